What follows belongs to an exercise in optimizing a design on an open flow for small area and a short achievable clock period; a production flow would make more cautious choices.
The RTL was checked by simulation tests, not by an equivalence proof against the original design.
Order is by start time. A run may have started before the one above it ended, and the first run may already hold edits.
Some runs may be left out. An edit can pass the tests and still lose a function that they never use.
Power figures rest on the tool's default switching activity, not on a simulated workload.

<file path="flow/run.sh">
#!/bin/bash
# synth_recipe.tcl (not shown) runs the flow's synth.tcl, then flattens the netlist and writes it again
# the make line also repeats each setting of config.mk as NAME=value (left out here)
make -C /OpenROAD-flow-scripts/flow DESIGN_CONFIG=/design/flow/config.mk WORK_HOME=/design/flow/orfs CLKGATE_MAP_FILE= SYNTH_SCRIPT=/design/flow/synth_recipe.tcl finish
</file>
<file path="flow/config.mk">
export PLATFORM = sky130hd
export DESIGN_NAME = RISCV_architecture
export DESIGN_NICKNAME = RISCV_architecture
export VERILOG_FILES = /design/flow/design.v
export SDC_FILE = /design/flow/constraint.sdc
export NUM_CORES = 4
export LEC_CHECK = 0
export CAP_MARGIN = 20
export CORE_MARGIN = 2
export CORE_UTILIZATION = 40
export SLEW_MARGIN = 20
</file>
<file path="flow/constraint.sdc">
create_clock -name core_clock -period 16.0 [get_ports {clk}]
set_input_delay 3.2000 -clock core_clock [delete_from_list [all_inputs] [get_ports {clk}]]
set_output_delay 3.2000 -clock core_clock [all_outputs]
set_load 0.01 [all_outputs]
</file>
<file path="flow/design.v">
`timescale 1ns / 1ps
module instructiondecoder #(parameter bitwidth = 32) (instruction, opcode, funct7,rd,funct3,rs1,rs2);
    input [bitwidth-1:0] instruction;
    output [6:0] opcode;
    output [6:0] funct7;
    output [4:0] rd;
    output [2:0] funct3;
    output [4:0] rs1;
    output [4:0] rs2;
    reg [6:0] opcode,funct7;
    reg [4:0] rd;
    reg [4:0] rs1, rs2;
    reg [2:0] funct3;
    always@(*) begin
        opcode = instruction[6:0];
        rd = instruction[11:7];
        funct3 = instruction[14:12];
        rs1 = instruction[19:15];
        rs2 = instruction[24:20];
        funct7 = instruction[31:25];
    end
 endmodule
`timescale 1ns / 1ps
module Control_Unit #(parameter bitwidth = 32) (opcode, funct3, funct7, zero, less_than, less_than_unsigned, greater_than, greater_than_or_equal, greater_than_or_equal_unsigned, RegWrite,MemRead,MemWrite,
    branch,ALUOp,ALUSrc, byte_enable);
    input [6:0] opcode; 
    input [2:0] funct3;
    input [6:0] funct7;
    input zero;
    input less_than;
    input less_than_unsigned;
    input greater_than;
    input greater_than_or_equal;
    input greater_than_or_equal_unsigned;
    output RegWrite;
    output MemRead;
    output MemWrite;
    output branch;
    output [3:0] ALUOp;
    output ALUSrc;
    output [3:0] byte_enable;
    reg RegWrite;
    reg MemRead;
    reg MemWrite;
    reg branch;
    reg [3:0] ALUOp;
    reg ALUSrc;
    reg [3:0] byte_enable;
    always@(*) begin
        ALUOp = 4'b0000;  
        ALUSrc = 0;
        MemRead = 0;
        MemWrite =0;
        RegWrite =0;
        byte_enable =0;
        if(opcode == 7'b0110011) begin  
            case (funct3)
                3'b000 : if(funct7 == 7'b000_0000) begin  
                            ALUOp = 4'b0000;
                            RegWrite = 1;
                         end
                         else if(funct7 == 7'b010_0000) begin
                            ALUOp = 4'b0001;
                            RegWrite = 1; 
                         end
                3'b001 : begin
                            ALUOp = 4'b0111;   
                            RegWrite = 1;
                         end
                3'b010 : begin
                            ALUOp = 4'b0101;  
                            RegWrite = 1;
                         end
                3'b011 : begin
                            ALUOp = 4'b1010;  
                            RegWrite = 1;
                         end
                3'b100 : begin
                            ALUOp = 4'b0100;  
                            RegWrite = 1;
                         end
                3'b101 : if(funct7 == 7'b000_0000) begin  
                            ALUOp = 4'b0110;  
                            RegWrite = 1;
                         end
                         else if(funct7 == 7'b0100000) begin
                            ALUOp = 4'b1001;  
                            RegWrite = 1;
                         end
                3'b110 : begin
                            ALUOp = 4'b0011;  
                            RegWrite = 1;
                         end
                3'b111 : begin
                            ALUOp = 4'b0010;  
                         end
            endcase
        end
        if(opcode == 7'b0000011) begin  
            case (funct3)
                3'b000 : begin  
                    ALUOp = 4'b0000; 
                    ALUSrc = 1;
                    MemRead = 1;  
                    RegWrite = 1;  
                    byte_enable = 4'b0001;
                end
                3'b001 : begin  
                    ALUOp = 4'b0000; 
                    ALUSrc = 1;
                    MemRead = 1; 
                    RegWrite = 1;
                    byte_enable = 4'b0011;
                end
                3'b010 : begin  
                    ALUOp = 4'b0000; 
                    ALUSrc = 1;
                    MemRead = 1;
                    RegWrite = 1;
                    byte_enable = 4'b1111;
                end
                default : begin
                    ALUOp = 4'b0000;
                    ALUSrc = 0;
                    MemRead = 0;
                    RegWrite = 0;
                end
            endcase
        end
        if(opcode == 7'b0010011) begin  
            case (funct3)
                3'b000 : begin  
                    ALUOp = 4'b0000; 
                    ALUSrc = 1;
                    RegWrite = 1;
                end
                3'b010 : begin  
                    ALUOp = 4'b0101;
                    ALUSrc = 1;
                    RegWrite = 1;
                end
                3'b011 : begin  
                    ALUOp = 4'b0100;
                    ALUSrc =1;
                    RegWrite = 1;
                end
                3'b100 : begin  
                    ALUOp = 4'b0100;
                    ALUSrc =1;
                    RegWrite = 1;
                end
                3'b110 : begin  
                    ALUOp = 4'b0011;
                    ALUSrc =1;
                    RegWrite = 1;
                end
                3'b111 : begin  
                    ALUOp = 4'b0010;
                    ALUSrc =1;
                    RegWrite = 1;
                end
                3'b001 : begin  
                    if(funct7 == 7'b000_000) begin
                        ALUOp = 4'b0111;
                        ALUSrc = 1;
                        RegWrite = 1;
                    end
                end
                3'b101 : begin  
                    if(funct7 == 7'b000_0000) begin
                        ALUOp = 4'b0110;
                        ALUSrc = 1;
                        RegWrite = 1;
                    end
                    else if(funct7 == 7'b010_0000) begin
                        ALUOp = 4'b1001;
                        ALUSrc = 1;
                        RegWrite = 1;
                    end
                end
                default : begin
                    ALUOp = 4'b0000;
                    ALUSrc = 0;
                    RegWrite = 0;
                end
            endcase
        end
        if(opcode == 7'b0100011) begin  
            case(funct3) 
                3'b000 : begin
                            ALUOp = 4'b0000;  
                            MemWrite = 1;  
                            byte_enable = 4'b0001;
                            ALUSrc = 1;
                         end
                3'b001 : begin
                            MemWrite = 1;  
                            byte_enable = 4'b0011;
                            ALUSrc = 1;
                            MemWrite = 1;
                         end
                3'b010 : begin
                            MemWrite = 1;  
                            byte_enable = 4'b1111;
                            ALUSrc = 1;
                            MemWrite = 1;
                         end
                default : MemWrite =0;
           endcase
        end
        if(opcode == 7'b1100011) begin  
            case(funct3)
                3'b000 : begin  
                    ALUOp = 4'b0001;  
                end
                3'b001 : begin  
                    ALUOp = 4'b0001;  
                end
                3'b100 : begin  
                    ALUOp = 4'b0001;  
                end
                3'b101 : begin  
                    ALUOp = 4'b0001;  
                end
                3'b110 : begin  
                    ALUOp = 4'b1010;  
                end
                3'b111 : begin  
                    ALUOp = 4'b1010;  
                end
                default : begin
                    ALUOp = 4'b0000;
                end
            endcase
         end
        if(opcode == 7'b0110111) begin   
            ALUSrc = 1;
            RegWrite = 1;
            ALUOp = 4'b1111;  
        end
        else if(opcode == 7'b0010111) begin  
            ALUSrc = 1;
            RegWrite = 1;
            ALUOp = 4'b0000;  
        end
        if(opcode == 7'b1101111) begin  
            ALUSrc = 1;
            RegWrite = 1;
            ALUOp = 4'b0000;  
        end
        else if(opcode == 7'b1100111 && funct3 == 3'b000) begin  
            ALUSrc = 1;
            RegWrite = 1;
            ALUOp = 4'b0000;  
        end
    end
    always @(*) begin
    branch = 0;
    if(opcode == 7'b1100011) begin
        case(funct3)
            3'b000 : if (zero == 1) branch = 1;  
            3'b001 : if (zero == 0) branch = 1;  
            3'b100 : if (less_than == 1) branch = 1;  
            3'b101 : if (greater_than_or_equal == 1) branch = 1;  
            3'b110 : if (less_than_unsigned == 1) branch = 1;  
            3'b111 : if (greater_than_or_equal_unsigned == 1) branch = 1;  
            default: branch = 0;
        endcase
   end
end
endmodule
`timescale 1ns / 1ps
module ALU_32bit #(parameter bitwidth = 32) (operand_A,operand_B,ALUSrc,immediate,ALUOp,ALU_Result,zero,less_than, less_than_unsigned, greater_than, greater_than_or_equal, greater_than_or_equal_unsigned);
    input [bitwidth-1:0] operand_A;
    input [bitwidth-1:0] operand_B;
    input [bitwidth-1:0] immediate;
    input ALUSrc;
    input [3:0] ALUOp;
    output [bitwidth-1:0] ALU_Result; 
    output zero, less_than, less_than_unsigned, greater_than, greater_than_or_equal, greater_than_or_equal_unsigned;
    wire [bitwidth-1:0] Value_B;
    reg [bitwidth-1:0] ALU_Result;
    reg zero, less_than, less_than_unsigned, greater_than, greater_than_or_equal, greater_than_or_equal_unsigned;
    assign Value_B = ALUSrc ? immediate : operand_B;  
    always@(*) begin
        zero = 0;  
        less_than = 0;
        less_than_unsigned = 0;  
        greater_than = 0;  
        greater_than_or_equal = 0;  
        greater_than_or_equal_unsigned = 0;  
        case (ALUOp)
            4'b0000 : ALU_Result = operand_A + Value_B;  
            4'b0001 : ALU_Result = operand_A - Value_B;  
            4'b0010 : ALU_Result = operand_A & Value_B;  
            4'b0011 : ALU_Result = operand_A | Value_B;  
            4'b0100 : ALU_Result = operand_A ^ Value_B;  
            4'b0101 : ALU_Result = operand_A < Value_B ? 32'b1 : 32'b0;  
            4'b1010 : begin  
                            ALU_Result = ($unsigned(operand_A) < $unsigned(Value_B)) ? 32'b1 : 32'b0;
                            less_than_unsigned = (ALU_Result == 1) ? 1'b1 : 1'b0;
                      end
            4'b1011 : begin  
                            ALU_Result = ($unsigned(operand_A) >= $unsigned(Value_B)) ? 32'b1 : 32'b0;
                            greater_than_or_equal_unsigned = (ALU_Result == 1) ? 1'b1 : 1'b0;
                      end          
            4'b0110 : ALU_Result = operand_A >> Value_B;  
            4'b0111 : ALU_Result = operand_A << Value_B;  
            4'b1001 : ALU_Result = {$signed(operand_A) >>> Value_B};  
            default : ALU_Result = 0;
       endcase
       if (ALUOp == 4'b0001) begin  
            zero = (ALU_Result == 8'h00000000) ? 1'b1 : 1'b0;  
            less_than = (ALU_Result[bitwidth-1] == 1) ? 1'b1 : 1'b0;  
            greater_than = (ALU_Result[bitwidth-1] == 0 && ALU_Result != 0) ? 1'b1 : 1'b0;  
            greater_than_or_equal = (ALU_Result[bitwidth-1] == 0) ? 1'b1 : 1'b0;  
       end
       else begin
            zero = 0;
            less_than = 0;
            greater_than = 0;  
            greater_than_or_equal = 0;  
       end
   end
endmodule
`timescale 1ns / 1ps
module ProgramCounter #(parameter bitwidth = 32) (clk, rst, pc_plus_4, branch_decision,branch_target, PC);
    input clk;
    input rst;
    input [bitwidth-1:0] pc_plus_4;
    input [bitwidth-1:0] branch_target;
    input branch_decision;
    output [bitwidth-1:0] PC;
    wire [bitwidth-1:0] pc_plus_4;
    wire [bitwidth-1:0] branch_target; 
    reg [bitwidth-1:0] PC;
    always @ (posedge clk or posedge rst) begin
        if(rst) begin
            PC <= 32'b0;  
        end
        else if (branch_decision) begin  
            PC <= branch_target;
        end
        else begin
            PC <= pc_plus_4;
        end
    end
endmodule
`timescale 1ns / 1ps
module Register_File #(parameter bitwidth = 32)(clk, write_enable, rd, write_data, rs1, rs2, operand_A, operand_B);
    input clk;
    input write_enable;  
    input [bitwidth-1:0] write_data;
    input [4:0] rd;
    input [4:0] rs1;    
    input [4:0] rs2;
    output [bitwidth-1:0] operand_A;
    output[bitwidth-1:0] operand_B;
    reg [bitwidth-1:0] operand_A;
    reg [bitwidth-1:0] operand_B;
    reg [bitwidth-1:0] registers [31:0];  
    always@(*)begin
       operand_A = (rs1 == 0) ? 0 : registers[rs1];  
       operand_B = (rs2 == 0) ? 0 : registers[rs2];
    end
    always @(posedge clk) begin
        if (write_enable && rd != 0) begin
            registers[rd] <= write_data;
        end
    end 
endmodule
`timescale 1ns / 1ps
module Data_Memory #(parameter bitwidth = 32) (clk, write_enable, byte_enable, read_enable, address, write_data, read_data);
    input clk;
    input write_enable;
    input [3:0] byte_enable;  
    input read_enable;
    input [bitwidth-1:0] address;
    input [bitwidth-1:0] write_data;
    output [bitwidth-1:0] read_data;
    wire [3:0] byte_enable;
    reg [bitwidth-1:0] read_data;
    reg [7:0] memory [31:0];  
    integer i;
    always @(posedge clk) begin 
        if (write_enable) begin
            for (i = 0; i < 4; i = i + 1) begin
                if (byte_enable[i]) begin  
                    memory[{address[2:0], i[1:0]}] <= write_data[i*8 +: 8];
                end 
            end
        end
    end 
     always @(*) begin 
        read_data = 0;  
        if (read_enable) begin
            read_data = 8'h00000000;  
            for (i = 0; i < 4; i = i + 1) begin
                if (byte_enable[i]) begin
                    read_data = read_data | (memory[{address[2:0], i[1:0]}] << (i*8));
                end  
            end
        end
    end
endmodule
`timescale 1ns / 1ps
module immediate_generator #(parameter bitwidth = 32)(instruction, immediate);
    input [bitwidth-1:0] instruction;
    output [bitwidth-1:0] immediate;
    reg [bitwidth-1:0] immediate;
    reg [6:0]opcode;
    always@(*) begin
        opcode  = instruction[6:0];
        case (opcode)
            7'b0010011, 7'b0000011 : immediate =  { {12{instruction[31]}}, instruction[31:20] };  
            7'b0100011 : immediate =  { {20{instruction[31]}}, instruction[31:25], instruction[11:7] };  
            7'b1100011 : immediate = { {19{instruction[31]}}, instruction[31], instruction[7], instruction[30:25], instruction[11:8], 1'b0 }; 
            7'b0110111, 7'b0010111 : immediate = { {19{instruction[31]}}, instruction[31:12] };  
            7'b1101111 : immediate = { {12{instruction[31]}}, instruction[31], instruction[30:21], instruction[20], instruction[19:12] };  
            default : immediate = 0;  
        endcase
    end
endmodule
`timescale 1ns / 1ps
module RISCV_architecture #(parameter bitwidth = 32)(clk, rst, instruction, ALU_Result, PC, immediate, address, ALU_Result_reg, 
read_data, ALUSrc, RegWrite, MemRead, MemWrite, branch, operand_A, operand_B, rd, byte_enable, rs2);
    input clk;
    input rst;
    input [bitwidth-1:0] instruction;  
    output [bitwidth-1:0] ALU_Result;
    output [bitwidth-1:0] PC;
    output [bitwidth-1:0] immediate;
    output [bitwidth-1:0] address; 
    output [bitwidth-1:0] ALU_Result_reg;
    output [bitwidth-1:0] read_data;
    output [bitwidth-1:0] operand_A; 
    output [bitwidth-1:0] operand_B;
    output [4:0] rd; 
    output [4:0] rs2;
    output [3:0] byte_enable;
    output ALUSrc;
    output RegWrite;
    output MemRead; 
    output MemWrite; 
    output branch;
    reg [bitwidth-1:0] operand_B_ALU;
    reg [bitwidth-1:0] operand_B_Mem;
    reg [bitwidth-1:0] address;
    reg [bitwidth-1:0] ALU_Result_reg;
    reg [bitwidth-1:0] read_data;
    wire [bitwidth-1:0] ALU_Result;
    wire [bitwidth-1:0] PC;
    wire [bitwidth-1:0] immediate;
    wire [bitwidth-1:0] operand_A;
    wire [bitwidth-1:0] operand_B;
    wire [6:0] opcode, funct7;
    wire [4:0] rs1;
    wire [4:0] rd;
    wire [4:0] rs2;
    wire [3:0] ALUOp;
    wire [3:0] byte_enable;
    wire [2:0] funct3;
    wire ALUSrc; 
    wire RegWrite; 
    wire MemRead; 
    wire MemWrite;
    wire branch;
    wire zero;
    wire [bitwidth-1:0] pc_plus_4, branch_target;
    wire less_than, less_than_unsigned, greater_than, greater_than_or_equal, greater_than_or_equal_unsigned;
    instructiondecoder U0 (.instruction(instruction), .opcode(opcode), .funct7(funct7), .funct3(funct3), .rs1(rs1), .rs2(rs2), .rd(rd));
    Control_Unit U1 (.opcode(opcode), .byte_enable(byte_enable), .funct3(funct3), .funct7(funct7), .zero(zero), .ALUOp(ALUOp), .RegWrite(RegWrite), .MemRead(MemRead), .MemWrite(MemWrite), .branch(branch), .ALUSrc(ALUSrc),
                     .less_than(less_than), .less_than_unsigned(less_than_unsigned), .greater_than(greater_than), .greater_than_or_equal(greater_than_or_equal), .greater_than_or_equal_unsigned(greater_than_or_equal_unsigned));
    ALU_32bit U2 (.operand_A(operand_A), .operand_B(operand_B_ALU), .ALUOp(ALUOp), .ALU_Result(ALU_Result), .zero(zero), .ALUSrc(ALUSrc), .immediate(immediate),
                   .less_than(less_than), .less_than_unsigned(less_than_unsigned), .greater_than(greater_than), .greater_than_or_equal(greater_than_or_equal), .greater_than_or_equal_unsigned(greater_than_or_equal_unsigned));
    ProgramCounter U3 (.clk(clk), .rst(rst), .pc_plus_4(pc_plus_4), .branch_target(branch_target), .branch_decision(branch), .PC(PC));
    Register_File U4 (.clk(clk), .write_enable(RegWrite), .rd(rd), .write_data(ALU_Result_reg), .rs1(rs1), .rs2(rs2), .operand_A(operand_A), .operand_B(operand_B));
    Data_Memory U5 (.clk(clk), .write_enable(MemWrite), .read_enable(MemRead), .address(address), .write_data(operand_B_Mem), .read_data(read_data), .byte_enable(byte_enable));
    assign pc_plus_4 = PC + 1;
    assign branch_target = PC + {{2{immediate[bitwidth-1]}}, immediate[bitwidth-1:2]};
    immediate_generator U7 (.instruction(instruction), .immediate(immediate));
    always @(*) begin
        if(opcode == 7'b0100011) begin  
            address = ALU_Result;
            operand_B_Mem = operand_B;
            ALU_Result_reg = 0;
            operand_B_ALU = 0;
        end
        else if(opcode == 7'b0000011)begin  
            address = ALU_Result;
            ALU_Result_reg = read_data;
            operand_B_Mem = 0;
            operand_B_ALU = operand_B;
        end
        else if(opcode != 7'b0000011)begin  
            ALU_Result_reg = ALU_Result;
            operand_B_ALU = operand_B;
            address = 0;
            operand_B_Mem = 0;
        end
        else begin
            address = 0;
            operand_B_Mem = 0;
            ALU_Result_reg = 0;
            operand_B_ALU = 0;
        end
    end
endmodule
</file>
==> results of run 1 <==
==> metrics by stage <==
| stage | instances | instance area [µm²] | hold WS, ns | setup WS, ns | total power [µW] |
|---|---|---|---|---|---|
| global placement | 8085 | 79500 | 0.545 | -0.118 | 7230 |
| CTS | 8341 | 84100 | 0.564 | 0.127 | 10500 |
| floorplan | 5383 | 71500 | 0.545 | 1.34 | 5630 |
| finish | 8360 | 84200 | 0.554 | 0.322 | 10500 |
| detailed placement | 8085 | 79500 | 0.547 | 0.0461 | 7230 |
| global route | 8347 | 84100 | 0.591 | 0.00773 | 10800 |
==> cell usage in the layout (no fill, tap or decap), types with 146 or more instances in the layout <==
master,n
inv_1,159
mux4_2,343
o21ai_0,159
clkdlybuf4s50_1,300
a22oi_1,246
buf_4,400
a21oi_1,169
nand2_1,321
clkbuf_16,146
edfxtp_1,1280
nor2_1,398
mux2i_1,459
nand3_1,150
==> where the power goes <==
| group | switching [µW] | internal [µW] |
|---|---|---|
| sequential | 20.1 | 4190 |
| combinational | 2040 | 983 |
| clock | 1430 | 1870 |
==> worst paths after layout <==
path                                              startpoint                   to  cells past startpoint
worst max-delay path                         instruction[24]               branch                     32
worst min-delay path                      U3.PC[0]$_DFF_PP0_   U3.PC[0]$_DFF_PP0_                      1
worst max register to register  U4.registers[7][4]$_DFFE_PP_  U3.PC[28]$_DFF_PP0_                     46
worst min register to register            U3.PC[0]$_DFF_PP0_   U3.PC[0]$_DFF_PP0_                      1
max in group asynchronous                                rst  U3.PC[20]$_DFF_PP0_                      3
min in group asynchronous                                rst   U3.PC[1]$_DFF_PP0_                      3
==> routing by layer <==
| metal | vias to the layer above | GRT usage | share of wire |
|---|---|---|---|
| met4 | 16 | 0.223 | 0.080 |
| met2 | 3344 | 0.528 | 0.46 |
| met3 | 811 | 0.0751 | 0.098 |
| met1 | 28000 | 0.416 | 0.36 |
| li1 | 22400 | - | - |
| met5 | - | 0 | 0.00045 |
==> cells by family after synthesis <==
logic type / Yosys count / synth area share
xor+xnor: 51 / 0.00626
other cells: 1 / 0.0000526
compound gates: 1169 / 0.116
flops: 1312 / 0.550
buf+inv: 561 / 0.0387
simple gates: 1287 / 0.0848
fa+ha+maj: 130 / 0.0231
mux: 841 / 0.181
==> state kept, by name, indices dropped and copies added, names as in the netlist <==
name          count
U4.registers   1024
U5.memory       256
U3.PC            32
==> cell type report <==
cell class / count / area [µm²] / share of cell area
clock inverters: 81 / 833 / 0.00990
inverters: 169 / 642 / 0.00763
multi-input cells: 3510 / 29900 / 0.356
flip-flops and latches: 1312 / 39200 / 0.466
well taps: 2355 / 2950 / 0.0350
diodes: 16 / 40.0 / 0.000476
clock buffers: 175 / 3760 / 0.0447
repair buffers: 742 / 6780 / 0.0806
==> repair_timing <==
item / 4_1_cts / 5_1_grt
buffers inserted: 0 / 3
hold endpoints to repair: 0 / 0
gates resized for setup: 0 / 1
setup endpoints to repair: 0 / 10
==> metrics list, run 1 <==
- The run finished with no timing, DRC or antenna violations.
* Clock buffer count from CTS: 145
* Clk sink count: between 1000 and 1500
* Overall overflow remaining after global route: 0
* Arrival @ worst endpoint: 12.48 ns
- STA classifies the critical path startpoint as an input port.
* P per Cell Area: 125 nW/µm²
- The most numerous cell type found on the critical path is buf_4.
- The first global-routing pass estimated 423 mm of wire.
- First-pass iteration count of the detailed router: 6
- The final layout contains routed wiring with a total length of roughly 310 mm.
* Seq cells post-synth: 1312
* Asr flop ratio synth: 0.0244
- Synth-to-Final Area Change: 18.0%
- The count of buffers added on input and output ports is just over 300.
- Core Area: 178000 µm²
* Kind of capture point of the worst setup path: primary output
* Initial core utilization: 0.401
- Pin count of the biggest net entering global routing: 76
- Post-layout minimum cycle time: about 16 ns
* Ranking of synthesized cells by area: edfxtp_1, mux4_2, mux2i_1, a22oi_1, nor2_1
- Clock latency on the worst-skew pair: a little under 0.9 ns
* Routed WL per cell: 37.1 µm
- The longest clock path from root to sink contains 3 buffers.
- Across every metal layer, demand over resource in global routing totals 0.336.
- IR analysis of the VDD net gives a maximum drop of about 0.13 mV.
- Summed over all instances, the cell type with the most area after synthesis is edfxtp_1.
* Share of layout cells above drive strength 1: 0.188
- The critical path in this run is classified as in2out.
- Of the post-synthesis cell area, the dominant cell type holds 0.539.
* Floorplan row count: 155
* Number of fill cells: around 16000
* Commonest register cell after synthesis: edfxtp_1
- Biggest fanout along the worst timing path: 24
- In the routed layout, each cell is associated on average with a via count of 6.52.
* Antenna violations before repair: 20
* Area of the mapped netlist: 71300 µm²
- Counting distinct cell types in the post-synthesis netlist gives between 100 and 150.
* Worst-case clock skew: 0.0774 ns
- Leading cell types by count after synthesis: edfxtp_1, mux2i_1, nor2_1
- Static Leak: 0.0298 µW
- The die covers 182000 µm².
* DP Wirelength: 215 mm
* DRC Markers: 0
- Across the run, the number of max-cap violations was 0.
- The detail route stage leaves a number of antenna-violating nets equal to 0.
- Max Freq: 63.8 MHz
- Setup violators final: 0
- In this run the worst hold path is classified as reg2reg.
- In this run the register-to-register setup slack is 3.87 ns.
* Share of synthesized area occupied by flip-flops and latches: 0.550
- On the worst path, the slowest cell contributes a delay of 0.59 ns.
- The floorplan step set the die width to 426 µm.
- Vert. Die Dim: 426 µm
* Slew Limit Fails: 0
- Via count of the first global-routing pass: ~52000
- 1st-iter DRT viols: 7233
* Final Hold Violating Endpoints: 0
- The tree is rooted in a clkbuf_16.
- Measured on the finished design, the core utilization comes to 0.473.
- The H-tree was split into 4 levels.
- The slowest stage of the critical path belongs to the cell buf_2.
* Category of cells accounting for the largest share of critical-path delay: simple AND/OR/NAND/NOR gates
- Total via count in the routed design: 54500
- Clock tree from TritonCTS: built
- After routing, the total negative slack on setup checks comes to 0 ns.
- At the worst endpoint, the required time is 12.80 ns.
* Number of top-level pins: 309
- Final worst path period share: 0.980
* Post-layout net count: 6044
- Slew at the pin with the worst max-slew slack: 1.17 ns
* Routability congestion estimate from global placement: 1.00
- Yosys mapped a number of flops with a built-in enable equal to 1280.
- Headroom to the max-slew limit came out at 0.215.
- For this run, the number of Yosys warnings is 8.
* Count of buffering cells on the critical path with inverters included: 9
- The average instance in the mapped netlist occupies 13.3 µm².
* Cell with the most instances after synthesis: edfxtp_1
- Clock-pin slew on the worst setup and hold paths: approximately 0.060 ns
- Setup repair after global routing left no endpoint under its margin.
- In the synthesized netlist, the number of instances is 5352.
- Post-CTS Hold Buffers: 0
## Run 2: large edit since run 1, in outline
flow/design.v: 508 -> 3593 lines; modules unchanged: 0
  RISCV_architecture: edited, 84 -> 3577 lines, shown in part
  g_inv: new, 1 line
  g_nand2: new, 1 line
  g_nor2: new, 1 line
  g_nand3: new, 1 line
  g_nand4: new, 1 line
  g_nor4: new, 1 line
  g_xor2: new, 1 line
  g_xnor2: new, 1 line
  g_a21o: new, 1 line
  g_a21oi: new, 1 line
  g_o21ai: new, 1 line
  g_a22oi: new, 1 line
  g_ao8: new, 1 line
  g_ao7: new, 1 line
  g_mux2i: new, 1 line
  removed: instructiondecoder, Control_Unit, ALU_32bit, ProgramCounter, Register_File, Data_Memory, immediate_generator
  code outside the modules changed too, not shown
==> module RISCV_architecture, changes in run 2, first 51 of 3650 lines <==
@@ -1,84 +1,3577 @@
-module RISCV_architecture #(parameter bitwidth = 32)(clk, rst, instruction, ALU_Result, PC, immediate, address, ALU_Result_reg, 
+module RISCV_architecture #(parameter bitwidth = 32)(clk, rst, instruction, ALU_Result, PC, immediate, address, ALU_Result_reg,
 read_data, ALUSrc, RegWrite, MemRead, MemWrite, branch, operand_A, operand_B, rd, byte_enable, rs2);
     input clk;
     input rst;
-    input [bitwidth-1:0] instruction;  
-    output [bitwidth-1:0] ALU_Result;
-    output [bitwidth-1:0] PC;
-    output [bitwidth-1:0] immediate;
-    output [bitwidth-1:0] address; 
-    output [bitwidth-1:0] ALU_Result_reg;
-    output [bitwidth-1:0] read_data;
-    output [bitwidth-1:0] operand_A; 
-    output [bitwidth-1:0] operand_B;
-    output [4:0] rd; 
+    input [31:0] instruction;
+    output [31:0] ALU_Result;
+    output [31:0] PC;
+    output [31:0] immediate;
+    output [31:0] address;
+    output [31:0] ALU_Result_reg;
+    output [31:0] read_data;
+    output [31:0] operand_A;
+    output [31:0] operand_B;
+    output [4:0] rd;
     output [4:0] rs2;
     output [3:0] byte_enable;
     output ALUSrc;
     output RegWrite;
-    output MemRead; 
-    output MemWrite; 
+    output MemRead;
+    output MemWrite;
     output branch;
-    reg [bitwidth-1:0] operand_B_ALU;
-    reg [bitwidth-1:0] operand_B_Mem;
-    reg [bitwidth-1:0] address;
-    reg [bitwidth-1:0] ALU_Result_reg;
-    reg [bitwidth-1:0] read_data;
-    wire [bitwidth-1:0] ALU_Result;
-    wire [bitwidth-1:0] PC;
-    wire [bitwidth-1:0] immediate;
-    wire [bitwidth-1:0] operand_A;
-    wire [bitwidth-1:0] operand_B;
-    wire [6:0] opcode, funct7;
-    wire [4:0] rs1;
-    wire [4:0] rd;
-    wire [4:0] rs2;
-    wire [3:0] ALUOp;
-    wire [3:0] byte_enable;
==> module g_inv as of run 2 <==
module g_inv   (a, y);             input a; output y;                assign y = ~a; endmodule
==> module g_nand2 as of run 2 <==
module g_nand2 (a, b, y);          input a, b; output y;             assign y = ~(a & b); endmodule
==> module g_nor2 as of run 2 <==
module g_nor2  (a, b, y);          input a, b; output y;             assign y = ~(a | b); endmodule
==> module g_nand3 as of run 2 <==
module g_nand3 (a, b, c, y);       input a, b, c; output y;          assign y = ~(a & b & c); endmodule
==> module g_nand4 as of run 2 <==
module g_nand4 (a, b, c, d, y);    input a, b, c, d; output y;       assign y = ~(a & b & c & d); endmodule
==> module g_nor4 as of run 2 <==
module g_nor4  (a, b, c, d, y);    input a, b, c, d; output y;       assign y = ~(a | b | c | d); endmodule
==> module g_xor2 as of run 2 <==
module g_xor2  (a, b, y);          input a, b; output y;             assign y = a ^ b; endmodule
==> module g_xnor2 as of run 2 <==
module g_xnor2 (a, b, y);          input a, b; output y;             assign y = ~(a ^ b); endmodule
==> module g_a21o as of run 2 <==
module g_a21o  (a1, a2, b1, y);    input a1, a2, b1; output y;       assign y = (a1 & a2) | b1; endmodule
==> module g_a21oi as of run 2 <==
module g_a21oi (a1, a2, b1, y);    input a1, a2, b1; output y;       assign y = ~((a1 & a2) | b1); endmodule
==> module g_o21ai as of run 2 <==
module g_o21ai (a1, a2, b1, y);    input a1, a2, b1; output y;       assign y = ~((a1 | a2) & b1); endmodule
==> module g_a22oi as of run 2 <==
module g_a22oi (a1, a2, b1, b2, y); input a1, a2, b1, b2; output y;  assign y = ~((a1 & a2) | (b1 & b2)); endmodule
==> module g_ao8 as of run 2 <==
module g_ao8   (s, d, y);          input [7:0] s, d; output y;       assign y = |(s & d); endmodule
==> module g_ao7 as of run 2 <==
module g_ao7   (s, d, y);          input [6:0] s, d; output y;       assign y = |(s & d); endmodule
==> module g_mux2i as of run 2 <==
module g_mux2i (a0, a1, s, y);     input a0, a1, s; output y;        assign y = ~(s ? a1 : a0); endmodule
--- a/flow/config.mk
+++ b/flow/config.mk
@@ -7,5 +7,9 @@
 export LEC_CHECK = 0
 export CAP_MARGIN = 20
 export CORE_MARGIN = 2
-export CORE_UTILIZATION = 40
+export CORE_UTILIZATION = 60
+export SETUP_SLACK_MARGIN = 5
 export SLEW_MARGIN = 20
+export SYNTH_HIERARCHICAL = 1
+export SYNTH_MINIMUM_KEEP_SIZE = 0
+export TNS_END_PERCENT = 5
==> run 2 against run 1 <==
Effect of this change:
- non-clock buffer count is 42 higher
- fmax up 35%
- worst hold slack got worse by 0.036 ns
- still clean
- highest routed layer unchanged
- largest cell class unchanged
- sequential power about the same
- utilization up 29 points
- worst setup slack gained 4.1 ns
==> metrics list, run 2 <==
* Run status: finished clean
- STA puts the critical path data required time at around 13 ns.
- Static Leak: 0.0277 µW
- Pin count of the biggest net entering global routing: 42
* Type of the setup path with the least slack: in2out
* Post-layout minimum cycle time: approximately 12 ns
- In this run the vertical extent of the chip is ~330 µm.
- Max-slew headroom at the worst pin: 0.215
- For this run, the number of Yosys warnings is 8.
- The cell sitting at the root of the clock tree is a clkbuf_16.
- For this block, the initial DRC count from the detailed router was 12200.
- The net count of the finished layout is 6028.
- Number of top-level pins: 309
* Portion of synthesized cell area occupied by the leading cell type: 0.586
* Arrival @ worst endpoint: around 8.4 ns
* MaxCap Viol Count: 0
- FF-to-FF Start: regs[29][17]$_DFFE_PP_
- The library cell used most frequently in the layout, excluding fill and tap cells, is edfxtp_1.
* Clock buffer count from CTS: 132
- Synthesis instantiated 64 different standard cells from the library.
- The final number of max-transition violations is 0.
- P per Cell Area: 136 nW/µm²
- The first global-routing pass estimated 389 mm of wire.
- Kind of launch point of the worst setup path: input port
- In this run the worst setup path begins at instruction[18].
- Final worst path period share: 0.724
- Asr flop ratio synth: 0.0250
- The startpoint identified for the worst hold timing path is pc_r[0]$_DFF_PP0_.
* Slew at the pin with the worst max-slew slack: 1.17 ns
* DP Wirelength: roughly 180 mm
* Routed WL per cell: 39.3 µm
* CTS H-Tree Depth: 4
- Dividing the detail-routed via count by the number of cells gives 7.75.
* Share of layout cells above drive strength 1: 0.237
- Die area: approximately 110000 µm²
* Post-route worst setup slack: about 4.4 ns
- In this run the critical register-to-register path is captured at pc_r[30]$_DFF_PP0_.
- The synthesized design spends more area on one cell type than any other, namely edfxtp_1.
- Total power for the finished layout comes to 11000 µW.
- Core Area: 106000 µm²
- Along the worst path, the maximum fanout reaches 12.
- Most flops, register: regs
- Compared with the post-synthesis result, the final layout area differs by 26.6%.
- The floorplan has 119 rows.
- Across all register-to-register paths, the minimum setup slack is 8.98 ns.
* DRC Markers: 0
- A synthesized cell averages 12.5 µm².
* Overall overflow remaining after global route: 0
* Via count of the first global-routing pass: 52200
- By count the netlist is led by edfxtp_1, a22oi_1, nand2_1.
* Final Hold Violating Endpoints: 0
* Routability congestion estimate from global placement: ~1.1
- The detail route stage leaves a number of antenna-violating nets equal to 0.
- Of the synthesized area, sequential elements account for 0.598.
* Setup slack after placement: 1.99 ns
- Worst-case clock skew: 0.0425 ns
* Peak supply drop: around 0.17 mV
* RSZ-0062 raised after global routing: yes
- Type of the worst min-delay path: reg2reg
- Counting every instance in the synthesized netlist gives between 5000 and 6000.
- The top cell types in the final layout, fill and taps aside, are edfxtp_1, a22oi_1, nand2_1.
- Final Routed Wirelength: 290 mm
* Seq cells post-synth: 1280
- Across all hold checks on the routed design, the worst slack comes to slightly above 0.5 ns.
* Cell with the most instances after synthesis: edfxtp_1
- Antenna violations before repair: 21
- The detailed router placed 57300 vias in this run.
- Largest register FFs: 992
- Number of fill cells: 6546
* Kind of capture point of the worst setup path: primary output
- Clock latency on the worst-skew pair: 0.79 ns
- Clk sink count: between 1000 and 1500
- Based on the critical path, the design can be clocked at up to approximately 86 MHz.
- Clock-pin slew on the worst setup and hold paths: 0.06 ns
- Global-route usage over all layers: 0.513
* Count of flip-flops with a built-in enable after synthesis: 1248
- Area of the mapped netlist: ~64000 µm²
- Number of port buffers: 308
- Setup violations remaining at the end of the flow were counted as 0.
- Chip Width: 331 µm
- Setup TNS: 0 ns
* Number of cell instances on the worst register-to-register path: 29
* Ranking of synthesized cells by area: edfxtp_1, a22oi_1, mux2i_1, nand2_1, nor2_1
- No sink is reached through more buffers than the 3 on the longest clock path.
- Initial core utilization: 0.606
* First-pass iteration count of the detailed router: 13
- Worst setup path endpoint: ALU_Result[9]
* Clock tree from TritonCTS: built
- For this run, the leading register cell type out of synthesis is edfxtp_1.
-- run 2: cell types whose count changed after synthesis, moves of 130 or more --
cell	delta
a22oi_1	+652
mux4_2	-300
mux2i_1	-250
nand4_1	+223
o21ai_1	+141
nand2_1	+138
a21oi_2	+137
clkbuf_1	-130
-- run 2: per-stage QoR --
stage                     utilization  instances  area (µm²)
after detailed placement        0.664       6851       70100
after global placement          0.664       6849       70100
after CTS                       0.746       7293       78800
after floorplan                     -       5110       64100
after global routing            0.767       7387       81000
final                           0.767       7396       81000
-- run 2: cell type report --
type	instances	area, µm²	area share
Tap cell	1391	1740	0.0215
Clock buffer	160	3470	0.0429
Antenna cell	10	25.0	0.000309
Sequential cell	1280	38300	0.473
Timing Repair Buffer	784	8480	0.105
Timing Repair inverter	1	7.51	0.0000927
Clock inverter	73	731	0.00902
Inverter	125	515	0.00637
Multi-Input combinational cell	3572	27700	0.343
-- run 2: cell families (layout without fill, tap and decap cells) --
logic type,count (synthesis),in the layout,synth area share
compound gates,1550,1554,0.180
simple gates,1460,1475,0.106
flops,1280,1280,0.598
buf+inv,278,1143,0.0217
mux,254,254,0.0482
xor+xnor,190,191,0.0260
fa+ha+maj,98,98,0.0194
other cells,0,10,0
-- run 2: power by group --
group	leakage, µW	internal, µW	switching (µW)
clock	0.00203	1730	1340
sequential	0.0117	4210	13.5
combinational	0.0140	1110	2640
total	0.0277	7040	3990
-- run 2: worst min-delay path by stage --
stage	endpoint	cells after the start
floorplan	pc_r[0]$_DFF_PP0_	1
global placement	pc_r[0]$_DFF_PP0_	1
detailed placement	pc_r[0]$_DFF_PP0_	1
CTS	pc_r[0]$_DFF_PP0_	1
global route	pc_r[0]$_DFF_PP0_	1
finish	pc_r[0]$_DFF_PP0_	1
-- run 2: critical path, cell delays in order --
cell	delay, ns
buf_6	0.19
inv_4	0.10
nand3_4	0.17
buf_4	0.22
nor2_4	0.07
buf_4	0.19
a22oi_1	0.21
nand4_1	0.33
nor2_2	0.64
nand2_4	0.36
mux2i_1	0.31
mux2i_1	0.13
mux2i_1	0.22
mux2i_1	0.13
mux2i_1	0.28
buf_4	0.17
mux2i_1	0.10
a22oi_2	0.53
nand4_1	0.45
dlymetal6s2s_1	0.31
-- run 2: per-module statistics from Yosys, one instance, submodules excluded, a selection --
module              copies in the design  area [µm²]  flip-flops and latches
g_xnor2                               55        8.76                       0
g_a22oi                               34        12.5                       0
g_o21ai                              147        5.00                       0
g_nor4                                 2        12.5                       0
g_inv                                 29        3.75                       0
g_nand4                               72        6.26                       0
g_nor2                               358        3.75                       0
RISCV_architecture                     1       46000                    1280
g_nand2                              317        3.75                       0
g_xor2                               103        8.76                       0
g_mux2i                              192        10.0                       0
g_ao8                                192        36.3                       0
g_nand3                               17        5.00                       0
-- run 2: per-layer routing --
layer,up-vias,wire (µm),global-route usage
li1,22200,-,-
met3,1610,54300,0.269
met4,36,28300,0.360
met5,-,696,0
met2,6116,117000,0.720
met1,27400,90100,0.606
-- run 2: what timing repair did --
action                                 CTS  global route
gates cloned                            37            11
endpoints found under the hold margin    0             0
setup endpoints to repair              147           106
hold buffers                             0             0
pin swaps                              132            91
setup buffers                          172            79
resized for setup                      613           299
## Run 3: large edit since run 2, in outline
flow/design.v: 3593 -> 3807 lines; modules unchanged: 15
  RISCV_architecture: edited, 3577 -> 3787 lines, shown in part
  g_a32oi: new, 1 line
  g_a211oi: new, 1 line
  g_nor3: new, 1 line
  g_a221oi: new, 1 line
==> module RISCV_architecture, changes in run 3, first 96 of 4628 lines <==
@@ -82,10 +82,12 @@
     wire en_b = ~ALUSrc & ~isS;
     wire [31:0] bimm = {32{ALUSrc}} & immediate;
     wire [31:0] Bv;
-    wire fill, filln, shR, shL;
+    wire fill, filln, shR, shL, shF;
+    wire srR, slR, sfR, srIn, slIn, sfI;
     wire [31:0] miscn, miscwn;
     wire misc0n, miscw0n;
     wire branch_w;
+    wire [31:0] wdata;                    
     wire n_1;
     wire n_3;
     wire n_5;
@@ -141,240 +143,272 @@
     wire n_74;
     wire n_76;
     wire opA_0;
-    wire n_79;
-    wire n_81;
-    wire n_83;
-    wire n_85;
-    wire n_87;
-    wire n_89;
+    wire opAc_0;
+    wire n_80;
+    wire n_82;
+    wire n_84;
+    wire n_86;
+    wire n_88;
+    wire n_90;
     wire opA_1;
-    wire n_92;
+    wire opAc_1;
     wire n_94;
     wire n_96;
     wire n_98;
     wire n_100;
     wire n_102;
+    wire n_104;
     wire opA_2;
-    wire n_105;
-    wire n_107;
-    wire n_109;
-    wire n_111;
-    wire n_113;
-    wire n_115;
-    wire opA_3;
+    wire opAc_2;
+    wire n_108;
+    wire n_110;
+    wire n_112;
+    wire n_114;
+    wire n_116;
     wire n_118;
-    wire n_120;
+    wire opA_3;
+    wire opAc_3;
     wire n_122;
     wire n_124;
     wire n_126;
     wire n_128;
+    wire n_130;
+    wire n_132;
     wire opA_4;
-    wire n_131;
-    wire n_133;
-    wire n_135;
-    wire n_137;
-    wire n_139;
-    wire n_141;
-    wire opA_5;
+    wire opAc_4;
+    wire n_136;
+    wire n_138;
+    wire n_140;
+    wire n_142;
     wire n_144;
     wire n_146;
-    wire n_148;
+    wire opA_5;
+    wire opAc_5;
     wire n_150;
     wire n_152;
     wire n_154;
+    wire n_156;
+    wire n_158;
+    wire n_160;
     wire opA_6;
-    wire n_157;
-    wire n_159;
-    wire n_161;
-    wire n_163;
-    wire n_165;
-    wire n_167;
-    wire opA_7;
==> module g_a32oi as of run 3 <==
module g_a32oi  (a1, a2, a3, b1, b2, y); input a1, a2, a3, b1, b2; output y; assign y = ~((a1 & a2 & a3) | (b1 & b2)); endmodule
==> module g_a211oi as of run 3 <==
module g_a211oi (a1, a2, b1, c1, y); input a1, a2, b1, c1; output y;  assign y = ~((a1 & a2) | b1 | c1); endmodule
==> module g_nor3 as of run 3 <==
module g_nor3  (a, b, c, y);       input a, b, c; output y;          assign y = ~(a | b | c); endmodule
==> module g_a221oi as of run 3 <==
module g_a221oi (a1, a2, b1, b2, c1, y); input a1, a2, b1, b2, c1; output y; assign y = ~((a1 & a2) | (b1 & b2) | c1); endmodule
removed: flow/run.sh
==> flow/flow/run.sh (new file) <==
#!/bin/bash
# Layout: the standard ORFS flow (standard.sh, with its standard synthesis), with
# three changes to how repair works:
#  - gate sizing may pick a cell of another footprint (MATCH_CELL_FOOTPRINT=0), so
#    repair_timing can up- and downsize gates instead of only buffering them;
#  - the ports are buffered with buf_4 instead of the delay buffer buffer_ports picks;
#  - repair_timing aims for SETUP_SLACK_MARGIN ns of slack.
# Every tool's output stays in orfs/logs/ (one log per step); make's output is in
# standard.log.
set -euo pipefail
bash standard.sh MATCH_CELL_FOOTPRINT=0 \
  "BUFFER_PORTS_ARGS=-buffer_cell sky130_fd_sc_hd__buf_4" \
  SETUP_SLACK_MARGIN=6.5 \
  finish > standard.log 2>&1
==> flow/standard.sh (new file) <==
#!/bin/bash
# synth_recipe.tcl (not shown) runs the flow's synth.tcl, then flattens the netlist and writes it again
# the make line also repeats each setting of config.mk as NAME=value (left out here)
make -C /OpenROAD-flow-scripts/flow DESIGN_CONFIG=/design/flow/config.mk WORK_HOME=/design/flow/orfs CLKGATE_MAP_FILE= SYNTH_SCRIPT=/design/flow/synth_recipe.tcl "${@:-finish}"
--- a/flow/config.mk
+++ b/flow/config.mk
@@ -7,7 +7,7 @@
 export LEC_CHECK = 0
 export CAP_MARGIN = 20
 export CORE_MARGIN = 2
-export CORE_UTILIZATION = 60
+export CORE_UTILIZATION = 50
 export SETUP_SLACK_MARGIN = 5
 export SLEW_MARGIN = 20
 export SYNTH_HIERARCHICAL = 1
==> run 3 against run 2 <==
Effect of this change:
- still clean
- combinational power shrank 14%
- register-to-register slack gained 0.59 ns
- die area increased by 22%
- clock power grew 6%
- first-iteration DRC count down 17%
- fmax grew 7.8%
- power shrank 3.0%
- clock skew up 0.0055 ns
- largest cell class unchanged
- largest power group unchanged
- highest routed layer unchanged
==> metrics list, run 3 <==
- Chip Width: 364 µm
- Most common library cell in the layout ignoring fill and taps: edfxtp_1
* Vert. Die Dim: 364 µm
- Arrival @ worst endpoint: 7.54 ns
- NetSw: 3670 µW
* Share of synthesized area occupied by flip-flops and latches: 0.589
* Clock-pin slew on the worst setup and hold paths: 0.05 ns
- Post-synth cell types: 68
* Wire length on met3: about 45 mm
- Sequential share of power: 0.393
* Wire length of the first global-routing pass: between 300 and 400 mm
* Type of the worst min-delay path: reg2reg
- The number of antenna violations at the first check in global routing is 6.
* P per Cell Area: 132 nW/µm²
* Warnings from Yosys: 8
* Met2 Routed Length: about 120 mm
* Synth Area per Inst: 12.4 µm²
* Uppermost signal routing layer after detailed routing: met5
- R2R Path End: pc_r[30]$_DFF_PP0_
* Biggest fanout along the worst timing path: 32
* Ranking of synthesized cells by area: edfxtp_1, a22oi_1, mux2i_1, nand4_1, nand2_1
- The number of failing hold endpoints at the final stage is 0.
* Number of top-level pins: 309
- The share of total power dissipated in the clock network is 0.305.
- The worst setup path is captured at a primary output.
- Setup violations remaining at the end of the flow were counted as 0.
- The longest clock path from root to sink contains 3 buffers.
- Global-route usage over all layers: 0.433
- Counting every instance in the synthesized netlist gives between 5000 and 6000.
* Type of the setup path with the least slack: in2out
- Largest register FFs: 992
- Synth-to-Final Area Change: 24.7%
- The final number of max-transition violations came to 0.
- Number of port buffers: 308
- After clock tree synthesis, the flow added hold-fix buffers numbering 0.
- Routed WL per cell: ~38 µm
* Highest-count cells in the layout ignoring fill and taps: edfxtp_1, a22oi_1, buf_4
* Total power: 10700 µW
- Core Area: 129000 µm²
* Int Pwr: 7040 µW
- Buffer type at the clock tree root: clkbuf_16
- Via count of the first global-routing pass: 51500
- Global routing finished with a remaining overflow of 0.
- Of the total power, combinational logic draws 0.302.
- Post-layout minimum cycle time: 10.74 ns
- After detailed routing, the number of vias per cell comes to 7.17.
* Clock buffer count from CTS: 138
- The H-tree was split into 4 levels.
* Static Leak: about 0.028 µW
* Final worst path period share: 0.671
- The run finished with no timing, DRC or antenna violations.
* Cell with the most instances after synthesis: edfxtp_1
- Summed over all instances, the cell type with the most area after synthesis is edfxtp_1.
* Clock tree from TritonCTS: built
- After routing, the total negative slack on setup checks comes to 0 ns.
- Kind of launch point of the worst setup path: input port
* Clk sink count: between 1000 and 1500
- Net switching fraction of the power: 0.342
- The critical path starts at instruction[22].
- Of the cells placed in the final design, the portion with a size suffix greater than 1 is 0.276.
- Max-slew headroom at the worst pin: 0.175
- 1st-iter DRT viols: between 10000 and 15000
* Detailed-routing wirelength on met1: 108 mm
- Count of flip-flops with a built-in enable after synthesis: 1248
- At the later pin of the worst-skew pair, clock insertion delay measures 0.81 ns.
- Seq cells post-synth: 1280
* Worst R2R Setup Slack: 9.57 ns
* Total via count in the routed design: 55700
- After synthesis, the share of flip-flops with an asynchronous set or reset is 0.0250.
* Commonest register cell after synthesis: edfxtp_1
* Leading cell types by count after synthesis: edfxtp_1, a22oi_1, nand2_1
- The share of synthesized area in the top cell type comes to 0.577.
- Row generation in the floorplan step produced 132 rows.
* Final instance area: 81000 µm²
- After the last flow step, the layout net total stands at 6046.
- The detail route stage leaves a number of antenna-violating nets equal to 0.
- Worst-case clock skew: 0.0480 ns
- For this run, the top clock speed supported by timing is 93.1 MHz.
- Placed standard-cell area: 70700 µm²
- Initial core utilization: 0.503
- For the pin with the worst max-slew slack, the measured transition is roughly 1.2 ns.
- The first detailed-routing pass ran for 12 iterations.
* MaxCap Viol Count: 0
- Summed over all nets, the half-perimeter wirelength after detailed placement is 186 mm.
* Required @ worst endpoint: 12.80 ns
* Die area: 133000 µm²
- The congestion estimate from routability-driven global placement came to 1.05.
- Hold is met by ~0.57 ns.
* Number of cell instances on the worst register-to-register path: 27
- DRC Markers: 0
* Area of the mapped netlist: 64900 µm²
* Final Routed Wirelength: 295 mm
- Peak supply drop: 0.149 mV
* Pin count of the biggest net entering global routing: 77
* FF-to-FF Start: regs[7][1]$_DFFE_PP_
- Setup repair after global routing could not meet its margin everywhere.
* Most flops, register: regs
- Worst setup path endpoint: ALU_Result_reg[30]
-- run 3: timing repair --
action,4_1_cts,5_1_grt
pin swaps,96,65
gates resized for setup,668,154
endpoints found under the setup margin,171,133
gates cloned,35,4
buffers inserted,111,56
endpoints found under the hold margin,0,0
-- run 3: how the worst min path moves through the flow --
stage	from	endpoint	slack (ns)	cells after the start
after floorplan	pc_r[0]$_DFF_PP0_	pc_r[0]$_DFF_PP0_	0.55	1
after global placement	pc_r[0]$_DFF_PP0_	pc_r[0]$_DFF_PP0_	0.58	1
after detailed placement	pc_r[0]$_DFF_PP0_	pc_r[0]$_DFF_PP0_	0.57	1
after CTS	pc_r[0]$_DFF_PP0_	pc_r[0]$_DFF_PP0_	0.58	1
after global routing	pc_r[0]$_DFF_PP0_	pc_r[0]$_DFF_PP0_	0.60	1
final	pc_r[0]$_DFF_PP0_	pc_r[0]$_DFF_PP0_	0.57	1
-- run 3: power by group through the flow --
stage	Combinational (µW)	Clock, µW	Sequential [µW]
2_1_floorplan	1480	0	4300
3_3_place_gp	2800	0	4280
3_5_place_dp	2810	0	4280
4_1_cts	3050	3280	4210
5_1_grt	3340	3420	4210
6_report	3240	3260	4210
-- run 3: metal layers --
metal | vias to the layer above | GRT usage
li1 | 22600 | -
met1 | 27500 | 0.577
met2 | 4728 | 0.613
met4 | 4 | 0.244
met5 | - | 0
met3 | 893 | 0.156
-- run 3: logic make-up after synthesis --
logic type      share of synthesized area
simple gates                        0.108
compound gates                      0.192
mux                                0.0439
buf+inv                            0.0217
xor+xnor                           0.0254
fa+ha+maj                          0.0191
flops                               0.589
-- run 3: modules after synthesis, one instance, submodules excluded, a selection --
module / copies in the design / flops+latches
g_a211oi: 30 / 0
g_a21o: 32 / 0
g_a22oi: 2 / 0
g_a32oi: 31 / 0
g_inv: 30 / 0
g_mux2i: 192 / 0
g_nand2: 357 / 0
g_nor4: 8 / 0
g_xnor2: 55 / 0
g_xor2: 103 / 0
-- run 3: layout make-up --
type | instances | area, µm²
antenna | 1 | 2.50
multi-input combinational | 3677 | 28800
timing repair buffer | 684 | 6630
fill | 9970 | 48200
sequential | 1280 | 38300
inverter | 133 | 544
clock inverter | 79 | 938
tap | 1742 | 2180
clock buffer | 170 | 3650
-- run 3: stage by stage --
step | setup WS, ns | utilization | cells
after CTS | 5.42 | 0.617 | 7705
after floorplan | 3.71 | - | 5230
after global placement | 3.25 | 0.548 | 7310
after detailed placement | 3.24 | 0.548 | 7310
final | 5.26 | 0.627 | 7766
after global routing | 5.26 | 0.627 | 7765
-- run 3: worst max-delay path: stages --
cell	delay, ns
buf_8	0.16
nand3_2	0.25
nor2_4	0.16
buf_4	0.57
a22oi_1	0.22
nand4_1	0.18
nor2_4	0.06
buf_12	0.14
nand2_4	0.15
buf_4	0.15
a32oi_4	0.16
o21ai_4	0.30
inv_1	0.12
o21ai_2	0.34
a21oi_2	0.18
o21ai_1	0.36
xor2_2	0.30
nand2_1	0.12
nand4_1	0.19
buf_4	0.15
--- run 4: outline of the changes from run 3 ---
flow/design.v: 3807 -> 4010 lines; modules unchanged: 19
  RISCV_architecture: edited, 3787 -> 3989 lines, shown in part
  g_ao6: new, 1 line
==> module RISCV_architecture, changes in run 4, first 105 of 6906 lines <==
@@ -142,273 +142,337 @@
     wire n_72;
     wire n_74;
     wire n_76;
+    wire n_78;
     wire opA_0;
+    wire opAs_0;
     wire opAc_0;
-    wire n_80;
-    wire n_82;
-    wire n_84;
-    wire n_86;
-    wire n_88;
-    wire n_90;
+    wire n_83;
+    wire n_85;
+    wire n_87;
+    wire n_89;
+    wire n_91;
+    wire n_93;
+    wire n_95;
     wire opA_1;
+    wire opAs_1;
     wire opAc_1;
-    wire n_94;
-    wire n_96;
-    wire n_98;
     wire n_100;
     wire n_102;
     wire n_104;
-    wire opA_2;
-    wire opAc_2;
+    wire n_106;
     wire n_108;
     wire n_110;
     wire n_112;
-    wire n_114;
-    wire n_116;
-    wire n_118;
+    wire opA_2;
+    wire opAs_2;
+    wire opAc_2;
+    wire n_117;
+    wire n_119;
+    wire n_121;
+    wire n_123;
+    wire n_125;
+    wire n_127;
+    wire n_129;
     wire opA_3;
+    wire opAs_3;
     wire opAc_3;
-    wire n_122;
-    wire n_124;
-    wire n_126;
-    wire n_128;
-    wire n_130;
-    wire n_132;
-    wire opA_4;
-    wire opAc_4;
+    wire n_134;
     wire n_136;
     wire n_138;
     wire n_140;
     wire n_142;
     wire n_144;
     wire n_146;
+    wire opA_4;
+    wire opAs_4;
+    wire opAc_4;
+    wire n_151;
+    wire n_153;
+    wire n_155;
+    wire n_157;
+    wire n_159;
+    wire n_161;
+    wire n_163;
     wire opA_5;
+    wire opAs_5;
     wire opAc_5;
-    wire n_150;
-    wire n_152;
-    wire n_154;
-    wire n_156;
-    wire n_158;
-    wire n_160;
-    wire opA_6;
-    wire opAc_6;
-    wire n_164;
-    wire n_166;
     wire n_168;
     wire n_170;
     wire n_172;
     wire n_174;
-    wire opA_7;
-    wire opAc_7;
+    wire n_176;
     wire n_178;
     wire n_180;
-    wire n_182;
-    wire n_184;
-    wire n_186;
-    wire n_188;
-    wire opA_8;
-    wire opAc_8;
==> module g_ao6 as of run 4 <==
module g_ao6   (s, d, y);          input [5:0] s, d; output y;       assign y = |(s & d); endmodule
==> flow/flow/run.sh (replaced) <==
#!/bin/bash
set -euo pipefail
bash standard.sh MATCH_CELL_FOOTPRINT=0 \
  "BUFFER_PORTS_ARGS=-buffer_cell sky130_fd_sc_hd__buf_4" \
  SETUP_SLACK_MARGIN=5.2 \
  finish > standard.log 2>&1
==> run 4 against run 3 <==
Effect of this change:
- still clean on timing, DRC and antenna
- worst setup slack lost 0.32 ns
- critical path depth is the same
- combinational power shrank 2%
- wire length shrank 3.6%
- area after synthesis grew 0.66%
==> metrics list, run 4 <==
- The flow ran to the end and the layout has no timing, DRC or antenna violations.
- The die covers roughly 130000 µm².
- FF-to-FF Start: regs[28][6]$_DFFE_PP_
* Commonest register cell after synthesis: edfxtp_1
- Setup TNS: 0 ns
- Static Leak: 0.0270 µW
* Int Pwr: 6740 µW
* Kind of capture point of the worst setup path: primary output
- Setup violators final: 0
* Via count of the first global-routing pass: 50800
* Number of cell instances on the worst register-to-register path: 21
- Dividing total power by cell area gives a power density of ~130 nW/µm².
- Routability congestion estimate from global placement: around 1.1
- Routed WL per cell: roughly 37 µm
- Slew at the pin with the worst max-slew slack: 1.05 ns
- Highest-count cells in the layout ignoring fill and taps: edfxtp_1, a22oi_1, buf_4
- Traced cell by cell, the critical path runs through buf_4 > inv_1 > nand3_2 > nor2_4 > buf_4 > a22oi_1 > nand3_1 > nor2_2 > nand3_2 > a21oi_2 > nor2_1 > nor2_1 > nand2_1 > nor2_1 > nand2_1 > o21ai_1 > xor2_1 > nand2_1 > nand4_1 > buf_4.
- For the worst setup path, the data required time is 12.80 ns.
- Counting I/O delays and the setup requirement, the final critical path takes 11.06 ns.
* Count of buffering cells on the critical path with inverters included: 4
- Portion of synthesized cell area occupied by the leading cell type: 0.573
* Post-layout net count: 5979
- The die is roughly 370 µm wide.
- The final number of max-transition violations came to 0.
* Asr flop ratio synth: 0.0250
- Instance count along the most critical hold path: 1
* Crit-path max cell delay: 0.45 ns
* Max-slew headroom at the worst pin: 0.295
- The number of failing hold endpoints at the final stage came to 0.
* Seq cells post-synth: ~1300
* Origin of the worst min-delay path: pc_r[0]$_DFF_PP0_
- For this run, the register share of the synthesized area comes to 0.586.
- Post-CTS Hold Buffers: 0
- Antenna Violating Nets Remaining: 0
- Most flops, register: regs
- The clock passes through at most 3 buffers.
- The tree built by TritonCTS fans out to about 1300 sinks.
- RSZ-0062 raised after global routing: yes
- Worst R2R Setup Slack: 9.07 ns
* Core Area: approximately 130000 µm²
- Entering global routing, the biggest net connects 60 pins.
* NetSw: 3680 µW
- Type of the worst min-delay path: reg2reg
* Antenna violations before repair: 10
* Number of top-level pins: 309
- The share of total power dissipated in the clock network is 0.293.
- Warnings from Yosys: 9
- Floorplan row count: ~130
- Leading cell types by count after synthesis: edfxtp_1, a22oi_1, nand2_1
- First-pass iteration count of the detailed router: 12
* 1st-iter DRT viols: 9134
* Arrival @ worst endpoint: 7.86 ns
* Area of the mapped netlist: 65400 µm²
* Initial core utilization: 0.504
* Clock buffer count from CTS: 138
* Category of cells accounting for the largest share of critical-path delay: simple AND/OR/NAND/NOR gates
- The largest individual stage delay along the critical path comes from the cell xor2_1.
- The register with the most flip-flops in the layout has roughly 990 of them.
* Worst-case clock skew: between 0.05 and 0.06 ns
- Ranked by total cell area, the synthesized netlist is headed by edfxtp_1, a22oi_1, mux2i_1, nand4_1, nand2_1.
- Cell with the most instances after synthesis: edfxtp_1
- The clock reaches the later pin of the worst-skew pair after 0.80 ns.
* Clock-pin slew on the worst setup and hold paths: 0.06 ns
- After legalization and detailed placement, the total HPWL measured 194 mm.
* Overall overflow remaining after global route: 0
- Leaving out fill and tap cells, the most frequent cell in the layout is edfxtp_1.
- Peak supply drop: 0.113 mV
* Clock tree from TritonCTS: built
- At the end of the flow the core is filled with cells to 0.604.
- Number of port buffers: 308
* CTS H-Tree Depth: 4
- For this block, the routed nets add up to 285 mm of wire.
- Buffer type at the clock tree root: clkbuf_16
* Global-route usage over all layers: 0.416
- Total via count in the routed design: 55100
- DRC Markers: 0
- Kind of launch point of the worst setup path: input port
- Synth Area per Inst: 12.3 µm²
- Type of the setup path with the least slack: in2out
- The first global-routing pass estimated 387 mm of wire.
- Relative to the synthesized area, the layout overhead comes to 19.8%.
* Sequential share of power: 0.404
* Biggest fanout along the worst timing path: 32
- R2R Path End: pc_r[27]$_DFF_PP0_
* Vert. Die Dim: 366 µm
* Hold Path Sink: pc_r[0]$_DFF_PP0_
- The most critical setup path has its startpoint at instruction[24].
* Count of flip-flops with a built-in enable after synthesis: 1248
- Max-cap violations in this run came to 0.
- Summed over all instances, the cell type with the most area after synthesis is edfxtp_1.
* Logic gate share of total power: 0.303
* Final worst path period share: 0.691
* Cells after synthesis: 5331
- In the final layout, the share of cells above drive strength 1 is 0.229.
- Of the total power, the share spent switching nets is 0.353.
- Avg Vias per Cell: 7.16
- Timing would allow up to 90.5 MHz.
* Post-synth cell types: 68
run 4: cell count changes after synthesis:
cell and delta:
a222oi_1 -64, nand2_1 -64, nand3_1 +165, a22oi_1 +64
run 4: kinds of logic after synthesis:
| logic type | after synthesis | synth area share |
|---|---|---|
| simple gates | 1603 | 0.117 |
| mux | 241 | 0.0436 |
| fa+ha+maj | 98 | 0.0190 |
| xor+xnor | 188 | 0.0252 |
| flops | 1280 | 0.586 |
| compound gates | 1638 | 0.188 |
| buf+inv | 283 | 0.0215 |
run 4: timing repair:
action	CTS	global route
pin swaps	18	19
endpoints found under the hold margin	0	0
gates cloned	5	2
resized for setup	383	134
setup buffers	21	10
endpoints found under the setup margin	132	93
run 4: how the worst max path moves through the flow:
stage                              end  cells past startpoint  slack [ns]
finish                  ALU_Result[19]                     20        4.94
global route        ALU_Result_reg[15]                     20        4.92
CTS                 ALU_Result_reg[30]                     18        5.15
detailed placement  ALU_Result_reg[14]                     18        3.76
global placement    ALU_Result_reg[14]                     18        3.79
floorplan               ALU_Result[16]                     17        3.71
run 4: final cells by class:
| class | instances | area (µm²) |
|---|---|---|
| Clock inverter | 73 | 702 |
| Fill cell | 10400 | 51400 |
| Timing Repair Buffer | 526 | 4640 |
| Clock buffer | 173 | 3620 |
| Inverter | 133 | 518 |
| Sequential cell | 1280 | 38300 |
| Tap cell | 1742 | 2180 |
| Antenna cell | 2 | 5.00 |
| Multi-Input combinational cell | 3768 | 28300 |
run 4: through the flow:
| stage | cells | instance area, µm² | hold slack [ns] | setup WS [ns] | power [µW] |
|---|---|---|---|---|---|
| after floorplan | 5331 | 65400 | 0.545 | 3.71 | 5800 |
| after global placement | 7411 | 71100 | 0.572 | 3.79 | 7140 |
| after detailed placement | 7411 | 71100 | 0.581 | 3.76 | 7160 |
| after CTS | 7683 | 77500 | 0.594 | 5.15 | 10300 |
| after global routing | 7695 | 78300 | 0.611 | 4.92 | 10700 |
| final | 7697 | 78300 | 0.592 | 4.94 | 10400 |
run 4: Yosys stat by module, one instance, submodules excluded, a selection:
module	cells	cell area (µm²)
g_nand3	1	5.00
g_a21o	1	7.51
g_xnor2	1	8.76
g_a21oi	1	8.76
g_ao6	4	27.5
g_a211oi	1	12.5
g_nor2	1	3.75
g_a221oi	1	15.0
g_inv	1	3.75
g_nand2	1	3.75
g_o21ai	1	5.00
g_ao8	5	36.3
run 4: power by group through the flow:
stage | sequential [µW] | clock [µW] | combinational (µW)
final | 4210 | 3050 | 3160
after global routing | 4210 | 3210 | 3250
after CTS | 4210 | 3080 | 2990
after detailed placement | 4280 | 0 | 2880
after global placement | 4280 | 0 | 2860
after floorplan | 4300 | 0 | 1490
run 4: per-layer routing:
| layer | global-route usage | routed length (µm) | vias up |
|---|---|---|---|
| li1 | - | - | 22600 |
| met5 | 0 | 23 | - |
| met3 | 0.137 | 42000 | 768 |
| met4 | 0.220 | 16400 | 2 |
| met2 | 0.579 | 117000 | 4585 |
| met1 | 0.575 | 109000 | 27200 |
==> run 5: changes to the inputs <==
==> flow/flow/run.sh (replaced) <==
#!/bin/bash
set -euo pipefail
bash standard.sh MATCH_CELL_FOOTPRINT=0 \
  "BUFFER_PORTS_ARGS=-buffer_cell sky130_fd_sc_hd__buf_2" \
  SETUP_SLACK_MARGIN=5.2 \
  finish > standard.log 2>&1
--- a/flow/config.mk
+++ b/flow/config.mk
@@ -8,6 +8,8 @@
 export CAP_MARGIN = 20
 export CORE_MARGIN = 2
 export CORE_UTILIZATION = 50
+export CTS_CLUSTER_DIAMETER = 80
+export CTS_CLUSTER_SIZE = 20
 export SETUP_SLACK_MARGIN = 5
 export SLEW_MARGIN = 20
 export SYNTH_HIERARCHICAL = 1
==> run 5 against run 4 <==
Effect of this change:
- utilization is 0.60 points lower
- worst setup slack better by 0.12 ns
- register-to-register slack better by 0.20 ns
- clock-buffer cell count is 86 lower
- power is 8.7% lower
- critical path depth stayed put
- sequential cell count stayed put
- sequential share of layout area is 0.49 points higher
==> metrics list, run 5 <==
* MaxCap Viol Count: 0
- Seq cells post-synth: 1280
* Count of buffering cells on the critical path with inverters included: 6
* Post-layout net count: between 5000 and 6000
- Summing every instance area after synthesis gives about 65000 µm².
* Kind of capture point of the worst setup path: primary output
* Chip Width: 366 µm
- Cell with the most instances after synthesis: edfxtp_1
- By startpoint and endpoint, the worst setup path is classified as in2out.
- Leading cell types by count after synthesis: edfxtp_1, a22oi_1, nand2_1
- DP Wirelength: about 190 mm
* Post-synth top area cell: edfxtp_1
- Number of cell instances on the worst register-to-register path: 24
- The startpoint identified for the worst hold timing path is pc_r[0]$_DFF_PP0_.
- The worst pin sits at a relative slew slack of 0.259.
- For this run, the number of Yosys warnings is 9.
* Initial core utilization: 0.504
* Cells after synthesis: 5331
* Kind of launch point of the worst setup path: input port
- Commonest register cell after synthesis: edfxtp_1
- Slew Limit Fails: 0
- Of the available clock period, the critical path in the final layout requires 0.684.
- Post-synth cell types: 68
- Largest register FFs: 992
- CTS built an H-tree with a depth of 3.
- Count of flip-flops with a built-in enable after synthesis: 1248
- After clock tree synthesis, the clock-pin slew on the worst setup and hold paths is approximately 0.080 ns.
* Via count of the first global-routing pass: 49700
* First-pass iteration count of the detailed router: 7
- Antenna Violating Nets Remaining: 0
- Avg Vias per Cell: 7.18
- In the routed design, unresolved DRC markers number 0.
- The first global-routing pass estimated 385 mm of wire.
- The worst register-to-register path ends at pc_r[30]$_DFF_PP0_.
* Worst-case clock skew: roughly 0.08 ns
- The core region is 130000 µm².
- Clock buffer count from CTS: 80
- Overall overflow remaining after global route: 0
* Max Freq: approximately 90 MHz
* Worst R2R Setup Slack: between 9 and 10 ns
* Number of port buffers: slightly above 300
- For the final routed database, the setup TNS stands at 0 ns.
- Along the worst hold path, the cell count comes to 1.
* Most flops, register: regs
- TritonCTS built the clock tree.
- The multi-input combinational cells in the finished layout cover a total of 29500 µm².
- Number of fill cells: between 10000 and 15000
* Crit-path max cell delay: 0.47 ns
- Clk sink count: 1280
* Static Leak: 0.0267 µW
- Final Util: 0.598
- Ranking of synthesized cells by area: edfxtp_1, a22oi_1, mux2i_1, nand4_1, nand2_1
- In this run the critical register-to-register path is launched from regs[18][28]$_DFFE_PP_.
- In this run the count of I/O pins placed on the die edge is 309.
- IR analysis of the VDD net gives a maximum drop of 0.118 mV.
- A synthesized cell averages 12.3 µm².
- For this run, the total global-route usage over all layers was measured as 0.414.
- For hold timing, the worst endpoint is pc_r[0]$_DFF_PP0_.
- Asr flop ratio synth: 0.0250
* Synth-to-Final Area Change: 18.6%
- Type of the worst min-delay path: reg2reg
* Die area: 134000 µm²
- Portion of synthesized cell area occupied by the leading cell type: 0.573
- Routed WL per cell: ~37 µm
- In the final layout, the share of cells above drive strength 1 is 0.246.
- Entering global routing, the biggest net connects 51 pins.
- Highest-count cells in the layout ignoring fill and taps: edfxtp_1, a22oi_1, nand2_1
- Row generation in the floorplan step produced between 100 and 150 rows.
- The clock period could shrink to 10.94 ns.
- Hold Slack: 0.571 ns
* Crit-path most repeated cell: mux2i_1
* P per Cell Area: 123 nW/µm²
- Final Hold Violating Endpoints: 0
* Clock latency on the worst-skew pair: 0.76 ns
* Run status: finished clean
- Ordered cell list for the critical path: buf_4 > clkinvlp_4 > nand3_4 > nor2_4 > buf_4 > buf_12 > a22oi_1 > nand3_1 > nor2_4 > buf_12 > nand3_2 > mux2i_1 > mux2i_1 > mux2i_1 > mux2i_1 > mux2i_1 > mux2i_2 > a221oi_4 > nand4_1 > buf_2
* Final Routed Wirelength: ~280 mm
- Of all nets on the critical path, the largest fanout is 30.
- Routability congestion estimate from global placement: 1.04
- Setup violators final: 0
- Share of synthesized area occupied by flip-flops and latches: 0.586
- The longest clock path from root to sink contains 3 buffers.
- Register Area: 38300 µm²
* Arrival @ worst endpoint: 7.74 ns
- Clock tree synthesis selected as its root buffer the cell clkbuf_16.
- Antenna violations before repair: 12
- Slew at the pin with the worst max-slew slack: 1.11 ns
- In this run the vertical extent of the chip is 366 µm.
- STA puts the critical path data required time at 12.80 ns.
- After the first detailed-routing iteration, the DRC count stood at 9119.
- In this design, the largest share of critical-path delay is due to multiplexers.
- The largest individual stage delay along the critical path comes from the cell a221oi_4.
- Total via count in the routed design: 54700
- RSZ-0062 raised after global routing: yes
- The library cell used most frequently in the layout, excluding fill and tap cells, is edfxtp_1.
-- run 5: cell counts after synthesis --
Identical to the previous run, type by type.
-- run 5: repair_timing --
item,4_1_cts,5_1_grt
gates resized for setup,435,308
buffers inserted,25,75
endpoints found under the setup margin,141,85
hold buffers,0,0
pin swaps,37,78
cloned,4,4
-- run 5: Yosys stat by module, one instance, submodules excluded, a selection --
module	cells inside	flops+latches	cell area (µm²)	copies in the design
g_ao6	4	0	27.5	64
g_o21ai	1	0	5.00	147
g_a211oi	1	0	12.5	30
g_ao8	5	0	36.3	192
g_mux2i	1	0	10.0	192
g_nand4	1	0	6.26	105
-- run 5: cell type report --
class,instances,area share
sequential,1280,0.494
multi-input combinational,3768,0.380
timing repair buffer,585,0.0596
tap,1742,0.0281
clock buffer,87,0.0263
inverter,133,0.00678
clock inverter,26,0.00501
antenna,4,0.000129
-- run 5: how the worst max path moves through the flow --
stage,from,to,slack [ns],cells after the start
2_1_floorplan,instruction[5],ALU_Result[16],3.71,17
3_3_place_gp,instruction[12],ALU_Result_reg[14],3.27,17
3_5_place_dp,instruction[12],branch,3.44,20
4_1_cts,instruction[5],ALU_Result_reg[15],5.14,15
5_1_grt,instruction[19],ALU_Result[8],5.07,20
6_report,instruction[19],ALU_Result_reg[8],5.06,20
-- run 5: kinds of logic after synthesis --
family	synth area share
buffers and inverters	0.0215
DFF	0.586
adders and majority gates	0.0190
AOI/OAI and AO/OA	0.188
muxes	0.0436
xor gates and xnor gates	0.0252
and+or+nand+nor	0.117
-- run 5: power breakdown --
group	switching, µW	internal [µW]
clock network	1180	976
registers	14.1	4190
logic	2330	832
total	3520	6000
-- run 5: metal layers --
| layer | track usage | part of all wire |
|---|---|---|
| met4 | 0.190 | 0.054 |
| met1 | 0.574 | 0.38 |
| met3 | 0.126 | 0.14 |
| met5 | 0 | 0.00058 |
| met2 | 0.596 | 0.42 |
-- run 5: stage by stage --
stage                     total power, µW  cells  cell area [µm²]  worst slack, ns
after floorplan                      5800   5331            65400             3.71
after detailed placement             7070   7400            70300             3.44
after global routing                 9760   7623            77500             5.07
final                                9520   7625            77500             5.06
after CTS                            9290   7542            75200             5.14
after global placement               7050   7399            70300             3.27
==> run 6: changes to the inputs <==
--- a/flow/config.mk
+++ b/flow/config.mk
@@ -7,7 +7,7 @@
 export LEC_CHECK = 0
 export CAP_MARGIN = 20
 export CORE_MARGIN = 2
-export CORE_UTILIZATION = 50
+export CORE_UTILIZATION = 58
 export CTS_CLUSTER_DIAMETER = 80
 export CTS_CLUSTER_SIZE = 20
 export SETUP_SLACK_MARGIN = 5
==> run 6 against run 5 <==
Effect of this change:
- worst setup slack better by 0.018 ns
- sequential power about the same
- area after synthesis unchanged
- combinational power up 2%
- die area down 14%
- sequential share of layout area up 0.29 points
- clock skew down 0.015 ns
- sequential cell count unchanged
- critical endpoint is now ALU_Result[15]
- register-to-register slack worse by 0.05 ns
- still clean
- cell count down 2.6%
==> metrics list, run 6 <==
- The run finished with no timing, DRC or antenna violations.
- Avg Vias per Cell: 7.45
- On the final layout, the worst clock skew is 0.0669 ns.
- The final number of max-transition violations is 0.
- Number of port buffers: 308
- By instance count, the leading cell after synthesis is edfxtp_1.
* Post-layout minimum cycle time: 10.92 ns
- CTS H-Tree Depth: 3
* Area of the mapped netlist: 65400 µm²
* Net switching fraction of the power: 0.371
- Leaving out fill and tap cells, the most frequent cell in the layout is edfxtp_1.
- DRC Markers: 0
- CP Launch Point: instruction[18]
- The first detailed-routing pass ran for 10 iterations.
- Dividing the final minimum period by the clock period gives 0.683.
* Via count of the first global-routing pass: ~50000
- In this run the standard cell core region covers 112000 µm².
- Counting every instance in the synthesized netlist gives 5331.
- In the layout the commonest cells are edfxtp_1, a22oi_1, nand2_1.
- regs holds more flip-flops than any other register.
- Type of the setup path with the least slack: in2out
- Warnings from Yosys: 9
- FF-to-FF Start: regs[20][3]$_DFFE_PP_
* Number of fill cells: slightly above 8000
* Kind of launch point of the worst setup path: input port
- Worst-case clock buffer depth: 3
- The area growth from synthesis to layout is 17.9%.
- Antenna violations before repair: 16
- Share of layout cells above drive strength 1: 0.245
- The die covers 115000 µm².
- Logic gate share of total power: 0.340
- The number of failing hold endpoints at the final stage is 0.
- Clk network pwr share: 0.214
- Setup violations remaining at the end of the flow were counted as 0.
- Worst R2R Setup Slack: 9.22 ns
- The number of hold buffers added after CTS was 0.
- The number of different library cells used by synthesis comes to 68.
* Clk sink count: ~1300
- After synthesis, the most frequently instantiated cells are edfxtp_1, a22oi_1, nand2_1.
* Type of the worst min-delay path: reg2reg
- Kind of capture point of the worst setup path: primary output
- Largest register FFs: 992
- Asr flop ratio synth: 0.0250
* Setup TNS: 0 ns
- Vert. Die Dim: between 300 and 400 µm
* Synth Area per Inst: between 10 and 15 µm²
- Final Routed Wirelength: ~280 mm
* Antenna Violating Nets Remaining: 0
- Based on the critical path, the design can be clocked at up to between 90 and 100 MHz.
* Ranking of synthesized cells by area: edfxtp_1, a22oi_1, mux2i_1, nand4_1, nand2_1
* P per Cell Area: 123 nW/µm²
- Clock latency on the worst-skew pair: 0.72 ns
- Max-slew headroom at the worst pin: 0.254
- In the global route stage, overall resource usage came out at 0.461.
- In this run the static leakage power is approximately 0.027 µW.
- In this run the critical register-to-register path is captured at pc_r[27]$_DFF_PP0_.
- In the final design database the tool counted between 6000 and 7000 nets.
- For this design the top-level I/O count stands at between 300 and 400.
- The most used flip-flop cell after synthesis is edfxtp_1.
* DP Wirelength: about 180 mm
* Routability congestion estimate from global placement: about 1.1
- In this run, the number of DRC markers left after iteration 0 of detailed routing was 9978.
- After floorplanning, the core was divided into 123 placement rows.
* Chip Width: 340 µm
- NetSw: 3500 µW
- Arrival @ worst endpoint: 7.72 ns
- Measured on the finished design, the core utilization comes to 0.687.
- Portion of synthesized cell area occupied by the leading cell type: 0.573
* Slew at the pin with the worst max-slew slack: 1.12 ns
- Total via count in the routed design: 55300
- Wire length of the first global-routing pass: 375 mm
- Max-cap violations in this run came to 0.
* Count of flip-flops with a built-in enable after synthesis: 1248
- Peak supply drop: 0.116 mV
* Buffer type at the clock tree root: clkbuf_16
* Clock buffer count from CTS: 77
* Clock tree from TritonCTS: built
* Int Pwr: 5940 µW
* Sequential share of power: 0.446
* Seq cells post-synth: 1280
- In this run the worst path has a maximum fanout of 32.
- Share of synthesized area occupied by flip-flops and latches: 0.586
- Number of cell instances on the worst register-to-register path: 24
- Following the worst setup path forward leads to its endpoint at ALU_Result[15].
- Required @ worst endpoint: approximately 13 ns
- Pin count of the biggest net entering global routing: 69
* Routed WL per cell: 37.0 µm
- RSZ-0062 raised after global routing: yes
* Overall overflow remaining after global route: 0
- For this configuration, the core starts out at a cell density of 0.583.
- Of all cell types, the one taking the most synthesized area is edfxtp_1.
- Clock-pin slew on the worst setup and hold paths: 0.08 ns
[run 6: worst max-delay path, cell delays in order]
cell and delay (ns):
buf_6 0.19, clkinvlp_4 0.24, nand3_4 0.22, nor2_4 0.06
buf_8 0.22, a22oi_1 0.25, nand4_1 0.27, nor2_4 0.42
nand3_1 0.25, mux2i_1 0.27, mux2i_1 0.15, mux2i_1 0.28
mux2i_1 0.20, mux2i_1 0.27, mux2i_2 0.17, a221oi_4 0.38
nand4_1 0.37, buf_2 0.27
[run 6: routing by layer]
metal | routed length [µm] | global-route usage | vias up
met3 | 44600 | 0.180 | 950
li1 | - | - | 22500
met1 | 93800 | 0.595 | 26900
met4 | 21900 | 0.269 | 10
met2 | 115000 | 0.663 | 4911
met5 | 85 | 0.000817 | -
[run 6: final cells by class]
| cell class | instances | area [µm²] | area share |
|---|---|---|---|
| Sequential cell | 1280 | 38300 | 0.497 |
| Multi-Input combinational cell | 3777 | 29200 | 0.379 |
| Timing Repair Buffer | 626 | 4860 | 0.0631 |
| Clock buffer | 92 | 2000 | 0.0260 |
| Tap cell | 1500 | 1880 | 0.0244 |
| Inverter | 133 | 544 | 0.00707 |
| Clock inverter | 15 | 243 | 0.00315 |
| Antenna cell | 4 | 10.0 | 0.000130 |
[run 6: logic make-up (layout without fill, tap and decap cells)]
| group | after synthesis | in the layout | share of synthesized area |
|---|---|---|---|
| multiplexers | 241 | 241 | 0.0436 |
| buffers and inverters | 283 | 866 | 0.0215 |
| AND/OR/NAND/NOR | 1603 | 1611 | 0.117 |
| adder cells (fa/ha/maj) | 98 | 98 | 0.0190 |
| flip-flops | 1280 | 1280 | 0.586 |
| other | 0 | 4 | 0 |
| AO/OA/AOI/OAI | 1638 | 1638 | 0.188 |
| XOR/XNOR | 188 | 189 | 0.0252 |
[run 6: worst min-delay path by stage]
stage                           start                end  cells after the start
floorplan           pc_r[0]$_DFF_PP0_  pc_r[0]$_DFF_PP0_                      1
global placement    pc_r[0]$_DFF_PP0_  pc_r[0]$_DFF_PP0_                      1
detailed placement  pc_r[0]$_DFF_PP0_  pc_r[0]$_DFF_PP0_                      1
CTS                 pc_r[0]$_DFF_PP0_  pc_r[0]$_DFF_PP0_                      1
global route        pc_r[0]$_DFF_PP0_  pc_r[0]$_DFF_PP0_                      1
finish              pc_r[0]$_DFF_PP0_  pc_r[0]$_DFF_PP0_                      1
[run 6: per-stage QoR]
| stage | cell area, µm² | std cells | hold slack [ns] | worst slack (ns) | total power, µW |
|---|---|---|---|---|---|
| floorplan | 65400 | 5331 | 0.545 | 3.71 | 5800 |
| global placement | 69900 | 7147 | 0.585 | 3.62 | 7060 |
| detailed placement | 69900 | 7147 | 0.582 | 3.54 | 7090 |
| CTS | 74400 | 7306 | 0.600 | 5.15 | 9150 |
| global route | 77000 | 7423 | 0.620 | 5.09 | 9630 |
| finish | 77000 | 7427 | 0.609 | 5.08 | 9440 |
[run 6: power by group through the flow]
stage | registers, µW | clock network [µW] | logic, µW
3_5_place_dp | 4280 | 0 | 2810
6_report | 4210 | 2020 | 3210
2_1_floorplan | 4300 | 0 | 1490
4_1_cts | 4200 | 2030 | 2910
5_1_grt | 4210 | 2150 | 3280
3_3_place_gp | 4280 | 0 | 2780
[run 6: modules after synthesis, one instance, submodules excluded, excerpt]
module	area (µm²)	times used
g_ao6	27.5	64
g_nand4	6.26	105
g_nor4	12.5	8
g_mux2i	10.0	192
g_a221oi	15.0	32
g_a21oi	8.76	143
[run 6: timing repair]
action                                  in CTS  in global routing
endpoints found under the setup margin     134                105
pin swaps                                   41                112
gates cloned                                 9                  7
setup buffers                               43                104
resized for setup                          395                289
==> run 7: changes to the inputs <==
--- a/flow/config.mk
+++ b/flow/config.mk
@@ -7,9 +7,9 @@
 export LEC_CHECK = 0
 export CAP_MARGIN = 20
 export CORE_MARGIN = 2
-export CORE_UTILIZATION = 58
-export CTS_CLUSTER_DIAMETER = 80
-export CTS_CLUSTER_SIZE = 20
+export CORE_UTILIZATION = 50
+export CTS_CLUSTER_DIAMETER = 100
+export CTS_CLUSTER_SIZE = 24
 export SETUP_SLACK_MARGIN = 5
 export SLEW_MARGIN = 20
 export SYNTH_HIERARCHICAL = 1
==> run 7 against run 6 <==
Effect of this change:
- highest routed layer unchanged
- critical path depth increased by 4
- wire length increased by 3.1%
- area after synthesis unchanged
- still clean
- sequential power about the same
- non-clock buffer count decreased by 54
- cell count increased by 2.2%
==> metrics list, run 7 <==
* Run status: finished clean
- The worst register-to-register path begins at regs[20][14]$_DFFE_PP_.
* Simple-gate share of the synthesized area: 0.117
- The synthesized netlist occupies a cell area of 65400 µm².
- Of the post-synthesis cell area, the dominant cell type holds 0.573.
- Final Hold Violating Endpoints: 0
* Worst-case clock buffer depth: 3
- Post-synth top area cell: edfxtp_1
- The floorplan step defined a die boundary enclosing 134000 µm².
- Final Routed Wirelength: 284 mm
- Fraction of synthesized cell area in xor and xnor cells: 0.0252
* DRC Markers: 0
- Summing all non-filler instances in the final layout gives an area of 76700 µm².
- For the pin with the worst max-slew slack, the measured transition is 1.14 ns.
* Number of cell instances on the worst register-to-register path: 24
- Type of the setup path with the least slack: in2out
- Initial core utilization: 0.504
* Adder-cell share of the synthesized area: 0.0190
- Compound-gate portion of the synthesized area: 0.188
- Ranking of synthesized cells by area: edfxtp_1, a22oi_1, mux2i_1, nand4_1, nand2_1
- Floorplan row count: 132
* Peak supply drop: approximately 0.11 mV
- Type of the worst min-delay path: reg2reg
- More flip-flops sit in one register than any other, and that register is regs.
- STA classifies the critical path startpoint as an input port.
- For the finished layout, the period the worst path requires is 10.93 ns.
- Max Freq: 91.5 MHz
- Data on the critical path is required at its endpoint by 12.80 ns.
* Cells after synthesis: between 5000 and 6000
- In the synthesized netlist the async set-or-reset flop fraction comes to 0.0250.
- Synth Area per Inst: 12.3 µm²
- First-pass iteration count of the detailed router: 6
* Number of top-level pins: 309
* Clock buffer count from CTS: 66
* Setup TNS: 0 ns
- Routed WL per cell: roughly 37 µm
* Global-route usage over all layers: 0.412
- Summing all placed instances gives a cell area of 70300 µm².
- The final number of max-transition violations was 0.
- From synthesis to final layout, the design area changed by 17.3%.
- Counting distinct cell types in the post-synthesis netlist gives 68.
- Clock tree synthesis selected as its root buffer the cell clkbuf_16.
- The register with the most flip-flops in the layout has roughly 990 of them.
* Warnings from Yosys: 9
- In the synthesized netlist, the cells that appear most often are edfxtp_1, a22oi_1, nand2_1.
- Setup violators final: 0
- Clock latency on the worst-skew pair: 0.71 ns
- MaxCap Viol Count: 0
- Core Area: around 130000 µm²
* DP Wirelength: 194 mm
- The most critical setup path has its startpoint at instruction[21].
- The worst setup path is captured at a primary output.
* Clock tree from TritonCTS: built
- In this run, synthesis produced a sequential element count of 1280.
* P per Cell Area: 121 nW/µm²
- Overall overflow remaining after global route: 0
- In the finished design, the share of the clock period the worst path needs comes to 0.683.
- Post-layout net count: 5953
* Arrival @ worst endpoint: 7.73 ns
- RSZ-0062 raised after global routing: yes
- The critical path ends at ALU_Result[24].
- In this run the register-to-register setup slack is ~9 ns.
- The die is 366 µm tall.
* Most common library cell in the layout ignoring fill and taps: edfxtp_1
* Chip Width: approximately 370 µm
* Placed Cells: 7400
* Static Leak: 0.0264 µW
* Via count of the first global-routing pass: just under 50000
- Routability congestion estimate from global placement: 1.04
- Commonest register cell after synthesis: edfxtp_1
- Post-CTS Hold Buffers: 0
- In this run the critical register-to-register path is captured at pc_r[30]$_DFF_PP0_.
- Count of flip-flops with a built-in enable after synthesis: between 1000 and 1500
- Post-Layout Cell Count: 7593
- After clock tree synthesis, the clock-pin slew on the worst setup and hold paths is around 0.1 ns.
- CTS H-Tree Depth: 3
* Max-slew headroom at the worst pin: 0.241
- For this run, the register share of the synthesized area comes to 0.586.
- The first global-routing pass estimated just under 400 mm of wire.
- Worst-case clock skew: 0.0629 ns
* Cell with the most instances after synthesis: edfxtp_1
* Final Util: 0.591
- For this design, the sink count on the clock tree is 1280.
* Share of layout cells above drive strength 1: 0.239
- Along the worst path, the maximum fanout reaches 32.
- Antenna Violating Nets Remaining: 0
- Entering global routing, the biggest net connects ~50 pins.
- The first routing iteration left 9179 violations.
- Antenna violations before repair: 13
- By area, the combinational part of the netlist is dominated by compound AO/OA/AOI/OAI gates.
* Multiplexer share of the synthesized area: 0.0436
- Avg Vias per Cell: approximately 7.2
* Total via count in the routed design: 54500
- Number of port buffers: ~310
* Highest-count cells in the layout ignoring fill and taps: edfxtp_1, a22oi_1, nand2_1
- Total power: 9280 µW
run 7: cell type report:
class | count | area [µm²]
antenna | 4 | 10.0
timing repair buffer | 572 | 4390
fill | 10500 | 53000
multi-input combinational | 3768 | 29300
clock inverter | 12 | 221
clock buffer | 82 | 1750
sequential | 1280 | 38300
inverter | 133 | 514
tap | 1742 | 2180
run 7: report_power, final:
| group | total, µW | switching (µW) | internal (µW) |
|---|---|---|---|
| clock | 1930 | 1130 | 806 |
| sequential | 4200 | 13.9 | 4190 |
| combinational | 3150 | 2320 | 833 |
| total | 9280 | 3450 | 5830 |
run 7: cell families after synthesis:
| group | after synthesis |
|---|---|
| and+or+nand+nor | 1603 |
| buffers and inverters | 283 |
| adders and majority gates | 98 |
| AOI/OAI and AO/OA | 1638 |
| xor gates and xnor gates | 188 |
| muxes | 241 |
| DFF | 1280 |
run 7: per-module statistics from Yosys, one instance, submodules excluded, excerpt:
| module | times used | flops+latches | cells | area, µm² |
|---|---|---|---|---|
| g_o21ai | 147 | 0 | 1 | 5.00 |
| g_ao6 | 64 | 0 | 4 | 27.5 |
| g_ao8 | 192 | 0 | 5 | 36.3 |
| g_nand3 | 183 | 0 | 1 | 5.00 |
| g_nand4 | 105 | 0 | 1 | 6.26 |
| g_a22oi | 2 | 0 | 1 | 12.5 |
run 7: routing by layer:
layer	GRT usage	routed length, µm	up-vias
met5	0	46	-
met4	0.183	15400	6
met3	0.120	40500	628
met2	0.597	120000	4105
met1	0.575	108000	27400
li1	-	-	22400
run 7: worst min-delay path by stage:
stage	to	from	slack [ns]	cells after the start
final	pc_r[0]$_DFF_PP0_	pc_r[0]$_DFF_PP0_	0.59	1
after global routing	pc_r[0]$_DFF_PP0_	pc_r[0]$_DFF_PP0_	0.58	1
after CTS	pc_r[0]$_DFF_PP0_	pc_r[0]$_DFF_PP0_	0.59	1
after detailed placement	pc_r[0]$_DFF_PP0_	pc_r[0]$_DFF_PP0_	0.56	1
after global placement	pc_r[0]$_DFF_PP0_	pc_r[0]$_DFF_PP0_	0.56	1
after floorplan	pc_r[0]$_DFF_PP0_	pc_r[0]$_DFF_PP0_	0.55	1
run 7: what timing repair did:
action                                  in CTS  in global routing
pin swaps                                   39                 75
resized for setup                          443                260
cloned                                       4                  2
setup buffers                               24                 65
endpoints found under the setup margin     142                 83
hold endpoints to repair                     0                  0
run 7: metrics by stage:
step	hold WS, ns	setup slack [ns]
floorplan	0.545	3.71
global placement	0.562	3.27
detailed placement	0.564	3.44
CTS	0.587	5.14
global route	0.583	5.03
finish	0.586	5.07
run 7: critical path: stages:
cell and delay (ns):
clkbuf_4 0.23, clkinvlp_4 0.24, nand2_8 0.19, buf_4 0.14, nor2_4 0.03, buf_6 0.22, a22oi_2 0.28, nand3_2 0.21
nor2_4 0.16, nand3_1 0.14, a21oi_4 0.21, buf_4 0.15, clkbuf_16 0.19, mux2i_1 0.13, mux2i_1 0.25, mux2i_1 0.19
mux2i_1 0.32, buf_4 0.18, mux2i_2 0.12, a221oi_4 0.46, nand4_1 0.22, buf_2 0.19
==> run 8: changes to the inputs <==
--- a/flow/config.mk
+++ b/flow/config.mk
@@ -8,8 +8,8 @@
 export CAP_MARGIN = 20
 export CORE_MARGIN = 2
 export CORE_UTILIZATION = 50
-export CTS_CLUSTER_DIAMETER = 100
-export CTS_CLUSTER_SIZE = 24
+export CTS_CLUSTER_DIAMETER = 110
+export CTS_CLUSTER_SIZE = 28
 export SETUP_SLACK_MARGIN = 5
 export SLEW_MARGIN = 20
 export SYNTH_HIERARCHICAL = 1
==> run 8 against run 7 <==
Effect of this change:
- largest cell class unchanged
- highest routed layer unchanged
- power decreased by 2.8%
- wire length shrank 0.23%
- first-iteration DRC count is 2.5% lower
- clock power decreased by 12%
==> metrics list, run 8 <==
- Run status: finished clean
* Overall overflow remaining after global route: 0
- Setup TNS: 0 ns
* Largest register FFs: 992
- Multiplexer share of the synthesized area: 0.0436
- Of the total power, the share spent switching nets is 0.376.
- The layout has around 11000 filler cells.
- Count of buffering cells on the critical path with inverters included: 4
* Slew Limit Fails: 0
- The average instance in the mapped netlist occupies 12.3 µm².
* Ranking of synthesized cells by area: edfxtp_1, a22oi_1, mux2i_1, nand4_1, nand2_1
* CTS H-Tree Depth: 2
* DRC Markers: 0
* Ordered cell list for the critical path: clkbuf_4 > clkinvlp_4 > nand3_4 > nor2_4 > buf_4 > a22oi_1 > nand4_1 > nor2_1 > nand3_4 > a21oi_2 > nor2_1 > nor2_1 > nand2_1 > nor2_1 > nand2_1 > o21ai_1 > xor2_1 > nand2_1 > nand4_1 > buf_2
* Sequential share of power: 0.466
- Clk network pwr share: 0.187
* Max Freq: 91.1 MHz
- The number of failing hold endpoints at the final stage came to 0.
* Area of the mapped netlist: between 60000 and 70000 µm²
* Clock buffer count from CTS: 53
- The worst setup path is of the in2out kind.
- Worst-case clock skew: 0.0902 ns
* Simple-gate share of the synthesized area: 0.117
* Core Area: 130000 µm²
- Warnings from Yosys: 9
- After routing the design area is between 70000 and 80000 µm².
- Clock tree from TritonCTS: built
- The complex-gate fraction of the synthesized area was 0.188.
- On the worst path, the slowest cell contributes a delay of 0.38 ns.
- The first TritonRoute pass finished after 8 iterations.
- Of the total synthesized cell area, the portion taken by XOR and XNOR cells is 0.0252.
- In this run the deepest clock path goes through 3 buffers.
- Biggest fanout along the worst timing path: 32
- The worst pin sits at a relative slew slack of 0.0946.
- Of all flip-flops after synthesis, the portion carrying an async set or reset was 0.0250.
- Clock-pin slew on the worst setup and hold paths: about 0.12 ns
- The routed design has 283 mm of wire.
- Commonest register cell after synthesis: edfxtp_1
- Dividing the detail-routed wire length by the instance count gives approximately 37 µm.
* Adder-cell share of the synthesized area: 0.0190
- After synthesis, the largest family of logic cells by area is compound AO/OA/AOI/OAI gates.
- Count of flip-flops with a built-in enable after synthesis: 1248
- The largest individual stage delay along the critical path comes from the cell nor2_1.
- Required @ worst endpoint: about 13 ns
- Slew at the pin with the worst max-slew slack: 1.35 ns
- Post-layout minimum cycle time: 10.98 ns
* 1st-iter DRT viols: 8947
* Die area: between 100000 and 150000 µm²
- Portion of synthesized cell area occupied by the leading cell type: 0.573
- For this configuration, the core starts out at a cell density of 0.504.
- The tool flagged a number of max-cap violations equal to 0.
* Share of layout cells above drive strength 1: 0.235
- After detailed routing, the number of vias per cell comes to 7.17.
- The clock drives 1280 sinks.
- Int Pwr: 5640 µW
- Buffer type at the clock tree root: clkbuf_16
- For this run, the register share of the synthesized area comes to 0.586.
* Most flops, register: regs
* Vert. Die Dim: 366 µm
- Leaving out fill and tap cells, the most frequent cell in the layout is edfxtp_1.
- In this run the cell area measured after placement is 70300 µm².
* Peak supply drop: 0.126 mV
- In the synthesized netlist, the cells that appear most often are edfxtp_1, a22oi_1, nand2_1.
* Antenna violations before repair: 12
- At the end of the flow, the number of nets in the layout was 5944.
- Row generation in the floorplan step produced 132 rows.
- For this design the top-level I/O count stands at 309.
- Synthesis handed over a netlist of approximately 5300 instances.
* Clock latency on the worst-skew pair: 0.75 ns
* Arrival @ worst endpoint: 7.78 ns
* Routability congestion estimate from global placement: 1.04
- Antenna Violating Nets Remaining: 0
- Kind of capture point of the worst setup path: primary output
* NetSw: 3390 µW
- Setup repair after global routing could not meet its margin everywhere.
- The tightest min-delay check is of the reg2reg type.
* Kind of launch point of the worst setup path: input port
- Static Leak: about 0.026 µW
- Setup violations remaining at the end of the flow were counted as 0.
- Global-route usage over all layers: 0.411
- Final worst path period share: 0.686
- Wire length of the first global-routing pass: between 300 and 400 mm
- Synth-to-Final Area Change: 16.5%
* Category of cells accounting for the largest share of critical-path delay: simple AND/OR/NAND/NOR gates
- The number of global-route vias before repair came to 49500.
* Logic gate share of total power: 0.347
- Crit-path most repeated cell: nor2_1
- Total via count in the routed design: 54400
- Entering global routing, the biggest net connects between 50 and 60 pins.
* Cell with the most instances after synthesis: edfxtp_1
* Post-synth cell types: between 60 and 70
- The HPWL after detailed placement is 194 mm.
- The biggest area contributor in the post-synthesis netlist is edfxtp_1.
- The top cell types in the final layout, fill and taps aside, are edfxtp_1, a22oi_1, nand2_1.
- Seq cells post-synth: 1280
* Post-CTS Hold Buffers: 0
* P per Cell Area: 119 nW/µm²
* Chip Width: around 370 µm
- Buffers placed on the I/O ports in this run total 308.
-- run 8: layout make-up --
| cell class | instances | area (µm²) | share of cell area |
|---|---|---|---|
| antenna | 9 | 22.5 | 0.000296 |
| clock buffer | 69 | 1390 | 0.0182 |
| clock inverter | 7 | 151 | 0.00199 |
| inverter | 133 | 537 | 0.00705 |
| multi-input combinational | 3768 | 29200 | 0.384 |
| sequential | 1280 | 38300 | 0.503 |
| tap | 1742 | 2180 | 0.0286 |
| timing repair buffer | 576 | 4360 | 0.0573 |
-- run 8: per-layer routing --
metal  vias up  part of all wire  global-route usage
met5         -            0.0011                   0
met4        10             0.056               0.195
met1     27300              0.38               0.564
met3       578              0.14               0.129
met2      4106              0.42               0.594
li1      22400                 -                   -
-- run 8: cells by family after synthesis --
| kind of cell | Yosys count |
|---|---|
| compound gates | 1638 |
| xor+xnor | 188 |
| fa+ha+maj | 98 |
| buf+inv | 283 |
| flops | 1280 |
| mux | 241 |
| simple gates | 1603 |
-- run 8: worst paths after layout --
path                                   startpoint                  to  slack, ns  depth (start not counted)
max in group asynchronous                     rst   pc_r[7]$_DFF_PP0_      13.13                          3
min                             pc_r[0]$_DFF_PP0_   pc_r[0]$_DFF_PP0_       0.58                          1
max                               instruction[22]  ALU_Result_reg[19]       5.02                         20
min in group asynchronous                     rst  pc_r[18]$_DFF_PP0_       2.53                          3
max reg2reg                regs[28][13]$_DFFE_PP_  pc_r[30]$_DFF_PP0_       9.24                         22
min reg2reg                     pc_r[0]$_DFF_PP0_   pc_r[0]$_DFF_PP0_       0.58                          1
-- run 8: power by group through the flow --
stage / clock [µW] / combinational (µW) / sequential [µW]
finish: 1690 / 3130 / 4210
global placement: 0 / 2770 / 4280
floorplan: 0 / 1490 / 4300
CTS: 1700 / 2920 / 4200
detailed placement: 0 / 2790 / 4280
global route: 1800 / 3240 / 4210
-- run 8: modules after synthesis (local to each module, per instance), a selection --
module	copies in the design	flops+latches
g_a22oi	2	0
g_nand4	105	0
g_nor3	1	0
g_nor4	8	0
g_o21ai	147	0
g_xnor2	55	0
g_xor2	103	0
-- run 8: repair_timing --
action,in CTS,in global routing
setup endpoints to repair,142,82
cloned,4,2
pin swaps,38,75
gates resized for setup,444,245
buffers inserted,25,68
-- run 8: per-stage QoR --
stage                     hold WS, ns  total power, µW  utilization  cells  worst slack, ns
after floorplan                 0.545             5800            -   5331             3.71
final                           0.583             9020        0.587   7584             5.02
after global placement          0.562             7050        0.542   7399             3.27
after CTS                       0.591             8830        0.573   7505             5.14
after global routing            0.586             9250        0.587   7578             5.02
after detailed placement        0.564             7070        0.542   7400             3.44
==> run 9: changes to the inputs <==
--- a/flow/design.v
+++ b/flow/design.v
@@ -1765,141 +1765,141 @@
     wire n_3152;
     wire n_3154;
     wire n_3156;
-    wire n_3159;
+    wire n_3158;
+    wire n_3160;
     wire n_3162;
     wire n_3164;
-    wire n_3167;
+    wire n_3166;
     wire n_3169;
-    wire n_3171;
-    wire n_3176;
-    wire n_3178;
-    wire n_3180;
-    wire n_3182;
-    wire n_3187;
-    wire n_3189;
-    wire n_3191;
-    wire n_3193;
-    wire n_3198;
-    wire n_3200;
-    wire n_3202;
-    wire n_3204;
-    wire n_3209;
-    wire n_3211;
-    wire n_3213;
-    wire n_3215;
-    wire n_3220;
-    wire n_3222;
-    wire n_3224;
-    wire n_3226;
-    wire n_3231;
-    wire n_3233;
-    wire n_3235;
-    wire n_3237;
-    wire n_3242;
-    wire n_3244;
-    wire n_3246;
-    wire n_3248;
-    wire n_3253;
-    wire n_3255;
-    wire n_3257;
-    wire n_3259;
-    wire n_3264;
-    wire n_3266;
-    wire n_3268;
-    wire n_3270;
-    wire n_3275;
-    wire n_3277;
-    wire n_3279;
-    wire n_3281;
-    wire n_3286;
-    wire n_3288;
-    wire n_3290;
-    wire n_3292;
-    wire n_3297;
-    wire n_3299;
-    wire n_3301;
-    wire n_3303;
-    wire n_3308;
-    wire n_3310;
-    wire n_3312;
-    wire n_3314;
-    wire n_3319;
-    wire n_3321;
-    wire n_3323;
-    wire n_3325;
-    wire n_3330;
-    wire n_3332;
-    wire n_3334;
-    wire n_3336;
-    wire n_3341;
-    wire n_3343;
-    wire n_3345;
-    wire n_3347;
-    wire n_3352;
-    wire n_3354;
-    wire n_3356;
-    wire n_3358;
-    wire n_3363;
-    wire n_3365;
-    wire n_3367;
-    wire n_3369;
-    wire n_3374;
-    wire n_3376;
-    wire n_3378;
-    wire n_3380;
-    wire n_3385;
-    wire n_3387;
-    wire n_3389;
-    wire n_3391;
-    wire n_3396;
-    wire n_3398;
-    wire n_3400;
-    wire n_3402;
-    wire n_3407;
-    wire n_3409;
-    wire n_3411;
-    wire n_3413;
-    wire n_3418;
-    wire n_3420;
-    wire n_3422;
-    wire n_3424;
-    wire n_3429;
-    wire n_3431;
-    wire n_3433;
-    wire n_3435;
-    wire n_3440;
-    wire n_3442;
-    wire n_3444;
-    wire n_3446;
-    wire n_3451;
-    wire n_3453;
-    wire n_3455;
-    wire n_3457;
-    wire n_3462;
-    wire n_3464;
-    wire n_3466;
-    wire n_3468;
-    wire n_3473;
-    wire n_3475;
-    wire n_3477;
-    wire n_3479;
-    wire n_3484;
-    wire n_3486;
-    wire n_3488;
-    wire n_3490;
-    wire n_3495;
-    wire n_3497;
-    wire n_3499;
-    wire n_3501;
-    wire n_3506;
-    wire n_3508;
-    wire n_3510;
-    wire n_3512;
-    wire n_3517;
-    wire n_3519;
-    wire n_3521;
-    wire n_3523;
-    wire n_3525;
+    wire n_3172;
+    wire n_3174;
+    wire n_3177;
+    wire n_3179;
+    wire n_3181;
+    wire n_3186;
+    wire n_3188;
+    wire n_3190;
+    wire n_3192;
+    wire n_3197;
+    wire n_3199;
+    wire n_3201;
+    wire n_3203;
+    wire n_3208;
+    wire n_3210;
+    wire n_3212;
+    wire n_3214;
+    wire n_3219;
+    wire n_3221;
+    wire n_3223;
+    wire n_3225;
+    wire n_3230;
+    wire n_3232;
+    wire n_3234;
+    wire n_3236;
+    wire n_3241;
+    wire n_3243;
+    wire n_3245;
+    wire n_3247;
+    wire n_3252;
+    wire n_3254;
+    wire n_3256;
+    wire n_3258;
+    wire n_3263;
+    wire n_3265;
+    wire n_3267;
+    wire n_3269;
+    wire n_3274;
+    wire n_3276;
+    wire n_3278;
+    wire n_3280;
+    wire n_3285;
+    wire n_3287;
+    wire n_3289;
+    wire n_3291;
+    wire n_3296;
+    wire n_3298;
+    wire n_3300;
+    wire n_3302;
+    wire n_3307;
+    wire n_3309;
+    wire n_3311;
+    wire n_3313;
+    wire n_3318;
+    wire n_3320;
+    wire n_3322;
+    wire n_3324;
+    wire n_3329;
+    wire n_3331;
+    wire n_3333;
+    wire n_3335;
+    wire n_3340;
+    wire n_3342;
+    wire n_3344;
+    wire n_3346;
+    wire n_3351;
+    wire n_3353;
+    wire n_3355;
+    wire n_3357;
+    wire n_3362;
+    wire n_3364;
+    wire n_3366;
+    wire n_3368;
+    wire n_3373;
+    wire n_3375;
+    wire n_3377;
+    wire n_3379;
+    wire n_3384;
+    wire n_3386;
+    wire n_3388;
+    wire n_3390;
+    wire n_3395;
+    wire n_3397;
+    wire n_3399;
+    wire n_3401;
+    wire n_3406;
+    wire n_3408;
+    wire n_3410;
+    wire n_3412;
+    wire n_3417;
+    wire n_3419;
+    wire n_3421;
+    wire n_3423;
+    wire n_3428;
+    wire n_3430;
+    wire n_3432;
+    wire n_3434;
+    wire n_3439;
+    wire n_3441;
+    wire n_3443;
+    wire n_3445;
+    wire n_3450;
+    wire n_3452;
+    wire n_3454;
+    wire n_3456;
+    wire n_3461;
+    wire n_3463;
+    wire n_3465;
+    wire n_3467;
+    wire n_3472;
+    wire n_3474;
+    wire n_3476;
+    wire n_3478;
+    wire n_3483;
+    wire n_3485;
+    wire n_3487;
+    wire n_3489;
+    wire n_3494;
+    wire n_3496;
+    wire n_3498;
+    wire n_3500;
+    wire n_3505;
+    wire n_3507;
+    wire n_3509;
+    wire n_3511;
+    wire n_3516;
+    wire n_3518;
+    wire n_3520;
+    wire n_3522;
     wire n_3527;
     wire n_3529;
     wire n_3531;
@@ -1943,6 +1943,11 @@
     wire n_3607;
     wire n_3609;
     wire n_3611;
+    wire n_3613;
+    wire n_3615;
+    wire n_3617;
+    wire n_3619;
+    wire n_3621;
     wire [31:0] opA = {opA_31, opA_30, opA_29, opA_28, opA_27, opA_26, opA_25, opA_24, opA_23, opA_22, opA_21, opA_20, opA_19, opA_18, opA_17, opA_16, opA_15, opA_14, opA_13, opA_12, opA_11, opA_10, opA_9, opA_8, opA_7, opA_6, opA_5, opA_4, opA_3, opA_2, opA_1, opA_0};
     wire [31:0] opB = {opB_31, opB_30, opB_29, opB_28, opB_27, opB_26, opB_25, opB_24, opB_23, opB_22, opB_21, opB_20, opB_19, opB_18, opB_17, opB_16, opB_15, opB_14, opB_13, opB_12, opB_11, opB_10, opB_9, opB_8, opB_7, opB_6, opB_5, opB_4, opB_3, opB_2, opB_1, opB_0};
     wire [31:0] opAc = {opAc_31, opAc_30, opAc_29, opAc_28, opAc_27, opAc_26, opAc_25, opAc_24, opAc_23, opAc_22, opAc_21, opAc_20, opAc_19, opAc_18, opAc_17, opAc_16, opAc_15, opAc_14, opAc_13, opAc_12, opAc_11, opAc_10, opAc_9, opAc_8, opAc_7, opAc_6, opAc_5, opAc_4, opAc_3, opAc_2, opAc_1, opAc_0};
@@ -3482,460 +3487,465 @@
     g_mux2i u2800 (opAs_30, opAs_1, opSLL, n_2800);
     g_mux2i u2802 (opAs_31, opAs_0, opSLL, n_2802);
     g_a21oi u2804 (opBs_0, en_b, bimm[0], n_2804);
-    g_mux2i u2806 (n_2742, n_2740, n_2804, n_2806);
-    g_mux2i u2808 (n_2744, n_2742, n_2804, n_2808);
-    g_mux2i u2810 (n_2746, n_2744, n_2804, n_2810);
-    g_mux2i u2812 (n_2748, n_2746, n_2804, n_2812);
-    g_mux2i u2814 (n_2750, n_2748, n_2804, n_2814);
-    g_mux2i u2816 (n_2752, n_2750, n_2804, n_2816);
-    g_mux2i u2818 (n_2754, n_2752, n_2804, n_2818);
-    g_mux2i u2820 (n_2756, n_2754, n_2804, n_2820);
-    g_mux2i u2822 (n_2758, n_2756, n_2804, n_2822);
-    g_mux2i u2824 (n_2760, n_2758, n_2804, n_2824);
-    g_mux2i u2826 (n_2762, n_2760, n_2804, n_2826);
-    g_mux2i u2828 (n_2764, n_2762, n_2804, n_2828);
-    g_mux2i u2830 (n_2766, n_2764, n_2804, n_2830);
-    g_mux2i u2832 (n_2768, n_2766, n_2804, n_2832);
-    g_mux2i u2834 (n_2770, n_2768, n_2804, n_2834);
-    g_mux2i u2836 (n_2772, n_2770, n_2804, n_2836);
-    g_mux2i u2838 (n_2774, n_2772, n_2804, n_2838);
-    g_mux2i u2840 (n_2776, n_2774, n_2804, n_2840);
-    g_mux2i u2842 (n_2778, n_2776, n_2804, n_2842);
-    g_mux2i u2844 (n_2780, n_2778, n_2804, n_2844);
-    g_mux2i u2846 (n_2782, n_2780, n_2804, n_2846);
-    g_mux2i u2848 (n_2784, n_2782, n_2804, n_2848);
-    g_mux2i u2850 (n_2786, n_2784, n_2804, n_2850);
-    g_mux2i u2852 (n_2788, n_2786, n_2804, n_2852);
-    g_mux2i u2854 (n_2790, n_2788, n_2804, n_2854);
-    g_mux2i u2856 (n_2792, n_2790, n_2804, n_2856);
-    g_mux2i u2858 (n_2794, n_2792, n_2804, n_2858);
-    g_mux2i u2860 (n_2796, n_2794, n_2804, n_2860);
-    g_mux2i u2862 (n_2798, n_2796, n_2804, n_2862);
-    g_mux2i u2864 (n_2800, n_2798, n_2804, n_2864);
-    g_mux2i u2866 (n_2802, n_2800, n_2804, n_2866);
-    g_mux2i u2868 (filln, n_2802, n_2804, n_2868);
-    g_a21oi u2870 (opBs_1, en_b, bimm[1], n_2870);
-    g_mux2i u2872 (n_2810, n_2806, n_2870, n_2872);
-    g_mux2i u2874 (n_2812, n_2808, n_2870, n_2874);
-    g_mux2i u2876 (n_2814, n_2810, n_2870, n_2876);
-    g_mux2i u2878 (n_2816, n_2812, n_2870, n_2878);
-    g_mux2i u2880 (n_2818, n_2814, n_2870, n_2880);
-    g_mux2i u2882 (n_2820, n_2816, n_2870, n_2882);
-    g_mux2i u2884 (n_2822, n_2818, n_2870, n_2884);
-    g_mux2i u2886 (n_2824, n_2820, n_2870, n_2886);
-    g_mux2i u2888 (n_2826, n_2822, n_2870, n_2888);
-    g_mux2i u2890 (n_2828, n_2824, n_2870, n_2890);
-    g_mux2i u2892 (n_2830, n_2826, n_2870, n_2892);
-    g_mux2i u2894 (n_2832, n_2828, n_2870, n_2894);
-    g_mux2i u2896 (n_2834, n_2830, n_2870, n_2896);
-    g_mux2i u2898 (n_2836, n_2832, n_2870, n_2898);
-    g_mux2i u2900 (n_2838, n_2834, n_2870, n_2900);
-    g_mux2i u2902 (n_2840, n_2836, n_2870, n_2902);
-    g_mux2i u2904 (n_2842, n_2838, n_2870, n_2904);
-    g_mux2i u2906 (n_2844, n_2840, n_2870, n_2906);
-    g_mux2i u2908 (n_2846, n_2842, n_2870, n_2908);
-    g_mux2i u2910 (n_2848, n_2844, n_2870, n_2910);
-    g_mux2i u2912 (n_2850, n_2846, n_2870, n_2912);
-    g_mux2i u2914 (n_2852, n_2848, n_2870, n_2914);
-    g_mux2i u2916 (n_2854, n_2850, n_2870, n_2916);
-    g_mux2i u2918 (n_2856, n_2852, n_2870, n_2918);
-    g_mux2i u2920 (n_2858, n_2854, n_2870, n_2920);
-    g_mux2i u2922 (n_2860, n_2856, n_2870, n_2922);
-    g_mux2i u2924 (n_2862, n_2858, n_2870, n_2924);
-    g_mux2i u2926 (n_2864, n_2860, n_2870, n_2926);
-    g_mux2i u2928 (n_2866, n_2862, n_2870, n_2928);
-    g_mux2i u2930 (n_2868, n_2864, n_2870, n_2930);
-    g_mux2i u2932 (fill, n_2866, n_2870, n_2932);
-    g_mux2i u2934 (fill, n_2868, n_2870, n_2934);
-    g_a21oi u2936 (opBs_2, en_b, bimm[2], n_2936);
-    g_mux2i u2938 (n_2880, n_2872, n_2936, n_2938);
-    g_mux2i u2940 (n_2882, n_2874, n_2936, n_2940);
-    g_mux2i u2942 (n_2884, n_2876, n_2936, n_2942);
-    g_mux2i u2944 (n_2886, n_2878, n_2936, n_2944);
-    g_mux2i u2946 (n_2888, n_2880, n_2936, n_2946);
-    g_mux2i u2948 (n_2890, n_2882, n_2936, n_2948);
-    g_mux2i u2950 (n_2892, n_2884, n_2936, n_2950);
-    g_mux2i u2952 (n_2894, n_2886, n_2936, n_2952);
-    g_mux2i u2954 (n_2896, n_2888, n_2936, n_2954);
-    g_mux2i u2956 (n_2898, n_2890, n_2936, n_2956);
-    g_mux2i u2958 (n_2900, n_2892, n_2936, n_2958);
-    g_mux2i u2960 (n_2902, n_2894, n_2936, n_2960);
-    g_mux2i u2962 (n_2904, n_2896, n_2936, n_2962);
-    g_mux2i u2964 (n_2906, n_2898, n_2936, n_2964);
-    g_mux2i u2966 (n_2908, n_2900, n_2936, n_2966);
-    g_mux2i u2968 (n_2910, n_2902, n_2936, n_2968);
-    g_mux2i u2970 (n_2912, n_2904, n_2936, n_2970);
-    g_mux2i u2972 (n_2914, n_2906, n_2936, n_2972);
-    g_mux2i u2974 (n_2916, n_2908, n_2936, n_2974);
-    g_mux2i u2976 (n_2918, n_2910, n_2936, n_2976);
-    g_mux2i u2978 (n_2920, n_2912, n_2936, n_2978);
-    g_mux2i u2980 (n_2922, n_2914, n_2936, n_2980);
-    g_mux2i u2982 (n_2924, n_2916, n_2936, n_2982);
-    g_mux2i u2984 (n_2926, n_2918, n_2936, n_2984);
-    g_mux2i u2986 (n_2928, n_2920, n_2936, n_2986);
-    g_mux2i u2988 (n_2930, n_2922, n_2936, n_2988);
-    g_mux2i u2990 (n_2932, n_2924, n_2936, n_2990);
-    g_mux2i u2992 (n_2934, n_2926, n_2936, n_2992);
-    g_mux2i u2994 (filln, n_2928, n_2936, n_2994);
-    g_mux2i u2996 (filln, n_2930, n_2936, n_2996);
-    g_mux2i u2998 (filln, n_2932, n_2936, n_2998);
-    g_mux2i u3000 (filln, n_2934, n_2936, n_3000);
-    g_a21oi u3002 (opBs_3, en_b, bimm[3], n_3002);
-    g_mux2i u3004 (n_2954, n_2938, n_3002, n_3004);
-    g_mux2i u3006 (n_2956, n_2940, n_3002, n_3006);
-    g_mux2i u3008 (n_2958, n_2942, n_3002, n_3008);
-    g_mux2i u3010 (n_2960, n_2944, n_3002, n_3010);
-    g_mux2i u3012 (n_2962, n_2946, n_3002, n_3012);
-    g_mux2i u3014 (n_2964, n_2948, n_3002, n_3014);
-    g_mux2i u3016 (n_2966, n_2950, n_3002, n_3016);
-    g_mux2i u3018 (n_2968, n_2952, n_3002, n_3018);
-    g_mux2i u3020 (n_2970, n_2954, n_3002, n_3020);
-    g_mux2i u3022 (n_2972, n_2956, n_3002, n_3022);
-    g_mux2i u3024 (n_2974, n_2958, n_3002, n_3024);
-    g_mux2i u3026 (n_2976, n_2960, n_3002, n_3026);
-    g_mux2i u3028 (n_2978, n_2962, n_3002, n_3028);
-    g_mux2i u3030 (n_2980, n_2964, n_3002, n_3030);
-    g_mux2i u3032 (n_2982, n_2966, n_3002, n_3032);
-    g_mux2i u3034 (n_2984, n_2968, n_3002, n_3034);
-    g_mux2i u3036 (n_2986, n_2970, n_3002, n_3036);
-    g_mux2i u3038 (n_2988, n_2972, n_3002, n_3038);
-    g_mux2i u3040 (n_2990, n_2974, n_3002, n_3040);
-    g_mux2i u3042 (n_2992, n_2976, n_3002, n_3042);
-    g_mux2i u3044 (n_2994, n_2978, n_3002, n_3044);
-    g_mux2i u3046 (n_2996, n_2980, n_3002, n_3046);
-    g_mux2i u3048 (n_2998, n_2982, n_3002, n_3048);
-    g_mux2i u3050 (n_3000, n_2984, n_3002, n_3050);
-    g_mux2i u3052 (fill, n_2986, n_3002, n_3052);
-    g_mux2i u3054 (fill, n_2988, n_3002, n_3054);
-    g_mux2i u3056 (fill, n_2990, n_3002, n_3056);
-    g_mux2i u3058 (fill, n_2992, n_3002, n_3058);
-    g_mux2i u3060 (fill, n_2994, n_3002, n_3060);
-    g_mux2i u3062 (fill, n_2996, n_3002, n_3062);
-    g_mux2i u3064 (fill, n_2998, n_3002, n_3064);
-    g_mux2i u3066 (fill, n_3000, n_3002, n_3066);
-    g_a21oi u3068 (opBs_4, en_b, bimm[4], n_3068);
-    g_mux2i u3070 (n_3036, n_3004, n_3068, n_3070);
-    g_mux2i u3072 (n_3038, n_3006, n_3068, n_3072);
-    g_mux2i u3074 (n_3040, n_3008, n_3068, n_3074);
-    g_mux2i u3076 (n_3042, n_3010, n_3068, n_3076);
-    g_mux2i u3078 (n_3044, n_3012, n_3068, n_3078);
-    g_mux2i u3080 (n_3046, n_3014, n_3068, n_3080);
-    g_mux2i u3082 (n_3048, n_3016, n_3068, n_3082);
-    g_mux2i u3084 (n_3050, n_3018, n_3068, n_3084);
-    g_mux2i u3086 (n_3052, n_3020, n_3068, n_3086);
-    g_mux2i u3088 (n_3054, n_3022, n_3068, n_3088);
-    g_mux2i u3090 (n_3056, n_3024, n_3068, n_3090);
-    g_mux2i u3092 (n_3058, n_3026, n_3068, n_3092);
-    g_mux2i u3094 (n_3060, n_3028, n_3068, n_3094);
-    g_mux2i u3096 (n_3062, n_3030, n_3068, n_3096);
-    g_mux2i u3098 (n_3064, n_3032, n_3068, n_3098);
-    g_mux2i u3100 (n_3066, n_3034, n_3068, n_3100);
-    g_mux2i u3102 (filln, n_3036, n_3068, n_3102);
-    g_mux2i u3104 (filln, n_3038, n_3068, n_3104);
-    g_mux2i u3106 (filln, n_3040, n_3068, n_3106);
-    g_mux2i u3108 (filln, n_3042, n_3068, n_3108);
-    g_mux2i u3110 (filln, n_3044, n_3068, n_3110);
-    g_mux2i u3112 (filln, n_3046, n_3068, n_3112);
-    g_mux2i u3114 (filln, n_3048, n_3068, n_3114);
-    g_mux2i u3116 (filln, n_3050, n_3068, n_3116);
-    g_mux2i u3118 (filln, n_3052, n_3068, n_3118);
-    g_mux2i u3120 (filln, n_3054, n_3068, n_3120);
-    g_mux2i u3122 (filln, n_3056, n_3068, n_3122);
-    g_mux2i u3124 (filln, n_3058, n_3068, n_3124);
-    g_mux2i u3126 (filln, n_3060, n_3068, n_3126);
-    g_mux2i u3128 (filln, n_3062, n_3068, n_3128);
-    g_mux2i u3130 (filln, n_3064, n_3068, n_3130);
-    g_mux2i u3132 (filln, n_3066, n_3068, n_3132);
-    g_nor4 u3134 (opB_5, opB_6, opB_7, opB_8, n_3134);
-    g_nor4 u3136 (opB_9, opB_10, opB_11, opB_12, n_3136);
-    g_nor4 u3138 (opB_13, opB_14, opB_15, opB_16, n_3138);
-    g_nor4 u3140 (opB_17, opB_18, opB_19, opB_20, n_3140);
-    g_nor4 u3142 (opB_21, opB_22, opB_23, opB_24, n_3142);
-    g_nor4 u3144 (opB_25, opB_26, opB_27, opB_28, n_3144);
-    g_nor3 u3146 (opB_29, opB_30, opB_31, n_3146);
-    g_nand4 u3148 (n_3134, n_3136, n_3138, n_3140, n_3148);
-    g_nand3 u3150 (n_3142, n_3144, n_3146, n_3150);
-    g_nor2 u3152 (n_3148, n_3150, n_3152);
-    g_inv u3154 (n_3152, n_3154);
-    g_nand2 u3156 (srR, n_3152, n_3156);
-    g_nand2 u3157 (n_3156, srIn, shR);
-    g_nand2 u3159 (slR, n_3152, n_3159);
-    g_nand2 u3160 (n_3159, slIn, shL);
-    g_nand2 u3162 (sfR, n_3154, n_3162);
-    g_nand2 u3164 (sfI, opA_31, n_3164);
-    g_nand2 u3165 (n_3162, n_3164, shF);
-    g_a221oi u3167 (n_3070, shR, n_3132, shL, shF, n_3167);
-    g_nand2 u3169 (n_2674, opSUB, n_3169);
-    g_nand2 u3171 (n_2738, opSLT, n_3171);
-    g_nand4 u3172 (n_3169, n_3167, n_3171, misc0n, ALU_Result[0]);
-    g_nand4 u3173 (n_3169, n_3167, n_3171, miscw0n, ALU_Result_reg[0]);
-    g_nand4 u3174 (n_3169, n_3167, n_3171, miscw0n, wdata[0]);
-    g_a221oi u3176 (n_3072, shR, n_3130, shL, shF, n_3176);
-    g_nand2 u3178 (n_2676, opSUB, n_3178);
-    g_nand2 u3180 (n_1950, opADD, n_3180);
-    g_nand2 u3182 (n_1950, wADD, n_3182);
-    g_nand4 u3183 (n_3180, n_3178, n_3176, miscn[1], ALU_Result[1]);
-    g_nand4 u3184 (n_3182, n_3178, n_3176, miscwn[1], ALU_Result_reg[1]);
-    g_nand4 u3185 (n_3182, n_3178, n_3176, miscwn[1], wdata[1]);
-    g_a221oi u3187 (n_3074, shR, n_3128, shL, shF, n_3187);
-    g_nand2 u3189 (n_2678, opSUB, n_3189);
-    g_nand2 u3191 (n_1952, opADD, n_3191);
-    g_nand2 u3193 (n_1952, wADD, n_3193);
-    g_nand4 u3194 (n_3191, n_3189, n_3187, miscn[2], ALU_Result[2]);
-    g_nand4 u3195 (n_3193, n_3189, n_3187, miscwn[2], ALU_Result_reg[2]);
-    g_nand4 u3196 (n_3193, n_3189, n_3187, miscwn[2], wdata[2]);
-    g_a221oi u3198 (n_3076, shR, n_3126, shL, shF, n_3198);
-    g_nand2 u3200 (n_2680, opSUB, n_3200);
-    g_nand2 u3202 (n_1954, opADD, n_3202);
-    g_nand2 u3204 (n_1954, wADD, n_3204);
-    g_nand4 u3205 (n_3202, n_3200, n_3198, miscn[3], ALU_Result[3]);
-    g_nand4 u3206 (n_3204, n_3200, n_3198, miscwn[3], ALU_Result_reg[3]);
-    g_nand4 u3207 (n_3204, n_3200, n_3198, miscwn[3], wdata[3]);
-    g_a221oi u3209 (n_3078, shR, n_3124, shL, shF, n_3209);
-    g_nand2 u3211 (n_2682, opSUB, n_3211);
-    g_nand2 u3213 (n_1956, opADD, n_3213);
-    g_nand2 u3215 (n_1956, wADD, n_3215);
-    g_nand4 u3216 (n_3213, n_3211, n_3209, miscn[4], ALU_Result[4]);
-    g_nand4 u3217 (n_3215, n_3211, n_3209, miscwn[4], ALU_Result_reg[4]);
-    g_nand4 u3218 (n_3215, n_3211, n_3209, miscwn[4], wdata[4]);
-    g_a221oi u3220 (n_3080, shR, n_3122, shL, shF, n_3220);
-    g_nand2 u3222 (n_2684, opSUB, n_3222);
-    g_nand2 u3224 (n_1958, opADD, n_3224);
-    g_nand2 u3226 (n_1958, wADD, n_3226);
-    g_nand4 u3227 (n_3224, n_3222, n_3220, miscn[5], ALU_Result[5]);
-    g_nand4 u3228 (n_3226, n_3222, n_3220, miscwn[5], ALU_Result_reg[5]);
-    g_nand4 u3229 (n_3226, n_3222, n_3220, miscwn[5], wdata[5]);
-    g_a221oi u3231 (n_3082, shR, n_3120, shL, shF, n_3231);
-    g_nand2 u3233 (n_2686, opSUB, n_3233);
-    g_nand2 u3235 (n_1960, opADD, n_3235);
-    g_nand2 u3237 (n_1960, wADD, n_3237);
-    g_nand4 u3238 (n_3235, n_3233, n_3231, miscn[6], ALU_Result[6]);
-    g_nand4 u3239 (n_3237, n_3233, n_3231, miscwn[6], ALU_Result_reg[6]);
-    g_nand4 u3240 (n_3237, n_3233, n_3231, miscwn[6], wdata[6]);
-    g_a221oi u3242 (n_3084, shR, n_3118, shL, shF, n_3242);
-    g_nand2 u3244 (n_2688, opSUB, n_3244);
-    g_nand2 u3246 (n_1962, opADD, n_3246);
-    g_nand2 u3248 (n_1962, wADD, n_3248);
-    g_nand4 u3249 (n_3246, n_3244, n_3242, miscn[7], ALU_Result[7]);
-    g_nand4 u3250 (n_3248, n_3244, n_3242, miscwn[7], ALU_Result_reg[7]);
-    g_nand4 u3251 (n_3248, n_3244, n_3242, miscwn[7], wdata[7]);
-    g_a221oi u3253 (n_3086, shR, n_3116, shL, shF, n_3253);
-    g_nand2 u3255 (n_2690, opSUB, n_3255);
-    g_nand2 u3257 (n_1964, opADD, n_3257);
-    g_nand2 u3259 (n_1964, wADD, n_3259);
-    g_nand4 u3260 (n_3257, n_3255, n_3253, miscn[8], ALU_Result[8]);
-    g_nand4 u3261 (n_3259, n_3255, n_3253, miscwn[8], ALU_Result_reg[8]);
-    g_nand4 u3262 (n_3259, n_3255, n_3253, miscwn[8], wdata[8]);
-    g_a221oi u3264 (n_3088, shR, n_3114, shL, shF, n_3264);
-    g_nand2 u3266 (n_2692, opSUB, n_3266);
-    g_nand2 u3268 (n_1966, opADD, n_3268);
-    g_nand2 u3270 (n_1966, wADD, n_3270);
-    g_nand4 u3271 (n_3268, n_3266, n_3264, miscn[9], ALU_Result[9]);
-    g_nand4 u3272 (n_3270, n_3266, n_3264, miscwn[9], ALU_Result_reg[9]);
-    g_nand4 u3273 (n_3270, n_3266, n_3264, miscwn[9], wdata[9]);
-    g_a221oi u3275 (n_3090, shR, n_3112, shL, shF, n_3275);
-    g_nand2 u3277 (n_2694, opSUB, n_3277);
-    g_nand2 u3279 (n_1968, opADD, n_3279);
-    g_nand2 u3281 (n_1968, wADD, n_3281);
-    g_nand4 u3282 (n_3279, n_3277, n_3275, miscn[10], ALU_Result[10]);
-    g_nand4 u3283 (n_3281, n_3277, n_3275, miscwn[10], ALU_Result_reg[10]);
-    g_nand4 u3284 (n_3281, n_3277, n_3275, miscwn[10], wdata[10]);
-    g_a221oi u3286 (n_3092, shR, n_3110, shL, shF, n_3286);
-    g_nand2 u3288 (n_2696, opSUB, n_3288);
-    g_nand2 u3290 (n_1970, opADD, n_3290);
-    g_nand2 u3292 (n_1970, wADD, n_3292);
-    g_nand4 u3293 (n_3290, n_3288, n_3286, miscn[11], ALU_Result[11]);
-    g_nand4 u3294 (n_3292, n_3288, n_3286, miscwn[11], ALU_Result_reg[11]);
-    g_nand4 u3295 (n_3292, n_3288, n_3286, miscwn[11], wdata[11]);
-    g_a221oi u3297 (n_3094, shR, n_3108, shL, shF, n_3297);
-    g_nand2 u3299 (n_2698, opSUB, n_3299);
-    g_nand2 u3301 (n_1972, opADD, n_3301);
-    g_nand2 u3303 (n_1972, wADD, n_3303);
-    g_nand4 u3304 (n_3301, n_3299, n_3297, miscn[12], ALU_Result[12]);
-    g_nand4 u3305 (n_3303, n_3299, n_3297, miscwn[12], ALU_Result_reg[12]);
-    g_nand4 u3306 (n_3303, n_3299, n_3297, miscwn[12], wdata[12]);
-    g_a221oi u3308 (n_3096, shR, n_3106, shL, shF, n_3308);
-    g_nand2 u3310 (n_2700, opSUB, n_3310);
-    g_nand2 u3312 (n_1974, opADD, n_3312);
-    g_nand2 u3314 (n_1974, wADD, n_3314);
-    g_nand4 u3315 (n_3312, n_3310, n_3308, miscn[13], ALU_Result[13]);
-    g_nand4 u3316 (n_3314, n_3310, n_3308, miscwn[13], ALU_Result_reg[13]);
-    g_nand4 u3317 (n_3314, n_3310, n_3308, miscwn[13], wdata[13]);
-    g_a221oi u3319 (n_3098, shR, n_3104, shL, shF, n_3319);
-    g_nand2 u3321 (n_2702, opSUB, n_3321);
-    g_nand2 u3323 (n_1976, opADD, n_3323);
-    g_nand2 u3325 (n_1976, wADD, n_3325);
-    g_nand4 u3326 (n_3323, n_3321, n_3319, miscn[14], ALU_Result[14]);
-    g_nand4 u3327 (n_3325, n_3321, n_3319, miscwn[14], ALU_Result_reg[14]);
-    g_nand4 u3328 (n_3325, n_3321, n_3319, miscwn[14], wdata[14]);
-    g_a221oi u3330 (n_3100, shR, n_3102, shL, shF, n_3330);
-    g_nand2 u3332 (n_2704, opSUB, n_3332);
-    g_nand2 u3334 (n_1978, opADD, n_3334);
-    g_nand2 u3336 (n_1978, wADD, n_3336);
-    g_nand4 u3337 (n_3334, n_3332, n_3330, miscn[15], ALU_Result[15]);
-    g_nand4 u3338 (n_3336, n_3332, n_3330, miscwn[15], ALU_Result_reg[15]);
-    g_nand4 u3339 (n_3336, n_3332, n_3330, miscwn[15], wdata[15]);
-    g_a221oi u3341 (n_3102, shR, n_3100, shL, shF, n_3341);
-    g_nand2 u3343 (n_2706, opSUB, n_3343);
-    g_nand2 u3345 (n_1980, opADD, n_3345);
-    g_nand2 u3347 (n_1980, wADD, n_3347);
-    g_nand4 u3348 (n_3345, n_3343, n_3341, miscn[16], ALU_Result[16]);
-    g_nand4 u3349 (n_3347, n_3343, n_3341, miscwn[16], ALU_Result_reg[16]);
-    g_nand4 u3350 (n_3347, n_3343, n_3341, miscwn[16], wdata[16]);
-    g_a221oi u3352 (n_3104, shR, n_3098, shL, shF, n_3352);
-    g_nand2 u3354 (n_2708, opSUB, n_3354);
-    g_nand2 u3356 (n_1982, opADD, n_3356);
-    g_nand2 u3358 (n_1982, wADD, n_3358);
-    g_nand4 u3359 (n_3356, n_3354, n_3352, miscn[17], ALU_Result[17]);
-    g_nand4 u3360 (n_3358, n_3354, n_3352, miscwn[17], ALU_Result_reg[17]);
-    g_nand4 u3361 (n_3358, n_3354, n_3352, miscwn[17], wdata[17]);
-    g_a221oi u3363 (n_3106, shR, n_3096, shL, shF, n_3363);
-    g_nand2 u3365 (n_2710, opSUB, n_3365);
-    g_nand2 u3367 (n_1984, opADD, n_3367);
-    g_nand2 u3369 (n_1984, wADD, n_3369);
-    g_nand4 u3370 (n_3367, n_3365, n_3363, miscn[18], ALU_Result[18]);
-    g_nand4 u3371 (n_3369, n_3365, n_3363, miscwn[18], ALU_Result_reg[18]);
-    g_nand4 u3372 (n_3369, n_3365, n_3363, miscwn[18], wdata[18]);
-    g_a221oi u3374 (n_3108, shR, n_3094, shL, shF, n_3374);
-    g_nand2 u3376 (n_2712, opSUB, n_3376);
-    g_nand2 u3378 (n_1986, opADD, n_3378);
-    g_nand2 u3380 (n_1986, wADD, n_3380);
-    g_nand4 u3381 (n_3378, n_3376, n_3374, miscn[19], ALU_Result[19]);
-    g_nand4 u3382 (n_3380, n_3376, n_3374, miscwn[19], ALU_Result_reg[19]);
-    g_nand4 u3383 (n_3380, n_3376, n_3374, miscwn[19], wdata[19]);
-    g_a221oi u3385 (n_3110, shR, n_3092, shL, shF, n_3385);
-    g_nand2 u3387 (n_2714, opSUB, n_3387);
-    g_nand2 u3389 (n_1988, opADD, n_3389);
-    g_nand2 u3391 (n_1988, wADD, n_3391);
-    g_nand4 u3392 (n_3389, n_3387, n_3385, miscn[20], ALU_Result[20]);
-    g_nand4 u3393 (n_3391, n_3387, n_3385, miscwn[20], ALU_Result_reg[20]);
-    g_nand4 u3394 (n_3391, n_3387, n_3385, miscwn[20], wdata[20]);
-    g_a221oi u3396 (n_3112, shR, n_3090, shL, shF, n_3396);
-    g_nand2 u3398 (n_2716, opSUB, n_3398);
-    g_nand2 u3400 (n_1990, opADD, n_3400);
-    g_nand2 u3402 (n_1990, wADD, n_3402);
-    g_nand4 u3403 (n_3400, n_3398, n_3396, miscn[21], ALU_Result[21]);
-    g_nand4 u3404 (n_3402, n_3398, n_3396, miscwn[21], ALU_Result_reg[21]);
-    g_nand4 u3405 (n_3402, n_3398, n_3396, miscwn[21], wdata[21]);
-    g_a221oi u3407 (n_3114, shR, n_3088, shL, shF, n_3407);
-    g_nand2 u3409 (n_2718, opSUB, n_3409);
-    g_nand2 u3411 (n_1992, opADD, n_3411);
-    g_nand2 u3413 (n_1992, wADD, n_3413);
-    g_nand4 u3414 (n_3411, n_3409, n_3407, miscn[22], ALU_Result[22]);
-    g_nand4 u3415 (n_3413, n_3409, n_3407, miscwn[22], ALU_Result_reg[22]);
-    g_nand4 u3416 (n_3413, n_3409, n_3407, miscwn[22], wdata[22]);
-    g_a221oi u3418 (n_3116, shR, n_3086, shL, shF, n_3418);
-    g_nand2 u3420 (n_2720, opSUB, n_3420);
-    g_nand2 u3422 (n_1994, opADD, n_3422);
-    g_nand2 u3424 (n_1994, wADD, n_3424);
-    g_nand4 u3425 (n_3422, n_3420, n_3418, miscn[23], ALU_Result[23]);
-    g_nand4 u3426 (n_3424, n_3420, n_3418, miscwn[23], ALU_Result_reg[23]);
-    g_nand4 u3427 (n_3424, n_3420, n_3418, miscwn[23], wdata[23]);
-    g_a221oi u3429 (n_3118, shR, n_3084, shL, shF, n_3429);
-    g_nand2 u3431 (n_2722, opSUB, n_3431);
-    g_nand2 u3433 (n_1996, opADD, n_3433);
-    g_nand2 u3435 (n_1996, wADD, n_3435);
-    g_nand4 u3436 (n_3433, n_3431, n_3429, miscn[24], ALU_Result[24]);
-    g_nand4 u3437 (n_3435, n_3431, n_3429, miscwn[24], ALU_Result_reg[24]);
-    g_nand4 u3438 (n_3435, n_3431, n_3429, miscwn[24], wdata[24]);
-    g_a221oi u3440 (n_3120, shR, n_3082, shL, shF, n_3440);
-    g_nand2 u3442 (n_2724, opSUB, n_3442);
-    g_nand2 u3444 (n_1998, opADD, n_3444);
-    g_nand2 u3446 (n_1998, wADD, n_3446);
-    g_nand4 u3447 (n_3444, n_3442, n_3440, miscn[25], ALU_Result[25]);
-    g_nand4 u3448 (n_3446, n_3442, n_3440, miscwn[25], ALU_Result_reg[25]);
-    g_nand4 u3449 (n_3446, n_3442, n_3440, miscwn[25], wdata[25]);
-    g_a221oi u3451 (n_3122, shR, n_3080, shL, shF, n_3451);
-    g_nand2 u3453 (n_2726, opSUB, n_3453);
-    g_nand2 u3455 (n_2000, opADD, n_3455);
-    g_nand2 u3457 (n_2000, wADD, n_3457);
-    g_nand4 u3458 (n_3455, n_3453, n_3451, miscn[26], ALU_Result[26]);
-    g_nand4 u3459 (n_3457, n_3453, n_3451, miscwn[26], ALU_Result_reg[26]);
-    g_nand4 u3460 (n_3457, n_3453, n_3451, miscwn[26], wdata[26]);
-    g_a221oi u3462 (n_3124, shR, n_3078, shL, shF, n_3462);
-    g_nand2 u3464 (n_2728, opSUB, n_3464);
-    g_nand2 u3466 (n_2002, opADD, n_3466);
-    g_nand2 u3468 (n_2002, wADD, n_3468);
-    g_nand4 u3469 (n_3466, n_3464, n_3462, miscn[27], ALU_Result[27]);
-    g_nand4 u3470 (n_3468, n_3464, n_3462, miscwn[27], ALU_Result_reg[27]);
-    g_nand4 u3471 (n_3468, n_3464, n_3462, miscwn[27], wdata[27]);
-    g_a221oi u3473 (n_3126, shR, n_3076, shL, shF, n_3473);
-    g_nand2 u3475 (n_2730, opSUB, n_3475);
-    g_nand2 u3477 (n_2004, opADD, n_3477);
-    g_nand2 u3479 (n_2004, wADD, n_3479);
-    g_nand4 u3480 (n_3477, n_3475, n_3473, miscn[28], ALU_Result[28]);
-    g_nand4 u3481 (n_3479, n_3475, n_3473, miscwn[28], ALU_Result_reg[28]);
-    g_nand4 u3482 (n_3479, n_3475, n_3473, miscwn[28], wdata[28]);
-    g_a221oi u3484 (n_3128, shR, n_3074, shL, shF, n_3484);
-    g_nand2 u3486 (n_2732, opSUB, n_3486);
-    g_nand2 u3488 (n_2006, opADD, n_3488);
-    g_nand2 u3490 (n_2006, wADD, n_3490);
-    g_nand4 u3491 (n_3488, n_3486, n_3484, miscn[29], ALU_Result[29]);
-    g_nand4 u3492 (n_3490, n_3486, n_3484, miscwn[29], ALU_Result_reg[29]);
-    g_nand4 u3493 (n_3490, n_3486, n_3484, miscwn[29], wdata[29]);
-    g_a221oi u3495 (n_3130, shR, n_3072, shL, shF, n_3495);
-    g_nand2 u3497 (n_2734, opSUB, n_3497);
-    g_nand2 u3499 (n_2008, opADD, n_3499);
-    g_nand2 u3501 (n_2008, wADD, n_3501);
-    g_nand4 u3502 (n_3499, n_3497, n_3495, miscn[30], ALU_Result[30]);
-    g_nand4 u3503 (n_3501, n_3497, n_3495, miscwn[30], ALU_Result_reg[30]);
-    g_nand4 u3504 (n_3501, n_3497, n_3495, miscwn[30], wdata[30]);
-    g_a221oi u3506 (n_3132, shR, n_3070, shL, shF, n_3506);
-    g_nand2 u3508 (n_2736, opSUB, n_3508);
-    g_nand2 u3510 (n_2010, opADD, n_3510);
-    g_nand2 u3512 (n_2010, wADD, n_3512);
-    g_nand4 u3513 (n_3510, n_3508, n_3506, miscn[31], ALU_Result[31]);
-    g_nand4 u3514 (n_3512, n_3508, n_3506, miscwn[31], ALU_Result_reg[31]);
-    g_nand4 u3515 (n_3512, n_3508, n_3506, miscwn[31], wdata[31]);
-    g_xnor2 u3517 (opA_0, opB_0, n_3517);
-    g_xnor2 u3519 (opA_1, opB_1, n_3519);
-    g_xnor2 u3521 (opA_2, opB_2, n_3521);
-    g_xnor2 u3523 (opA_3, opB_3, n_3523);
-    g_xnor2 u3525 (opA_4, opB_4, n_3525);
-    g_xnor2 u3527 (opA_5, opB_5, n_3527);
-    g_xnor2 u3529 (opA_6, opB_6, n_3529);
-    g_xnor2 u3531 (opA_7, opB_7, n_3531);
-    g_xnor2 u3533 (opA_8, opB_8, n_3533);
-    g_xnor2 u3535 (opA_9, opB_9, n_3535);
-    g_xnor2 u3537 (opA_10, opB_10, n_3537);
-    g_xnor2 u3539 (opA_11, opB_11, n_3539);
-    g_xnor2 u3541 (opA_12, opB_12, n_3541);
-    g_xnor2 u3543 (opA_13, opB_13, n_3543);
-    g_xnor2 u3545 (opA_14, opB_14, n_3545);
-    g_xnor2 u3547 (opA_15, opB_15, n_3547);
-    g_xnor2 u3549 (opA_16, opB_16, n_3549);
-    g_xnor2 u3551 (opA_17, opB_17, n_3551);
-    g_xnor2 u3553 (opA_18, opB_18, n_3553);
-    g_xnor2 u3555 (opA_19, opB_19, n_3555);
-    g_xnor2 u3557 (opA_20, opB_20, n_3557);
-    g_xnor2 u3559 (opA_21, opB_21, n_3559);
-    g_xnor2 u3561 (opA_22, opB_22, n_3561);
-    g_xnor2 u3563 (opA_23, opB_23, n_3563);
-    g_xnor2 u3565 (opA_24, opB_24, n_3565);
-    g_xnor2 u3567 (opA_25, opB_25, n_3567);
-    g_xnor2 u3569 (opA_26, opB_26, n_3569);
-    g_xnor2 u3571 (opA_27, opB_27, n_3571);
-    g_xnor2 u3573 (opA_28, opB_28, n_3573);
-    g_xnor2 u3575 (opA_29, opB_29, n_3575);
-    g_xnor2 u3577 (opA_30, opB_30, n_3577);
-    g_xnor2 u3579 (opA_31, opB_31, n_3579);
-    g_nand4 u3581 (n_3517, n_3519, n_3521, n_3523, n_3581);
-    g_nand4 u3583 (n_3525, n_3527, n_3529, n_3531, n_3583);
-    g_nand4 u3585 (n_3533, n_3535, n_3537, n_3539, n_3585);
-    g_nand4 u3587 (n_3541, n_3543, n_3545, n_3547, n_3587);
-    g_nand4 u3589 (n_3549, n_3551, n_3553, n_3555, n_3589);
-    g_nand4 u3591 (n_3557, n_3559, n_3561, n_3563, n_3591);
-    g_nand4 u3593 (n_3565, n_3567, n_3569, n_3571, n_3593);
-    g_nand4 u3595 (n_3573, n_3575, n_3577, n_3579, n_3595);
-    g_nor4 u3597 (n_3581, n_3583, n_3585, n_3587, n_3597);
-    g_nor4 u3599 (n_3589, n_3591, n_3593, n_3595, n_3599);
-    g_nand2 u3601 (n_3597, n_3599, n_3601);
-    g_inv u3603 (n_3601, n_3603);
-    g_inv u3605 (n_2736, n_3605);
-    g_a22oi u3607 (bEQ, n_3603, bNE, n_3601, n_3607);
-    g_a22oi u3609 (bLT, n_2736, bGE, n_3605, n_3609);
-    g_nand2 u3611 (bLTU, n_2738, n_3611);
-    g_nand3 u3612 (n_3607, n_3609, n_3611, branch_w);
+    g_a21oi u2806 (opBs_0, en_b, bimm[0], n_2806);
+    g_mux2i u2808 (n_2742, n_2740, n_2804, n_2808);
+    g_mux2i u2810 (n_2744, n_2742, n_2804, n_2810);
+    g_mux2i u2812 (n_2746, n_2744, n_2804, n_2812);
+    g_mux2i u2814 (n_2748, n_2746, n_2804, n_2814);
+    g_mux2i u2816 (n_2750, n_2748, n_2804, n_2816);
+    g_mux2i u2818 (n_2752, n_2750, n_2804, n_2818);
+    g_mux2i u2820 (n_2754, n_2752, n_2804, n_2820);
+    g_mux2i u2822 (n_2756, n_2754, n_2804, n_2822);
+    g_mux2i u2824 (n_2758, n_2756, n_2804, n_2824);
+    g_mux2i u2826 (n_2760, n_2758, n_2804, n_2826);
+    g_mux2i u2828 (n_2762, n_2760, n_2804, n_2828);
+    g_mux2i u2830 (n_2764, n_2762, n_2804, n_2830);
+    g_mux2i u2832 (n_2766, n_2764, n_2804, n_2832);
+    g_mux2i u2834 (n_2768, n_2766, n_2804, n_2834);
+    g_mux2i u2836 (n_2770, n_2768, n_2804, n_2836);
+    g_mux2i u2838 (n_2772, n_2770, n_2804, n_2838);
+    g_mux2i u2840 (n_2774, n_2772, n_2806, n_2840);
+    g_mux2i u2842 (n_2776, n_2774, n_2806, n_2842);
+    g_mux2i u2844 (n_2778, n_2776, n_2806, n_2844);
+    g_mux2i u2846 (n_2780, n_2778, n_2806, n_2846);
+    g_mux2i u2848 (n_2782, n_2780, n_2806, n_2848);
+    g_mux2i u2850 (n_2784, n_2782, n_2806, n_2850);
+    g_mux2i u2852 (n_2786, n_2784, n_2806, n_2852);
+    g_mux2i u2854 (n_2788, n_2786, n_2806, n_2854);
+    g_mux2i u2856 (n_2790, n_2788, n_2806, n_2856);
+    g_mux2i u2858 (n_2792, n_2790, n_2806, n_2858);
+    g_mux2i u2860 (n_2794, n_2792, n_2806, n_2860);
+    g_mux2i u2862 (n_2796, n_2794, n_2806, n_2862);
+    g_mux2i u2864 (n_2798, n_2796, n_2806, n_2864);
+    g_mux2i u2866 (n_2800, n_2798, n_2806, n_2866);
+    g_mux2i u2868 (n_2802, n_2800, n_2806, n_2868);
+    g_mux2i u2870 (filln, n_2802, n_2806, n_2870);
+    g_a21oi u2872 (opBs_1, en_b, bimm[1], n_2872);
+    g_a21oi u2874 (opBs_1, en_b, bimm[1], n_2874);
+    g_mux2i u2876 (n_2812, n_2808, n_2872, n_2876);
+    g_mux2i u2878 (n_2814, n_2810, n_2872, n_2878);
+    g_mux2i u2880 (n_2816, n_2812, n_2872, n_2880);
+    g_mux2i u2882 (n_2818, n_2814, n_2872, n_2882);
+    g_mux2i u2884 (n_2820, n_2816, n_2872, n_2884);
+    g_mux2i u2886 (n_2822, n_2818, n_2872, n_2886);
+    g_mux2i u2888 (n_2824, n_2820, n_2872, n_2888);
+    g_mux2i u2890 (n_2826, n_2822, n_2872, n_2890);
+    g_mux2i u2892 (n_2828, n_2824, n_2872, n_2892);
+    g_mux2i u2894 (n_2830, n_2826, n_2872, n_2894);
+    g_mux2i u2896 (n_2832, n_2828, n_2872, n_2896);
+    g_mux2i u2898 (n_2834, n_2830, n_2872, n_2898);
+    g_mux2i u2900 (n_2836, n_2832, n_2872, n_2900);
+    g_mux2i u2902 (n_2838, n_2834, n_2872, n_2902);
+    g_mux2i u2904 (n_2840, n_2836, n_2872, n_2904);
+    g_mux2i u2906 (n_2842, n_2838, n_2872, n_2906);
+    g_mux2i u2908 (n_2844, n_2840, n_2874, n_2908);
+    g_mux2i u2910 (n_2846, n_2842, n_2874, n_2910);
+    g_mux2i u2912 (n_2848, n_2844, n_2874, n_2912);
+    g_mux2i u2914 (n_2850, n_2846, n_2874, n_2914);
+    g_mux2i u2916 (n_2852, n_2848, n_2874, n_2916);
+    g_mux2i u2918 (n_2854, n_2850, n_2874, n_2918);
+    g_mux2i u2920 (n_2856, n_2852, n_2874, n_2920);
+    g_mux2i u2922 (n_2858, n_2854, n_2874, n_2922);
+    g_mux2i u2924 (n_2860, n_2856, n_2874, n_2924);
+    g_mux2i u2926 (n_2862, n_2858, n_2874, n_2926);
+    g_mux2i u2928 (n_2864, n_2860, n_2874, n_2928);
+    g_mux2i u2930 (n_2866, n_2862, n_2874, n_2930);
+    g_mux2i u2932 (n_2868, n_2864, n_2874, n_2932);
+    g_mux2i u2934 (n_2870, n_2866, n_2874, n_2934);
+    g_mux2i u2936 (fill, n_2868, n_2874, n_2936);
+    g_mux2i u2938 (fill, n_2870, n_2874, n_2938);
+    g_a21oi u2940 (opBs_2, en_b, bimm[2], n_2940);
+    g_a21oi u2942 (opBs_2, en_b, bimm[2], n_2942);
+    g_mux2i u2944 (n_2884, n_2876, n_2940, n_2944);
+    g_mux2i u2946 (n_2886, n_2878, n_2940, n_2946);
+    g_mux2i u2948 (n_2888, n_2880, n_2940, n_2948);
+    g_mux2i u2950 (n_2890, n_2882, n_2940, n_2950);
+    g_mux2i u2952 (n_2892, n_2884, n_2940, n_2952);
+    g_mux2i u2954 (n_2894, n_2886, n_2940, n_2954);
+    g_mux2i u2956 (n_2896, n_2888, n_2940, n_2956);
+    g_mux2i u2958 (n_2898, n_2890, n_2940, n_2958);
+    g_mux2i u2960 (n_2900, n_2892, n_2940, n_2960);
+    g_mux2i u2962 (n_2902, n_2894, n_2940, n_2962);
+    g_mux2i u2964 (n_2904, n_2896, n_2940, n_2964);
+    g_mux2i u2966 (n_2906, n_2898, n_2940, n_2966);
+    g_mux2i u2968 (n_2908, n_2900, n_2940, n_2968);
+    g_mux2i u2970 (n_2910, n_2902, n_2940, n_2970);
+    g_mux2i u2972 (n_2912, n_2904, n_2940, n_2972);
+    g_mux2i u2974 (n_2914, n_2906, n_2940, n_2974);
+    g_mux2i u2976 (n_2916, n_2908, n_2942, n_2976);
+    g_mux2i u2978 (n_2918, n_2910, n_2942, n_2978);
+    g_mux2i u2980 (n_2920, n_2912, n_2942, n_2980);
+    g_mux2i u2982 (n_2922, n_2914, n_2942, n_2982);
+    g_mux2i u2984 (n_2924, n_2916, n_2942, n_2984);
+    g_mux2i u2986 (n_2926, n_2918, n_2942, n_2986);
+    g_mux2i u2988 (n_2928, n_2920, n_2942, n_2988);
+    g_mux2i u2990 (n_2930, n_2922, n_2942, n_2990);
+    g_mux2i u2992 (n_2932, n_2924, n_2942, n_2992);
+    g_mux2i u2994 (n_2934, n_2926, n_2942, n_2994);
+    g_mux2i u2996 (n_2936, n_2928, n_2942, n_2996);
+    g_mux2i u2998 (n_2938, n_2930, n_2942, n_2998);
+    g_mux2i u3000 (filln, n_2932, n_2942, n_3000);
+    g_mux2i u3002 (filln, n_2934, n_2942, n_3002);
+    g_mux2i u3004 (filln, n_2936, n_2942, n_3004);
+    g_mux2i u3006 (filln, n_2938, n_2942, n_3006);
+    g_a21oi u3008 (opBs_3, en_b, bimm[3], n_3008);
+    g_a21oi u3010 (opBs_3, en_b, bimm[3], n_3010);
+    g_mux2i u3012 (n_2960, n_2944, n_3008, n_3012);
+    g_mux2i u3014 (n_2962, n_2946, n_3008, n_3014);
+    g_mux2i u3016 (n_2964, n_2948, n_3008, n_3016);
+    g_mux2i u3018 (n_2966, n_2950, n_3008, n_3018);
+    g_mux2i u3020 (n_2968, n_2952, n_3008, n_3020);
+    g_mux2i u3022 (n_2970, n_2954, n_3008, n_3022);
+    g_mux2i u3024 (n_2972, n_2956, n_3008, n_3024);
+    g_mux2i u3026 (n_2974, n_2958, n_3008, n_3026);
+    g_mux2i u3028 (n_2976, n_2960, n_3008, n_3028);
+    g_mux2i u3030 (n_2978, n_2962, n_3008, n_3030);
+    g_mux2i u3032 (n_2980, n_2964, n_3008, n_3032);
+    g_mux2i u3034 (n_2982, n_2966, n_3008, n_3034);
+    g_mux2i u3036 (n_2984, n_2968, n_3008, n_3036);
+    g_mux2i u3038 (n_2986, n_2970, n_3008, n_3038);
+    g_mux2i u3040 (n_2988, n_2972, n_3008, n_3040);
+    g_mux2i u3042 (n_2990, n_2974, n_3008, n_3042);
+    g_mux2i u3044 (n_2992, n_2976, n_3010, n_3044);
+    g_mux2i u3046 (n_2994, n_2978, n_3010, n_3046);
+    g_mux2i u3048 (n_2996, n_2980, n_3010, n_3048);
+    g_mux2i u3050 (n_2998, n_2982, n_3010, n_3050);
+    g_mux2i u3052 (n_3000, n_2984, n_3010, n_3052);
+    g_mux2i u3054 (n_3002, n_2986, n_3010, n_3054);
+    g_mux2i u3056 (n_3004, n_2988, n_3010, n_3056);
+    g_mux2i u3058 (n_3006, n_2990, n_3010, n_3058);
+    g_mux2i u3060 (fill, n_2992, n_3010, n_3060);
+    g_mux2i u3062 (fill, n_2994, n_3010, n_3062);
+    g_mux2i u3064 (fill, n_2996, n_3010, n_3064);
+    g_mux2i u3066 (fill, n_2998, n_3010, n_3066);
+    g_mux2i u3068 (fill, n_3000, n_3010, n_3068);
+    g_mux2i u3070 (fill, n_3002, n_3010, n_3070);
+    g_mux2i u3072 (fill, n_3004, n_3010, n_3072);
+    g_mux2i u3074 (fill, n_3006, n_3010, n_3074);
+    g_a21oi u3076 (opBs_4, en_b, bimm[4], n_3076);
+    g_a21oi u3078 (opBs_4, en_b, bimm[4], n_3078);
+    g_mux2i u3080 (n_3044, n_3012, n_3076, n_3080);
+    g_mux2i u3082 (n_3046, n_3014, n_3076, n_3082);
+    g_mux2i u3084 (n_3048, n_3016, n_3076, n_3084);
+    g_mux2i u3086 (n_3050, n_3018, n_3076, n_3086);
+    g_mux2i u3088 (n_3052, n_3020, n_3076, n_3088);
+    g_mux2i u3090 (n_3054, n_3022, n_3076, n_3090);
+    g_mux2i u3092 (n_3056, n_3024, n_3076, n_3092);
+    g_mux2i u3094 (n_3058, n_3026, n_3076, n_3094);
+    g_mux2i u3096 (n_3060, n_3028, n_3076, n_3096);
+    g_mux2i u3098 (n_3062, n_3030, n_3076, n_3098);
+    g_mux2i u3100 (n_3064, n_3032, n_3076, n_3100);
+    g_mux2i u3102 (n_3066, n_3034, n_3076, n_3102);
+    g_mux2i u3104 (n_3068, n_3036, n_3076, n_3104);
+    g_mux2i u3106 (n_3070, n_3038, n_3076, n_3106);
+    g_mux2i u3108 (n_3072, n_3040, n_3076, n_3108);
+    g_mux2i u3110 (n_3074, n_3042, n_3076, n_3110);
+    g_mux2i u3112 (filln, n_3044, n_3078, n_3112);
+    g_mux2i u3114 (filln, n_3046, n_3078, n_3114);
+    g_mux2i u3116 (filln, n_3048, n_3078, n_3116);
+    g_mux2i u3118 (filln, n_3050, n_3078, n_3118);
+    g_mux2i u3120 (filln, n_3052, n_3078, n_3120);
+    g_mux2i u3122 (filln, n_3054, n_3078, n_3122);
+    g_mux2i u3124 (filln, n_3056, n_3078, n_3124);
+    g_mux2i u3126 (filln, n_3058, n_3078, n_3126);
+    g_mux2i u3128 (filln, n_3060, n_3078, n_3128);
+    g_mux2i u3130 (filln, n_3062, n_3078, n_3130);
+    g_mux2i u3132 (filln, n_3064, n_3078, n_3132);
+    g_mux2i u3134 (filln, n_3066, n_3078, n_3134);
+    g_mux2i u3136 (filln, n_3068, n_3078, n_3136);
+    g_mux2i u3138 (filln, n_3070, n_3078, n_3138);
+    g_mux2i u3140 (filln, n_3072, n_3078, n_3140);
+    g_mux2i u3142 (filln, n_3074, n_3078, n_3142);
+    g_nor4 u3144 (opB_5, opB_6, opB_7, opB_8, n_3144);
+    g_nor4 u3146 (opB_9, opB_10, opB_11, opB_12, n_3146);
+    g_nor4 u3148 (opB_13, opB_14, opB_15, opB_16, n_3148);
+    g_nor4 u3150 (opB_17, opB_18, opB_19, opB_20, n_3150);
+    g_nor4 u3152 (opB_21, opB_22, opB_23, opB_24, n_3152);
+    g_nor4 u3154 (opB_25, opB_26, opB_27, opB_28, n_3154);
+    g_nor3 u3156 (opB_29, opB_30, opB_31, n_3156);
+    g_nand4 u3158 (n_3144, n_3146, n_3148, n_3150, n_3158);
+    g_nand3 u3160 (n_3152, n_3154, n_3156, n_3160);
+    g_nor2 u3162 (n_3158, n_3160, n_3162);
+    g_inv u3164 (n_3162, n_3164);
+    g_nand2 u3166 (srR, n_3162, n_3166);
+    g_nand2 u3167 (n_3166, srIn, shR);
+    g_nand2 u3169 (slR, n_3162, n_3169);
+    g_nand2 u3170 (n_3169, slIn, shL);
+    g_nand2 u3172 (sfR, n_3164, n_3172);
+    g_nand2 u3174 (sfI, opA_31, n_3174);
+    g_nand2 u3175 (n_3172, n_3174, shF);
+    g_a221oi u3177 (n_3080, shR, n_3142, shL, shF, n_3177);
+    g_nand2 u3179 (n_2674, opSUB, n_3179);
+    g_nand2 u3181 (n_2738, opSLT, n_3181);
+    g_nand4 u3182 (n_3179, n_3177, n_3181, misc0n, ALU_Result[0]);
+    g_nand4 u3183 (n_3179, n_3177, n_3181, miscw0n, ALU_Result_reg[0]);
+    g_nand4 u3184 (n_3179, n_3177, n_3181, miscw0n, wdata[0]);
+    g_a221oi u3186 (n_3082, shR, n_3140, shL, shF, n_3186);
+    g_nand2 u3188 (n_2676, opSUB, n_3188);
+    g_nand2 u3190 (n_1950, opADD, n_3190);
+    g_nand2 u3192 (n_1950, wADD, n_3192);
+    g_nand4 u3193 (n_3190, n_3188, n_3186, miscn[1], ALU_Result[1]);
+    g_nand4 u3194 (n_3192, n_3188, n_3186, miscwn[1], ALU_Result_reg[1]);
+    g_nand4 u3195 (n_3192, n_3188, n_3186, miscwn[1], wdata[1]);
+    g_a221oi u3197 (n_3084, shR, n_3138, shL, shF, n_3197);
+    g_nand2 u3199 (n_2678, opSUB, n_3199);
+    g_nand2 u3201 (n_1952, opADD, n_3201);
+    g_nand2 u3203 (n_1952, wADD, n_3203);
+    g_nand4 u3204 (n_3201, n_3199, n_3197, miscn[2], ALU_Result[2]);
+    g_nand4 u3205 (n_3203, n_3199, n_3197, miscwn[2], ALU_Result_reg[2]);
+    g_nand4 u3206 (n_3203, n_3199, n_3197, miscwn[2], wdata[2]);
+    g_a221oi u3208 (n_3086, shR, n_3136, shL, shF, n_3208);
+    g_nand2 u3210 (n_2680, opSUB, n_3210);
+    g_nand2 u3212 (n_1954, opADD, n_3212);
+    g_nand2 u3214 (n_1954, wADD, n_3214);
+    g_nand4 u3215 (n_3212, n_3210, n_3208, miscn[3], ALU_Result[3]);
+    g_nand4 u3216 (n_3214, n_3210, n_3208, miscwn[3], ALU_Result_reg[3]);
+    g_nand4 u3217 (n_3214, n_3210, n_3208, miscwn[3], wdata[3]);
+    g_a221oi u3219 (n_3088, shR, n_3134, shL, shF, n_3219);
+    g_nand2 u3221 (n_2682, opSUB, n_3221);
+    g_nand2 u3223 (n_1956, opADD, n_3223);
+    g_nand2 u3225 (n_1956, wADD, n_3225);
+    g_nand4 u3226 (n_3223, n_3221, n_3219, miscn[4], ALU_Result[4]);
+    g_nand4 u3227 (n_3225, n_3221, n_3219, miscwn[4], ALU_Result_reg[4]);
+    g_nand4 u3228 (n_3225, n_3221, n_3219, miscwn[4], wdata[4]);
+    g_a221oi u3230 (n_3090, shR, n_3132, shL, shF, n_3230);
+    g_nand2 u3232 (n_2684, opSUB, n_3232);
+    g_nand2 u3234 (n_1958, opADD, n_3234);
+    g_nand2 u3236 (n_1958, wADD, n_3236);
+    g_nand4 u3237 (n_3234, n_3232, n_3230, miscn[5], ALU_Result[5]);
+    g_nand4 u3238 (n_3236, n_3232, n_3230, miscwn[5], ALU_Result_reg[5]);
+    g_nand4 u3239 (n_3236, n_3232, n_3230, miscwn[5], wdata[5]);
+    g_a221oi u3241 (n_3092, shR, n_3130, shL, shF, n_3241);
+    g_nand2 u3243 (n_2686, opSUB, n_3243);
+    g_nand2 u3245 (n_1960, opADD, n_3245);
+    g_nand2 u3247 (n_1960, wADD, n_3247);
+    g_nand4 u3248 (n_3245, n_3243, n_3241, miscn[6], ALU_Result[6]);
+    g_nand4 u3249 (n_3247, n_3243, n_3241, miscwn[6], ALU_Result_reg[6]);
+    g_nand4 u3250 (n_3247, n_3243, n_3241, miscwn[6], wdata[6]);
+    g_a221oi u3252 (n_3094, shR, n_3128, shL, shF, n_3252);
+    g_nand2 u3254 (n_2688, opSUB, n_3254);
+    g_nand2 u3256 (n_1962, opADD, n_3256);
+    g_nand2 u3258 (n_1962, wADD, n_3258);
+    g_nand4 u3259 (n_3256, n_3254, n_3252, miscn[7], ALU_Result[7]);
+    g_nand4 u3260 (n_3258, n_3254, n_3252, miscwn[7], ALU_Result_reg[7]);
+    g_nand4 u3261 (n_3258, n_3254, n_3252, miscwn[7], wdata[7]);
+    g_a221oi u3263 (n_3096, shR, n_3126, shL, shF, n_3263);
+    g_nand2 u3265 (n_2690, opSUB, n_3265);
+    g_nand2 u3267 (n_1964, opADD, n_3267);
+    g_nand2 u3269 (n_1964, wADD, n_3269);
+    g_nand4 u3270 (n_3267, n_3265, n_3263, miscn[8], ALU_Result[8]);
+    g_nand4 u3271 (n_3269, n_3265, n_3263, miscwn[8], ALU_Result_reg[8]);
+    g_nand4 u3272 (n_3269, n_3265, n_3263, miscwn[8], wdata[8]);
+    g_a221oi u3274 (n_3098, shR, n_3124, shL, shF, n_3274);
+    g_nand2 u3276 (n_2692, opSUB, n_3276);
+    g_nand2 u3278 (n_1966, opADD, n_3278);
+    g_nand2 u3280 (n_1966, wADD, n_3280);
+    g_nand4 u3281 (n_3278, n_3276, n_3274, miscn[9], ALU_Result[9]);
+    g_nand4 u3282 (n_3280, n_3276, n_3274, miscwn[9], ALU_Result_reg[9]);
+    g_nand4 u3283 (n_3280, n_3276, n_3274, miscwn[9], wdata[9]);
+    g_a221oi u3285 (n_3100, shR, n_3122, shL, shF, n_3285);
+    g_nand2 u3287 (n_2694, opSUB, n_3287);
+    g_nand2 u3289 (n_1968, opADD, n_3289);
+    g_nand2 u3291 (n_1968, wADD, n_3291);
+    g_nand4 u3292 (n_3289, n_3287, n_3285, miscn[10], ALU_Result[10]);
+    g_nand4 u3293 (n_3291, n_3287, n_3285, miscwn[10], ALU_Result_reg[10]);
+    g_nand4 u3294 (n_3291, n_3287, n_3285, miscwn[10], wdata[10]);
+    g_a221oi u3296 (n_3102, shR, n_3120, shL, shF, n_3296);
+    g_nand2 u3298 (n_2696, opSUB, n_3298);
+    g_nand2 u3300 (n_1970, opADD, n_3300);
+    g_nand2 u3302 (n_1970, wADD, n_3302);
+    g_nand4 u3303 (n_3300, n_3298, n_3296, miscn[11], ALU_Result[11]);
+    g_nand4 u3304 (n_3302, n_3298, n_3296, miscwn[11], ALU_Result_reg[11]);
+    g_nand4 u3305 (n_3302, n_3298, n_3296, miscwn[11], wdata[11]);
+    g_a221oi u3307 (n_3104, shR, n_3118, shL, shF, n_3307);
+    g_nand2 u3309 (n_2698, opSUB, n_3309);
+    g_nand2 u3311 (n_1972, opADD, n_3311);
+    g_nand2 u3313 (n_1972, wADD, n_3313);
+    g_nand4 u3314 (n_3311, n_3309, n_3307, miscn[12], ALU_Result[12]);
+    g_nand4 u3315 (n_3313, n_3309, n_3307, miscwn[12], ALU_Result_reg[12]);
+    g_nand4 u3316 (n_3313, n_3309, n_3307, miscwn[12], wdata[12]);
+    g_a221oi u3318 (n_3106, shR, n_3116, shL, shF, n_3318);
+    g_nand2 u3320 (n_2700, opSUB, n_3320);
+    g_nand2 u3322 (n_1974, opADD, n_3322);
+    g_nand2 u3324 (n_1974, wADD, n_3324);
+    g_nand4 u3325 (n_3322, n_3320, n_3318, miscn[13], ALU_Result[13]);
+    g_nand4 u3326 (n_3324, n_3320, n_3318, miscwn[13], ALU_Result_reg[13]);
+    g_nand4 u3327 (n_3324, n_3320, n_3318, miscwn[13], wdata[13]);
+    g_a221oi u3329 (n_3108, shR, n_3114, shL, shF, n_3329);
+    g_nand2 u3331 (n_2702, opSUB, n_3331);
+    g_nand2 u3333 (n_1976, opADD, n_3333);
+    g_nand2 u3335 (n_1976, wADD, n_3335);
+    g_nand4 u3336 (n_3333, n_3331, n_3329, miscn[14], ALU_Result[14]);
+    g_nand4 u3337 (n_3335, n_3331, n_3329, miscwn[14], ALU_Result_reg[14]);
+    g_nand4 u3338 (n_3335, n_3331, n_3329, miscwn[14], wdata[14]);
+    g_a221oi u3340 (n_3110, shR, n_3112, shL, shF, n_3340);
+    g_nand2 u3342 (n_2704, opSUB, n_3342);
+    g_nand2 u3344 (n_1978, opADD, n_3344);
+    g_nand2 u3346 (n_1978, wADD, n_3346);
+    g_nand4 u3347 (n_3344, n_3342, n_3340, miscn[15], ALU_Result[15]);
+    g_nand4 u3348 (n_3346, n_3342, n_3340, miscwn[15], ALU_Result_reg[15]);
+    g_nand4 u3349 (n_3346, n_3342, n_3340, miscwn[15], wdata[15]);
+    g_a221oi u3351 (n_3112, shR, n_3110, shL, shF, n_3351);
+    g_nand2 u3353 (n_2706, opSUB, n_3353);
+    g_nand2 u3355 (n_1980, opADD, n_3355);
+    g_nand2 u3357 (n_1980, wADD, n_3357);
+    g_nand4 u3358 (n_3355, n_3353, n_3351, miscn[16], ALU_Result[16]);
+    g_nand4 u3359 (n_3357, n_3353, n_3351, miscwn[16], ALU_Result_reg[16]);
+    g_nand4 u3360 (n_3357, n_3353, n_3351, miscwn[16], wdata[16]);
+    g_a221oi u3362 (n_3114, shR, n_3108, shL, shF, n_3362);
+    g_nand2 u3364 (n_2708, opSUB, n_3364);
+    g_nand2 u3366 (n_1982, opADD, n_3366);
+    g_nand2 u3368 (n_1982, wADD, n_3368);
+    g_nand4 u3369 (n_3366, n_3364, n_3362, miscn[17], ALU_Result[17]);
+    g_nand4 u3370 (n_3368, n_3364, n_3362, miscwn[17], ALU_Result_reg[17]);
+    g_nand4 u3371 (n_3368, n_3364, n_3362, miscwn[17], wdata[17]);
+    g_a221oi u3373 (n_3116, shR, n_3106, shL, shF, n_3373);
+    g_nand2 u3375 (n_2710, opSUB, n_3375);
+    g_nand2 u3377 (n_1984, opADD, n_3377);
+    g_nand2 u3379 (n_1984, wADD, n_3379);
+    g_nand4 u3380 (n_3377, n_3375, n_3373, miscn[18], ALU_Result[18]);
+    g_nand4 u3381 (n_3379, n_3375, n_3373, miscwn[18], ALU_Result_reg[18]);
+    g_nand4 u3382 (n_3379, n_3375, n_3373, miscwn[18], wdata[18]);
+    g_a221oi u3384 (n_3118, shR, n_3104, shL, shF, n_3384);
+    g_nand2 u3386 (n_2712, opSUB, n_3386);
+    g_nand2 u3388 (n_1986, opADD, n_3388);
+    g_nand2 u3390 (n_1986, wADD, n_3390);
+    g_nand4 u3391 (n_3388, n_3386, n_3384, miscn[19], ALU_Result[19]);
+    g_nand4 u3392 (n_3390, n_3386, n_3384, miscwn[19], ALU_Result_reg[19]);
+    g_nand4 u3393 (n_3390, n_3386, n_3384, miscwn[19], wdata[19]);
+    g_a221oi u3395 (n_3120, shR, n_3102, shL, shF, n_3395);
+    g_nand2 u3397 (n_2714, opSUB, n_3397);
+    g_nand2 u3399 (n_1988, opADD, n_3399);
+    g_nand2 u3401 (n_1988, wADD, n_3401);
+    g_nand4 u3402 (n_3399, n_3397, n_3395, miscn[20], ALU_Result[20]);
+    g_nand4 u3403 (n_3401, n_3397, n_3395, miscwn[20], ALU_Result_reg[20]);
+    g_nand4 u3404 (n_3401, n_3397, n_3395, miscwn[20], wdata[20]);
+    g_a221oi u3406 (n_3122, shR, n_3100, shL, shF, n_3406);
+    g_nand2 u3408 (n_2716, opSUB, n_3408);
+    g_nand2 u3410 (n_1990, opADD, n_3410);
+    g_nand2 u3412 (n_1990, wADD, n_3412);
+    g_nand4 u3413 (n_3410, n_3408, n_3406, miscn[21], ALU_Result[21]);
+    g_nand4 u3414 (n_3412, n_3408, n_3406, miscwn[21], ALU_Result_reg[21]);
+    g_nand4 u3415 (n_3412, n_3408, n_3406, miscwn[21], wdata[21]);
+    g_a221oi u3417 (n_3124, shR, n_3098, shL, shF, n_3417);
+    g_nand2 u3419 (n_2718, opSUB, n_3419);
+    g_nand2 u3421 (n_1992, opADD, n_3421);
+    g_nand2 u3423 (n_1992, wADD, n_3423);
+    g_nand4 u3424 (n_3421, n_3419, n_3417, miscn[22], ALU_Result[22]);
+    g_nand4 u3425 (n_3423, n_3419, n_3417, miscwn[22], ALU_Result_reg[22]);
+    g_nand4 u3426 (n_3423, n_3419, n_3417, miscwn[22], wdata[22]);
+    g_a221oi u3428 (n_3126, shR, n_3096, shL, shF, n_3428);
+    g_nand2 u3430 (n_2720, opSUB, n_3430);
+    g_nand2 u3432 (n_1994, opADD, n_3432);
+    g_nand2 u3434 (n_1994, wADD, n_3434);
+    g_nand4 u3435 (n_3432, n_3430, n_3428, miscn[23], ALU_Result[23]);
+    g_nand4 u3436 (n_3434, n_3430, n_3428, miscwn[23], ALU_Result_reg[23]);
+    g_nand4 u3437 (n_3434, n_3430, n_3428, miscwn[23], wdata[23]);
+    g_a221oi u3439 (n_3128, shR, n_3094, shL, shF, n_3439);
+    g_nand2 u3441 (n_2722, opSUB, n_3441);
+    g_nand2 u3443 (n_1996, opADD, n_3443);
+    g_nand2 u3445 (n_1996, wADD, n_3445);
+    g_nand4 u3446 (n_3443, n_3441, n_3439, miscn[24], ALU_Result[24]);
+    g_nand4 u3447 (n_3445, n_3441, n_3439, miscwn[24], ALU_Result_reg[24]);
+    g_nand4 u3448 (n_3445, n_3441, n_3439, miscwn[24], wdata[24]);
+    g_a221oi u3450 (n_3130, shR, n_3092, shL, shF, n_3450);
+    g_nand2 u3452 (n_2724, opSUB, n_3452);
+    g_nand2 u3454 (n_1998, opADD, n_3454);
+    g_nand2 u3456 (n_1998, wADD, n_3456);
+    g_nand4 u3457 (n_3454, n_3452, n_3450, miscn[25], ALU_Result[25]);
+    g_nand4 u3458 (n_3456, n_3452, n_3450, miscwn[25], ALU_Result_reg[25]);
+    g_nand4 u3459 (n_3456, n_3452, n_3450, miscwn[25], wdata[25]);
+    g_a221oi u3461 (n_3132, shR, n_3090, shL, shF, n_3461);
+    g_nand2 u3463 (n_2726, opSUB, n_3463);
+    g_nand2 u3465 (n_2000, opADD, n_3465);
+    g_nand2 u3467 (n_2000, wADD, n_3467);
+    g_nand4 u3468 (n_3465, n_3463, n_3461, miscn[26], ALU_Result[26]);
+    g_nand4 u3469 (n_3467, n_3463, n_3461, miscwn[26], ALU_Result_reg[26]);
+    g_nand4 u3470 (n_3467, n_3463, n_3461, miscwn[26], wdata[26]);
+    g_a221oi u3472 (n_3134, shR, n_3088, shL, shF, n_3472);
+    g_nand2 u3474 (n_2728, opSUB, n_3474);
+    g_nand2 u3476 (n_2002, opADD, n_3476);
+    g_nand2 u3478 (n_2002, wADD, n_3478);
+    g_nand4 u3479 (n_3476, n_3474, n_3472, miscn[27], ALU_Result[27]);
+    g_nand4 u3480 (n_3478, n_3474, n_3472, miscwn[27], ALU_Result_reg[27]);
+    g_nand4 u3481 (n_3478, n_3474, n_3472, miscwn[27], wdata[27]);
+    g_a221oi u3483 (n_3136, shR, n_3086, shL, shF, n_3483);
+    g_nand2 u3485 (n_2730, opSUB, n_3485);
+    g_nand2 u3487 (n_2004, opADD, n_3487);
+    g_nand2 u3489 (n_2004, wADD, n_3489);
+    g_nand4 u3490 (n_3487, n_3485, n_3483, miscn[28], ALU_Result[28]);
+    g_nand4 u3491 (n_3489, n_3485, n_3483, miscwn[28], ALU_Result_reg[28]);
+    g_nand4 u3492 (n_3489, n_3485, n_3483, miscwn[28], wdata[28]);
+    g_a221oi u3494 (n_3138, shR, n_3084, shL, shF, n_3494);
+    g_nand2 u3496 (n_2732, opSUB, n_3496);
+    g_nand2 u3498 (n_2006, opADD, n_3498);
+    g_nand2 u3500 (n_2006, wADD, n_3500);
+    g_nand4 u3501 (n_3498, n_3496, n_3494, miscn[29], ALU_Result[29]);
+    g_nand4 u3502 (n_3500, n_3496, n_3494, miscwn[29], ALU_Result_reg[29]);
+    g_nand4 u3503 (n_3500, n_3496, n_3494, miscwn[29], wdata[29]);
+    g_a221oi u3505 (n_3140, shR, n_3082, shL, shF, n_3505);
+    g_nand2 u3507 (n_2734, opSUB, n_3507);
+    g_nand2 u3509 (n_2008, opADD, n_3509);
+    g_nand2 u3511 (n_2008, wADD, n_3511);
+    g_nand4 u3512 (n_3509, n_3507, n_3505, miscn[30], ALU_Result[30]);
+    g_nand4 u3513 (n_3511, n_3507, n_3505, miscwn[30], ALU_Result_reg[30]);
+    g_nand4 u3514 (n_3511, n_3507, n_3505, miscwn[30], wdata[30]);
+    g_a221oi u3516 (n_3142, shR, n_3080, shL, shF, n_3516);
+    g_nand2 u3518 (n_2736, opSUB, n_3518);
+    g_nand2 u3520 (n_2010, opADD, n_3520);
+    g_nand2 u3522 (n_2010, wADD, n_3522);
+    g_nand4 u3523 (n_3520, n_3518, n_3516, miscn[31], ALU_Result[31]);
+    g_nand4 u3524 (n_3522, n_3518, n_3516, miscwn[31], ALU_Result_reg[31]);
+    g_nand4 u3525 (n_3522, n_3518, n_3516, miscwn[31], wdata[31]);
+    g_xnor2 u3527 (opA_0, opB_0, n_3527);
+    g_xnor2 u3529 (opA_1, opB_1, n_3529);
+    g_xnor2 u3531 (opA_2, opB_2, n_3531);
+    g_xnor2 u3533 (opA_3, opB_3, n_3533);
+    g_xnor2 u3535 (opA_4, opB_4, n_3535);
+    g_xnor2 u3537 (opA_5, opB_5, n_3537);
+    g_xnor2 u3539 (opA_6, opB_6, n_3539);
+    g_xnor2 u3541 (opA_7, opB_7, n_3541);
+    g_xnor2 u3543 (opA_8, opB_8, n_3543);
+    g_xnor2 u3545 (opA_9, opB_9, n_3545);
+    g_xnor2 u3547 (opA_10, opB_10, n_3547);
+    g_xnor2 u3549 (opA_11, opB_11, n_3549);
+    g_xnor2 u3551 (opA_12, opB_12, n_3551);
+    g_xnor2 u3553 (opA_13, opB_13, n_3553);
+    g_xnor2 u3555 (opA_14, opB_14, n_3555);
+    g_xnor2 u3557 (opA_15, opB_15, n_3557);
+    g_xnor2 u3559 (opA_16, opB_16, n_3559);
+    g_xnor2 u3561 (opA_17, opB_17, n_3561);
+    g_xnor2 u3563 (opA_18, opB_18, n_3563);
+    g_xnor2 u3565 (opA_19, opB_19, n_3565);
+    g_xnor2 u3567 (opA_20, opB_20, n_3567);
+    g_xnor2 u3569 (opA_21, opB_21, n_3569);
+    g_xnor2 u3571 (opA_22, opB_22, n_3571);
+    g_xnor2 u3573 (opA_23, opB_23, n_3573);
+    g_xnor2 u3575 (opA_24, opB_24, n_3575);
+    g_xnor2 u3577 (opA_25, opB_25, n_3577);
+    g_xnor2 u3579 (opA_26, opB_26, n_3579);
+    g_xnor2 u3581 (opA_27, opB_27, n_3581);
+    g_xnor2 u3583 (opA_28, opB_28, n_3583);
+    g_xnor2 u3585 (opA_29, opB_29, n_3585);
+    g_xnor2 u3587 (opA_30, opB_30, n_3587);
+    g_xnor2 u3589 (opA_31, opB_31, n_3589);
+    g_nand4 u3591 (n_3527, n_3529, n_3531, n_3533, n_3591);
+    g_nand4 u3593 (n_3535, n_3537, n_3539, n_3541, n_3593);
+    g_nand4 u3595 (n_3543, n_3545, n_3547, n_3549, n_3595);
+    g_nand4 u3597 (n_3551, n_3553, n_3555, n_3557, n_3597);
+    g_nand4 u3599 (n_3559, n_3561, n_3563, n_3565, n_3599);
+    g_nand4 u3601 (n_3567, n_3569, n_3571, n_3573, n_3601);
+    g_nand4 u3603 (n_3575, n_3577, n_3579, n_3581, n_3603);
+    g_nand4 u3605 (n_3583, n_3585, n_3587, n_3589, n_3605);
+    g_nor4 u3607 (n_3591, n_3593, n_3595, n_3597, n_3607);
+    g_nor4 u3609 (n_3599, n_3601, n_3603, n_3605, n_3609);
+    g_nand2 u3611 (n_3607, n_3609, n_3611);
+    g_inv u3613 (n_3611, n_3613);
+    g_inv u3615 (n_2736, n_3615);
+    g_a22oi u3617 (bEQ, n_3613, bNE, n_3611, n_3617);
+    g_a22oi u3619 (bLT, n_2736, bGE, n_3615, n_3619);
+    g_nand2 u3621 (bLTU, n_2738, n_3621);
+    g_nand3 u3622 (n_3617, n_3619, n_3621, branch_w);
     assign operand_A = opAc;
     assign operand_B = opBc;
     assign branch = branch_w;
--- a/flow/config.mk
+++ b/flow/config.mk
@@ -8,8 +8,8 @@
 export CAP_MARGIN = 20
 export CORE_MARGIN = 2
 export CORE_UTILIZATION = 50
-export CTS_CLUSTER_DIAMETER = 110
-export CTS_CLUSTER_SIZE = 28
+export CTS_CLUSTER_DIAMETER = 100
+export CTS_CLUSTER_SIZE = 24
 export SETUP_SLACK_MARGIN = 5
 export SLEW_MARGIN = 20
 export SYNTH_HIERARCHICAL = 1
==> run 9 against run 8 <==
Effect of this change:
- synthesized cell count about the same
- via count up 0.25%
- power rose by 0.86%
- sequential share of layout area is 0.18 points lower
- non-clock buffer count down 2
- worst setup slack gained 0.055 ns
- utilization grew 0.21 points
- cell area up 0.35%
- clock-buffer cell count increased by 7
- sequential cell count did not move
- worst hold slack worse by 0.00051 ns
==> metrics list, run 9 <==
- The final layout contains routed wiring with a total length of between 200 and 300 mm.
- First-pass iteration count of the detailed router: 6
- Slew Limit Fails: 0
* Antenna violations before repair: 10
* Category of cells accounting for the largest share of critical-path delay: simple AND/OR/NAND/NOR gates
* Number of port buffers: 308
* Cell with the most instances after synthesis: edfxtp_1
* MaxCap Viol Count: 0
- Portion of synthesized cell area occupied by the leading cell type: 0.573
- The worst pin sits at a relative slew slack of 0.276.
* Slew at the pin with the worst max-slew slack: 1.09 ns
- Clock-pin slew on the worst setup and hold paths: ~0.080 ns
* Ranking of synthesized cells by area: edfxtp_1, a22oi_1, mux2i_1, nand4_1, nand2_1
- Total power: 9100 µW
* Run status: finished clean
- In this run the worst path has a maximum fanout of 16.
- OpenSTA, run right after detailed placement, puts the worst setup slack at 3.22 ns.
- Entering global routing, the biggest net connects 68 pins.
- Counting the buffers created by CTS gives 61.
- Post-CTS Hold Buffers: 0
* Total via count in the routed design: roughly 55000
- For the final routed database, the setup TNS stands at 0 ns.
- The worst setup path is of the in2out kind.
- Together, buffers and inverters on the worst path number 5.
* Chip Width: 366 µm
* Antenna Violating Nets Remaining: 0
- In this run the register-to-register setup slack is 9.32 ns.
* CTS H-Tree Depth: 2
* Post-synth top area cell: edfxtp_1
- Post-route worst setup slack: a little over 5 ns
* Logic gate share of total power: 0.341
- Clk sink count: 1280
- 1st-iter DRT viols: 9588
- For the worst-skew pair, the clock arrives at the later sink with an insertion delay of 0.78 ns.
- Dividing the final minimum period by the clock period gives 0.683.
- Clk network pwr share: 0.197
- In this design, the stage delay of the slowest critical-path cell is 0.42 ns.
- Area of the mapped netlist: 65400 µm²
- Warnings from Yosys: 9
- Static timing analysis puts the maximum clock frequency at 91.6 MHz.
* Highest-count cells in the layout ignoring fill and taps: edfxtp_1, a22oi_1, nand2_1
- Cells after synthesis: 5336
- Type of the worst min-delay path: reg2reg
- Synth Area per Inst: 12.3 µm²
- Share of layout cells above drive strength 1: 0.240
- Number of top-level pins: 309
- Dividing the detail-routed wire length by the instance count gives roughly 37 µm.
* DP Wirelength: 190 mm
- Final instance area: 76400 µm²
- Among the stages of the critical path, the cell type that occurs most often is mux2i_1.
- Kind of capture point of the worst setup path: primary output
* Sequential share of power: 0.462
- Post-layout net count: about 6000
* Net switching fraction of the power: 0.371
- Routability-driven placement finished with a final weighted congestion of roughly 1.0.
- The initial utilization of the core area, before any placement, comes to 0.504.
- Instance count along the most critical hold path: 1
* NetSw: approximately 3400 µW
* P per Cell Area: 119 nW/µm²
- CTS placed an instance of clkbuf_16 at the clock tree root.
- The number of global-route vias before repair is 49200.
- Floorplan row count: 132
- Leading cell types by count after synthesis: edfxtp_1, a22oi_1, nand2_1
- The area growth from synthesis to layout is 16.8%.
- Core Area: between 100000 and 150000 µm²
* Overall overflow remaining after global route: 0
* Post-layout minimum cycle time: 10.92 ns
* Seq cells post-synth: approximately 1300
- Avg Vias per Cell: 7.18
* Setup violators final: 0
- The library cell used most frequently in the layout, excluding fill and tap cells, is edfxtp_1.
- Wire length of the first global-routing pass: 381 mm
- Commonest register cell after synthesis: edfxtp_1
- Count of flip-flops with a built-in enable after synthesis: 1248
- At the worst endpoint, the required time is 12.80 ns.
- The signal on the critical path passes through buf_6 > clkinvlp_4 > nand3_4 > nor2_4 > buf_4 > clkbuf_16 > a22oi_1 > nand4_1 > nor2_4 > nand3_1 > mux2i_1 > mux2i_1 > mux2i_2 > mux2i_1 > mux2i_1 > mux2i_2 > a221oi_4 > nand4_1 > buf_2.
- Across the VDD grid, the largest voltage drop is 0.136 mV.
- Critical Path Slowest Stage Cell: a221oi_4
- Die area: 134000 µm²
* Final Hold Violating Endpoints: 0
- Asr flop ratio synth: 0.0250
- STA puts the critical path data arrival time at between 7 and 8 ns.
- In this run the static leakage power is 0.0263 µW.
* Post-synth cell types: 68
* DRC Markers: 0
- Setup repair after global routing could not meet its margin everywhere.
- Kind of launch point of the worst setup path: input port
- Largest register FFs: 992
* Global-route usage over all layers: 0.409
- For this run, the share of the core covered by cells in the final layout is 0.589.
- The internal power of the cells totals 5720 µW.
- Worst-case clock buffer depth: 3
* Share of synthesized area occupied by flip-flops and latches: 0.585
* Worst-case clock skew: 0.0614 ns
- Summing all placed instances gives a cell area of 70200 µm².
- Counting buffers and inverters, the worst setup path is 19 cells deep.
* Most flops, register: regs
* Number of cell instances on the worst register-to-register path: 24
* Clock tree from TritonCTS: built
* Vert. Die Dim: 366 µm
-- run 9: changes by cell type after synthesis, sizes merged --
cell   previous run  this run
a21oi           204       209
-- run 9: Yosys stat by module, one instance, submodules excluded, excerpt --
module	cells inside	copies in the design
g_a21o	1	32
g_nand3	1	183
g_nor4	1	8
g_ao8	5	192
g_inv	1	30
g_nand2	1	293
g_a32oi	1	31
g_a211oi	1	30
g_nand4	1	105
-- run 9: final timing paths --
kind,from,to
hold reg to reg,pc_r[0]$_DFF_PP0_,pc_r[0]$_DFF_PP0_
max in group asynchronous,rst,pc_r[7]$_DFF_PP0_
hold / removal,pc_r[0]$_DFF_PP0_,pc_r[0]$_DFF_PP0_
setup / recovery,instruction[19],ALU_Result[15]
min in group asynchronous,rst,pc_r[8]$_DFF_PP0_
setup reg to reg,regs[18][30]$_DFFE_PP_,pc_r[30]$_DFF_PP0_
-- run 9: cell type report --
class | instances | area, µm²
Antenna cell | 3 | 7.51
Clock buffer | 76 | 1600
Clock inverter | 8 | 130
Fill cell | 10500 | 53300
Inverter | 133 | 514
Multi-Input combinational cell | 3774 | 29200
Sequential cell | 1280 | 38300
Tap cell | 1742 | 2180
Timing Repair Buffer | 574 | 4470
-- run 9: kinds of logic (layout without fill, tap and decap cells) --
| logic type | after synthesis | count (layout) | synth area share |
|---|---|---|---|
| flip-flops | 1280 | 1280 | 0.585 |
| adder cells (fa/ha/maj) | 98 | 98 | 0.0190 |
| other | 0 | 3 | 0 |
| AND/OR/NAND/NOR | 1603 | 1604 | 0.117 |
| AO/OA/AOI/OAI | 1643 | 1643 | 0.189 |
| XOR/XNOR | 188 | 188 | 0.0252 |
| multiplexers | 241 | 241 | 0.0436 |
| buffers and inverters | 283 | 791 | 0.0215 |
-- run 9: metal layers --
layer  track usage  vias to the layer above  share of wire
met5             0                        -        0.00028
met4         0.191                        6          0.054
met3         0.109                      632           0.14
met2         0.579                     4290           0.42
met1         0.585                    27200           0.38
li1              -                    22400              -
-- run 9: timing repair --
item / in CTS / in global routing
gates cloned: 12 / 5
setup endpoints to repair: 133 / 86
gates resized for setup: 362 / 361
pin swaps: 36 / 68
setup buffers: 33 / 46
-- run 9: per-stage QoR --
step | std cells | hold WS [ns]
3_3_place_gp | 7405 | 0.560
2_1_floorplan | 5336 | 0.545
4_1_cts | 7536 | 0.583
6_report | 7590 | 0.583
3_5_place_dp | 7407 | 0.563
5_1_grt | 7587 | 0.585
-- run 9: power groups by stage --
| stage | clock network (µW) | registers, µW | logic (µW) |
|---|---|---|---|
| after floorplan | 0 | 4300 | 1490 |
| after global placement | 0 | 4280 | 2750 |
| after detailed placement | 0 | 4280 | 2760 |
| after CTS | 1800 | 4200 | 2870 |
| after global routing | 1920 | 4210 | 3210 |
| final | 1790 | 4210 | 3100 |

-- afterwards: timing with drivers on the ports --
No port has a modelled driver above. Below, the same layouts with a new extraction and two added sets of constraints. Step 1 sets driving cells, clkbuf_16 on the clock port and buf_2 on the other inputs (assumed; they add their load-dependent delay and slew). Step 2 moves the port delays by t, midway between the first and last clock arrival at a register: inputs arrive t later, outputs are due t later. That takes back most of the time a late clock gives input paths. a / b / c = no drivers / after step 1 / after step 2; a / b = the first two.
run	t (ns)	setup slack, ns	hold WS [ns]	clock arrival spread, ns	worst data-port slew with drivers (ns)
run 1	0.924	0.322 / 0.300 / 0.076	0.554 / 0.554 / 0.554	0.080 / 0.080	0.12
run 2	0.845	4.424 / 4.382 / 4.382	0.518 / 0.518 / 0.518	0.043 / 0.043	0.10
run 3	0.862	5.264 / 5.210 / 5.210	0.571 / 0.571 / 0.571	0.048 / 0.048	0.09
run 4	0.853	4.945 / 4.892 / 4.892	0.592 / 0.592 / 0.592	0.059 / 0.059	0.10
run 5	0.795	5.062 / 5.025 / 5.025	0.571 / 0.571 / 0.571	0.082 / 0.082	0.07
run 6	0.764	5.080 / 5.039 / 5.039	0.609 / 0.609 / 0.609	0.067 / 0.067	0.08
run 7	0.754	5.072 / 5.016 / 5.016	0.586 / 0.586 / 0.586	0.063 / 0.063	0.07
run 8	0.790	5.022 / 4.998 / 4.998	0.583 / 0.583 / 0.583	0.090 / 0.091	0.07
run 9	0.830	5.077 / 5.026 / 5.026	0.583 / 0.583 / 0.583	0.062 / 0.062	0.05
After both steps every run listed still meets setup and hold. For run 1, which loses most, drivers alone change the setup slack by -0.022 ns; drivers and shift together by -0.246 ns.
